This is an optimization exercise on Yosys and OpenROAD, whose aim is small area, not a production implementation. Only simulation tests tie the RTL to the original design; equivalence was not proved. Order is by start time. A run may have started before the one above it ended, and the first run may already hold edits. Some runs may be left out. An edit can pass the tests and still lose a function that they never use. The clock input has no modelled driver; a real chip could not lean on it and would need a root buffer or a full tree. Power is estimated from default activity; no workload was simulated.

==> flow/design.v <==
module clock_div
#(parameter DIVISOR = 16)
(
input clk, reset, ce,
output reg div_clk,
output rise, fall);
reg [31:0] count;
always @(posedge clk)
begin
	if (reset)
		begin
		div_clk <= 1'b0;
		count <= 32'h0000;
		end
	else if (ce)
		begin
		count <= count + 32'd1;
		if(count>=(DIVISOR-1))
			count <= 32'h0000;
		div_clk <= (count<DIVISOR/2)?1'b1:1'b0;
		end
end
assign rise = ~reset & ce & ~div_clk & (count<DIVISOR/2);
assign fall = ~reset & ce &  div_clk & ~(count<DIVISOR/2);
endmodule
module i2s_decode
	#(parameter RESOLUTION = 24)
(
	input clk, SCLK_rise, LRCK, data_in,
	output reg[RESOLUTION-1:0] data_out_L, data_out_R
);
reg [RESOLUTION-1:0] count;
reg LR;
reg [RESOLUTION-1:0] data_L, data_R;
always @(posedge clk)
	if (SCLK_rise) begin
	count <= count + 1;
	if (LR != LRCK)
		begin
		count <= 0;
		LR <= LRCK;
		data_out_L <= data_L;
		data_out_R <= data_R;
		end
	else if (count < RESOLUTION) begin
		if (LRCK == 0)
			data_L[RESOLUTION-1-count] <= data_in;
		else
			data_R[RESOLUTION-1-count] <= data_in;
		end
	end
endmodule
module i2s_encode
	#(parameter RESOLUTION = 24)
(
	input clk, SCLK_fall, LRCK,
	input [RESOLUTION-1:0] data_in_L, data_in_R,
	output reg data_out
);
reg [31:0] count;
reg [RESOLUTION-1:0] data_buf;
reg LR;
always @(posedge clk)
	if (SCLK_fall) begin
	count <= count + 1;
	if (LR != LRCK)
		begin
		count <= 0;
		LR <= LRCK;
		if (LRCK == 0)
			data_buf <= data_in_L;
		else
			data_buf <= data_in_R;
		end
	else if (count < RESOLUTION)
		data_out <= data_buf[RESOLUTION-1-count];
	end
endmodule
module clipping
	#(parameter RESOLUTION = 24,
	SHIFT = 4)
	(
	input clk, ce, enable,
	input [RESOLUTION - 1:0]data_in,
	output reg[RESOLUTION - 1:0]data_out
);
	always @(posedge clk)
		if (ce) begin
			if (!enable)
				data_out <= data_in;
			else begin
				data_out[RESOLUTION - SHIFT - 1] <= |data_in[RESOLUTION-1:RESOLUTION - SHIFT - 1];
				data_out <= data_in << SHIFT;
			end
		end
endmodule
module echo
	#(parameter RESOLUTION = 32, DEPTH = 128)
	(
	input clk, ce, enable,
	input [RESOLUTION - 1:0] data_in,
	output reg [RESOLUTION - 1:0] data_out
	);
	reg [RESOLUTION - 1:0] buffer [DEPTH-1:0];
	integer i;
	always @(posedge clk)
		if (ce) begin
			if (!enable)
				data_out <= data_in;
			else begin
				data_out <= data_in + (buffer[DEPTH-1]<<2);
				for (i = DEPTH-1; i>0; i = i-1)
					begin
						buffer[i] <= buffer[i-1];
					end
				buffer[0] <= data_in;
			end
		end
	endmodule
module flip_flop_data
	#(parameter RESOLUTION = 24)
	(
	input clk, ce,
	input [RESOLUTION - 1:0]data_in,
	output reg[RESOLUTION - 1:0]data_out
);
reg [RESOLUTION - 1:0] data_hold;
always @(posedge clk)
	if (ce) begin
		data_out <= data_hold;
		data_hold <= data_in;
	end
endmodule
module effects
	#(parameter RESOLUTION = 24, DEPTH = 128)
	(
	input clk, data_CLK_rise,
	input [9:0] SW,
	input [RESOLUTION-1:0] data_in,
	output [RESOLUTION-1:0] data_out
	);
wire [RESOLUTION-1:0] L1;
clipping #(.RESOLUTION(RESOLUTION), .SHIFT(6)) clipL (.clk(clk), .ce(data_CLK_rise), .enable(SW[0]), .data_in(data_in), .data_out(L1));
echo #(.RESOLUTION(RESOLUTION), .DEPTH(DEPTH)) eL (.clk(clk), .ce(data_CLK_rise), .enable(SW[1]), .data_in(L1), .data_out(data_out));
endmodule
module audio_top
	#(parameter RESOLUTION = 24, ECHO_DEPTH = 128)
(
	input MCLK,
	input reset,
	input GPIO3,
	input [9:0] SW,
	output GPIO1, GPIO2, GPIO4,
	output [9:0] LEDR
	);
wire LRCK, SCLK, data_CLK;
wire SCLK_rise, SCLK_fall, data_CLK_rise, data_CLK_fall;
wire [RESOLUTION-1:0] data_L_in, data_R_in, data_L_out, data_R_out;
assign GPIO1 = LRCK;
assign GPIO2 = SCLK;
clock_div #(8) clk0 (.clk(MCLK), .reset(reset), .ce(1'b1), .div_clk(SCLK), .rise(SCLK_rise), .fall(SCLK_fall));						 
clock_div #(32) clk1 (.clk(MCLK), .reset(reset), .ce(SCLK_rise), .div_clk(data_CLK), .rise(data_CLK_rise), .fall(data_CLK_fall));	 
clock_div #(64) clk2 (.clk(MCLK), .reset(reset), .ce(SCLK_rise), .div_clk(LRCK), .rise(), .fall());									 
i2s_decode #(.RESOLUTION(RESOLUTION)) dec (.clk(MCLK), .SCLK_rise(SCLK_rise), .LRCK(LRCK), .data_in(GPIO3), .data_out_L(data_L_in), .data_out_R(data_R_in));
wire [RESOLUTION-1:0] effects_L_out, effects_R_out;
effects #(.RESOLUTION(RESOLUTION), .DEPTH(ECHO_DEPTH)) eL1 (.clk(MCLK), .data_CLK_rise(data_CLK_rise), .SW(SW), .data_in(data_R_in), .data_out(effects_L_out));
effects #(.RESOLUTION(RESOLUTION), .DEPTH(ECHO_DEPTH)) eR1 (.clk(MCLK), .data_CLK_rise(data_CLK_rise), .SW(SW), .data_in(data_L_in), .data_out(effects_R_out));
flip_flop_data #(.RESOLUTION(RESOLUTION)) bp1 (.clk(MCLK), .ce(data_CLK_fall), .data_in(effects_L_out), .data_out(data_L_out));
flip_flop_data #(.RESOLUTION(RESOLUTION)) bp2 (.clk(MCLK), .ce(data_CLK_fall), .data_in(effects_R_out), .data_out(data_R_out));
i2s_encode #(.RESOLUTION(RESOLUTION)) enc (.clk(MCLK), .SCLK_fall(SCLK_fall), .LRCK(LRCK), .data_in_L(data_L_out), .data_in_R(data_R_out), .data_out(GPIO4));
assign LEDR[9:1] = data_L_in[RESOLUTION-1:RESOLUTION-10];
assign LEDR[0] =  data_L_in[0];                                                      
endmodule
==> flow/run.sh <==
#!/bin/bash
# synth_recipe.tcl (not shown) runs the flow's synth.tcl, then flattens the netlist and writes it again
# the make line also repeats each setting of config.mk as NAME=value (left out here)
make -C /OpenROAD-flow-scripts/flow DESIGN_CONFIG=/design/flow/config.mk WORK_HOME=/design/flow/orfs CLKGATE_MAP_FILE= SYNTH_SCRIPT=/design/flow/synth_recipe.tcl finish
==> flow/config.mk <==
export PLATFORM = sky130hd
export DESIGN_NAME = audio_top
export DESIGN_NICKNAME = audio_top
export VERILOG_FILES = /design/flow/design.v
export SDC_FILE = /design/flow/constraint.sdc
export NUM_CORES = 8
export LEC_CHECK = 0
export CAP_MARGIN = 20
export CORE_MARGIN = 2
export CORE_UTILIZATION = 40
export SLEW_MARGIN = 20
==> flow/constraint.sdc <==
create_clock -name core_clock -period 40.0 [get_ports {MCLK}]
set_input_delay 8.0000 -clock core_clock [delete_from_list [all_inputs] [get_ports {MCLK}]]
set_output_delay 8.0000 -clock core_clock [all_outputs]
set_load 0.01 [all_outputs]
==> metrics.csv, run 1 <==
metric;value;unit
Post-CTS Setup Inserts;0;
CTS Root Cell;clkbuf_16;
Synth Flop Type;edfxtp_1;
GR Overflow Total;0;
clock skew;0.0553;ns
critical path class;in2reg;
DRT antenna net count;0;
slew margin rel.;0.221;
row cnt;252;
Reg clk slew, reported paths;0.06;ns
critical path peak fanout;190;
routability-driven placement congestion ratio;0.803;
unrepaired setup endpoints after global routing;no;
Post-CTS Resized;0;
Die X;693;um
hold crit path type;reg2reg;
Buffers on Ports;17;
Top cell by count, worst path;buf_4;
status;finished clean;
ys async rst share;0;
CTS tree;built;
measured slew at the worst slew-check pin;1.17;ns
Layout Area Growth over Synthesis;14.1;%
layout net count;7896;
largest net degree at the start of global routing;227;
post-route clock period utilization;0.391;
Synth top area share;0.951;
routed via count;66300;
Crit path buffers/inverters;10;
DRC marker count from the first detailed-route iteration;7011;
Max-Cap Viols;0;
final WL;242000;um
GR Layer Usage met2;0.133;
ranking of synthesized cells by area;edfxtp_1, dfxtp_1, mux2_2;
Final Hold Fails;0;
clk latency of the worst-skew pair;0.99;ns
CP Cell Sequence;clkdlybuf4s50_1 -> buf_4 -> nor2_4 -> nand2_4 -> nor3b_4 -> buf_4 -> and2_4 -> buf_12 -> buf_12 -> buf_4 -> buf_4 -> buf_6 -> buf_4 -> buf_4;
EDFF count, synth;6003;
first-pass GRT wire length;373000;um
CP delay by family, top;buffers and inverters;
initial antenna violation count;17;
fin. max-slew vios;0;
CP Launch Type;input port;
DRC viols;0;
highest clock rate;0.0640;GHz
I/O pins;26;
CP max stage cell;buf_4;
htree depth;6;
flops & latches, synth;6102;
Mapped Area;190000;sq um
most frequent cell after synthesis;edfxtp_1;
Die Area;480000;sq um
core box area;472000;sq um
Synth Warn #;9;
GR Util met3;0.0205;
DR WL/cell;16.7;um
synthesized area per cell;26.4;sq um
Cell variety after synth;68;
GRT busiest layer;met1;
TritonCTS buffer count;580;
Post-Syn Instances;7193;
total track usage;0.0963;
Sink Count;6102;
CP Capture Type;flip-flop;
most frequent cells after synthesis;edfxtp_1, nor2_1, mux2_2, dfxtp_1, nand2_1;
Initial Utilization;0.402;
TritonRoute pass-1 iters;5;
CTS hold repair buffers;0;
CP peak stage delay;0.93;ns
worst-case clock buffer depth;4;
fraction of layout cells with a size suffix above 1;0.123;
sequential share of the synthesized area;0.961;
CP required;40.60;ns
Setup Viol. Count Final;0;
Post-DP HPWL;120000;um
Die Span Y;693;um
crit path DAT;16.23;ns
DR vias/cell;4.57;
number of global-route vias before repair;65600;
setup_tns;0;ns
Tmin final;15.63;ns
area leader, netlist;edfxtp_1;
GR Util met1;0.151;
-- final cells by class --
| cell class | count | area [sq um] |
|---|---|---|
| clock buffers | 720 | 15200 |
| fillers | 37900 | 255000 |
| flip-flops and latches | 6102 | 182000 |
| well taps | 6223 | 7790 |
| repair buffers | 85 | 900 |
| inverters | 35 | 131 |
| clock inverters | 325 | 2900 |
| diodes | 5 | 12.5 |
| multi-input cells | 1025 | 7170 |
-- registers in the layout, summed over array words and instances (netlist names), 32 cells and up --
register,count
clk2.count,32
eL1.eL.buffer,2816
clk1.count,32
clk0.count,32
enc.count,32
eR1.eL.buffer,2816
-- cell families (layout without fill, tap and decap cells) --
kind of cell,Yosys count,count (layout),share of synthesized area
muxes,144,144,0.00886
AOI/OAI and AO/OA,205,205,0.00686
other,1,33,0.0000198
DFF,6102,6102,0.961
xor gates and xnor gates,81,81,0.00374
and+or+nand+nor,513,513,0.0138
buffers and inverters,93,1165,0.00209
adders and majority gates,54,54,0.00364
-- cell usage in the layout, fill, tap and decap left out, drive strengths merged, types with 8 or more instances in the layout --
cell and n:
clkinvlp 12, nand2 71, ha 52, nand3 46, clkdlybuf4s50 15, a21o 12
nor3 48, nand4 24, xnor2 45, clkinv 265, mux2 131, o31ai 11
xor2 36, nor2b 26, and3 20, dfxtp 99, edfxtp 6003, or3 24
bufinv 27, a21oi 66, a41oi 8, buf 70, o21ai 33, and4 9
a31oi 26, conb 28, a211oi 10, nor4 35, and2 9, clkbuf 720
inv 56, nor2 169, o21a 8
-- metrics by stage --
step	area, sq um	setup slack (ns)	utilization	hold slack (ns)	instances
after floorplan	190000	-39.01	-	0.400	7220
after global placement	198000	22.71	0.420	0.400	13500
after detailed placement	198000	22.38	0.420	0.405	13500
after CTS	216000	23.54	0.458	0.378	14500
after global routing	216000	23.73	0.459	0.385	14500
final	216000	24.37	0.459	0.377	14500
-- final timing paths --
path	slack [ns]	from	endpoint	cells after the start
max	24.37	reset	eR1.eL.buffer[53][19]	14
min	0.38	eL1.eL.buffer[80][11]	eL1.eL.buffer[81][11]	0
max reg2reg	30.81	clk0.count[21]	eR1.eL.buffer[53][19]	14
min reg2reg	0.38	eL1.eL.buffer[80][11]	eL1.eL.buffer[81][11]	0
-- metal layers --
layer	routed length (um)	up-vias
met3	12600	525
met4	6270	2
li1	-	30300
met5	13	-
met2	103000	1385
met1	120000	34100
Power of run 1 is not shown: the default activity estimate is doubtful for this run.
==> run 2: changes to the inputs <==
==> flow/design.v (replaced) <==
module clock_div (
	input clk, reset,
	output reg [8:0] n
);
always @(posedge clk)
	if (reset)
		n <= 9'h1ff;
	else
		n <= n + 9'd1;
endmodule
module i2s_decode
	#(parameter RESOLUTION = 24)
(
	input clk,
	input [8:0] n,
	input data_in,
	output reg [RESOLUTION-1:0] data_out_L, data_out_R
);
reg [RESOLUTION-1:0] sr;
wire [4:0] q = n[7:3];
wire shift = (n[2:0] == 3'd7) && (q >= 5'd1) && (q <= 5'd24);
always @(posedge clk) begin
	if (shift)
		sr <= {sr[RESOLUTION-2:0], data_in};
	if (n == 9'd7)
		data_out_L <= sr;
	if (n == 9'd263)
		data_out_R <= sr;
end
endmodule
module i2s_encode
	#(parameter RESOLUTION = 24)
(
	input clk,
	input [8:0] n,
	input [RESOLUTION-1:0] data_in_L, data_in_R,
	output reg data_out
);
wire [4:0] q = n[7:3];
wire [4:0] idx = 5'd24 - q;
wire [RESOLUTION-1:0] w = n[8] ? data_in_L : data_in_R;
always @(posedge clk)
	if ((n[2:0] == 3'd3) && (q >= 5'd1) && (q <= 5'd24))
		data_out <= w[idx];
endmodule
module clipping
	#(parameter RESOLUTION = 24, SHIFT = 6)
(
	input enable,
	input [RESOLUTION-1:0] data_in,
	output [RESOLUTION-1:0] data_out
);
assign data_out = enable ? (data_in << SHIFT) : data_in;
endmodule
module echo
	#(parameter W = 44, DEPTH = 128)
(
	input clk, reset, step, enable,
	input [6:0] phase,
	input [W-1:0] push,
	output [W-1:0] delayed,
	output acc
);
reg [W*DEPTH-1:0] ring;
reg [6:0] ptr;
reg pending;
wire want = step ? enable : pending;
wire match = (phase == ptr);
assign acc = want & match;
assign delayed = ring[W*DEPTH-1 -: W];
always @(posedge clk) begin
	ring <= {ring[W*(DEPTH-1)-1:0], acc ? push : delayed};
	if (reset) begin
		pending <= 1'b0;
		ptr <= 7'd0;
	end else begin
		pending <= want & ~match;
		ptr <= ptr + {6'd0, acc};
	end
end
endmodule
module flip_flop_data
	#(parameter RESOLUTION = 24)
(
	input clk, ce,
	input [RESOLUTION-1:0] data_in,
	output reg [RESOLUTION-1:0] data_out
);
always @(posedge clk)
	if (ce)
		data_out <= data_in;
endmodule
module effects
	#(parameter RESOLUTION = 24, BW = 22)
(
	input clk, step, acc, sw0,
	input [RESOLUTION-1:0] data_in,
	input [BW-1:0] delayed,
	output [BW-1:0] push,
	output reg [RESOLUTION-1:0] data_out
);
reg [RESOLUTION-1:0] c;
wire [RESOLUTION-1:0] clip;
wire [RESOLUTION-1:0] a = step ? c : data_out;
clipping #(.RESOLUTION(RESOLUTION), .SHIFT(6)) clp (.enable(sw0), .data_in(data_in), .data_out(clip));
always @(posedge clk) begin
	if (step)
		c <= clip;
	data_out <= a + (acc ? {delayed, 2'b00} : {RESOLUTION{1'b0}});
end
assign push = a[BW-1:0];
endmodule
module audio_top
	#(parameter RESOLUTION = 24, ECHO_DEPTH = 128)
(
	input MCLK,
	input reset,
	input GPIO3,
	input [9:0] SW,
	output GPIO1, GPIO2, GPIO4,
	output [9:0] LEDR
	);
localparam BW = 22;	 
wire [8:0] n;
wire [RESOLUTION-1:0] data_L_in, data_R_in, effects_L_out, effects_R_out, data_L_out, data_R_out;
wire [BW-1:0] push_L, push_R, delayed_L, delayed_R;
wire acc;
clock_div clk0 (.clk(MCLK), .reset(reset), .n(n));
assign GPIO2 = ~n[2];	 
assign GPIO1 = ~n[8];	 
wire step = ~reset & (n[7:0] == 8'hff);
i2s_decode #(.RESOLUTION(RESOLUTION)) dec (.clk(MCLK), .n(n), .data_in(GPIO3), .data_out_L(data_L_in), .data_out_R(data_R_in));
effects #(.RESOLUTION(RESOLUTION), .BW(BW)) eL1 (.clk(MCLK), .step(step), .acc(acc), .sw0(SW[0]), .data_in(data_R_in), .delayed(delayed_L), .push(push_L), .data_out(effects_L_out));
effects #(.RESOLUTION(RESOLUTION), .BW(BW)) eR1 (.clk(MCLK), .step(step), .acc(acc), .sw0(SW[0]), .data_in(data_L_in), .delayed(delayed_R), .push(push_R), .data_out(effects_R_out));
echo #(.W(2*BW), .DEPTH(ECHO_DEPTH)) dl (.clk(MCLK), .reset(reset), .step(step), .enable(SW[1]), .phase(n[6:0]),
	.push({push_L, push_R}), .delayed({delayed_L, delayed_R}), .acc(acc));
flip_flop_data #(.RESOLUTION(RESOLUTION)) bp1 (.clk(MCLK), .ce(step & n[8]), .data_in(effects_L_out), .data_out(data_L_out));
flip_flop_data #(.RESOLUTION(RESOLUTION)) bp2 (.clk(MCLK), .ce(step & ~n[8]), .data_in(effects_R_out), .data_out(data_R_out));
i2s_encode #(.RESOLUTION(RESOLUTION)) enc (.clk(MCLK), .n(n), .data_in_L(data_L_out), .data_in_R(data_R_out), .data_out(GPIO4));
assign LEDR[9:1] = data_L_in[RESOLUTION-2:RESOLUTION-10];
assign LEDR[0] = data_L_in[0];
endmodule
==> run 2 against run 1 <==
Against the previous run:
- critical path type unchanged
- die area is 34% lower
- fmax is 17% higher
- clock skew shrank 0.010 ns
- critical endpoint is now eL1.data_out[22]
- non-clock buffer count down 61
- global-route usage up 0.16 points
- first-iteration DRC count is 76% lower
- worst setup slack improved by 2.3 ns
- hold slack got worse by 0.088 ns
- still clean
- flip-flop and latch count down 236
==> metrics.csv, run 2 <==
metric;value;unit;change
area leader, netlist;dfxtp_1;;
Util after Layout;0.479;;+0.0203
total track usage;0.0979;;+0.00158
Top cell by count, worst path;o21ai_0;;
most frequent cells after synthesis;dfxtp_1, edfxtp_1, mux2_2, ha_1, and2_1;;
switching share of power;0.200;;
Cell variety after synth;58;;-15%
htree depth;6;;unchanged
Crit path buffers/inverters;4;;-6
critical path class;in2reg;;
CTS hold repair buffers;0;;unchanged
sequential share of the synthesized area;0.961;;about the same
Die Area;315000;sq um;-34%
DRC viols;0;;unchanged
core box area;309000;sq um;-35%
crit path DAT;14.20;ns;-2.03 ns
DRT antenna net count;0;;unchanged
worst-case clock buffer depth;4;;unchanged
most frequent cell after synthesis;dfxtp_1;;
Sink Count;5866;;-3.9%
first-pass GRT wire length;246000;um;-34%
Die X;561;um;-19%
CP peak stage delay;0.76;ns;-0.17 ns
TritonCTS buffer count;540;;-6.9%
M1 WL;79400;um;-34%
EDFF count, synth;169;;-97%
Synth top area share;0.920;;-0.0309
R2R Path Start;clk0.n[3];;
Setup Viol. Count Final;0;;unchanged
unrepaired setup endpoints after global routing;no;;
setup_tns;0;ns;unchanged
final hold slack;0.288;ns;-0.0882 ns
largest net degree at the start of global routing;100;;-56%
DR top layer;met4;;
Layout Area Growth over Synthesis;19.2;%;
Max-Cap Viols;0;;unchanged
number of global-route vias before repair;45000;;-31%
reg-to-reg endpoint;eL1.data_out[22];;
Synth Flop Type;dfxtp_1;;
NetSw;2.26;mW;
Die Span Y;561;um;-19%
critical path peak fanout;99;;-48%
routability-driven placement congestion ratio;0.742;;-7.6%
final WL;153000;um;-37%
fin. max-slew vios;0;;unchanged
CP Launch Type;input port;;
initial antenna violation count;14;;-3
fraction of layout cells with a size suffix above 1;0.138;;+0.0151
CP delay by family, top;buffers and inverters;;
Buffers on Ports;17;;unchanged
Initial Utilization;0.402;;about the same
GR Overflow Total;0;;unchanged
CP required;40.85;ns;+0.25 ns
Register-to-Register Path Depth;17;;+3
Gate power share;0.016;;
clk latency of the worst-skew pair;0.97;ns;-0.02 ns
total power;11.3;mW;
Flop pwr share;0.529;;
row cnt;204;;-19%
CP Capture Type;flip-flop;;
DRC marker count from the first detailed-route iteration;1666;;-76%
synthesized area per cell;19.2;sq um;-27%
CP Cell Sequence;clkdlybuf4s50_1 -> nor4_4 -> buf_12 -> mux2i_1 -> nor2_4 -> buf_4 -> and2_1 -> ha_1 -> inv_1 -> fa_1 -> nor2b_1 -> o31a_1 -> o21ai_0 -> a31o_2 -> o21ai_0 -> a311oi_1 -> xnor2_1;;
TritonRoute pass-1 iters;4;;-1
hold crit path type;reg2reg;;
largest reg by FF count;dl.ring;;
Pleak;58.7;nW;
slew margin rel.;0.410;;+0.189
clock skew;0.0449;ns;-0.0104 ns
clock power share;0.455;;
ys async rst share;0;;unchanged
Reg clk slew, reported paths;0.06;ns;about the same
routed via count;43100;;-35%
Post-CTS Setup Inserts;0;;unchanged
Hold Path Depth;0;;unchanged
ranking of synthesized cells by area;dfxtp_1, edfxtp_1, mux2_2;;
Post-Syn Instances;6454;;-10%
Mapped Area;124000;sq um;-35%
Synth Warn #;6;;-3
I/O pins;26;;unchanged
status;finished clean;;
Int Power;9.03;mW;
Tmin final;13.35;ns;-2.28 ns
CTS tree;built;;
post-route clock period utilization;0.334;;-0.0570
highest clock rate;0.0749;GHz;+17%
Worst Hold Path EP;dl.ring[2998];;
routed wl met3;7120;um;-43%
worst vdd ir;0.0449;mV;
Cell Pwr Density;76.4;nW/um^2;
DR WL/cell;13.3;um;-20%
Post-DP HPWL;81400;um;-32%
CTS Root Cell;clkbuf_16;;
metal2 WL;61200;um;-41%
internal reg-to-reg setup slack;33.28;ns;+2.47 ns
most common cell after layout, fill and taps aside;dfxtp_1;;
layout net count;7045;;-11%
max reg flops;5632;;
measured slew at the worst slew-check pin;0.884;ns;-0.284 ns
hold path startpoint;dl.ring[2954];;
Final Hold Fails;0;;unchanged
most frequent cells in the layout;dfxtp_1, clkbuf_16, edfxtp_1;;
CP max stage cell;clkdlybuf4s50_1;;
DR vias/cell;3.74;;-18%
flops & latches, synth;5866;;-3.9%
Post-CTS Resized;0;;unchanged
[run 2: cell count changes in the layout (fill, tap and decap cells not counted), sizes merged, moves of 40 or more]
| cell | previous run | this run |
|---|---|---|
| clkbuf | 720 | 776 |
| buf | 70 | 8 |
| nor3 | 48 | 6 |
| clkinv | 265 | 111 |
| dfxtp | 99 | 5697 |
| edfxtp | 6003 | 169 |
| nand2 | 71 | 18 |
| and2 | 9 | 49 |
| nor2 | 169 | 25 |
[run 2: worst max-delay path by stage]
stage | cells past startpoint | startpoint | endpoint | slack (ns)
2_1_floorplan | 13 | reset | eL1.data_out[23] | 28.35
3_3_place_gp | 17 | reset | eL1.data_out[22] | 25.31
3_5_place_dp | 17 | reset | eL1.data_out[22] | 25.41
4_1_cts | 17 | reset | eL1.data_out[22] | 26.50
5_1_grt | 17 | reset | eL1.data_out[22] | 26.08
6_report | 17 | reset | eL1.data_out[22] | 26.65
[run 2: logic make-up after synthesis]
| kind of cell | Yosys count | share of synthesized area |
|---|---|---|
| AO/OA/AOI/OAI | 110 | 0.00591 |
| XOR/XNOR | 58 | 0.00410 |
| adder cells (fa/ha/maj) | 52 | 0.00537 |
| buffers and inverters | 56 | 0.00215 |
| flip-flops | 5866 | 0.961 |
| multiplexers | 144 | 0.0142 |
| AND/OR/NAND/NOR | 168 | 0.00773 |
[run 2: area by class of cell]
type                            instances  area [sq um]
Inverter                               16          60.1
Antenna cell                           16          40.0
Clock buffer                          776         15900
Sequential cell                      5866        119000
Multi-Input combinational cell        532          4640
Timing Repair Buffer                   24           230
Tap cell                             4120          5150
Fill cell                           25400        161000
Clock inverter                        188          2690
[run 2: per-stage QoR]
step | worst slack [ns] | area, sq um | cells
floorplan | 28.35 | 124000 | 6454
global placement | 25.31 | 129000 | 10600
detailed placement | 25.41 | 129000 | 10600
CTS | 26.50 | 148000 | 11500
global route | 26.08 | 148000 | 11500
finish | 26.65 | 148000 | 11500
[run 2: routing by layer]
layer,global-route usage,up-vias
met5,0,-
met4,0.0465,0
met3,0.0232,431
met2,0.136,684
met1,0.143,20500
li1,-,21600
[run 2: power groups by stage]
stage	clock, mW	sequential, mW	combinational [mW]
2_1_floorplan	0	6.06	0.137
3_3_place_gp	0	6.11	0.189
5_1_grt	5.55	5.97	0.200
4_1_cts	5.31	5.98	0.184
6_report	5.14	5.97	0.179
3_5_place_dp	0	6.11	0.182
==> run 3: changes to the inputs <==
--- a/flow/config.mk
+++ b/flow/config.mk
@@ -9,3 +9,6 @@
 export CORE_MARGIN = 2
-export CORE_UTILIZATION = 40
+export CORE_UTILIZATION = 65
+export CTS_CLUSTER_DIAMETER = 80
+export CTS_CLUSTER_SIZE = 30
+export PLACE_DENSITY = 0.75
 export SLEW_MARGIN = 20
==> run 3 against run 2 <==
Against the previous run:
- critical path depth down 2
- sequential share of layout area up 8.6 points
- die area down 38%
- cell area down 9.7%
- total power down 22%
- via count down 6.0%
- wire length up 4.9%
- register-to-register slack better by 1.3 ns
- combinational power about the same
- sequential power about the same
- synthesized area unchanged
- critical endpoint is now eR1.data_out[22]
==> metrics.csv, run 3 <==
metric;value;unit;change
Final Hold Fails;0;;unchanged
Cell variety after synth;58;;unchanged
Buffers on Ports;17;;unchanged
flops & latches, synth;5866;;unchanged
CP required;40.81;ns;-0.04 ns
number of global-route vias before repair;43200;;-3.9%
Sink Count;5866;;unchanged
DRT antenna net count;0;;unchanged
TritonRoute pass-1 iters;5;;+1
area leader, netlist;dfxtp_1;;
Util after Layout;0.704;;+0.225
largest reg by FF count;dl.ring;;
most common cell after layout, fill and taps aside;dfxtp_1;;
core box area;190000;sq um;-39%
row cnt;160;;-22%
Post-DP HPWL;79900;um;-1.9%
Mapped Area;124000;sq um;unchanged
crit path DAT;13.36;ns;-0.84 ns
hold crit path type;reg2reg;;
slew margin rel.;0.297;;-0.113
most frequent cells after synthesis;dfxtp_1, edfxtp_1, mux2_2, ha_1, and2_1;;
DR vias/cell;4.39;;+18%
ys async rst share;0;;unchanged
CTS Root Cell;clkbuf_16;;
internal reg-to-reg setup slack;34.58;ns;+1.30 ns
setup_tns;0;ns;unchanged
CTS hold repair buffers;0;;unchanged
critical path class;in2reg;;
worst vdd ir;0.0525;mV;+17%
routability-driven placement congestion ratio;0.781;;+5.2%
clk latency of the worst-skew pair;0.88;ns;-0.09 ns
ranking of synthesized cells by area;dfxtp_1, edfxtp_1, mux2_2;;
DR WL/cell;17.4;um;+31%
routed via count;40600;;-6.0%
total track usage;0.168;;+0.0702
Post-CTS Resized;0;;unchanged
CP Launch Type;input port;;
CTS tree;built;;
DRC marker count from the first detailed-route iteration;2148;;+29%
Synth Warn #;6;;unchanged
Setup Viol. Count Final;0;;unchanged
Max-Cap Viols;0;;unchanged
Cell Pwr Density;66.2;nW/um^2;-13%
layout net count;6730;;-4.5%
post-route clock period utilization;0.314;;-0.0202
final hold slack;0.297;ns;+0.00865 ns
DRC viols;0;;unchanged
Post-Syn Instances;6454;;unchanged
fraction of layout cells with a size suffix above 1;0.0628;;-0.0749
worst-case clock buffer depth;3;;-1
largest net degree at the start of global routing;51;;-49%
max reg flops;5632;;unchanged
status;finished clean;;
R2R Path Start;clk0.n[0];;
final WL;161000;um;+4.9%
synthesized area per cell;19.2;sq um;unchanged
Reg clk slew, reported paths;0.10;ns;+0.04 ns
most frequent cells in the layout;dfxtp_1, clkbuf_16, edfxtp_1;;
Initial Utilization;0.653;;+0.252
Die Area;194000;sq um;-38%
Tmin final;12.54;ns;-0.807 ns
critical path endpoint;eR1.data_out[22];;
sequential share of the synthesized area;0.961;;unchanged
Register-to-Register Path Depth;16;;-1
GR Overflow Total;0;;unchanged
Synth top area share;0.920;;unchanged
most frequent cell after synthesis;dfxtp_1;;
reg-to-reg endpoint;eR1.data_out[22];;
I/O pins;26;;unchanged
Die Span Y;441;um;-21%
Synth Flop Type;dfxtp_1;;
EDFF count, synth;169;;unchanged
Fillers;11100;;-56%
Pleak;52.7;nW;-10%
Layout Area Growth over Synthesis;7.68;%;
highest clock rate;0.0797;GHz;+6.4%
total power;8.84;mW;-22%
CP Capture Type;flip-flop;;
initial antenna violation count;19;;+5
htree depth;4;;-2
TritonCTS buffer count;222;;-59%
clock skew;0.0512;ns;+0.00634 ns
critical path peak fanout;50;;-49%
crit path launch;reset;;
fin. max-slew vios;0;;unchanged
measured slew at the worst slew-check pin;1.05;ns;+0.171 ns
first-pass GRT wire length;249000;um;+1.3%
Post-CTS Setup Inserts;0;;unchanged
Die X;441;um;-21%
unrepaired setup endpoints after global routing;no;;
[run 3: how the worst min path moves through the flow]
stage | startpoint | end | depth (start not counted) | slack [ns]
2_1_floorplan | dl.ring[956] | dl.ring[1000] | 0 | 0.31
3_3_place_gp | dl.ring[2342] | dl.ring[2386] | 0 | 0.31
3_5_place_dp | dl.ring[1323] | dl.ring[1367] | 0 | 0.31
4_1_cts | dl.ring[38] | dl.ring[82] | 0 | 0.28
5_1_grt | dl.ring[38] | dl.ring[82] | 0 | 0.28
6_report | dl.ring[3820] | dl.ring[3864] | 0 | 0.30
[run 3: metal layers]
layer / GRT usage / wire length, um
met1: 0.240 / 78900
met2: 0.269 / 73700
met3: 0.0284 / 4650
met4: 0.0460 / 3360
met5: 0 / 0
[run 3: final cells by class]
| class | count | area [sq um] | share of cell area |
|---|---|---|---|
| sequential | 5866 | 119000 | 0.892 |
| clock buffer | 235 | 5690 | 0.0426 |
| multi-input combinational | 532 | 4630 | 0.0347 |
| tap | 2511 | 3140 | 0.0235 |
| clock inverter | 31 | 621 | 0.00465 |
| timing repair buffer | 27 | 240 | 0.00180 |
| inverter | 16 | 60.1 | 0.000450 |
| antenna | 11 | 27.5 | 0.000206 |
[run 3: metrics by stage]
| step | area (sq um) | std cells | worst slack (ns) |
|---|---|---|---|
| finish | 134000 | 9229 | 27.46 |
| global route | 134000 | 9219 | 27.17 |
| CTS | 134000 | 9218 | 27.37 |
| detailed placement | 127000 | 8952 | 26.38 |
| global placement | 127000 | 8952 | 26.33 |
| floorplan | 124000 | 6454 | 28.35 |
[run 3: cells by family (layout without fill, tap and decap cells)]
group	Yosys count	count (layout)	share of synthesized area
AOI/OAI and AO/OA	110	110	0.00591
adders and majority gates	52	52	0.00537
and+or+nand+nor	168	168	0.00773
xor gates and xnor gates	58	58	0.00410
other	0	11	0
DFF	5866	5866	0.961
buffers and inverters	56	309	0.00215
muxes	144	144	0.0142
[run 3: worst max-delay path, stage by stage]
cell and delay [ns]:
clkdlybuf4s50_1 0.74, nor4_4 0.44, buf_4 0.66, buf_4 0.70, mux2_2 0.42, ha_1 0.21
inv_1 0.07, fa_1 0.21, nor2b_1 0.08, o31a_1 0.27, o41ai_1 0.59, o21a_1 0.28
a21oi_1 0.22, a21boi_0 0.30, xnor2_1 0.14
[run 3: power breakdown]
group	leakage, nW	switching (mW)	total (mW)	internal (mW)
clock	3.06	1.66	2.71	1.05
sequential	47.4	0.0337	5.95	5.92
combinational	2.24	0.0970	0.178	0.0806
total	52.7	1.79	8.84	7.05
==> run 4: changes to the inputs <==
--- a/flow/config.mk
+++ b/flow/config.mk
@@ -9,6 +9,5 @@
 export CORE_MARGIN = 2
-export CORE_UTILIZATION = 65
+export CORE_UTILIZATION = 40
 export CTS_CLUSTER_DIAMETER = 80
 export CTS_CLUSTER_SIZE = 30
-export PLACE_DENSITY = 0.75
 export SLEW_MARGIN = 20
==> run 4 against run 3 <==
Against the previous run:
- fmax decreased by 5.8%
- worst setup slack worse by 0.78 ns
- total power increased by 1.4%
- combinational power hardly changed
- clock-buffer cell count up 16
- clock skew is 0.0077 ns lower
- cell count up 18%
- sequential power barely moved
- critical path type unchanged
==> metrics.csv, run 4 <==
metric;value;unit;change
Hold Path Depth;0;;unchanged
most common cell after layout, fill and taps aside;dfxtp_1;;
DR WL/cell;13.3;um;-23%
most frequent cells after synthesis;dfxtp_1, edfxtp_1, mux2_2, ha_1, and2_1;;
largest reg by FF count;dl.ring;;
total track usage;0.0919;;-0.0762
EDFF count, synth;169;;unchanged
Synth top area share;0.920;;unchanged
Fillers;26400;;+140%
htree depth;4;;unchanged
synthesized area per cell;19.2;sq um;unchanged
CTS Root Cell;clkbuf_16;;
Die X;561;um;+27%
final WL;145000;um;-9.7%
Sink Count;5866;;unchanged
Initial Utilization;0.402;;-0.252
XOR/XNOR share of the synthesized area;0.00410;;unchanged
Register-to-Register Path Depth;17;;+1
Max-Cap Viols;0;;unchanged
layout net count;6741;;+0.16%
Die Span Y;561;um;+27%
DP Area;129000;sq um;+1.6%
worst vdd ir;0.0377;mV;-28%
area occupied by multi-input gates;4640;sq um;about the same
CP required;40.80;ns;about the same
post-synthesis adder-cell area fraction;0.00537;;unchanged
Die Area;315000;sq um;+62%
Tmin final;13.32;ns;+0.777 ns
clk latency of the worst-skew pair;0.90;ns;+0.02 ns
post-synthesis mux area share;0.0142;;unchanged
area leader, netlist;dfxtp_1;;
DRC viols;0;;unchanged
slew margin rel.;0.392;;+0.0948
Layout Area Growth over Synthesis;9.83;%;
Post-CTS Setup Inserts;0;;unchanged
max reg flops;5632;;unchanged
post-route clock period utilization;0.333;;+0.0194
Mapped Area;124000;sq um;unchanged
hold crit path type;reg2reg;;
highest clock rate;0.0751;GHz;-5.8%
measured slew at the worst slew-check pin;0.911;ns;-0.143 ns
fin. max-slew vios;0;;unchanged
unrepaired setup endpoints after global routing;no;;
critical path class;in2reg;;
Post-DP HPWL;81400;um;+1.9%
critical path peak fanout;99;;+98%
flops & latches, synth;5866;;unchanged
initial antenna violation count;14;;-5
CP Cell Sequence;clkdlybuf4s50_1 -> nor4_4 -> buf_12 -> mux2i_1 -> nor2_4 -> buf_4 -> and2_1 -> ha_1 -> inv_1 -> fa_1 -> nor2b_1 -> o31a_1 -> o21ai_0 -> a31o_2 -> o21ai_0 -> a311oi_1 -> xnor2_1;;
Reg clk slew, reported paths;0.10;ns;about the same
setup_tns;0;ns;unchanged
most frequent cell after synthesis;dfxtp_1;;
Synth Flop Type;dfxtp_1;;
ranking of synthesized cells by area;dfxtp_1, edfxtp_1, mux2_2;;
sequential share of the synthesized area;0.961;;unchanged
I/O pins;26;;unchanged
R2R Path Start;clk0.n[3];;
routability-driven placement congestion ratio;0.742;;-5.0%
hold path startpoint;dl.ring[195];;
Seq. cell area;119000;sq um;about the same
ys async rst share;0;;unchanged
crit path launch;reset;;
fraction of layout cells with a size suffix above 1;0.0665;;+0.00375
worst-case clock buffer depth;4;;+1
final instance area;136000;sq um;+2.0%
largest net degree at the start of global routing;100;;+96%
CP max stage cell;clkdlybuf4s50_1;;
Cell Pwr Density;65.8;nW/um^2;-0.56%
Top cell by count, worst path;o21ai_0;;
Setup WS pre-CTS;25.41;ns;-0.971 ns
DR vias/cell;3.74;;-15%
setup ws final;26.68;ns;-0.777 ns
Pleak;53.0;nW;+0.57%
GR Util met3;0.0173;;-0.0110
Synth Warn #;6;;unchanged
GRT busiest layer;met1;;
CTS tree;built;;
CP Capture Type;flip-flop;;
Cell variety after synth;58;;unchanged
Post-Syn Instances;6454;;unchanged
Post-Place Cells;10600;;+18%
status;finished clean;;
core box area;309000;sq um;+63%
largest family of logic cells by synthesized area;multiplexers;;
GR Util met1;0.141;;-0.0993
number of global-route vias before repair;40800;;-5.7%
Final Hold Fails;0;;unchanged
TritonRoute pass-1 iters;4;;-1
fin cells;10900;;+18%
GR Layer Usage met2;0.128;;-0.140
simple logic cell fraction of the synthesized area;0.00773;;unchanged
first-pass GRT wire length;230000;um;-7.7%
CTS hold repair buffers;0;;unchanged
CP peak stage delay;0.76;ns;+0.02 ns
Synth Area in Compound Gates;0.00591;;unchanged
DRC marker count from the first detailed-route iteration;1830;;-15%
most frequent cells in the layout;dfxtp_1, clkbuf_16, edfxtp_1;;
clock skew;0.0435;ns;-0.00773 ns
Post-CTS Resized;0;;unchanged
DRT antenna net count;0;;unchanged
Buffers on Ports;17;;unchanged
row cnt;204;;+28%
TritonCTS buffer count;236;;+6.3%
routed via count;40600;;+0.20%
crit path DAT;14.12;ns;+0.76 ns
Util after Layout;0.441;;-0.262
GR Overflow Total;0;;unchanged
Setup Viol. Count Final;0;;unchanged
CP Launch Type;input port;;
-- run 4: changes by cell type in the layout (fill, tap and decap cells not counted), moves of 2 or more --
cell,before,now
clkbuf_16,225,239
inv_16,2,9
inv_8,0,2
buf_4,10,6
diode_2,11,9
inv_4,2,0
inv_6,2,6
clkinv_16,10,16
clkbuf_1,8,11
clkinv_8,9,2
clkinv_2,0,2
-- run 4: metrics by stage --
stage               power (mW)  hold WS (ns)
floorplan                 6.20         0.310
global placement          6.30         0.309
detailed placement        6.29         0.312
CTS                       9.11         0.285
global route              9.34         0.286
finish                    8.96         0.291
-- run 4: area by class of cell --
cell class | count | area share
antenna | 9 | 0.000165
tap | 4120 | 0.0378
timing repair buffer | 24 | 0.00169
multi-input combinational | 532 | 0.0340
clock buffer | 251 | 0.0443
sequential | 5866 | 0.875
clock inverter | 46 | 0.00688
inverter | 16 | 0.000441
-- run 4: report_power, final --
| group | internal [mW] | total (mW) | switching (mW) |
|---|---|---|---|
| Combinational | 0.0807 | 0.179 | 0.0984 |
| Sequential | 5.92 | 5.96 | 0.0485 |
| Clock | 1.14 | 2.82 | 1.68 |
| Total | 7.14 | 8.96 | 1.83 |
-- run 4: worst max-delay path, delay by kind of cell --
family | cells | cell delay, ns
fa+ha+maj | 2 | 0.61
mux | 1 | 0.23
xor+xnor | 1 | 0.16
simple gates | 4 | 1.51
buf+inv | 4 | 1.95
compound gates | 5 | 1.60
-- run 4: path summary, 6_finish.rpt --
path	slack (ns)	to
setup / recovery	26.68	eL1.data_out[22]
hold / removal	0.29	dl.ring[239]
setup reg to reg	33.31	eL1.data_out[22]
hold reg to reg	0.29	dl.ring[239]
-- run 4: routing by layer --
metal / up-vias / part of all wire
li1: 20500 / -
met1: 19500 / 0.54
met2: 363 / 0.39
met3: 282 / 0.040
met4: 0 / 0.030
met5: - / 0
-- run 4: logic make-up (layout without fill, tap and decap cells) --
kind of cell | after synthesis | in the layout
XOR/XNOR | 58 | 58
AO/OA/AOI/OAI | 110 | 110
adder cells (fa/ha/maj) | 52 | 52
flip-flops | 5866 | 5866
AND/OR/NAND/NOR | 168 | 168
buffers and inverters | 56 | 337
multiplexers | 144 | 144
other | 0 | 9
==> run 5: changes to the inputs <==
==> flow/design.v (replaced) <==
module clock_div (
	input clk, reset,
	output reg [8:0] n
);
always @(posedge clk)
	if (reset)
		n <= 9'h1ff;
	else
		n <= n + 9'd1;
endmodule
module i2s_decode
	#(parameter RESOLUTION = 24)
(
	input clk,
	input [8:0] n,
	input data_in,
	input [RESOLUTION-1:0] word_L, word_R,
	output reg [RESOLUTION-1:0] data_out_L, data_out_R,
	output top
);
reg [RESOLUTION-1:0] sr;
wire [4:0] q = n[7:3];
wire shift = (n[2:0] == 3'd7) && (q >= 5'd1) && (q <= 5'd24);
wire take = (n[7:0] == 8'd7);
always @(posedge clk) begin
	if (take)
		sr <= n[8] ? word_L : word_R;
	else if (shift)
		sr <= {sr[RESOLUTION-2:0], data_in};
	if (take & ~n[8])
		data_out_L <= sr;
	if (take & n[8])
		data_out_R <= sr;
end
assign top = sr[RESOLUTION-1];
endmodule
module i2s_encode
(
	input clk,
	input [8:0] n,
	input top,
	output reg data_out
);
wire [4:0] q = n[7:3];
always @(posedge clk)
	if ((n[2:0] == 3'd3) && (q >= 5'd1) && (q <= 5'd24))
		data_out <= top;
endmodule
module clipping
	#(parameter RESOLUTION = 24, SHIFT = 6)
(
	input enable,
	input [RESOLUTION-1:0] data_in,
	output [RESOLUTION-1:0] data_out
);
assign data_out = enable ? (data_in << SHIFT) : data_in;
endmodule
module echo
	#(parameter W = 44, DEPTH = 128)
(
	input clk, reset, step, enable,
	input [7:0] n,
	input [W-1:0] push,
	output [W-1:0] delayed,
	output acc
);
reg [W*DEPTH-1:0] ring;
reg [6:0] ptr;
reg pending;
wire window = n[7] ^ (n[6:3] != 4'd0);	 
assign acc = pending & window & (n[6:0] == ptr);
assign delayed = ring[W*DEPTH-1 -: W];
always @(posedge clk) begin
	ring <= {ring[W*(DEPTH-1)-1:0], acc ? push : delayed};
	if (reset) begin
		pending <= 1'b0;
		ptr <= 7'd0;
	end else begin
		if (step)
			pending <= enable;
		else if (acc)
			pending <= 1'b0;
		ptr <= ptr + {6'd0, acc};
	end
end
endmodule
module effects
	#(parameter RESOLUTION = 24, BW = 22)
(
	input clk, ce_step, ce_flag, ce_load, own, acc, sw0,
	input [RESOLUTION-1:0] data_in,
	input [BW-1:0] delayed,
	output [BW-1:0] push,
	output reg [RESOLUTION-1:0] data_out
);
reg [BW-1:0] c;
reg flag;
wire [RESOLUTION-1:0] clip;
wire [RESOLUTION-1:0] base = ce_load ? clip : data_out;
clipping #(.RESOLUTION(RESOLUTION), .SHIFT(6)) clp (.enable(ce_step ? sw0 : flag), .data_in(data_in), .data_out(clip));
always @(posedge clk) begin
	if (ce_step)
		c <= clip[BW-1:0];
	if (ce_flag)
		flag <= sw0;
	data_out <= base + ((acc & own) ? {delayed, 2'b00} : {RESOLUTION{1'b0}});
end
assign push = own ? data_out[BW-1:0] : c;
endmodule
module audio_top
	#(parameter RESOLUTION = 24, ECHO_DEPTH = 128)
(
	input MCLK,
	input reset,
	input GPIO3,
	input [9:0] SW,
	output GPIO1, GPIO2, GPIO4,
	output [9:0] LEDR
	);
localparam BW = 22;	 
wire [8:0] n;
wire [RESOLUTION-1:0] data_L_in, data_R_in, effects_L_out, effects_R_out;
wire [BW-1:0] push_L, push_R, delayed_L, delayed_R;
wire acc, top;
clock_div clk0 (.clk(MCLK), .reset(reset), .n(n));
assign GPIO2 = ~n[2];	 
assign GPIO1 = ~n[8];	 
wire step = n[7:0] == 8'hff;
wire s0 = step & n[8];
wire s32 = step & ~n[8];
wire p1 = n == 9'd7;
wire p33 = n == 9'd263;
i2s_decode #(.RESOLUTION(RESOLUTION)) dec (.clk(MCLK), .n(n), .data_in(GPIO3),
	.word_L(effects_L_out), .word_R(effects_R_out),
	.data_out_L(data_L_in), .data_out_R(data_R_in), .top(top));
effects #(.RESOLUTION(RESOLUTION), .BW(BW)) eL1 (.clk(MCLK), .ce_step(s32), .ce_flag(s0), .ce_load(p33), .own(n[8]),
	.acc(acc), .sw0(SW[0]), .data_in(data_R_in), .delayed(delayed_L), .push(push_L), .data_out(effects_L_out));
effects #(.RESOLUTION(RESOLUTION), .BW(BW)) eR1 (.clk(MCLK), .ce_step(s0), .ce_flag(s32), .ce_load(p1), .own(~n[8]),
	.acc(acc), .sw0(SW[0]), .data_in(data_L_in), .delayed(delayed_R), .push(push_R), .data_out(effects_R_out));
echo #(.W(2*BW), .DEPTH(ECHO_DEPTH)) dl (.clk(MCLK), .reset(reset), .step(step), .enable(SW[1]), .n(n[7:0]),
	.push({push_L, push_R}), .delayed({delayed_L, delayed_R}), .acc(acc));
i2s_encode enc (.clk(MCLK), .n(n), .top(top), .data_out(GPIO4));
assign LEDR[9:1] = data_L_in[RESOLUTION-2:RESOLUTION-10];
assign LEDR[0] = data_L_in[0];
endmodule
==> run 5 against run 4 <==
Against the previous run:
- synthesized cell count is 2.4% higher
- fmax is 16% higher
- total power is 3.8% lower
- sequential share of layout area is 0.10 points lower
- global-route usage hardly changed
- die area is 0.85% lower
- first-iteration DRC count is 12% higher
- sequential power is 2% lower
- flip-flop and latch count is 50 lower
- cell area is 1.1% lower
- critical path depth is 4 lower
- largest cell class unchanged
==> metrics.csv, run 5 <==
metric;value;unit;change
Worst Hold Path EP;dl.ring[3435];;
Post-Place Cells;10700;;+1.2%
Synth Area in Compound Gates;0.0112;;+0.00524
most frequent cells after synthesis;dfxtp_1, edfxtp_1, a21oi_1, nand2_1, o21ai_0;;
Die Area;312000;sq um;-0.85%
largest net degree at the start of global routing;53;;-47%
largest family of logic cells by synthesized area;compound AO/OA/AOI/OAI gates;;
Setup Viol. Count Final;0;;unchanged
DRC viols;0;;unchanged
Post-Syn Instances;6609;;+2.4%
clk latency of the worst-skew pair;0.91;ns;about the same
final WL;143000;um;-1.5%
most frequent cells in the layout;dfxtp_1, clkbuf_16, edfxtp_1;;
slew margin rel.;0.297;;-0.0944
first-pass GRT wire length;232000;um;+0.79%
simple logic cell fraction of the synthesized area;0.0109;;+0.00313
Post-DP HPWL;77200;um;-5.2%
Layout Area Growth over Synthesis;9.55;%;
DR WL/cell;13.0;um;-2.5%
EDFF count, synth;123;;-27%
Tmin final;11.45;ns;-1.87 ns
setup_tns;0;ns;unchanged
most frequent cell after synthesis;dfxtp_1;;
post-route clock period utilization;0.286;;-0.0468
DRT antenna net count;0;;unchanged
internal reg-to-reg setup slack;34.17;ns;+0.86 ns
final hold slack;0.275;ns;-0.0160 ns
Gate power share;0.008;;-0.012
Reg clk slew, reported paths;0.10;ns;about the same
I/O pins;26;;unchanged
critical path peak fanout;24;;-76%
area occupied by multi-input gates;4920;sq um;+6.2%
CTS tree;built;;
Initial Utilization;0.402;;about the same
ranking of synthesized cells by area;dfxtp_1, edfxtp_1, ha_1;;
worst vdd ir;0.0439;mV;+17%
Seq. cell area;118000;sq um;-1.2%
switching share of power;0.196;;-0.00818
total power;8.62;mW;-3.8%
CP Capture Type;flip-flop;;
Sink Count;5816;;-0.85%
Post-CTS Setup Inserts;0;;unchanged
sequential share of the synthesized area;0.957;;-0.00362
worst-case clock buffer depth;4;;unchanged
Setup WS pre-CTS;27.66;ns;+2.25 ns
Cell Pwr Density;64.0;nW/um^2;-2.7%
Buffers on Ports;17;;unchanged
routed via count;41300;;+1.6%
area leader, netlist;dfxtp_1;;
TritonCTS buffer count;232;;-1.7%
routability-driven placement congestion ratio;0.725;;-2.4%
unrepaired setup endpoints after global routing;no;;
Mapped Area;123000;sq um;-0.85%
fraction of layout cells with a size suffix above 1;0.0517;;-0.0148
clock power share;0.315;;about the same
GR Overflow Total;0;;unchanged
R2R Path Start;clk0.n[6];;
Die Span Y;558;um;-0.42%
Flop pwr share;0.677;;+0.012
layout net count;6880;;+2.1%
highest clock rate;0.0874;GHz;+16%
hold crit path type;reg2reg;;
most common cell after layout, fill and taps aside;dfxtp_1;;
Synth Flop Type;dfxtp_1;;
Int Power;6.94;mW;-2.8%
critical path class;in2reg;;
fin cells;11000;;+1.0%
Post-CTS Resized;0;;unchanged
measured slew at the worst slew-check pin;1.04;ns;+0.132 ns
setup ws final;28.55;ns;+1.87 ns
ys async rst share;0;;unchanged
reg-to-reg endpoint;eL1.data_out[20];;
Fillers;26300;;-0.15%
largest reg by FF count;dl.ring;;
htree depth;4;;unchanged
CP required;40.76;ns;-0.04 ns
Register-to-Register Path Depth;16;;-1
Die X;558;um;-0.42%
fin. max-slew vios;0;;unchanged
Synth top area share;0.927;;+0.00727
initial antenna violation count;6;;-8
Max-Cap Viols;0;;unchanged
NetSw;1.69;mW;-7.6%
max reg flops;5632;;unchanged
CP Launch Type;input port;;
core box area;306000;sq um;-0.90%
XOR/XNOR share of the synthesized area;0.00370;;-0.000392
flops & latches, synth;5816;;-0.85%
TritonRoute pass-1 iters;5;;+1
crit path DAT;12.20;ns;-1.92 ns
post-synthesis adder-cell area fraction;0.00531;;-0.0000556
clock skew;0.0980;ns;+0.0545 ns
CTS Root Cell;clkbuf_16;;
status;finished clean;;
Pleak;52.7;nW;-0.61%
CTS hold repair buffers;0;;unchanged
Synth Warn #;5;;-1
total track usage;0.0920;;+0.000159
row cnt;203;;-0.49%
Cell variety after synth;56;;-3.4%
number of global-route vias before repair;41700;;+2.2%
synthesized area per cell;18.6;sq um;-3.2%
Final Hold Fails;0;;unchanged
DR vias/cell;3.76;;+0.52%
hold path startpoint;dl.ring[3391];;
post-synthesis mux area share;0.00893;;-0.00524
DRC marker count from the first detailed-route iteration;2045;;+12%
Hold Path Depth;0;;unchanged
==> run 5: cell types whose count changed after synthesis, sizes merged, moves of 6 or more <==
cell / change
a21oi: +70
mux2: -53
nand2: +53
o21ai: +52
edfxtp: -46
and3: +38
nor2: +37
and2: -32
mux2i: +23
clkbuf: +20
mux4: -13
inv: +8
nand3: +6
==> run 5: cells by family after synthesis <==
logic type	after synthesis
compound gates	239
xor+xnor	52
fa+ha+maj	51
buf+inv	84
flops	5816
mux	101
simple gates	266
==> run 5: final cells by class <==
cell class	instances	share of cell area
antenna	6	0.000111
inverter	24	0.000669
timing repair buffer	33	0.00216
multi-input combinational	709	0.0366
clock buffer	248	0.0440
clock inverter	39	0.00481
tap	4100	0.0381
sequential	5816	0.874
==> run 5: worst max-delay path, stage by stage <==
cell,delay [ns]
clkdlybuf4s50_1,0.50
mux2i_2,0.18
buf_4,0.45
mux2_2,0.41
mux2_1,0.30
ha_1,0.37
a211oi_1,0.37
nand2_1,0.09
o21ai_0,0.21
a21oi_1,0.18
a221oi_1,0.66
o21ai_0,0.28
xnor2_1,0.18
==> run 5: how the worst max path moves through the flow <==
stage                                   to  slack (ns)  start  cells after the start
after floorplan           eR1.data_out[23]       28.78  SW[0]                     12
after global placement    eR1.data_out[23]       27.61  SW[0]                     13
after detailed placement  eR1.data_out[23]       27.66  SW[0]                     13
after CTS                 eR1.data_out[23]       28.62  SW[0]                     13
after global routing      eR1.data_out[23]       28.34  SW[0]                     13
final                     eR1.data_out[23]       28.55  SW[0]                     13
==> run 5: power by group through the flow <==
stage / clock (mW) / sequential [mW] / combinational, mW
CTS: 2.83 / 5.84 / 0.0760
floorplan: 0 / 5.96 / 0.0488
global route: 3.04 / 5.84 / 0.0806
finish: 2.72 / 5.84 / 0.0725
detailed placement: 0 / 5.97 / 0.0757
global placement: 0 / 5.97 / 0.0758
==> run 5: stage by stage <==
| step | utilization | area, sq um |
|---|---|---|
| global placement | 0.419 | 128000 |
| floorplan | - | 123000 |
| detailed placement | 0.419 | 128000 |
| CTS | 0.440 | 135000 |
| global route | 0.440 | 135000 |
| finish | 0.440 | 135000 |
==> run 5: layer usage <==
layer | vias up | track usage | part of all wire
li1 | 21000 | - | -
met1 | 19600 | 0.141 | 0.54
met2 | 348 | 0.129 | 0.39
met3 | 271 | 0.0170 | 0.037
met4 | 4 | 0.0307 | 0.028
met5 | - | 0 | 0.00014
==> run 6: changes to the inputs <==
==> flow/flow/run.sh (new file) <==
#!/bin/bash
# The standard layout, with the clock tree built without dummy loads
# (TritonCTS's skew-balancing load cells) and with larger sink clusters.
set -euo pipefail
export CTS_ARGS="-sink_clustering_enable -repair_clock_nets -dont_use_dummy_load -sink_clustering_size 30 -sink_clustering_max_diameter 80"
bash standard.sh > standard.log 2>&1
==> flow/standard.sh (new file) <==
#!/bin/bash
# synth_recipe.tcl (not shown) runs the flow's synth.tcl, then flattens the netlist and writes it again
# the make line also repeats each setting of config.mk as NAME=value (left out here)
make -C /OpenROAD-flow-scripts/flow DESIGN_CONFIG=/design/flow/config.mk WORK_HOME=/design/flow/orfs CLKGATE_MAP_FILE= SYNTH_SCRIPT=/design/flow/synth_recipe.tcl "${@:-finish}"
removed: flow/run.sh
==> run 6 against run 5 <==
Against the previous run:
- synthesized area is the same
- cell area shrank 0.57%
- wire length shrank 0.22%
- synthesized cell count is the same
- fmax shrank 0.57%
- clock skew grew 0.046 ns
- first-iteration DRC count grew 1.7%
- sequential share of layout area grew 0.50 points
- via count shrank 0.32%
- critical endpoint unchanged
==> metrics.csv, run 6 <==
metric;value;unit;change
DRC viols;0;;unchanged
Post-DP HPWL;77200;um;unchanged
fin cells;10900;;-0.50%
worst vdd ir;0.0439;mV;about the same
EDFF count, synth;123;;unchanged
Buffers on Ports;17;;unchanged
fin. max-slew vios;0;;unchanged
crit path launch;SW[0];;
Setup Viol. Count Final;0;;unchanged
sequential share of the synthesized area;0.957;;unchanged
most common cell after layout, fill and taps aside;dfxtp_1;;
DRC marker count from the first detailed-route iteration;2080;;+1.7%
unrepaired setup endpoints after global routing;no;;
M1 WL;77900;um;+0.21%
slew margin rel.;0.265;;-0.0319
Gate power share;0.009;;about the same
Seq. cell area;118000;sq um;unchanged
layout net count;6880;;unchanged
DR WL/cell;13.1;um;+0.28%
Die Span Y;558;um;unchanged
max reg flops;5632;;unchanged
total power;8.49;mW;-1.6%
measured slew at the worst slew-check pin;1.09;ns;+0.0473 ns
routed wl met3;4920;um;-5.8%
CP Capture Type;flip-flop;;
core box area;306000;sq um;unchanged
Synth top area share;0.927;;unchanged
Cell variety after synth;56;;unchanged
ys async rst share;0;;unchanged
Mapped Area;123000;sq um;unchanged
DR vias/cell;3.77;;+0.18%
total track usage;0.0919;;-0.000137
Max-Cap Viols;0;;unchanged
TritonRoute pass-1 iters;4;;-1
Flop pwr share;0.687;;+0.010
DR top layer;met5;;
Sink Count;5816;;unchanged
reg-to-reg endpoint;eL1.data_out[20];;
CTS Root Cell;clkbuf_16;;
R2R Path Start;clk0.n[6];;
number of global-route vias before repair;41600;;-0.28%
critical path endpoint;eR1.data_out[23];;
largest net degree at the start of global routing;53;;unchanged
CP peak stage delay;0.68;ns;+0.02 ns
Register-to-Register Path Depth;16;;unchanged
Die X;558;um;unchanged
CTS hold repair buffers;0;;unchanged
Int Power;6.89;mW;-0.76%
Final Hold Fails;0;;unchanged
Pleak;52.4;nW;-0.62%
CP Launch Type;input port;;
ranking of synthesized cells by area;dfxtp_1, edfxtp_1, ha_1;;
Die Area;312000;sq um;unchanged
Initial Utilization;0.402;;unchanged
final WL;143000;um;-0.22%
Post-CTS Setup Inserts;0;;unchanged
Post-Place Cells;10700;;unchanged
post-route clock period utilization;0.288;;+0.00165
switching share of power;0.189;;-0.00652
CP required;40.73;ns;-0.03 ns
metal2 WL;55600;um;-0.40%
CP Cell Sequence;clkdlybuf4s50_1 -> mux2i_2 -> buf_4 -> mux2_2 -> mux2_1 -> ha_1 -> a211oi_1 -> nand2_1 -> o21ai_0 -> a21oi_1 -> a221oi_1 -> o21ai_0 -> xnor2_1;;
worst-case clock buffer depth;4;;unchanged
most frequent cells in the layout;dfxtp_1, clkbuf_16, edfxtp_1;;
I/O pins;26;;unchanged
first-pass GRT wire length;231000;um;-0.19%
Synth Flop Type;dfxtp_1;;
Post-Syn Instances;6609;;unchanged
CP max stage cell;a221oi_1;;
critical path class;in2reg;;
internal reg-to-reg setup slack;34.19;ns;+0.02 ns
area leader, netlist;dfxtp_1;;
flops & latches, synth;5816;;unchanged
most frequent cell after synthesis;dfxtp_1;;
Util after Layout;0.438;;-0.00252
Fillers;26400;;+0.16%
largest reg by FF count;dl.ring;;
final hold slack;0.224;ns;-0.0502 ns
Layout Area Growth over Synthesis;8.92;%;
status;finished clean;;
Synth Warn #;5;;unchanged
Top cell by count, worst path;o21ai_0;;
initial antenna violation count;6;;unchanged
row cnt;203;;unchanged
Cell Pwr Density;63.4;nW/um^2;-0.99%
clock power share;0.304;;-0.011
GR Overflow Total;0;;unchanged
CTS tree;built;;
routed via count;41100;;-0.32%
TritonCTS buffer count;232;;unchanged
highest clock rate;0.0869;GHz;-0.57%
Tmin final;11.51;ns;+0.0661 ns
Post-CTS Resized;0;;unchanged
area occupied by multi-input gates;4920;sq um;unchanged
setup_tns;0;ns;unchanged
clk latency of the worst-skew pair;0.90;ns;about the same
DRT antenna net count;0;;unchanged
synthesized area per cell;18.6;sq um;unchanged
htree depth;4;;unchanged
Reg clk slew, reported paths;0.10;ns;about the same
hold crit path type;reg2reg;;
critical path peak fanout;24;;unchanged
crit path DAT;12.24;ns;+0.04 ns
NetSw;1.60;mW;-4.8%
fraction of layout cells with a size suffix above 1;0.0456;;-0.00604
clock skew;0.144;ns;+0.0457 ns
routability-driven placement congestion ratio;0.725;;unchanged
most frequent cells after synthesis;dfxtp_1, edfxtp_1, a21oi_1, nand2_1, o21ai_0;;
[run 6: changes by cell type in the layout (fill, tap and decap cells not counted), sizes merged]
cell      change
clkbuf       -16
clkinv       -21
inv          -16
clkinvlp      -2
[run 6: worst min-delay path by stage]
stage / startpoint / to / slack, ns / depth (start not counted)
2_1_floorplan: dl.ring[956] / dl.ring[1000] / 0.31 / 0
3_3_place_gp: dl.ring[4983] / dl.ring[5027] / 0.31 / 0
3_5_place_dp: dl.ring[1065] / dl.ring[1109] / 0.31 / 0
4_1_cts: dl.ring[2180] / dl.ring[2224] / 0.22 / 0
5_1_grt: dl.ring[62] / dl.ring[106] / 0.23 / 0
6_report: dl.ring[62] / dl.ring[106] / 0.22 / 0
[run 6: power groups by stage]
stage	Clock (mW)	Sequential [mW]	Combinational, mW
2_1_floorplan	0	5.96	0.0488
3_3_place_gp	0	5.97	0.0758
3_5_place_dp	0	5.97	0.0757
4_1_cts	2.70	5.84	0.0760
5_1_grt	2.90	5.84	0.0806
6_report	2.58	5.84	0.0726
[run 6: logic make-up (layout without fill, tap and decap cells)]
family / Yosys count / after routing / share of synthesized area
DFF: 5816 / 5816 / 0.957
and+or+nand+nor: 266 / 266 / 0.0109
AOI/OAI and AO/OA: 239 / 239 / 0.0112
muxes: 101 / 101 / 0.00893
buffers and inverters: 84 / 289 / 0.00308
xor gates and xnor gates: 52 / 52 / 0.00370
adders and majority gates: 51 / 51 / 0.00531
other: 0 / 6 / 0
[run 6: through the flow]
| step | setup WS [ns] | instance area (sq um) |
|---|---|---|
| final | 28.49 | 134000 |
| after global routing | 28.32 | 134000 |
| after CTS | 28.60 | 134000 |
| after detailed placement | 27.66 | 128000 |
| after global placement | 27.61 | 128000 |
| after floorplan | 28.78 | 123000 |
[run 6: critical path, delay by kind of cell]
kind	cells	cell delay [ns]
xor gates and xnor gates	1	0.18
muxes	3	0.89
AOI/OAI and AO/OA	5	1.74
buffers and inverters	2	0.95
and+or+nand+nor	1	0.09
adders and majority gates	1	0.37
[run 6: final cells by class]
type / instances / area share
Tap cell: 4100 / 0.0383
Clock buffer: 232 / 0.0434
Antenna cell: 6 / 0.000112
Sequential cell: 5816 / 0.879
Multi-Input combinational cell: 709 / 0.0368
Inverter: 24 / 0.000673
Timing Repair Buffer: 33 / 0.00217
[run 6: metal layers]
layer  GRT usage  up-vias
met4      0.0305        4
li1            -    21000
met1       0.141    19600
met5           0        -
met2       0.129      310
met3      0.0168      279
==> run 7: changes to the inputs <==
--- a/flow/config.mk
+++ b/flow/config.mk
@@ -9,5 +9,4 @@
 export CORE_MARGIN = 2
-export CORE_UTILIZATION = 40
-export CTS_CLUSTER_DIAMETER = 80
-export CTS_CLUSTER_SIZE = 30
+export CORE_UTILIZATION = 60
+export PLACE_DENSITY = 0.7
 export SLEW_MARGIN = 20
==> run 7 against run 6 <==
Against the previous run:
- total power shrank 0.51%
- via count shrank 1.1%
- cell area shrank 1.5%
- synthesized area is the same
- first-iteration DRC count shrank 3.7%
- synthesized cell count is the same
- clock skew shrank 0.039 ns
- non-clock buffer count shrank 3
- largest cell class unchanged
- critical endpoint unchanged
- worst setup slack lost 0.31 ns
- cell count shrank 13%
- flip-flop and latch count is the same
- largest power group unchanged
==> metrics.csv, run 7 <==
metric;value;unit;change
CP Capture Type;flip-flop;;
EDFF count, synth;123;;unchanged
ys async rst share;0;;unchanged
row cnt;166;;-18%
fin. max-slew vios;0;;unchanged
Cell Pwr Density;64.0;nW/um^2;+0.98%
core box area;204000;sq um;-33%
setup ws final;28.18;ns;-0.307 ns
htree depth;4;;unchanged
DR vias/cell;4.28;;+14%
Max-Cap Viols;0;;unchanged
Fillers;13600;;-49%
Tmin final;11.82;ns;+0.307 ns
total track usage;0.142;;+0.0501
sequential share of the synthesized area;0.957;;unchanged
ranking of synthesized cells by area;dfxtp_1, edfxtp_1, ha_1;;
DRC viols;0;;unchanged
max reg flops;5632;;unchanged
DR WL/cell;15.4;um;+18%
TritonCTS buffer count;225;;-3.0%
Post-Syn Instances;6609;;unchanged
largest reg by FF count;dl.ring;;
Reg clk slew, reported paths;0.10;ns;about the same
Post-DP HPWL;76700;um;-0.73%
Synth top area share;0.927;;unchanged
area occupied by multi-input gates;4920;sq um;unchanged
first-pass GRT wire length;234000;um;+1.3%
clock skew;0.104;ns;-0.0394 ns
Hold Path Depth;0;;unchanged
Cell variety after synth;56;;unchanged
status;finished clean;;
Mapped Area;123000;sq um;unchanged
post-route clock period utilization;0.296;;+0.00767
measured slew at the worst slew-check pin;1.08;ns;-0.0148 ns
most common cell after layout, fill and taps aside;dfxtp_1;;
Seq. cell area;118000;sq um;unchanged
layout net count;6870;;-0.15%
final hold slack;0.244;ns;+0.0193 ns
slew margin rel.;0.275;;+0.00997
most frequent cells in the layout;dfxtp_1, clkbuf_16, edfxtp_1;;
Register-to-Register Path Depth;18;;+2
Synth Warn #;5;;unchanged
Post-CTS Setup Inserts;0;;unchanged
unrepaired setup endpoints after global routing;no;;
Buffers on Ports;17;;unchanged
crit path DAT;12.56;ns;+0.32 ns
worst-case clock buffer depth;3;;-1
most frequent cells after synthesis;dfxtp_1, edfxtp_1, a21oi_1, nand2_1, o21ai_0;;
GR Overflow Total;0;;unchanged
I/O pins;26;;unchanged
Initial Utilization;0.602;;+0.200
routed via count;40700;;-1.1%
Util after Layout;0.646;;+0.208
CP required;40.74;ns;about the same
DRT antenna net count;0;;unchanged
worst vdd ir;0.0586;mV;+34%
DRC marker count from the first detailed-route iteration;2003;;-3.7%
clk latency of the worst-skew pair;0.86;ns;-0.04 ns
CP Launch Type;input port;;
Post-CTS Resized;0;;unchanged
Final Hold Fails;0;;unchanged
Die Area;209000;sq um;-33%
most frequent cell after synthesis;dfxtp_1;;
Top cell by count, worst path;o21ai_0;;
flops & latches, synth;5816;;unchanged
CTS hold repair buffers;0;;unchanged
highest clock rate;0.0846;GHz;-2.6%
area leader, netlist;dfxtp_1;;
initial antenna violation count;3;;-3
Setup WS pre-CTS;27.25;ns;-0.407 ns
Sink Count;5816;;unchanged
final WL;147000;um;+2.9%
largest net degree at the start of global routing;56;;+5.7%
CTS Root Cell;clkbuf_16;;
critical path class;in2reg;;
Pleak;52.3;nW;-0.20%
CP peak stage delay;0.68;ns;about the same
CP max stage cell;mux2i_2;;
Die X;457;um;-18%
number of global-route vias before repair;41900;;+0.87%
setup_tns;0;ns;unchanged
synthesized area per cell;18.6;sq um;unchanged
Layout Area Growth over Synthesis;7.32;%;
hold crit path type;reg2reg;;
CP Cell Sequence;clkdlybuf4s50_1 -> mux2i_2 -> buf_4 -> mux2_2 -> mux2_1 -> ha_1 -> a211oi_1 -> nor2_1 -> o21ai_0 -> a21oi_1 -> a221oi_1 -> o21ai_0 -> xnor2_1;;
Synth Flop Type;dfxtp_1;;
critical path peak fanout;16;;-33%
TritonRoute pass-1 iters;4;;unchanged
Setup Viol. Count Final;0;;unchanged
fraction of layout cells with a size suffix above 1;0.0442;;-0.00140
CTS tree;built;;
routability-driven placement congestion ratio;0.755;;+4.2%
Die Span Y;457;um;-18%
run 7: cell counts after synthesis:
Identical to the previous run, type by type.
run 7: cell families after synthesis:
| kind of cell | share of synthesized area |
|---|---|
| multiplexers | 0.00893 |
| buffers and inverters | 0.00308 |
| AO/OA/AOI/OAI | 0.0112 |
| XOR/XNOR | 0.00370 |
| AND/OR/NAND/NOR | 0.0109 |
| adder cells (fa/ha/maj) | 0.00531 |
| flip-flops | 0.957 |
run 7: where the power goes:
group	switching (mW)	internal, mW
Clock	1.54	1.01
Sequential	0.0119	5.82
Combinational	0.0446	0.0236
run 7: critical path: cells and delay by family:
kind                       cells  cell delay (ns)
AOI/OAI and AO/OA              5             1.55
muxes                          3             1.38
buffers and inverters          2             0.89
xor gates and xnor gates       1             0.19
adders and majority gates      1             0.39
and+or+nand+nor                1             0.11
run 7: metrics by stage:
| step | power, mW | cell area [sq um] | cells |
|---|---|---|---|
| 2_1_floorplan | 6.01 | 123000 | 6609 |
| 3_3_place_gp | 6.04 | 126000 | 9267 |
| 3_5_place_dp | 6.04 | 126000 | 9267 |
| 4_1_cts | 8.53 | 132000 | 9492 |
| 5_1_grt | 8.73 | 132000 | 9493 |
| 6_report | 8.45 | 132000 | 9495 |
run 7: path summary, 6_finish.rpt:
path,from,endpoint,slack [ns]
max,SW[0],eR1.data_out[23],28.18
min,dl.ring[4237],dl.ring[4281],0.24
max reg2reg,clk0.n[0],eR1.data_out[23],33.48
min reg2reg,dl.ring[4237],dl.ring[4281],0.24
run 7: area by class of cell:
cell class              instances  area share
inverters                      24    0.000702
repair buffers                 30     0.00203
flip-flops and latches       5816       0.892
multi-input cells             709      0.0373
diodes                          3   0.0000569
well taps                    2688      0.0255
clock buffers                 225      0.0427
run 7: routing by layer:
metal / share of wire / track usage / up-vias
li1: - / - / 20900
met1: 0.52 / 0.211 / 19200
met2: 0.43 / 0.215 / 301
met3: 0.028 / 0.0256 / 236
met4: 0.022 / 0.0401 / 0
met5: 0 / 0 / -
==> run 8: changes to the inputs <==
==> flow/flow/run.sh (replaced) <==
#!/bin/bash
# The standard layout, with the clock tree built without dummy loads
# (TritonCTS's skew-balancing load cells) and with larger sink clusters.
set -euo pipefail
export CTS_ARGS="-sink_clustering_enable -repair_clock_nets -dont_use_dummy_load -sink_clustering_size 35 -sink_clustering_max_diameter 80"
bash standard.sh > standard.log 2>&1
--- a/flow/config.mk
+++ b/flow/config.mk
@@ -9,4 +9,3 @@
 export CORE_MARGIN = 2
-export CORE_UTILIZATION = 60
-export PLACE_DENSITY = 0.7
+export CORE_UTILIZATION = 40
 export SLEW_MARGIN = 20
==> run 8 against run 7 <==
Against the previous run:
- total power is 0.96% lower
- register-to-register slack better by 0.64 ns
- clock skew is 0.023 ns higher
- die area is 50% higher
- first-iteration DRC count hardly changed
- sequential share of layout area is 0.91 points lower
- fmax is 2.7% higher
- wire length is 3.1% lower
- synthesized cell count stayed put
- synthesized area stayed put
- cell count is 15% higher
- critical path depth stayed put
==> metrics.csv, run 8 <==
metric;value;unit;change
status;finished clean;;
area leader, netlist;dfxtp_1;;
switching share of power;0.189;;+0.000563
DR WL/cell;13.0;um;-16%
largest net degree at the start of global routing;53;;-5.4%
Layout Area Growth over Synthesis;8.42;%;
NetSw;1.58;mW;-0.66%
Int Power;6.78;mW;-1.0%
DRT antenna net count;0;;unchanged
CP required;40.73;ns;about the same
XOR/XNOR share of the synthesized area;0.00370;;unchanged
post-route clock period utilization;0.288;;-0.00765
setup ws final;28.49;ns;+0.306 ns
Buffers on Ports;17;;unchanged
post-synthesis adder-cell area fraction;0.00531;;unchanged
EDFF count, synth;123;;unchanged
core box area;306000;sq um;+50%
first-pass GRT wire length;230000;um;-1.9%
measured slew at the worst slew-check pin;1.06;ns;-0.0108 ns
layout net count;6855;;-0.22%
Initial Utilization;0.402;;-0.200
Final Hold Fails;0;;unchanged
CTS hold repair buffers;0;;unchanged
crit path DAT;12.25;ns;-0.31 ns
final WL;142000;um;-3.1%
Die Span Y;558;um;+22%
routability-driven placement congestion ratio;0.725;;-4.1%
total power;8.37;mW;-0.96%
Cell variety after synth;56;;unchanged
Max-Cap Viols;0;;unchanged
Reg clk slew, reported paths;0.12;ns;+0.02 ns
fin. max-slew vios;0;;unchanged
initial antenna violation count;7;;+4
Flop pwr share;0.698;;+0.007
Die X;558;um;+22%
setup_tns;0;ns;unchanged
largest reg by FF count;dl.ring;;
clock skew;0.128;ns;+0.0232 ns
Util after Layout;0.436;;-0.210
Post-CTS Setup Inserts;0;;unchanged
DP Area;128000;sq um;+1.4%
Synth Area in Compound Gates;0.0112;;unchanged
largest family of logic cells by synthesized area;compound AO/OA/AOI/OAI gates;;
final instance area;133000;sq um;+1.0%
ys async rst share;0;;unchanged
synthesized area per cell;18.6;sq um;unchanged
fraction of layout cells with a size suffix above 1;0.0421;;-0.00211
CP Launch Type;input port;;
Post-Syn Instances;6609;;unchanged
worst vdd ir;0.0392;mV;-33%
most frequent cells after synthesis;dfxtp_1, edfxtp_1, a21oi_1, nand2_1, o21ai_0;;
Sink Count;5816;;unchanged
critical path peak fanout;24;;+8
Pleak;52.1;nW;-0.39%
Gate power share;0.009;;about the same
Mapped Area;123000;sq um;unchanged
Post-DP HPWL;77200;um;+0.74%
GR Overflow Total;0;;unchanged
routed via count;40900;;+0.55%
I/O pins;26;;unchanged
number of global-route vias before repair;41100;;-2.0%
Synth top area share;0.927;;unchanged
most frequent cell after synthesis;dfxtp_1;;
hold crit path type;reg2reg;;
clock power share;0.294;;-0.007
ranking of synthesized cells by area;dfxtp_1, edfxtp_1, ha_1;;
Synth Flop Type;dfxtp_1;;
critical path class;in2reg;;
CP Capture Type;flip-flop;;
most frequent cells in the layout;dfxtp_1, clkbuf_16, edfxtp_1;;
row cnt;203;;+22%
Fillers;26400;;+95%
TritonRoute pass-1 iters;4;;unchanged
Setup WS pre-CTS;27.66;ns;+0.407 ns
sequential share of the synthesized area;0.957;;unchanged
Synth Warn #;5;;unchanged
unrepaired setup endpoints after global routing;no;;
simple logic cell fraction of the synthesized area;0.0109;;unchanged
Tmin final;11.51;ns;-0.306 ns
CTS Root Cell;clkbuf_16;;
DRC viols;0;;unchanged
htree depth;4;;unchanged
Die Area;312000;sq um;+50%
Post-CTS Resized;0;;unchanged
total track usage;0.0914;;-0.0506
TritonCTS buffer count;207;;-8.0%
highest clock rate;0.0868;GHz;+2.7%
flops & latches, synth;5816;;unchanged
CTS tree;built;;
most common cell after layout, fill and taps aside;dfxtp_1;;
slew margin rel.;0.283;;+0.00726
post-synthesis mux area share;0.00893;;unchanged
clk latency of the worst-skew pair;0.89;ns;+0.03 ns
DRC marker count from the first detailed-route iteration;2001;;-0.10%
max reg flops;5632;;unchanged
DR vias/cell;3.75;;-12%
Cell Pwr Density;62.8;nW/um^2;-2.0%
worst-case clock buffer depth;4;;+1
Setup Viol. Count Final;0;;unchanged
==> run 8: cell counts after synthesis <==
Identical to the previous run, type by type.
==> run 8: worst max-delay path, cell delays in order <==
cell	delay, ns
clkdlybuf4s50_1	0.50
mux2i_2	0.18
buf_4	0.45
mux2_2	0.41
mux2_1	0.30
ha_1	0.37
a211oi_1	0.37
nand2_1	0.09
o21ai_0	0.22
a21oi_1	0.19
a221oi_1	0.68
o21ai_0	0.28
xnor2_1	0.18
==> run 8: per-layer routing <==
layer / wire [um] / track usage
met1: 77700 / 0.141
met5: 20 / 0
met3: 5190 / 0.0166
met4: 3990 / 0.0302
met2: 55300 / 0.128
==> run 8: through the flow <==
step / hold WS (ns) / cells
6_report: 0.203 / 10900
5_1_grt: 0.199 / 10900
4_1_cts: 0.196 / 10900
3_5_place_dp: 0.312 / 10700
3_3_place_gp: 0.310 / 10700
2_1_floorplan: 0.310 / 6609
==> run 8: final timing paths <==
path | startpoint | end | slack (ns) | depth (start not counted)
setup / recovery | SW[0] | eR1.data_out[23] | 28.49 | 13
hold reg to reg | dl.ring[62] | dl.ring[106] | 0.20 | 0
hold / removal | dl.ring[62] | dl.ring[106] | 0.20 | 0
setup reg to reg | clk0.n[6] | eL1.data_out[20] | 34.12 | 16
==> run 8: logic make-up after synthesis <==
logic type / count (synthesis)
buf+inv: 84
xor+xnor: 52
flops: 5816
mux: 101
compound gates: 239
simple gates: 266
fa+ha+maj: 51
==> run 8: power groups by stage <==
| stage | Combinational [mW] | Sequential, mW | Clock [mW] |
|---|---|---|---|
| 6_report | 0.0724 | 5.84 | 2.46 |
| 5_1_grt | 0.0806 | 5.84 | 2.76 |
| 4_1_cts | 0.0760 | 5.84 | 2.57 |
| 3_5_place_dp | 0.0757 | 5.97 | 0 |
| 3_3_place_gp | 0.0758 | 5.97 | 0 |
| 2_1_floorplan | 0.0488 | 5.96 | 0 |
==> run 8: cell type report <==
type | count | area, sq um | share of cell area
Sequential cell | 5816 | 118000 | 0.883
Inverter | 24 | 90.1 | 0.000676
Tap cell | 4100 | 5130 | 0.0385
Antenna cell | 12 | 30.0 | 0.000225
Multi-Input combinational cell | 709 | 4920 | 0.0369
Timing Repair Buffer | 33 | 290 | 0.00218
Clock buffer | 207 | 5180 | 0.0389
==> run 9: changes to the inputs <==
==> flow/flow/run.sh (replaced) <==
#!/bin/bash
# The standard layout, except for the clock tree: TritonCTS builds it without
# dummy loads and with the sink clusters below, then flow/leafsize.tcl gives
# each leaf clock buffer the smallest size that keeps the slew at its
# flip-flop clock pins at or below LEAF_SLEW_TARGET.
set -euo pipefail
export CTS_ARGS="-sink_clustering_enable -repair_clock_nets -dont_use_dummy_load -buf_list sky130_fd_sc_hd__clkbuf_8 -sink_clustering_size 20 -sink_clustering_max_diameter 60"
export POST_CTS_TCL="$(pwd)/flow/leafsize.tcl"
export LEAF_SLEW_TARGET=0.12
bash standard.sh > standard.log 2>&1
==> flow/flow/leafsize.tcl (new file) <==
# Resize each leaf clock buffer (one that drives flip-flop clock pins) to the
# smallest clkbuf that keeps the slew at its flip-flop clock pins at or below
# LEAF_SLEW_TARGET (ns), then legalise the placement again.
proc leaf_worst_slew {pins} {
  set w 0.0
  foreach p $pins {
    foreach a {min max} { foreach e {rise fall} {
      set s [get_property $p slew_${a}_$e]
      if {$s > $w} { set w $s }
    }}
  }
  return $w
}
set target $::env(LEAF_SLEW_TARGET)
set sizes {sky130_fd_sc_hd__clkbuf_2 sky130_fd_sc_hd__clkbuf_4 sky130_fd_sc_hd__clkbuf_8 sky130_fd_sc_hd__clkbuf_16}
estimate_parasitics -placement
set nleaf 0
set changed 0
foreach inst [[ord::get_db_block] getInsts] {
  set m [[$inst getMaster] getName]
  if {![string match sky130_fd_sc_hd__clkbuf_* $m]} continue
  set onet [[$inst findITerm X] getNet]
  if {$onet eq "NULL"} continue
  set pins {}
  set leaf 1
  foreach it [$onet getITerms] {
    if {![$it isInputSignal] && ![$it isClocked]} { if {[$it getInst] eq $inst} continue }
    if {[$it getInst] eq $inst} continue
    set mt [$it getMTerm]
    if {[$mt getName] ne "CLK"} { set leaf 0; break }
    lappend pins [get_pins [[$it getInst] getName]/CLK]
  }
  if {!$leaf || [llength $pins] == 0} continue
  incr nleaf
  set name [$inst getName]
  set chosen $m
  foreach sz $sizes {
    replace_cell [get_cells $name] $sz
    if {[leaf_worst_slew $pins] <= $target} { set chosen $sz; break }
    set chosen $sz
  }
  if {$chosen ne $m} { incr changed }
}
puts "leafsize: $nleaf leaf buffers, $changed resized"
detailed_placement
check_placement -verbose
==> run 9 against run 8 <==
Against the previous run:
- flip-flop and latch count unchanged
- wire length up 1.6%
- critical endpoint unchanged
- synthesized cell count unchanged
==> metrics.csv, run 9 <==
metric;value;unit;change
DRC viols;0;;unchanged
DR vias/cell;3.79;;+1.0%
GR Overflow Total;0;;unchanged
Setup Viol. Count Final;0;;unchanged
R2R Path Start;clk0.n[6];;
Synth Flop Type;dfxtp_1;;
GRT busiest layer;met1;;
GR Layer Usage met2;0.129;;+0.000991
Cell Pwr Density;61.8;nW/um^2;-1.5%
Tmin final;11.44;ns;-0.0771 ns
Synth Area in Compound Gates;0.0112;;unchanged
I/O pins;26;;unchanged
ranking of synthesized cells by area;dfxtp_1, edfxtp_1, ha_1;;
hold crit path type;reg2reg;;
status;finished clean;;
most frequent cells in the layout;dfxtp_1, clkbuf_8, edfxtp_1;;
final WL;144000;um;+1.6%
unrepaired setup endpoints after global routing;no;;
Pleak;52.0;nW;-0.17%
area leader, netlist;dfxtp_1;;
CP Launch Type;input port;;
EDFF count, synth;123;;unchanged
row cnt;203;;unchanged
routed via count;41900;;+2.3%
reg-to-reg endpoint;eL1.data_out[20];;
Top cell by count, worst path;o21ai_0;;
Mapped Area;123000;sq um;unchanged
Die Area;312000;sq um;unchanged
CP Cell Sequence;clkdlybuf4s50_1 -> mux2i_2 -> buf_4 -> mux2_2 -> mux2_1 -> ha_1 -> a211oi_1 -> nand2_1 -> o21ai_0 -> a21oi_1 -> a221oi_1 -> o21ai_0 -> xnor2_1;;
setup_tns;0;ns;unchanged
critical path class;in2reg;;
Die Span Y;558;um;unchanged
critical path peak fanout;24;;unchanged
Final Hold Fails;0;;unchanged
flops & latches, synth;5816;;unchanged
internal reg-to-reg setup slack;34.12;ns;about the same
Synth Warn #;5;;unchanged
fraction of layout cells with a size suffix above 1;0.0622;;+0.0200
CP peak stage delay;0.68;ns;about the same
sequential share of the synthesized area;0.957;;unchanged
most frequent cell after synthesis;dfxtp_1;;
layout net count;7000;;+2.1%
synthesized area per cell;18.6;sq um;unchanged
post-synthesis mux area share;0.00893;;unchanged
max reg flops;5632;;unchanged
GR Util met3;0.0188;;+0.00217
slew margin rel.;0.267;;-0.0156
Post-Place Cells;10700;;unchanged
largest reg by FF count;dl.ring;;
Register-to-Register Path Depth;16;;unchanged
CP Capture Type;flip-flop;;
measured slew at the worst slew-check pin;1.09;ns;+0.0232 ns
TritonRoute pass-1 iters;5;;+1
Die X;558;um;unchanged
simple logic cell fraction of the synthesized area;0.0109;;unchanged
core box area;306000;sq um;unchanged
Sink Count;5816;;unchanged
XOR/XNOR share of the synthesized area;0.00370;;unchanged
Worst Hold Path EP;dl.ring[3827];;
number of global-route vias before repair;42700;;+3.9%
clk latency of the worst-skew pair;1.03;ns;+0.14 ns
highest clock rate;0.0874;GHz;+0.67%
Cell variety after synth;56;;unchanged
Layout Area Growth over Synthesis;8.00;%;
fin cells;11000;;+1.3%
Hold Path Depth;0;;unchanged
Buffers on Ports;17;;unchanged
post-route clock period utilization;0.286;;-0.00193
CTS tree;built;;
most frequent cells after synthesis;dfxtp_1, edfxtp_1, a21oi_1, nand2_1, o21ai_0;;
total track usage;0.0934;;+0.00194
hold path startpoint;dl.ring[3783];;
DR WL/cell;13.1;um;+0.32%
DRC marker count from the first detailed-route iteration;1820;;-9.0%
fin. max-slew vios;0;;unchanged
worst vdd ir;0.0356;mV;-9.2%
Post-DP HPWL;77200;um;unchanged
Max-Cap Viols;0;;unchanged
Reg clk slew, reported paths;0.11;ns;about the same
GR Util met1;0.141;;+0.000232
Setup WS pre-CTS;27.66;ns;unchanged
initial antenna violation count;8;;+1
clock skew;0.125;ns;-0.00250 ns
crit path DAT;12.26;ns;about the same
largest family of logic cells by synthesized area;compound AO/OA/AOI/OAI gates;;
post-synthesis adder-cell area fraction;0.00531;;unchanged
CP required;40.82;ns;+0.09 ns
routability-driven placement congestion ratio;0.725;;unchanged
most common cell after layout, fill and taps aside;dfxtp_1;;
first-pass GRT wire length;235000;um;+2.2%
ys async rst share;0;;unchanged
DRT antenna net count;0;;unchanged
largest net degree at the start of global routing;53;;unchanged
Synth top area share;0.927;;unchanged
Post-Syn Instances;6609;;unchanged
CP max stage cell;a221oi_1;;
Initial Utilization;0.402;;unchanged
setup ws final;28.56;ns;+0.0771 ns
run 9: cell counts after synthesis:
No cell type changed its count.
run 9: how the worst max path moves through the flow:
stage	startpoint	cells after the start	endpoint	slack (ns)
after detailed placement	SW[0]	13	eR1.data_out[23]	27.66
final	SW[0]	13	eR1.data_out[23]	28.56
after global placement	SW[0]	13	eR1.data_out[23]	27.61
after global routing	SW[0]	13	eR1.data_out[23]	28.45
after floorplan	SW[0]	12	eR1.data_out[23]	28.78
run 9: cell families after synthesis:
kind of cell               after synthesis
and+or+nand+nor                        266
AOI/OAI and AO/OA                      239
xor gates and xnor gates                52
adders and majority gates               51
muxes                                  101
DFF                                   5816
buffers and inverters                   84
run 9: area by class of cell:
class / count / area, sq um
Clock buffer: 352 / 4670
Tap cell: 4100 / 5130
Inverter: 24 / 90.1
Sequential cell: 5816 / 118000
Multi-Input combinational cell: 709 / 4920
Antenna cell: 8 / 20.0
Timing Repair Buffer: 33 / 290
Fill cell: 26600 / 173000
run 9: per-layer routing:
metal | part of all wire | wire, um
met4 | 0.036 | 5230
met1 | 0.54 | 77400
met2 | 0.39 | 56000
met3 | 0.040 | 5770
met5 | 0.00028 | 41
run 9: power breakdown:
part	switching, mW	internal (mW)
Clock	1.54	0.765
Combinational	0.0487	0.0240
Sequential	0.0118	5.82
Total	1.60	6.61
run 9: critical path: cells and delay by family:
family | cells | cell delay, ns
XOR/XNOR | 1 | 0.18
AND/OR/NAND/NOR | 1 | 0.09
AO/OA/AOI/OAI | 5 | 1.75
multiplexers | 3 | 0.89
buffers and inverters | 2 | 0.95
adder cells (fa/ha/maj) | 1 | 0.37
run 9: stage by stage:
stage | cell area [sq um] | hold slack (ns) | total power, mW | util
after floorplan | 123000 | 0.310 | 6.01 | -
after global placement | 128000 | 0.310 | 6.05 | 0.419
after detailed placement | 128000 | 0.312 | 6.05 | 0.419
after global routing | 133000 | 0.219 | 8.55 | 0.434
final | 133000 | 0.224 | 8.21 | 0.434
==> run 10: changes to the inputs <==
--- a/flow/flow/run.sh
+++ b/flow/flow/run.sh
@@ -6,3 +6,3 @@
 set -euo pipefail
-export CTS_ARGS="-sink_clustering_enable -repair_clock_nets -dont_use_dummy_load -buf_list sky130_fd_sc_hd__clkbuf_8 -sink_clustering_size 20 -sink_clustering_max_diameter 60"
+export CTS_ARGS="-sink_clustering_enable -repair_clock_nets -dont_use_dummy_load -buf_list sky130_fd_sc_hd__clkbuf_4 -sink_clustering_size 12 -sink_clustering_max_diameter 40"
 export POST_CTS_TCL="$(pwd)/flow/leafsize.tcl"
==> run 10 against run 9 <==
Against the previous run:
- total power down 0.49%
- highest routed layer unchanged
- core utilization about the same
- hold slack worse by 0.013 ns
- via count up 3.8%
- synthesized cell count unchanged
- flip-flop and latch count unchanged
- cell count up 2.5%
- worst setup slack better by 0.32 ns
- register-to-register slack worse by 0.15 ns
- sequential power about the same
==> metrics.csv, run 10 <==
metric;value;unit;change
most common cell after layout, fill and taps aside;dfxtp_1;;
largest family of logic cells by synthesized area;compound AO/OA/AOI/OAI gates;;
switching share of power;0.200;;+0.00534
Flop pwr share;0.714;;+0.003
Hold Path Depth;0;;unchanged
sequential share of the synthesized area;0.957;;unchanged
Die X;558;um;unchanged
GR Overflow Total;0;;unchanged
fin. max-slew vios;0;;unchanged
CP Launch Type;input port;;
total power;8.17;mW;-0.49%
simple logic cell fraction of the synthesized area;0.0109;;unchanged
R2R Path Start;clk0.n[6];;
slew margin rel.;0.284;;+0.0174
crit path DAT;12.21;ns;-0.05 ns
DRC marker count from the first detailed-route iteration;1668;;-8.4%
total track usage;0.0961;;+0.00278
NetSw;1.63;mW;+2.2%
Gate power share;0.009;;about the same
final hold slack;0.211;ns;-0.0130 ns
critical path class;in2reg;;
max reg flops;5632;;unchanged
Post-Place Cells;10700;;unchanged
Sink Count;5816;;unchanged
reg-to-reg endpoint;eL1.data_out[20];;
CP required;41.10;ns;+0.28 ns
Initial Utilization;0.402;;unchanged
Synth top area share;0.927;;unchanged
internal reg-to-reg setup slack;33.97;ns;-0.15 ns
Synth Warn #;5;;unchanged
number of global-route vias before repair;45400;;+6.4%
post-route clock period utilization;0.278;;-0.00811
Worst Hold Path EP;dl.ring[5288];;
CP Capture Type;flip-flop;;
first-pass GRT wire length;242000;um;+3.2%
Final Hold Fails;0;;unchanged
final WL;147000;um;+1.9%
fraction of layout cells with a size suffix above 1;0.0959;;+0.0338
Cell Pwr Density;61.6;nW/um^2;-0.39%
most frequent cell after synthesis;dfxtp_1;;
flops & latches, synth;5816;;unchanged
core box area;306000;sq um;unchanged
Int Power;6.54;mW;-1.1%
Post-DP HPWL;77200;um;unchanged
row cnt;203;;unchanged
unrepaired setup endpoints after global routing;no;;
highest clock rate;0.0900;GHz;+2.9%
Register-to-Register Path Depth;16;;unchanged
post-synthesis adder-cell area fraction;0.00531;;unchanged
clock skew;0.222;ns;+0.0970 ns
critical path peak fanout;24;;unchanged
hold path startpoint;dl.ring[5244];;
Layout Area Growth over Synthesis;7.89;%;
worst vdd ir;0.0319;mV;-10%
Buffers on Ports;17;;unchanged
I/O pins;26;;unchanged
synthesized area per cell;18.6;sq um;unchanged
Pleak;52.3;nW;+0.67%
Reg clk slew, reported paths;0.10;ns;about the same
Setup Viol. Count Final;0;;unchanged
largest reg by FF count;dl.ring;;
XOR/XNOR share of the synthesized area;0.00370;;unchanged
Synth Area in Compound Gates;0.0112;;unchanged
fin cells;11300;;+2.5%
TritonRoute pass-1 iters;5;;unchanged
CTS tree;built;;
hold crit path type;reg2reg;;
DR WL/cell;13.0;um;-0.56%
routed via count;43500;;+3.8%
Die Area;312000;sq um;unchanged
measured slew at the worst slew-check pin;1.06;ns;-0.0258 ns
Die Span Y;558;um;unchanged
Mapped Area;123000;sq um;unchanged
EDFF count, synth;123;;unchanged
Tmin final;11.11;ns;-0.325 ns
clk latency of the worst-skew pair;1.42;ns;+0.39 ns
ranking of synthesized cells by area;dfxtp_1, edfxtp_1, ha_1;;
largest net degree at the start of global routing;53;;unchanged
most frequent cells in the layout;dfxtp_1, clkbuf_4, edfxtp_1;;
DRT antenna net count;0;;unchanged
most frequent cells after synthesis;dfxtp_1, edfxtp_1, a21oi_1, nand2_1, o21ai_0;;
Util after Layout;0.434;;-0.000438
setup_tns;0;ns;unchanged
post-synthesis mux area share;0.00893;;unchanged
Post-Syn Instances;6609;;unchanged
DR vias/cell;3.84;;+1.3%
Max-Cap Viols;0;;unchanged
Synth Flop Type;dfxtp_1;;
Cell variety after synth;56;;unchanged
status;finished clean;;
ys async rst share;0;;unchanged
DRC viols;0;;unchanged
clock power share;0.277;;-0.003
layout net count;7259;;+3.7%
routability-driven placement congestion ratio;0.725;;unchanged
initial antenna violation count;11;;+3
area leader, netlist;dfxtp_1;;
run 10: cell counts after synthesis:
Identical to the previous run, type by type.
run 10: final cells by class:
cell class / instances / area [sq um]
Inverter: 24 / 90.1
Sequential cell: 5816 / 118000
Antenna cell: 20 / 50.0
Fill cell: 26700 / 173000
Clock buffer: 611 / 4500
Timing Repair Buffer: 33 / 290
Multi-Input combinational cell: 709 / 4920
Tap cell: 4100 / 5130
run 10: critical path, cell delays in order:
cell and delay (ns):
clkdlybuf4s50_1 0.50, mux2i_2 0.18, buf_4 0.45, mux2_2 0.41, mux2_1 0.30, ha_1 0.37, a211oi_1 0.36, nand2_1 0.09
o21ai_0 0.21, a21oi_1 0.18, a221oi_1 0.67, o21ai_0 0.28, xnor2_1 0.18
run 10: power by group through the flow:
| stage | Sequential, mW | Clock, mW | Combinational, mW |
|---|---|---|---|
| finish | 5.84 | 2.26 | 0.0727 |
| global route | 5.84 | 2.64 | 0.0806 |
| detailed placement | 5.97 | 0 | 0.0757 |
| global placement | 5.97 | 0 | 0.0758 |
| floorplan | 5.96 | 0 | 0.0488 |
run 10: cells by family after synthesis:
kind of cell | after synthesis
flip-flops | 5816
buffers and inverters | 84
AND/OR/NAND/NOR | 266
adder cells (fa/ha/maj) | 51
AO/OA/AOI/OAI | 239
XOR/XNOR | 52
multiplexers | 101
run 10: through the flow:
step / area, sq um / worst slack (ns)
finish: 133000 / 28.89
global route: 133000 / 28.80
detailed placement: 128000 / 27.66
global placement: 128000 / 27.61
floorplan: 123000 / 28.78
run 10: worst max path at each step:
stage	startpoint	end	slack, ns
after global routing	SW[0]	eR1.data_out[23]	28.80
final	SW[0]	eR1.data_out[23]	28.89
after global placement	SW[0]	eR1.data_out[23]	27.61
after floorplan	SW[0]	eR1.data_out[23]	28.78
after detailed placement	SW[0]	eR1.data_out[23]	27.66
run 10: layer usage:
layer	global-route usage	routed length, um	vias to the layer above
li1	-	-	21900
met1	0.141	76800	20400
met2	0.131	57400	718
met3	0.0258	7810	448
met4	0.0446	5140	8
met5	0	53	-
==> run 11: changes to the inputs <==
--- a/flow/flow/run.sh
+++ b/flow/flow/run.sh
@@ -9,2 +9,3 @@
 export LEAF_SLEW_TARGET=0.12
+export BUFFER_PORTS_ARGS="-buffer_cell sky130_fd_sc_hd__buf_1"
 bash standard.sh > standard.log 2>&1
--- a/flow/config.mk
+++ b/flow/config.mk
@@ -10,2 +10,3 @@
 export CORE_UTILIZATION = 40
+export PLACE_DENSITY = 0.8
 export SLEW_MARGIN = 20
==> run 11 against run 10 <==
Against the previous run:
- still clean
- flip-flop and latch count unchanged
- clock-buffer cell count shrank 25
- critical path type unchanged
- sequential share of layout area up 0.16 points
==> metrics.csv, run 11 <==
metric;value;unit;change
most common cell after layout, fill and taps aside;dfxtp_1;;
largest net degree at the start of global routing;50;;-5.7%
CP Capture Type;flip-flop;;
critical path peak fanout;18;;-25%
setup ws final;29.05;ns;+0.159 ns
row cnt;203;;unchanged
sequential share of the synthesized area;0.957;;unchanged
Fillers;25700;;-3.7%
Setup Viol. Count Final;0;;unchanged
most frequent cell after synthesis;dfxtp_1;;
Seq. cell area;118000;sq um;unchanged
fin cells;11300;;-0.27%
most frequent cells after synthesis;dfxtp_1, edfxtp_1, a21oi_1, nand2_1, o21ai_0;;
unrepaired setup endpoints after global routing;no;;
Layout Area Growth over Synthesis;7.70;%;
GR Util met3;0.0259;;+0.000103
Setup WS pre-CTS;27.58;ns;-0.0804 ns
GR Overflow Total;0;;unchanged
DRT antenna net count;0;;unchanged
Cell variety after synth;56;;unchanged
status;finished clean;;
Synth Warn #;5;;unchanged
clock skew;0.152;ns;-0.0701 ns
Max-Cap Viols;0;;unchanged
Pleak;52.2;nW;-0.29%
total power;8.15;mW;-0.24%
Post-Syn Instances;6609;;unchanged
most frequent cells in the layout;dfxtp_1, clkbuf_4, edfxtp_1;;
slew margin rel.;0.213;;-0.0715
critical path class;in2reg;;
largest reg by FF count;dl.ring;;
flops & latches, synth;5816;;unchanged
Reg clk slew, reported paths;0.11;ns;about the same
synthesized area per cell;18.6;sq um;unchanged
post-route clock period utilization;0.274;;-0.00396
EDFF count, synth;123;;unchanged
CP Launch Type;input port;;
Die Span Y;558;um;unchanged
DR vias/cell;3.78;;-1.7%
area leader, netlist;dfxtp_1;;
routed via count;42600;;-2.0%
Sink Count;5816;;unchanged
clk latency of the worst-skew pair;1.30;ns;-0.12 ns
Post-Place Cells;10700;;unchanged
Synth Flop Type;dfxtp_1;;
GRT busiest layer;met2;;
DRC viols;0;;unchanged
fin. max-slew vios;0;;unchanged
Die Area;312000;sq um;unchanged
initial antenna violation count;10;;-1
crit path DAT;12.16;ns;-0.05 ns
Tmin final;10.95;ns;-0.159 ns
Final Hold Fails;0;;unchanged
measured slew at the worst slew-check pin;1.17;ns;+0.106 ns
TritonRoute pass-1 iters;4;;-1
R2R Path Start;clk0.n[0];;
final WL;159000;um;+8.2%
hold crit path type;reg2reg;;
Post-DP HPWL;89100;um;+15%
I/O pins;26;;unchanged
Buffers on Ports;17;;unchanged
CP required;41.21;ns;+0.11 ns
Synth top area share;0.927;;unchanged
Die X;558;um;unchanged
setup_tns;0;ns;unchanged
core box area;306000;sq um;unchanged
ranking of synthesized cells by area;dfxtp_1, edfxtp_1, ha_1;;
layout net count;7234;;-0.34%
GR Layer Usage met2;0.157;;+0.0259
worst vdd ir;0.0362;mV;+13%
area occupied by multi-input gates;4930;sq um;+0.10%
first-pass GRT wire length;253000;um;+4.4%
fraction of layout cells with a size suffix above 1;0.0931;;-0.00287
routability-driven placement congestion ratio;0.757;;+4.4%
hold path startpoint;dl.ring[3542];;
highest clock rate;0.0913;GHz;+1.4%
CTS tree;built;;
total track usage;0.102;;+0.00594
GR Util met1;0.140;;-0.00130
DR WL/cell;14.1;um;+8.5%
Mapped Area;123000;sq um;unchanged
Initial Utilization;0.402;;unchanged
ys async rst share;0;;unchanged
DRC marker count from the first detailed-route iteration;1752;;+5.0%
crit path launch;SW[0];;
number of global-route vias before repair;45900;;+1.0%
Util after Layout;0.433;;-0.000773
max reg flops;5632;;unchanged
Cell Pwr Density;61.6;nW/um^2;about the same
[run 11: metal layers]
layer / vias to the layer above / wire length, um
met5: - / 34
met4: 6 / 4030
met3: 325 / 6770
met2: 636 / 70100
met1: 19800 / 78300
li1: 21800 / -
[run 11: kinds of logic (layout without fill, tap and decap cells)]
kind of cell | Yosys count | in the layout | share of synthesized area
muxes | 101 | 101 | 0.00893
other | 0 | 14 | 0
AOI/OAI and AO/OA | 239 | 239 | 0.0112
and+or+nand+nor | 266 | 266 | 0.0109
xor gates and xnor gates | 52 | 52 | 0.00370
buffers and inverters | 84 | 643 | 0.00308
DFF | 5816 | 5816 | 0.957
adders and majority gates | 51 | 51 | 0.00531
[run 11: report_power, final]
part           internal [mW]  total, mW  switching [mW]
clock network          0.676       2.24            1.57
logic                 0.0229     0.0690          0.0461
registers               5.82       5.84          0.0134
[run 11: cell type report]
| type | instances | area share |
|---|---|---|
| repair buffers | 33 | 0.00139 |
| multi-input cells | 709 | 0.0372 |
| flip-flops and latches | 5816 | 0.889 |
| clock buffers | 586 | 0.0331 |
| diodes | 14 | 0.000265 |
| well taps | 4100 | 0.0387 |
| inverters | 24 | 0.000680 |
[run 11: through the flow]
| step | hold slack, ns | instance area [sq um] |
|---|---|---|
| 2_1_floorplan | 0.310 | 123000 |
| 5_1_grt | 0.222 | 132000 |
| 6_report | 0.221 | 132000 |
| 3_5_place_dp | 0.312 | 128000 |
| 3_3_place_gp | 0.310 | 128000 |
[run 11: critical path, cell delays in order]
cell	delay (ns)
buf_1	0.13
mux2i_2	0.56
buf_4	0.45
mux2_2	0.39
mux2_1	0.32
ha_1	0.38
a211oi_1	0.39
nand2_1	0.10
o21ai_0	0.20
a21oi_1	0.15
a221oi_1	0.60
o21ai_0	0.29
xnor2_1	0.19
[run 11: path summary, 6_finish.rpt]
| path | end | depth (start not counted) | slack, ns |
|---|---|---|---|
| hold / removal | dl.ring[3586] | 0 | 0.22 |
| setup / recovery | eR1.data_out[23] | 13 | 29.05 |
| hold reg to reg | dl.ring[3586] | 0 | 0.22 |
| setup reg to reg | eR1.data_out[23] | 17 | 33.57 |
==> run 12: changes to the inputs <==
--- a/flow/config.mk
+++ b/flow/config.mk
@@ -10,3 +10,2 @@
 export CORE_UTILIZATION = 40
-export PLACE_DENSITY = 0.8
 export SLEW_MARGIN = 20
==> run 12 against run 11 <==
Against the previous run:
- total power grew 0.31%
- synthesized cell count did not move
- cell area rose by 0.12%
- fmax increased by 1.8%
- critical path depth did not move
- wire length down 3.0%
- hold slack better by 0.0054 ns
- cell count up 0.26%
- clock power about the same
- die area stayed put
- register-to-register slack improved by 0.52 ns
- still clean on timing, DRC and antenna
==> metrics.csv, run 12 <==
metric;value;unit;change
fin. max-slew vios;0;;unchanged
Buffers on Ports;17;;unchanged
GR Util met1;0.142;;+0.00255
routed via count;43500;;+2.2%
Synth Flop Type;dfxtp_1;;
setup_tns;0;ns;unchanged
final hold slack;0.226;ns;+0.00542 ns
slew margin rel.;0.308;;+0.0951
ranking of synthesized cells by area;dfxtp_1, edfxtp_1, ha_1;;
routability-driven placement congestion ratio;0.731;;-3.3%
initial antenna violation count;16;;+6
flops & latches, synth;5816;;unchanged
clock skew;0.204;ns;+0.0521 ns
Die Area;312000;sq um;unchanged
Max-Cap Viols;0;;unchanged
area leader, netlist;dfxtp_1;;
most frequent cells after synthesis;dfxtp_1, edfxtp_1, a21oi_1, nand2_1, o21ai_0;;
Final Hold Fails;0;;unchanged
Reg clk slew, reported paths;0.11;ns;about the same
number of global-route vias before repair;45800;;-0.13%
CP required;41.24;ns;+0.03 ns
CP max stage cell;a221oi_1;;
EDFF count, synth;123;;unchanged
highest clock rate;0.0930;GHz;+1.8%
GR Layer Usage met2;0.145;;-0.0116
CP peak stage delay;0.80;ns;+0.20 ns
ys async rst share;0;;unchanged
Util after Layout;0.434;;+0.000507
DRT antenna net count;0;;unchanged
most frequent cell after synthesis;dfxtp_1;;
Sink Count;5816;;unchanged
CP Cell Sequence;buf_1 -> mux2i_2 -> buf_4 -> mux2_2 -> mux2_1 -> ha_1 -> nand4_1 -> nor4_1 -> nor2_1 -> a21oi_1 -> a221oi_1 -> o21ai_0 -> xnor2_1;;
worst vdd ir;0.0334;mV;-7.6%
GRT busiest layer;met2;;
synthesized area per cell;18.6;sq um;unchanged
Post-DP HPWL;85300;um;-4.2%
Post-Syn Instances;6609;;unchanged
status;finished clean;;
largest net degree at the start of global routing;53;;+6.0%
Cell variety after synth;56;;unchanged
TritonRoute pass-1 iters;4;;unchanged
Die Span Y;558;um;unchanged
DR vias/cell;3.85;;+2.0%
most common cell after layout, fill and taps aside;dfxtp_1;;
final WL;154000;um;-3.0%
hold crit path type;reg2reg;;
I/O pins;26;;unchanged
largest reg by FF count;dl.ring;;
DR WL/cell;13.6;um;-3.3%
DRC viols;0;;unchanged
Tmin final;10.76;ns;-0.199 ns
most frequent cells in the layout;dfxtp_1, clkbuf_4, edfxtp_1;;
Layout Area Growth over Synthesis;7.82;%;
Cell Pwr Density;61.7;nW/um^2;+0.19%
unrepaired setup endpoints after global routing;no;;
row cnt;203;;unchanged
DRC marker count from the first detailed-route iteration;1477;;-16%
CP Launch Type;input port;;
Synth Warn #;5;;unchanged
sequential share of the synthesized area;0.957;;unchanged
max reg flops;5632;;unchanged
fraction of layout cells with a size suffix above 1;0.0971;;+0.00400
core box area;306000;sq um;unchanged
post-route clock period utilization;0.269;;-0.00497
critical path class;in2reg;;
Die X;558;um;unchanged
Synth top area share;0.927;;unchanged
measured slew at the worst slew-check pin;1.03;ns;-0.141 ns
CP Capture Type;flip-flop;;
layout net count;7268;;+0.47%
crit path DAT;11.99;ns;-0.17 ns
clk latency of the worst-skew pair;1.42;ns;+0.12 ns
Setup Viol. Count Final;0;;unchanged
internal reg-to-reg setup slack;34.09;ns;+0.52 ns
GR Overflow Total;0;;unchanged
critical path peak fanout;24;;+6
Mapped Area;123000;sq um;unchanged
first-pass GRT wire length;250000;um;-1.1%
Initial Utilization;0.402;;unchanged
CTS tree;built;;
Pleak;52.3;nW;+0.29%
GR Util met3;0.0259;;-0.0000620
total track usage;0.101;;-0.00113
run 12: cell counts after synthesis:
No cell type changed its count.
run 12: worst paths after layout:
| path | startpoint | end | cells after the start |
|---|---|---|---|
| worst max-delay path | SW[0] | eR1.data_out[23] | 13 |
| worst min register to register | dl.ring[303] | dl.ring[347] | 0 |
| worst min-delay path | dl.ring[303] | dl.ring[347] | 0 |
| worst max register to register | clk0.n[6] | eL1.data_out[20] | 17 |
run 12: cells by family (layout without fill, tap and decap cells):
family	Yosys count	count (layout)	synth area share
AOI/OAI and AO/OA	239	239	0.0112
xor gates and xnor gates	52	52	0.00370
adders and majority gates	51	51	0.00531
buffers and inverters	84	677	0.00308
DFF	5816	5816	0.957
muxes	101	101	0.00893
other	0	9	0
and+or+nand+nor	266	266	0.0109
run 12: routing by layer:
layer	up-vias	part of all wire
met2	718	0.41
met3	448	0.049
met1	20500	0.50
met5	-	0.00061
li1	21900	-
met4	16	0.037
run 12: final cells by class:
class | count | area [sq um]
antenna | 9 | 22.5
clock buffer | 619 | 4550
fill | 26800 | 173000
inverter | 24 | 90.1
multi-input combinational | 709 | 4920
sequential | 5816 | 118000
tap | 4100 | 5130
timing repair buffer | 34 | 191
run 12: per-stage QoR:
step / setup slack [ns] / total power [mW] / cell area [sq um] / cells
floorplan: 28.78 / 6.01 / 123000 / 6609
global placement: 27.81 / 6.05 / 128000 / 10700
finish: 29.24 / 8.18 / 133000 / 11300
global route: 29.12 / 8.58 / 133000 / 11300
detailed placement: 27.85 / 6.04 / 128000 / 10700
run 12: worst max-delay path, delay by kind of cell:
family,cells,cell delay [ns]
AOI/OAI and AO/OA,3,1.33
xor gates and xnor gates,1,0.18
adders and majority gates,1,0.37
buffers and inverters,2,0.56
muxes,3,0.86
and+or+nand+nor,3,0.61
run 12: report_power, final:
part | switching (mW) | internal (mW)
combinational | 0.0510 | 0.0235
clock | 1.57 | 0.694
sequential | 0.00938 | 5.82
==> run 13: changes to the inputs <==
--- a/flow/flow/run.sh
+++ b/flow/flow/run.sh
@@ -8,3 +8,3 @@
 export POST_CTS_TCL="$(pwd)/flow/leafsize.tcl"
-export LEAF_SLEW_TARGET=0.12
+export LEAF_SLEW_TARGET=0.115
 export BUFFER_PORTS_ARGS="-buffer_cell sky130_fd_sc_hd__buf_1"
--- a/flow/config.mk
+++ b/flow/config.mk
@@ -10,2 +10,3 @@
 export CORE_UTILIZATION = 40
+export PLACE_DENSITY = 0.8
 export SLEW_MARGIN = 20
==> run 13 against run 12 <==
Against the previous run:
- first-iteration DRC count grew 22%
- flip-flop and latch count is the same
- critical endpoint unchanged
- clock power grew 2%
- sequential power is essentially flat
- global-route usage grew 0.16 points
- via count shrank 2.3%
==> metrics.csv, run 13 <==
metric;value;unit;change
status;finished clean;;
clock power share;0.281;;+0.004
fin. max-slew vios;0;;unchanged
largest reg by FF count;dl.ring;;
most common cell after layout, fill and taps aside;dfxtp_1;;
switching share of power;0.199;;-0.000639
measured slew at the worst slew-check pin;1.16;ns;+0.128 ns
Final Hold Fails;0;;unchanged
Cell Pwr Density;61.9;nW/um^2;+0.35%
Initial Utilization;0.402;;unchanged
Setup Viol. Count Final;0;;unchanged
Pleak;52.3;nW;about the same
routability-driven placement congestion ratio;0.757;;+3.4%
TritonRoute pass-1 iters;4;;unchanged
synthesized area per cell;18.6;sq um;unchanged
Top cell by count, worst path;o21ai_0;;
Mapped Area;123000;sq um;unchanged
Sink Count;5816;;unchanged
Crit path buffers/inverters;2;;unchanged
Reg clk slew, reported paths;0.11;ns;about the same
max reg flops;5632;;unchanged
routed via count;42500;;-2.3%
post-synthesis mux area share;0.00893;;unchanged
Synth Flop Type;dfxtp_1;;
Max-Cap Viols;0;;unchanged
ranking of synthesized cells by area;dfxtp_1, edfxtp_1, ha_1;;
Synth top area share;0.927;;unchanged
CP required;41.18;ns;-0.06 ns
slew margin rel.;0.222;;-0.0861
Tmin final;10.96;ns;+0.204 ns
GR Overflow Total;0;;unchanged
fraction of layout cells with a size suffix above 1;0.0931;;-0.00400
Int Power;6.58;mW;+0.56%
critical path peak fanout;18;;-25%
NetSw;1.64;mW;+0.16%
CP Capture Type;flip-flop;;
CP Launch Type;input port;;
CP Cell Sequence;buf_1 -> mux2i_2 -> buf_4 -> mux2_2 -> mux2_1 -> ha_1 -> a211oi_1 -> nand2_1 -> o21ai_0 -> a21oi_1 -> a221oi_1 -> o21ai_0 -> xnor2_1;;
first-pass GRT wire length;254000;um;+1.6%
Synth Area in Compound Gates;0.0112;;unchanged
area leader, netlist;dfxtp_1;;
initial antenna violation count;11;;-5
hold crit path type;reg2reg;;
ys async rst share;0;;unchanged
most frequent cells after synthesis;dfxtp_1, edfxtp_1, a21oi_1, nand2_1, o21ai_0;;
worst vdd ir;0.0362;mV;+8.3%
row cnt;203;;unchanged
number of global-route vias before repair;46000;;+0.36%
post-synthesis adder-cell area fraction;0.00531;;unchanged
critical path class;in2reg;;
CP delay by family, top;compound AO/OA/AOI/OAI gates;;
core box area;306000;sq um;unchanged
final WL;160000;um;+3.6%
Post-DP HPWL;89100;um;+4.4%
Fillers;25700;;-4.4%
unrepaired setup endpoints after global routing;no;;
Die Span Y;558;um;unchanged
EDFF count, synth;123;;unchanged
Buffers on Ports;17;;unchanged
sequential share of the synthesized area;0.957;;unchanged
total track usage;0.103;;+0.00161
total power;8.21;mW;+0.48%
Layout Area Growth over Synthesis;7.96;%;
Flop pwr share;0.711;;-0.003
DRC marker count from the first detailed-route iteration;1805;;+22%
most frequent cells in the layout;dfxtp_1, clkbuf_4, edfxtp_1;;
CP peak stage delay;0.60;ns;-0.20 ns
setup_tns;0;ns;unchanged
clock skew;0.166;ns;-0.0382 ns
DRC viols;0;;unchanged
largest family of logic cells by synthesized area;compound AO/OA/AOI/OAI gates;;
fin cells;11300;;-0.27%
I/O pins;26;;unchanged
Post-Syn Instances;6609;;unchanged
highest clock rate;0.0912;GHz;-1.9%
flops & latches, synth;5816;;unchanged
layout net count;7234;;-0.47%
CTS tree;built;;
DRT antenna net count;0;;unchanged
Gate power share;0.008;;about the same
Die X;558;um;unchanged
crit path DAT;12.14;ns;+0.15 ns
Util after Layout;0.434;;+0.000544
most frequent cell after synthesis;dfxtp_1;;
clk latency of the worst-skew pair;1.31;ns;-0.11 ns
simple logic cell fraction of the synthesized area;0.0109;;unchanged
DR vias/cell;3.77;;-2.0%
post-route clock period utilization;0.274;;+0.00511
DR WL/cell;14.2;um;+3.9%
CP max stage cell;a221oi_1;;
XOR/XNOR share of the synthesized area;0.00370;;unchanged
largest net degree at the start of global routing;50;;-5.7%
Cell variety after synth;56;;unchanged
Die Area;312000;sq um;unchanged
Post-Place Cells;10700;;-0.0094%
Synth Warn #;5;;unchanged
[run 13: cell counts after synthesis]
Identical to the previous run, type by type.
[run 13: stage by stage]
stage                     cell area, sq um  worst slack (ns)  hold WS (ns)
after global placement              128000             27.51         0.310
final                               133000             29.04         0.208
after detailed placement            128000             27.58         0.312
after floorplan                     123000             28.78         0.310
after global routing                133000             28.88         0.206
[run 13: worst reg2reg max path, stage by stage (launching register included)]
cell,delay (ns)
dfxtp_1,0.41
ha_1,0.27
nand2_1,0.16
nor2_1,0.20
and3_1,0.29
ha_2,0.83
mux2i_2,0.68
buf_4,0.46
mux2_2,0.41
mux2_1,0.32
ha_1,0.38
a211oi_1,0.37
nand2_1,0.10
o21ai_0,0.20
a21oi_1,0.15
a221oi_1,0.60
o21ai_0,0.29
xnor2_1,0.19
[run 13: final timing paths]
| kind | start | end | slack, ns | cells after the start |
|---|---|---|---|---|
| worst min-delay path | dl.ring[3542] | dl.ring[3586] | 0.21 | 0 |
| worst max-delay path | SW[0] | eR1.data_out[23] | 29.04 | 13 |
| worst min register to register | dl.ring[3542] | dl.ring[3586] | 0.21 | 0 |
| worst max register to register | clk0.n[0] | eR1.data_out[23] | 33.59 | 17 |
[run 13: cell type report]
type / instances / area (sq um) / area share
antenna: 12 / 30.0 / 0.000226
sequential: 5816 / 118000 / 0.886
clock buffer: 586 / 4710 / 0.0355
multi-input combinational: 709 / 4930 / 0.0371
tap: 4100 / 5130 / 0.0386
timing repair buffer: 33 / 184 / 0.00139
inverter: 24 / 90.1 / 0.000679
[run 13: power by group through the flow]
stage / registers [mW] / logic, mW / clock network [mW]
floorplan: 5.96 / 0.0488 / 0
finish: 5.84 / 0.0690 / 2.31
detailed placement: 5.97 / 0.0714 / 0
global route: 5.84 / 0.0762 / 2.62
global placement: 5.97 / 0.0714 / 0
[run 13: kinds of logic after synthesis]
logic type	after synthesis
fa+ha+maj	51
simple gates	266
buf+inv	84
flops	5816
compound gates	239
mux	101
xor+xnor	52
[run 13: per-layer routing]
layer / global-route usage / part of all wire
met1: 0.140 / 0.49
met2: 0.158 / 0.44
met3: 0.0261 / 0.042
met4: 0.0360 / 0.025
met5: 0 / 0.00034
==> run 14: changes to the inputs <==
==> flow/flow/run.sh (replaced) <==
#!/bin/bash
# Own layout flow: the standard flow with three changes.
# 1. Synthesis: the standard flow's synthesis script unchanged, except that the final ABC
#    technology mapping uses flow/abc_area.script (area-oriented amap) and the
#    adders are not pre-mapped to half/full-adder cells (ADDER_MAP_FILE empty),
#    so ABC maps them too. Registers are untouched by either.
# 2. Port buffers are buf_1.
# 3. Clock tree: TritonCTS without dummy loads, clkbuf_4 leaf clusters, then
#    flow/leafsize.tcl gives each leaf clock buffer the smallest size that
#    keeps the slew at its flip-flop clock pins at or below LEAF_SLEW_TARGET.
set -euo pipefail
here=$(pwd)
{
  echo 'proc abc {args} {'
  echo '  set i [lsearch -exact $args -script]'
  echo "  if {\$i >= 0} { lset args [expr {\$i + 1}] $here/flow/abc_area.script }"
  echo '  yosys abc {*}$args'
  echo '}'
  cat synth_recipe.tcl
} > synth_area.tcl
make -C "$FLOW_HOME" DESIGN_CONFIG="$here/config.mk" WORK_HOME="$here/orfs" CLKGATE_MAP_FILE= SYNTH_SCRIPT="$here/synth_area.tcl" synth > synth.log 2>&1
export BUFFER_PORTS_ARGS="-buffer_cell sky130_fd_sc_hd__buf_1"
export CTS_ARGS="-sink_clustering_enable -repair_clock_nets -dont_use_dummy_load -buf_list sky130_fd_sc_hd__clkbuf_4 -sink_clustering_size 12 -sink_clustering_max_diameter 40"
export POST_CTS_TCL="$here/flow/leafsize.tcl"
export LEAF_SLEW_TARGET=0.12
bash standard.sh > standard.log 2>&1
==> flow/flow/abc_area.script (new file) <==
strash
dc2
dch -f
amap
topo
--- a/flow/config.mk
+++ b/flow/config.mk
@@ -10,3 +10,2 @@
 export CORE_UTILIZATION = 40
-export PLACE_DENSITY = 0.8
 export SLEW_MARGIN = 20
==> run 14 against run 13 <==
Against the previous run:
- still clean on timing, DRC and antenna
- non-clock buffer count grew 3
- die area decreased by 0.82%
- cell area is 0.80% lower
- cell count is 1.1% lower
- flip-flop and latch count unchanged
- synthesized area decreased by 0.82%
- worst setup slack got worse by 1.0 ns
- largest cell class unchanged
- largest power group unchanged
==> metrics.csv, run 14 <==
metric;value;unit;change
DRC viols;0;;unchanged
CP required;41.14;ns;-0.04 ns
core box area;303000;sq um;-0.91%
routability-driven placement congestion ratio;0.729;;-3.6%
ys async rst share;0;;unchanged
sequential share of the synthesized area;0.965;;+0.00795
slew margin rel.;0.339;;+0.117
most common cell after layout, fill and taps aside;dfxtp_1;;
CTS tree;built;;
layout net count;7239;;+0.069%
DRC marker count from the first detailed-route iteration;1571;;-13%
final WL;146000;um;-8.6%
unrepaired setup endpoints after global routing;no;;
CP peak stage delay;0.41;ns;-0.19 ns
Synth Flop Type;dfxtp_1;;
total power;8.15;mW;-0.80%
row cnt;202;;-0.49%
Buffers on Ports;17;;unchanged
CP Capture Type;flip-flop;;
ranking of synthesized cells by area;dfxtp_1, edfxtp_1, ha_1;;
Register-to-Register Path Depth;37;;+20
DR vias/cell;3.87;;+2.5%
Die Span Y;556;um;-0.41%
worst vdd ir;0.0285;mV;-21%
CP Launch Type;input port;;
largest reg by FF count;dl.ring;;
GR Util met1;0.140;;+0.000390
total track usage;0.0959;;-0.00661
Tmin final;12.01;ns;+1.05 ns
measured slew at the worst slew-check pin;0.992;ns;-0.163 ns
most frequent cells in the layout;dfxtp_1, clkbuf_4, edfxtp_1;;
I/O pins;26;;unchanged
highest clock rate;0.0833;GHz;-8.7%
DR WL/cell;13.1;um;-7.6%
GR Util met3;0.0250;;-0.00112
Reg clk slew, reported paths;0.08;ns;-0.03 ns
Sink Count;5816;;unchanged
fraction of layout cells with a size suffix above 1;0.0908;;-0.00230
initial antenna violation count;11;;unchanged
flops & latches, synth;5816;;unchanged
clock skew;0.246;ns;+0.0802 ns
Max-Cap Viols;0;;unchanged
routed via count;43200;;+1.4%
EDFF count, synth;123;;unchanged
Synth Warn #;5;;unchanged
largest net degree at the start of global routing;49;;-2.0%
most frequent cells after synthesis;dfxtp_1, edfxtp_1, nor2_1, clkinv_1, a22oi_1;;
Top cell by count, worst path;nor2_1;;
Die X;556;um;-0.41%
Die Area;309000;sq um;-0.82%
crit path DAT;13.15;ns;+1.01 ns
GRT busiest layer;met1;;
fin. max-slew vios;0;;unchanged
Post-DP HPWL;78900;um;-11%
max reg flops;5632;;unchanged
synthesized area per cell;18.7;sq um;+0.45%
most frequent cell after synthesis;dfxtp_1;;
Final Hold Fails;0;;unchanged
Pleak;51.9;nW;-0.85%
hold crit path type;reg2reg;;
first-pass GRT wire length;238000;um;-6.1%
Synth top area share;0.935;;+0.00770
number of global-route vias before repair;45000;;-2.1%
Cell Pwr Density;61.9;nW/um^2;about the same
post-route clock period utilization;0.300;;+0.0262
clk latency of the worst-skew pair;1.39;ns;+0.08 ns
DRT antenna net count;0;;unchanged
Cell variety after synth;35;;-38%
GR Layer Usage met2;0.130;;-0.0282
Setup WS pre-CTS;26.67;ns;-0.901 ns
Initial Utilization;0.402;;about the same
CP max stage cell;a311oi_1;;
Setup Viol. Count Final;0;;unchanged
setup ws final;27.99;ns;-1.05 ns
Hold Path Depth;0;;unchanged
area leader, netlist;dfxtp_1;;
GR Overflow Total;0;;unchanged
critical path peak fanout;28;;+10
Post-Syn Instances;6525;;-1.3%
critical path class;in2reg;;
Mapped Area;122000;sq um;-0.82%
Layout Area Growth over Synthesis;7.99;%;about the same
TritonRoute pass-1 iters;5;;+1
status;finished clean;;
setup_tns;0;ns;unchanged
[run 14: cell count changes in the layout (fill, tap and decap cells not counted), sizes merged, moves of 42 or more]
cell | before | now
and3 | 44 | 2
a21oi | 106 | 51
o22a | 1 | 66
nor2 | 62 | 120
mux2 | 70 | 0
clkinv | 0 | 109
a22oi | 1 | 71
o22ai | 2 | 50
[run 14: power by group]
group / switching [mW] / total (mW) / internal, mW
clock network: 1.57 / 2.26 / 0.692
logic: 0.0418 / 0.0564 / 0.0146
registers: 0.00818 / 5.83 / 5.82
[run 14: layout make-up]
type,instances,area (sq um)
antenna,9,22.5
clock buffer,622,4550
fill,26300,171000
inverter,111,417
multi-input combinational,588,3830
sequential,5816,118000
tap,3978,4980
timing repair buffer,36,226
[run 14: metal layers]
metal | share of wire | vias up | routed length [um]
li1 | - | 21800 | -
met1 | 0.53 | 20100 | 76900
met2 | 0.38 | 735 | 56300
met3 | 0.051 | 456 | 7530
met4 | 0.037 | 6 | 5480
met5 | 0.00028 | - | 41
[run 14: cell families (layout without fill, tap and decap cells)]
logic type / Yosys count / after routing / synth area share
other: 0 / 9 / 0
AO/OA/AOI/OAI: 329 / 329 / 0.0187
AND/OR/NAND/NOR: 208 / 208 / 0.00699
adder cells (fa/ha/maj): 51 / 51 / 0.00536
flip-flops: 5816 / 5816 / 0.965
buffers and inverters: 121 / 769 / 0.00403
[run 14: stage by stage]
stage               instance area [sq um]   util  cells  hold slack, ns
finish                             132000  0.435  11200           0.146
global route                       132000  0.434  11200           0.138
detailed placement                 127000  0.419  10500           0.312
global placement                   127000  0.419  10500           0.309
floorplan                          122000      -   6525           0.310
[run 14: path summary, 6_finish.rpt]
path | from | end | slack [ns]
worst max-delay path | SW[0] | eL1.data_out[22] | 27.99
worst min-delay path | dl.ring[1262] | dl.ring[1306] | 0.15
worst max register to register | clk0.n[8] | eL1.data_out[22] | 31.87
worst min register to register | dl.ring[1262] | dl.ring[1306] | 0.15
[run 14: worst max-delay path: cells and delay by family]
| family | cells | cell delay (ns) |
|---|---|---|
| buffers and inverters | 6 | 1.01 |
| AO/OA/AOI/OAI | 12 | 2.10 |
| adder cells (fa/ha/maj) | 2 | 0.41 |
| AND/OR/NAND/NOR | 15 | 1.59 |
==> run 15: changes to the inputs <==
--- a/flow/flow/run.sh
+++ b/flow/flow/run.sh
@@ -20,3 +20,3 @@
 } > synth_area.tcl
-make -C "$FLOW_HOME" DESIGN_CONFIG="$here/config.mk" WORK_HOME="$here/orfs" CLKGATE_MAP_FILE= SYNTH_SCRIPT="$here/synth_area.tcl" synth > synth.log 2>&1
+make -C "$FLOW_HOME" DESIGN_CONFIG="$here/config.mk" WORK_HOME="$here/orfs" CLKGATE_MAP_FILE= ADDER_MAP_FILE= SYNTH_SCRIPT="$here/synth_area.tcl" synth > synth.log 2>&1
 export BUFFER_PORTS_ARGS="-buffer_cell sky130_fd_sc_hd__buf_1"
==> run 15 against run 14 <==
Against the previous run:
- core utilization is essentially flat
- sequential power hardly changed
- critical path type unchanged
- synthesized area is 0.14% lower
- sequential share of layout area rose by 0.15 points
- first-iteration DRC count is 2.7% higher
- critical path depth fell by 1
- worst setup slack worse by 0.12 ns
- non-clock buffer count is 3 lower
- fmax decreased by 1.0%
==> metrics.csv, run 15 <==
metric;value;unit;change
status;finished clean;;
number of global-route vias before repair;45700;;+1.5%
most frequent cells in the layout;dfxtp_1, clkbuf_4, nor2_1;;
layout net count;7269;;+0.41%
sequential share of the synthesized area;0.966;;+0.00137
Reg clk slew, reported paths;0.10;ns;+0.02 ns
Pleak;51.1;nW;-1.5%
CP peak stage delay;0.35;ns;-0.06 ns
crit path DAT;13.36;ns;+0.21 ns
final WL;148000;um;+1.2%
most frequent cell after synthesis;dfxtp_1;;
GR Overflow Total;0;;unchanged
row cnt;202;;unchanged
CP delay by family, top;compound AO/OA/AOI/OAI gates;;
ys async rst share;0;;unchanged
Die X;556;um;about the same
ranking of synthesized cells by area;dfxtp_1, edfxtp_1, nor2_1;;
total track usage;0.0970;;+0.00105
CP max stage cell;buf_4;;
DRC marker count from the first detailed-route iteration;1613;;+2.7%
worst vdd ir;0.0321;mV;+13%
Cell Pwr Density;61.9;nW/um^2;about the same
critical path class;in2reg;;
Top cell by count, worst path;nor2_1;;
Die Area;309000;sq um;-0.14%
DRC viols;0;;unchanged
Setup Viol. Count Final;0;;unchanged
Crit path buffers/inverters;5;;-1
DR WL/cell;13.2;um;+0.43%
CP Launch Type;input port;;
Post-DP HPWL;77700;um;-1.6%
Setup WS pre-CTS;26.40;ns;-0.278 ns
routed via count;43500;;+0.80%
Layout Area Growth over Synthesis;7.95;%;about the same
critical path peak fanout;31;;+11%
I/O pins;26;;unchanged
Max-Cap Viols;0;;unchanged
Sink Count;5816;;unchanged
synthesized area per cell;18.4;sq um;-1.6%
fin. max-slew vios;0;;unchanged
Cell variety after synth;37;;+5.7%
setup ws final;27.87;ns;-0.125 ns
Initial Utilization;0.402;;about the same
Final Hold Fails;0;;unchanged
CP Capture Type;flip-flop;;
Tmin final;12.13;ns;+0.125 ns
TritonRoute pass-1 iters;4;;-1
CP required;41.22;ns;+0.08 ns
first-pass GRT wire length;242000;um;+1.5%
core box area;303000;sq um;about the same
area leader, netlist;dfxtp_1;;
slew margin rel.;0.274;;-0.0647
setup_tns;0;ns;unchanged
Synth top area share;0.936;;+0.00133
EDFF count, synth;123;;unchanged
DR vias/cell;3.87;;about the same
Die Span Y;556;um;about the same
Mapped Area;122000;sq um;-0.14%
initial antenna violation count;14;;+3
Buffers on Ports;17;;unchanged
highest clock rate;0.0824;GHz;-1.0%
post-route clock period utilization;0.303;;+0.00312
fraction of layout cells with a size suffix above 1;0.0875;;-0.00322
final hold slack;0.229;ns;+0.0828 ns
CTS tree;built;;
most common cell after layout, fill and taps aside;dfxtp_1;;
most frequent cells after synthesis;dfxtp_1, nor2_1, nand2_1, edfxtp_1, nor2b_1;;
DRT antenna net count;0;;unchanged
hold crit path type;reg2reg;;
Synth Warn #;5;;unchanged
max reg flops;5632;;unchanged
clock skew;0.191;ns;-0.0550 ns
Synth Flop Type;dfxtp_1;;
measured slew at the worst slew-check pin;1.08;ns;+0.0871 ns
clk latency of the worst-skew pair;1.43;ns;+0.04 ns
routability-driven placement congestion ratio;0.729;;about the same
Post-Syn Instances;6622;;+1.5%
unrepaired setup endpoints after global routing;no;;
flops & latches, synth;5816;;unchanged
largest reg by FF count;dl.ring;;
largest net degree at the start of global routing;58;;+18%
## run 15: cell types whose count changed after synthesis, moves of 7 or more
| cell | delta |
|---|---|
| o22a_1 | -38 |
| nand2_1 | +74 |
| nor2b_1 | +71 |
| a31oi_1 | +62 |
| o21ai_0 | -13 |
| clkinv_1 | -39 |
| or2_0 | +7 |
| ha_1 | -49 |
| a22oi_1 | -64 |
| nor2_1 | +83 |
| o22ai_1 | -11 |
## run 15: area by class of cell
class	count	area [sq um]
fillers	26600	171000
flip-flops and latches	5816	118000
well taps	3978	4980
clock buffers	609	4530
multi-input cells	724	3800
inverters	72	270
repair buffers	33	184
diodes	11	27.5
## run 15: cell families (layout without fill, tap and decap cells)
| logic type | count (synthesis) | count (layout) | share of synthesized area |
|---|---|---|---|
| buffers and inverters | 82 | 714 | 0.00284 |
| AO/OA/AOI/OAI | 260 | 260 | 0.0138 |
| XOR/XNOR | 7 | 7 | 0.000503 |
| AND/OR/NAND/NOR | 457 | 457 | 0.0166 |
| other | 0 | 11 | 0 |
| flip-flops | 5816 | 5816 | 0.966 |
## run 15: final timing paths
| path | start | end | slack [ns] | cells past startpoint |
|---|---|---|---|---|
| max | SW[0] | eL1.data_out[23] | 27.87 | 34 |
| min | dl.ring[2366] | dl.ring[2410] | 0.23 | 0 |
| max reg2reg | clk0.n[0] | eL1.data_out[23] | 31.43 | 46 |
| min reg2reg | dl.ring[2366] | dl.ring[2410] | 0.23 | 0 |
## run 15: metal layers
metal  GRT usage  up-vias  share of wire
li1            -    22000              -
met1       0.140    20300           0.52
met2       0.136      697           0.40
met3      0.0233      502          0.045
met4      0.0475        8          0.038
met5           0        -        0.00032
## run 15: worst register-to-register path: cells and delay by family (launching register included)
family          cells  cell delay (ns)
compound gates     13             2.64
flops               1             0.42
buf+inv             9             1.97
simple gates       24             3.48
## run 15: power by group
group	internal [mW]	leakage, nW	total [mW]	switching [mW]
clock	0.693	2.82	2.27	1.58
combinational	0.00950	1.32	0.0428	0.0333
sequential	5.82	47.0	5.82	0.00527
total	6.52	51.1	8.13	1.62
## run 15: stage by stage
stage	total power, mW	std cells	util	cell area, sq um
detailed placement	6.00	10600	0.419	127000
finish	8.13	11200	0.434	131000
floorplan	5.98	6622	-	122000
global route	8.53	11200	0.434	131000
global placement	6.00	10600	0.419	127000
==> run 16: changes to the inputs <==
--- a/flow/flow/run.sh
+++ b/flow/flow/run.sh
@@ -24,3 +24,3 @@
 export POST_CTS_TCL="$here/flow/leafsize.tcl"
-export LEAF_SLEW_TARGET=0.12
+export LEAF_SLEW_TARGET=0.124
 bash standard.sh > standard.log 2>&1
==> run 16 against run 15 <==
Against the previous run:
- via count about the same
- flip-flop and latch count unchanged
- critical endpoint unchanged
- sequential power about the same
- cell area about the same
- critical path depth unchanged
- non-clock buffer count unchanged
- clock skew increased by 0.011 ns
==> metrics.csv, run 16 <==
metric;value;unit;change
most frequent cells in the layout;dfxtp_1, clkbuf_4, nor2_1;;
DR vias/cell;3.87;;about the same
Buffers on Ports;17;;unchanged
EDFF count, synth;123;;unchanged
DR WL/cell;13.2;um;about the same
Die Span Y;556;um;unchanged
Reg clk slew, reported paths;0.10;ns;about the same
Synth Flop Type;dfxtp_1;;
largest reg by FF count;dl.ring;;
setup_tns;0;ns;unchanged
sequential share of the synthesized area;0.966;;unchanged
slew margin rel.;0.257;;-0.0175
most frequent cell after synthesis;dfxtp_1;;
clk latency of the worst-skew pair;1.44;ns;about the same
Sink Count;5816;;unchanged
Cell variety after synth;37;;unchanged
DP Area;127000;sq um;unchanged
DRT antenna net count;0;;unchanged
Synth Warn #;5;;unchanged
routability-driven placement congestion ratio;0.729;;unchanged
row cnt;202;;unchanged
worst vdd ir;0.0321;mV;about the same
Setup Viol. Count Final;0;;unchanged
CP required;41.22;ns;about the same
measured slew at the worst slew-check pin;1.11;ns;+0.0261 ns
routed via count;43500;;-0.034%
flops & latches, synth;5816;;unchanged
Tmin final;12.14;ns;+0.00260 ns
total power;8.12;mW;-0.23%
layout net count;7269;;unchanged
unrepaired setup endpoints after global routing;no;;
final hold slack;0.229;ns;unchanged
most common cell after layout, fill and taps aside;dfxtp_1;;
Top cell by count, worst path;nor2_1;;
Max-Cap Viols;0;;unchanged
I/O pins;26;;unchanged
fraction of layout cells with a size suffix above 1;0.0875;;unchanged
largest net degree at the start of global routing;58;;unchanged
initial antenna violation count;14;;unchanged
Initial Utilization;0.402;;unchanged
crit path DAT;13.36;ns;about the same
Mapped Area;122000;sq um;unchanged
hold crit path type;reg2reg;;
final instance area;131000;sq um;about the same
fin. max-slew vios;0;;unchanged
Pleak;51.1;nW;about the same
ys async rst share;0;;unchanged
number of global-route vias before repair;45700;;-0.0066%
most frequent cells after synthesis;dfxtp_1, nor2_1, nand2_1, edfxtp_1, nor2b_1;;
highest clock rate;0.0824;GHz;about the same
CP peak stage delay;0.35;ns;about the same
first-pass GRT wire length;242000;um;about the same
CP Launch Type;input port;;
CP max stage cell;buf_4;;
Synth top area share;0.936;;unchanged
DRC viols;0;;unchanged
CTS tree;built;;
Final Hold Fails;0;;unchanged
area leader, netlist;dfxtp_1;;
Die Area;309000;sq um;unchanged
GR Overflow Total;0;;unchanged
Cell Pwr Density;61.8;nW/um^2;-0.16%
Post-Syn Instances;6622;;unchanged
TritonRoute pass-1 iters;4;;unchanged
final WL;148000;um;about the same
synthesized area per cell;18.4;sq um;unchanged
critical path class;in2reg;;
Layout Area Growth over Synthesis;7.88;%;about the same
status;finished clean;;
max reg flops;5632;;unchanged
critical path peak fanout;31;;unchanged
CP Capture Type;flip-flop;;
Post-DP HPWL;77700;um;unchanged
Die X;556;um;unchanged
ranking of synthesized cells by area;dfxtp_1, edfxtp_1, nor2_1;;
core box area;303000;sq um;unchanged
post-route clock period utilization;0.303;;about the same
clock skew;0.202;ns;+0.0111 ns
total track usage;0.0970;;about the same
DRC marker count from the first detailed-route iteration;1584;;-1.8%
==> run 16: cell counts after synthesis <==
No cell type changed its count.
==> run 16: routing by layer <==
metal,routed length [um],track usage
met4,5620,0.0476
met5,47,0
met1,76900,0.140
met3,6610,0.0234
met2,58800,0.136
==> run 16: power by group <==
| part | leakage (nW) | internal [mW] | total, mW | switching, mW |
|---|---|---|---|---|
| logic | 1.32 | 0.00950 | 0.0428 | 0.0333 |
| clock network | 2.78 | 0.677 | 2.25 | 1.57 |
| registers | 47.0 | 5.82 | 5.82 | 0.00528 |
==> run 16: metrics by stage <==
stage | cells | utilization | setup slack (ns)
5_1_grt | 11200 | 0.434 | 27.24
6_report | 11200 | 0.434 | 27.86
3_5_place_dp | 10600 | 0.419 | 26.40
3_3_place_gp | 10600 | 0.419 | 25.99
2_1_floorplan | 6622 | - | 26.92
==> run 16: critical path: cells and delay by family <==
family	cells	cell delay, ns
simple gates	16	1.82
buf+inv	5	0.83
compound gates	13	2.65
==> run 16: final cells by class <==
| cell class | instances | area [sq um] |
|---|---|---|
| Antenna cell | 10 | 25.0 |
| Clock buffer | 609 | 4440 |
| Sequential cell | 5816 | 118000 |
| Fill cell | 26600 | 171000 |
| Multi-Input combinational cell | 724 | 3800 |
| Tap cell | 3978 | 4980 |
| Timing Repair Buffer | 33 | 184 |
| Inverter | 72 | 270 |
==> run 16: path summary, 6_finish.rpt <==
path / startpoint / endpoint / slack [ns] / cells after the start
worst max-delay path: SW[0] / eL1.data_out[23] / 27.86 / 34
worst min-delay path: dl.ring[2366] / dl.ring[2410] / 0.23 / 0
worst max register to register: clk0.n[1] / eL1.data_out[23] / 31.43 / 46
worst min register to register: dl.ring[2366] / dl.ring[2410] / 0.23 / 0
==> run 16: logic make-up (layout without fill, tap and decap cells) <==
group                  Yosys count  in the layout  synth area share
other                            0             10                 0
XOR/XNOR                         7              7          0.000503
AO/OA/AOI/OAI                  260            260            0.0138
buffers and inverters           82            714           0.00284
AND/OR/NAND/NOR                457            457            0.0166
flip-flops                    5816           5816             0.966
==> run 17: changes to the inputs <==
--- a/flow/flow/run.sh
+++ b/flow/flow/run.sh
@@ -23,4 +23,5 @@
 export CTS_ARGS="-sink_clustering_enable -repair_clock_nets -dont_use_dummy_load -buf_list sky130_fd_sc_hd__clkbuf_4 -sink_clustering_size 12 -sink_clustering_max_diameter 40"
-export POST_CTS_TCL="$here/flow/leafsize.tcl"
-export LEAF_SLEW_TARGET=0.124
+export POST_CTS_TCL="$here/flow/post_cts.tcl"
+export DISSOLVE_MAX_SINKS=10 DISSOLVE_RADIUS_UM=70
+export LEAF_SLEW_TARGET=0.12
 bash standard.sh > standard.log 2>&1
==> flow/flow/dissolve.tcl (new file) <==
# Dissolve small leaf clock clusters: move each sink of a leaf buffer with few
# sinks to the nearest other leaf whose flip-flop clock-pin slew stays at or
# below LEAF_SLEW_TARGET, and delete the emptied buffer.
proc pin_worst_slew {pins} {
  set w 0.0
  foreach p $pins {
    foreach a {min max} { foreach e {rise fall} {
      set s [get_property $p slew_${a}_$e]
      if {$s > $w} { set w $s }
    }}
  }
  return $w
}
proc leaf_sinks {net inst} {
  set r {}
  foreach it [$net getITerms] {
    if {[$it getInst] eq $inst} continue
    lappend r $it
  }
  return $r
}
proc iterm_pin {it} { return [get_pins [[$it getInst] getName]/[[$it getMTerm] getName]] }
proc iterm_xy {it} { set b [[$it getInst] getBBox]; return [list [expr {([$b xMin]+[$b xMax])/2}] [expr {([$b yMin]+[$b yMax])/2}]] }

set target $::env(LEAF_SLEW_TARGET)
set maxsinks $::env(DISSOLVE_MAX_SINKS)
set radius [expr {$::env(DISSOLVE_RADIUS_UM) * [[ord::get_db_block] getDbUnitsPerMicron]}]
set block [ord::get_db_block]
estimate_parasitics -placement

# leaves: buffers whose output drives only flip-flop clock pins
set leaves {}
foreach inst [$block getInsts] {
  set m [[$inst getMaster] getName]
  if {![regexp {__clkbuf_[0-9]+$} $m]} continue
  set net [[$inst findITerm X] getNet]
  if {$net eq "NULL"} continue
  set ok 1; set n 0
  foreach it [leaf_sinks $net $inst] {
    if {[[$it getMTerm] getName] ne "CLK"} { set ok 0; break }
    incr n
  }
  if {$ok && $n > 0} { lappend leaves [list $n $inst] }
}
set leaves [lsort -integer -index 0 $leaves]
set alive [dict create]
foreach l $leaves { dict set alive [[lindex $l 1] getName] 1 }
set dissolved 0
foreach l $leaves {
  lassign $l n inst
  if {$n > $maxsinks} break
  set name [$inst getName]
  set net [[$inst findITerm X] getNet]
  set sinks [leaf_sinks $net $inst]
  set moved {}
  set fail 0
  foreach it $sinks {
    lassign [iterm_xy $it] sx sy
    # candidate leaves by distance from the sink to the leaf buffer
    set cands {}
    dict for {oname a} $alive {
      if {!$a || $oname eq $name} continue
      set oi [$block findInst $oname]
      set ob [$oi getBBox]
      set d [expr {abs(([$ob xMin]+[$ob xMax])/2 - $sx) + abs(([$ob yMin]+[$ob yMax])/2 - $sy)}]
      if {$d <= $radius} { lappend cands [list $d $oi] }
    }
    set placed 0
    foreach c [lsort -integer -index 0 $cands] {
      set oi [lindex $c 1]
      set onet [[$oi findITerm X] getNet]
      $it disconnect
      $it connect $onet
      estimate_parasitics -placement
      set pins {}
      foreach s [leaf_sinks $onet $oi] { lappend pins [iterm_pin $s] }
      if {[pin_worst_slew $pins] <= $target} { set placed 1; lappend moved [list $it $net]; break }
      $it disconnect
      $it connect $net
    }
    if {!$placed} { set fail 1; break }
  }
  if {$fail} {
    foreach mv $moved { lassign $mv it onet; $it disconnect; $it connect $onet }
    estimate_parasitics -placement
    continue
  }
  # all sinks moved: remove the buffer and its net
  dict set alive $name 0
  odb::dbInst_destroy $inst
  odb::dbNet_destroy $net
  incr dissolved
}
estimate_parasitics -placement
puts "dissolve: $dissolved leaf buffers removed"
==> flow/flow/post_cts.tcl (new file) <==
source [file dirname [info script]]/dissolve.tcl
source [file dirname [info script]]/leafsize.tcl
==> run 17 against run 16 <==
Against the previous run:
- first-iteration DRC count hardly changed
- clock power is essentially flat
- clock skew decreased by 0.017 ns
- cell count fell by 0.31%
- clock-buffer cell count shrank 35
- core utilization about the same
- worst setup slack got worse by 0.063 ns
- sequential share of layout area about the same
- sequential power about the same
- wire length is 0.14% lower
- global-route usage hardly changed
==> metrics.csv, run 17 <==
metric;value;unit;change
number of global-route vias before repair;45400;;-0.57%
largest reg by FF count;dl.ring;;
Mapped Area;122000;sq um;unchanged
first-pass GRT wire length;241000;um;-0.20%
CP max stage cell;buf_4;;
flops & latches, synth;5816;;unchanged
ranking of synthesized cells by area;dfxtp_1, edfxtp_1, nor2_1;;
EDFF count, synth;123;;unchanged
total track usage;0.0968;;-0.000164
Tmin final;12.20;ns;+0.0628 ns
final WL;148000;um;-0.14%
most frequent cells in the layout;dfxtp_1, clkbuf_4, nor2_1;;
most frequent cells after synthesis;dfxtp_1, nor2_1, nand2_1, edfxtp_1, nor2b_1;;
area leader, netlist;dfxtp_1;;
I/O pins;26;;unchanged
Die Span Y;556;um;unchanged
ys async rst share;0;;unchanged
Final Hold Fails;0;;unchanged
fin. max-slew vios;0;;unchanged
post-route clock period utilization;0.305;;+0.00157
unrepaired setup endpoints after global routing;no;;
Synth Warn #;5;;unchanged
critical path class;in2reg;;
CP peak stage delay;0.36;ns;about the same
Top cell by count, worst path;nor2_1;;
Setup WS pre-CTS;26.40;ns;unchanged
max reg flops;5632;;unchanged
setup ws final;27.80;ns;-0.0628 ns
DRC viols;0;;unchanged
DR vias/cell;3.86;;-0.13%
worst vdd ir;0.0321;mV;about the same
core box area;303000;sq um;unchanged
Synth top area share;0.936;;unchanged
Buffers on Ports;17;;unchanged
routability-driven placement congestion ratio;0.729;;unchanged
row cnt;202;;unchanged
GR Overflow Total;0;;unchanged
most frequent cell after synthesis;dfxtp_1;;
Cell variety after synth;37;;unchanged
clk latency of the worst-skew pair;1.44;ns;about the same
Cell Pwr Density;61.8;nW/um^2;about the same
highest clock rate;0.0820;GHz;-0.52%
DR WL/cell;13.2;um;+0.17%
status;finished clean;;
Reg clk slew, reported paths;0.11;ns;about the same
largest net degree at the start of global routing;58;;unchanged
Sink Count;5816;;unchanged
Max-Cap Viols;0;;unchanged
Pleak;51.0;nW;-0.20%
most common cell after layout, fill and taps aside;dfxtp_1;;
measured slew at the worst slew-check pin;1.10;ns;-0.000442 ns
routed via count;43300;;-0.44%
Setup Viol. Count Final;0;;unchanged
DRC marker count from the first detailed-route iteration;1585;;+0.063%
synthesized area per cell;18.4;sq um;unchanged
Initial Utilization;0.402;;unchanged
CP Capture Type;flip-flop;;
layout net count;7234;;-0.48%
setup_tns;0;ns;unchanged
slew margin rel.;0.257;;+0.000298
final instance area;131000;sq um;about the same
fraction of layout cells with a size suffix above 1;0.0831;;-0.00442
critical path peak fanout;31;;unchanged
TritonRoute pass-1 iters;4;;unchanged
crit path DAT;13.40;ns;+0.04 ns
sequential share of the synthesized area;0.966;;unchanged
Die X;556;um;unchanged
hold crit path type;reg2reg;;
Layout Area Growth over Synthesis;7.85;%;about the same
Post-Syn Instances;6622;;unchanged
DRT antenna net count;0;;unchanged
Die Area;309000;sq um;unchanged
initial antenna violation count;14;;unchanged
Post-DP HPWL;77700;um;unchanged
DP Area;127000;sq um;unchanged
final hold slack;0.231;ns;+0.00196 ns
clock skew;0.185;ns;-0.0172 ns
CP required;41.20;ns;-0.02 ns
CP Launch Type;input port;;
Synth Flop Type;dfxtp_1;;
run 17: cell counts after synthesis:
No cell type changed its count.
run 17: final cells by class:
type	instances	area [sq um]
clock buffers	574	4400
inverters	72	270
diodes	10	25.0
well taps	3978	4980
multi-input cells	724	3800
repair buffers	33	184
fillers	26600	171000
flip-flops and latches	5816	118000
run 17: worst paths after layout:
check                                 start          endpoint  slack (ns)  cells past startpoint
worst max-delay path                  SW[0]  eL1.data_out[23]       27.80                     34
worst min-delay path            dl.ring[12]       dl.ring[56]        0.23                      0
worst max register to register    clk0.n[0]  eL1.data_out[23]       31.28                     46
worst min register to register  dl.ring[12]       dl.ring[56]        0.23                      0
run 17: power by group:
part / internal (mW) / total, mW / switching [mW]
clock: 0.681 / 2.25 / 1.57
combinational: 0.00950 / 0.0427 / 0.0332
sequential: 5.82 / 5.82 / 0.00533
total: 6.51 / 8.11 / 1.60
run 17: kinds of logic after synthesis:
| logic type | Yosys count | share of synthesized area |
|---|---|---|
| buffers and inverters | 82 | 0.00284 |
| XOR/XNOR | 7 | 0.000503 |
| AND/OR/NAND/NOR | 457 | 0.0166 |
| AO/OA/AOI/OAI | 260 | 0.0138 |
| flip-flops | 5816 | 0.966 |
run 17: routing by layer:
layer,vias to the layer above,GRT usage,part of all wire
li1,21900,-,-
met1,20300,0.140,0.52
met2,640,0.137,0.40
met3,460,0.0223,0.043
met4,8,0.0452,0.035
met5,-,0,0.00034
run 17: critical path: cells and delay by family:
kind,cells,cell delay (ns)
buffers and inverters,5,0.84
AND/OR/NAND/NOR,16,1.82
AO/OA/AOI/OAI,13,2.67
run 17: through the flow:
step / utilization / total power, mW / instances
detailed placement: 0.419 / 6.00 / 10600
global placement: 0.419 / 6.00 / 10600
finish: 0.434 / 8.11 / 11200
floorplan: - / 5.98 / 6622
global route: 0.434 / 8.50 / 11200
==> run 18: changes to the inputs <==
--- a/flow/flow/run.sh
+++ b/flow/flow/run.sh
@@ -23,5 +23,4 @@
 export CTS_ARGS="-sink_clustering_enable -repair_clock_nets -dont_use_dummy_load -buf_list sky130_fd_sc_hd__clkbuf_4 -sink_clustering_size 12 -sink_clustering_max_diameter 40"
-export POST_CTS_TCL="$here/flow/post_cts.tcl"
-export DISSOLVE_MAX_SINKS=10 DISSOLVE_RADIUS_UM=70
-export LEAF_SLEW_TARGET=0.12
+export POST_CTS_TCL="$here/flow/leafsize.tcl"
+export LEAF_SLEW_TARGET=0.128
 bash standard.sh > standard.log 2>&1
removed: flow/flow/dissolve.tcl
removed: flow/flow/post_cts.tcl
==> run 18 against run 17 <==
Against the previous run:
- synthesized cell count unchanged
- fmax grew 0.45%
- wire length up 0.14%
- clock skew up 0.017 ns
- first-iteration DRC count down 1.8%
- die area unchanged
- clock-buffer cell count rose by 35
- largest cell class unchanged
- largest power group unchanged
==> metrics.csv, run 18 <==
metric;value;unit;change
Buffers on Ports;17;;unchanged
measured slew at the worst slew-check pin;1.11;ns;+0.000442 ns
most frequent cells in the layout;dfxtp_1, clkbuf_4, nor2_1;;
Max-Cap Viols;0;;unchanged
initial antenna violation count;14;;unchanged
Die Span Y;556;um;unchanged
clk latency of the worst-skew pair;1.44;ns;about the same
highest clock rate;0.0823;GHz;+0.45%
Seq. cell area;118000;sq um;unchanged
CP Launch Type;input port;;
I/O pins;26;;unchanged
CP Capture Type;flip-flop;;
largest net degree at the start of global routing;58;;unchanged
Initial Utilization;0.402;;unchanged
Fillers;26600;;+0.087%
DRC viols;0;;unchanged
Post-Syn Instances;6622;;unchanged
hold path startpoint;dl.ring[2366];;
max reg flops;5632;;unchanged
Sink Count;5816;;unchanged
Mapped Area;122000;sq um;unchanged
total power;8.11;mW;about the same
clock skew;0.202;ns;+0.0172 ns
area leader, netlist;dfxtp_1;;
CP delay by family, top;compound AO/OA/AOI/OAI gates;;
Cell variety after synth;37;;unchanged
most frequent cell after synthesis;dfxtp_1;;
final WL;148000;um;+0.14%
routed via count;43500;;+0.45%
slew margin rel.;0.257;;-0.000298
Crit path buffers/inverters;5;;unchanged
first-pass GRT wire length;242000;um;+0.17%
fin. max-slew vios;0;;unchanged
Die X;556;um;unchanged
Synth top area share;0.936;;unchanged
most frequent cells after synthesis;dfxtp_1, nor2_1, nand2_1, edfxtp_1, nor2b_1;;
Register-to-Register Path Depth;46;;unchanged
CP max stage cell;buf_4;;
reg-to-reg endpoint;eL1.data_out[23];;
final hold slack;0.229;ns;-0.00172 ns
largest reg by FF count;dl.ring;;
setup ws final;27.86;ns;+0.0544 ns
number of global-route vias before repair;45700;;+0.57%
unrepaired setup endpoints after global routing;no;;
post-route clock period utilization;0.304;;-0.00136
setup_tns;0;ns;unchanged
status;finished clean;;
DR WL/cell;13.2;um;-0.17%
TritonRoute pass-1 iters;4;;unchanged
critical path peak fanout;31;;unchanged
total track usage;0.0970;;+0.000137
Synth Flop Type;dfxtp_1;;
Die Area;309000;sq um;unchanged
fraction of layout cells with a size suffix above 1;0.0875;;+0.00442
Reg clk slew, reported paths;0.10;ns;about the same
Cell Pwr Density;61.8;nW/um^2;about the same
CTS tree;built;;
routability-driven placement congestion ratio;0.729;;unchanged
DR vias/cell;3.87;;+0.14%
Util after Layout;0.434;;about the same
layout net count;7269;;+0.48%
Synth Warn #;5;;unchanged
most common cell after layout, fill and taps aside;dfxtp_1;;
Tmin final;12.14;ns;-0.0544 ns
EDFF count, synth;123;;unchanged
Pleak;51.1;nW;+0.18%
Setup WS pre-CTS;26.40;ns;unchanged
Final Hold Fails;0;;unchanged
Layout Area Growth over Synthesis;7.86;%;about the same
DRC marker count from the first detailed-route iteration;1557;;-1.8%
flops & latches, synth;5816;;unchanged
internal reg-to-reg setup slack;31.42;ns;+0.14 ns
synthesized area per cell;18.4;sq um;unchanged
Post-DP HPWL;77700;um;unchanged
core box area;303000;sq um;unchanged
row cnt;202;;unchanged
crit path DAT;13.37;ns;-0.03 ns
CP required;41.22;ns;+0.02 ns
ys async rst share;0;;unchanged
CP peak stage delay;0.36;ns;about the same
worst vdd ir;0.0321;mV;about the same
ranking of synthesized cells by area;dfxtp_1, edfxtp_1, nor2_1;;
sequential share of the synthesized area;0.966;;unchanged
area occupied by multi-input gates;3800;sq um;unchanged
hold crit path type;reg2reg;;
Hold Path Depth;0;;unchanged
Top cell by count, worst path;nor2_1;;
R2R Path Start;clk0.n[1];;
Worst Hold Path EP;dl.ring[2410];;
Setup Viol. Count Final;0;;unchanged
GR Overflow Total;0;;unchanged
DRT antenna net count;0;;unchanged
critical path class;in2reg;;
-- run 18: logic make-up (layout without fill, tap and decap cells) --
| family | count (synthesis) | count (layout) | share of synthesized area |
|---|---|---|---|
| xor+xnor | 7 | 7 | 0.000503 |
| compound gates | 260 | 260 | 0.0138 |
| buf+inv | 82 | 714 | 0.00284 |
| flops | 5816 | 5816 | 0.966 |
| simple gates | 457 | 457 | 0.0166 |
| other cells | 0 | 10 | 0 |
-- run 18: power breakdown --
part           leakage (nW)  switching [mW]  internal (mW)
Sequential             47.0         0.00527           5.82
Clock                  2.77            1.57          0.673
Combinational          1.32          0.0333        0.00950
-- run 18: how the worst max path moves through the flow --
stage	to	start	cells past startpoint	slack, ns
finish	eL1.data_out[23]	SW[0]	34	27.86
global route	eL1.data_out[23]	SW[0]	35	27.24
detailed placement	eL1.data_out[23]	SW[0]	34	26.40
global placement	eL1.data_out[23]	SW[0]	35	25.99
floorplan	eL1.data_out[23]	SW[0]	32	26.92
-- run 18: area by class of cell --
class | count | area share
well taps | 3978 | 0.0379
flip-flops and latches | 5816 | 0.896
diodes | 10 | 0.000191
inverters | 72 | 0.00206
repair buffers | 33 | 0.00140
clock buffers | 609 | 0.0336
multi-input cells | 724 | 0.0290
-- run 18: per-stage QoR --
step / area, sq um / std cells
2_1_floorplan: 122000 / 6622
3_3_place_gp: 127000 / 10600
3_5_place_dp: 127000 / 10600
5_1_grt: 131000 / 11200
6_report: 131000 / 11200
-- run 18: routing by layer --
metal,vias up,global-route usage,share of wire
li1,22000,-,-
met2,689,0.136,0.40
met1,20300,0.139,0.52
met5,-,0,0.00032
met3,500,0.0234,0.045
met4,8,0.0475,0.038
==> run 19: changes to the inputs <==
--- a/flow/flow/run.sh
+++ b/flow/flow/run.sh
@@ -24,3 +24,3 @@
 export POST_CTS_TCL="$here/flow/leafsize.tcl"
-export LEAF_SLEW_TARGET=0.128
+export LEAF_SLEW_TARGET=0.124
 bash standard.sh > standard.log 2>&1
--- a/flow/config.mk
+++ b/flow/config.mk
@@ -9,3 +9,3 @@
 export CORE_MARGIN = 2
-export CORE_UTILIZATION = 40
+export CORE_UTILIZATION = 50
 export SLEW_MARGIN = 20
==> run 19 against run 18 <==
Against the previous run:
- still clean on timing, DRC and antenna
- clock power is essentially flat
- cell area shrank 0.71%
- wire length shrank 5.0%
- critical path depth grew 1
- flip-flop and latch count is the same
- via count grew 0.19%
- sequential share of layout area grew 0.64 points
- largest cell class unchanged
- highest routed layer unchanged
==> metrics.csv, run 19 <==
metric;value;unit;change
CP Launch Type;input port;;
Cell Pwr Density;62.1;nW/um^2;+0.50%
Reg clk slew, reported paths;0.10;ns;about the same
Post-DP HPWL;73700;um;-5.2%
CP max stage cell;buf_4;;
DRT antenna net count;0;;unchanged
unrepaired setup endpoints after global routing;no;;
post-route clock period utilization;0.306;;+0.00216
Die Area;248000;sq um;-20%
layout net count;7266;;-0.041%
CP required;41.15;ns;-0.07 ns
routability-driven placement congestion ratio;0.731;;+0.22%
GRT busiest layer;met1;;
Post-Syn Instances;6622;;unchanged
CTS tree;built;;
Die X;497;um;-10%
sequential share of the synthesized area;0.966;;unchanged
CP delay by family, top;compound AO/OA/AOI/OAI gates;;
ys async rst share;0;;unchanged
hold crit path type;reg2reg;;
Initial Utilization;0.502;;+0.0994
total track usage;0.116;;+0.0190
largest reg by FF count;dl.ring;;
Buffers on Ports;17;;unchanged
GR Util met1;0.167;;+0.0274
max reg flops;5632;;unchanged
routed via count;43600;;+0.19%
most frequent cell after synthesis;dfxtp_1;;
Die Span Y;497;um;-10%
area occupied by multi-input gates;3800;sq um;unchanged
critical path peak fanout;31;;unchanged
critical path class;in2reg;;
initial antenna violation count;11;;-3
ranking of synthesized cells by area;dfxtp_1, edfxtp_1, nor2_1;;
Seq. cell area;118000;sq um;about the same
Max-Cap Viols;0;;unchanged
Fillers;19400;;-27%
most common cell after layout, fill and taps aside;dfxtp_1;;
TritonRoute pass-1 iters;5;;+1
most frequent cells after synthesis;dfxtp_1, nor2_1, nand2_1, edfxtp_1, nor2b_1;;
crit path DAT;13.38;ns;about the same
Tmin final;12.23;ns;+0.0866 ns
slew margin rel.;0.304;;+0.0479
first-pass GRT wire length;233000;um;-3.5%
largest net degree at the start of global routing;51;;-12%
DR vias/cell;4.16;;+7.6%
CP Capture Type;flip-flop;;
clk latency of the worst-skew pair;1.32;ns;-0.12 ns
GR Layer Usage met2;0.162;;+0.0262
Top cell by count, worst path;nor2_1;;
EDFF count, synth;123;;unchanged
worst vdd ir;0.0371;mV;+16%
Sink Count;5816;;unchanged
Synth Flop Type;dfxtp_1;;
GR Overflow Total;0;;unchanged
final WL;141000;um;-5.0%
highest clock rate;0.0818;GHz;-0.71%
setup_tns;0;ns;unchanged
fin. max-slew vios;0;;unchanged
Setup Viol. Count Final;0;;unchanged
final hold slack;0.164;ns;-0.0647 ns
Cell variety after synth;37;;unchanged
DRC viols;0;;unchanged
clock skew;0.159;ns;-0.0434 ns
R2R Path Start;clk0.n[0];;
Pleak;51.0;nW;about the same
fraction of layout cells with a size suffix above 1;0.0873;;-0.000240
number of global-route vias before repair;45400;;-0.55%
GR Util met3;0.0331;;+0.00972
DRC marker count from the first detailed-route iteration;1604;;+3.0%
crit path launch;SW[0];;
I/O pins;26;;unchanged
hold path startpoint;dl.ring[327];;
Crit path buffers/inverters;5;;unchanged
row cnt;181;;-10%
core box area;243000;sq um;-20%
synthesized area per cell;18.4;sq um;unchanged
CP peak stage delay;0.35;ns;about the same
Mapped Area;122000;sq um;unchanged
flops & latches, synth;5816;;unchanged
measured slew at the worst slew-check pin;1.04;ns;-0.0616 ns
status;finished clean;;
most frequent cells in the layout;dfxtp_1, clkbuf_4, nor2_1;;
Synth top area share;0.936;;unchanged
DR WL/cell;13.4;um;+2.0%
Synth Warn #;5;;unchanged
Layout Area Growth over Synthesis;7.09;%;
area leader, netlist;dfxtp_1;;
Final Hold Fails;0;;unchanged
## run 19: cell counts after synthesis
No cell type changed its count.
## run 19: path summary, 6_finish.rpt
check	to	slack, ns	cells past startpoint
setup reg to reg	eL1.data_out[23]	31.51	47
hold / removal	dl.ring[371]	0.16	0
hold reg to reg	dl.ring[371]	0.16	0
setup / recovery	eL1.data_out[23]	27.77	35
## run 19: logic make-up (layout without fill, tap and decap cells)
| group | count (synthesis) | in the layout | share of synthesized area |
|---|---|---|---|
| flip-flops | 5816 | 5816 | 0.966 |
| AND/OR/NAND/NOR | 457 | 457 | 0.0166 |
| AO/OA/AOI/OAI | 260 | 260 | 0.0138 |
| buffers and inverters | 82 | 711 | 0.00284 |
| XOR/XNOR | 7 | 7 | 0.000503 |
| other | 0 | 17 | 0 |
## run 19: layer usage
layer  part of all wire  routed length, um
met1               0.52              72500
met5            0.00019                 27
met3              0.048               6730
met4              0.033               4590
met2               0.40              56700
## run 19: report_power, final
part           internal, mW  switching, mW  total (mW)
registers              5.82        0.00452        5.82
logic               0.00945         0.0309      0.0403
clock network         0.682           1.55        2.23
## run 19: metrics by stage
stage | instances | cell area (sq um) | util | setup WS (ns) | power [mW]
after floorplan | 6622 | 122000 | - | 26.92 | 5.98
after global placement | 9846 | 126000 | 0.519 | 26.42 | 6.00
after detailed placement | 9846 | 126000 | 0.519 | 26.51 | 6.00
after global routing | 10500 | 130000 | 0.537 | 27.19 | 8.47
final | 10500 | 130000 | 0.537 | 27.77 | 8.09
## run 19: cell type report
class	count	area share
sequential	5816	0.902
clock buffer	607	0.0341
tap	3202	0.0307
multi-input combinational	724	0.0292
inverter	72	0.00207
timing repair buffer	32	0.00135
antenna	17	0.000326
==> run 20: changes to the inputs <==
--- a/flow/config.mk
+++ b/flow/config.mk
@@ -7,5 +7,5 @@
 export LEC_CHECK = 0
-export CAP_MARGIN = 20
+export CAP_MARGIN = 0
 export CORE_MARGIN = 2
-export CORE_UTILIZATION = 50
-export SLEW_MARGIN = 20
+export CORE_UTILIZATION = 40
+export SLEW_MARGIN = 0
==> run 20 against run 19 <==
Against the previous run:
- hold slack better by 0.064 ns
- register-to-register slack lost 0.08 ns
- clock power is essentially flat
- worst setup slack gained 0.093 ns
- cell count increased by 7.4%
- die area is 25% higher
- global-route usage is 1.9 points lower
- largest cell class unchanged
- largest power group unchanged
- highest routed layer unchanged
==> metrics.csv, run 20 <==
metric;value;unit;change
sequential share of the synthesized area;0.966;;unchanged
number of global-route vias before repair;45700;;+0.56%
flops & latches, synth;5816;;unchanged
synthesized area per cell;18.4;sq um;unchanged
Buffers on Ports;17;;unchanged
hold crit path type;reg2reg;;
ranking of synthesized cells by area;dfxtp_1, edfxtp_1, nor2_1;;
max reg flops;5632;;unchanged
most frequent cells in the layout;dfxtp_1, clkbuf_4, nor2_1;;
core box area;303000;sq um;+25%
Die Span Y;556;um;+12%
largest reg by FF count;dl.ring;;
critical path class;in2reg;;
Die Area;309000;sq um;+25%
GR Overflow Total;0;;unchanged
Reg clk slew, reported paths;0.10;ns;about the same
routability-driven placement congestion ratio;0.729;;-0.22%
clock skew;0.202;ns;+0.0434 ns
Post-Syn Instances;6622;;unchanged
final WL;148000;um;+5.3%
highest clock rate;0.0824;GHz;+0.77%
DRC viols;0;;unchanged
CP max stage cell;buf_4;;
Synth top area share;0.936;;unchanged
CP peak stage delay;0.35;ns;about the same
DR vias/cell;3.87;;-7.1%
Post-DP HPWL;77700;um;+5.5%
Cell Pwr Density;61.8;nW/um^2;-0.46%
Synth Warn #;5;;unchanged
final hold slack;0.229;ns;+0.0644 ns
ys async rst share;0;;unchanged
fin. max-slew vios;0;;unchanged
initial antenna violation count;14;;+3
row cnt;202;;+12%
setup_tns;0;ns;unchanged
post-route clock period utilization;0.303;;-0.00232
Die X;556;um;+12%
Max-Cap Viols;0;;unchanged
unrepaired setup endpoints after global routing;no;;
Initial Utilization;0.402;;-0.0994
largest net degree at the start of global routing;58;;+14%
DR WL/cell;13.2;um;-2.0%
fin cells;11200;;+7.4%
Layout Area Growth over Synthesis;7.88;%;
layout net count;7269;;+0.041%
crit path DAT;13.36;ns;-0.02 ns
clk latency of the worst-skew pair;1.44;ns;+0.12 ns
CP Launch Type;input port;;
DRT antenna net count;0;;unchanged
Synth Flop Type;dfxtp_1;;
Fillers;26600;;+37%
Sink Count;5816;;unchanged
total track usage;0.0970;;-0.0190
worst vdd ir;0.0321;mV;-13%
DRC marker count from the first detailed-route iteration;1584;;-1.2%
Final Hold Fails;0;;unchanged
status;finished clean;;
Setup WS pre-CTS;26.39;ns;-0.117 ns
Top cell by count, worst path;nor2_1;;
setup ws final;27.86;ns;+0.0929 ns
slew margin rel.;0.257;;-0.0479
CTS tree;built;;
CP required;41.22;ns;+0.07 ns
area leader, netlist;dfxtp_1;;
I/O pins;26;;unchanged
Pleak;51.1;nW;about the same
measured slew at the worst slew-check pin;1.11;ns;+0.0616 ns
Post-Place Cells;10600;;+7.9%
most frequent cells after synthesis;dfxtp_1, nor2_1, nand2_1, edfxtp_1, nor2b_1;;
most common cell after layout, fill and taps aside;dfxtp_1;;
CP Capture Type;flip-flop;;
total power;8.12;mW;+0.27%
Mapped Area;122000;sq um;unchanged
first-pass GRT wire length;242000;um;+3.6%
Cell variety after synth;37;;unchanged
most frequent cell after synthesis;dfxtp_1;;
EDFF count, synth;123;;unchanged
critical path peak fanout;31;;unchanged
TritonRoute pass-1 iters;4;;-1
Setup Viol. Count Final;0;;unchanged
Tmin final;12.14;ns;-0.0929 ns
routed via count;43500;;-0.20%
fraction of layout cells with a size suffix above 1;0.0874;;+0.000102
run 20: cell count changes in the layout (fill, tap and decap cells not counted), sizes merged:
cell    change
clkbuf      +2
diode       -7
inv         -1
clkinv      +1
buf         +1
run 20: final timing paths:
path                            slack [ns]  depth (start not counted)               end           from
worst min register to register        0.23                          0     dl.ring[2410]  dl.ring[2366]
worst max-delay path                 27.86                         34  eL1.data_out[23]          SW[0]
worst min-delay path                  0.23                          0     dl.ring[2410]  dl.ring[2366]
worst max register to register       31.43                         46  eL1.data_out[23]      clk0.n[1]
run 20: cell families after synthesis:
family	Yosys count	share of synthesized area
flip-flops	5816	0.966
AO/OA/AOI/OAI	260	0.0138
buffers and inverters	82	0.00284
XOR/XNOR	7	0.000503
AND/OR/NAND/NOR	457	0.0166
run 20: cell type report:
type | count | area, sq um | share of cell area
Multi-Input combinational cell | 724 | 3800 | 0.0290
Inverter | 72 | 270 | 0.00206
Sequential cell | 5816 | 118000 | 0.896
Tap cell | 3978 | 4980 | 0.0379
Antenna cell | 10 | 25.0 | 0.000190
Timing Repair Buffer | 33 | 184 | 0.00140
Clock buffer | 609 | 4440 | 0.0338
run 20: per-layer routing:
| metal | wire length [um] | share of wire | GRT usage |
|---|---|---|---|
| met5 | 47 | 0.00032 | 0 |
| met4 | 5620 | 0.038 | 0.0476 |
| met3 | 6610 | 0.045 | 0.0234 |
| met2 | 58800 | 0.40 | 0.136 |
| met1 | 76900 | 0.52 | 0.140 |
run 20: power by group:
group          switching (mW)  internal [mW]
clock                    1.57          0.677
sequential            0.00528           5.82
combinational          0.0332        0.00950
run 20: critical path: cells and delay by family:
kind | cells | cell delay, ns
compound gates | 13 | 2.65
buf+inv | 5 | 0.83
simple gates | 16 | 1.82
run 20: per-stage QoR:
step / util / cell area, sq um
2_1_floorplan: - / 122000
3_3_place_gp: 0.419 / 127000
3_5_place_dp: 0.419 / 127000
5_1_grt: 0.434 / 131000
6_report: 0.434 / 131000
==> run 21: changes to the inputs <==
--- a/flow/flow/run.sh
+++ b/flow/flow/run.sh
@@ -23,3 +23,4 @@
 export CTS_ARGS="-sink_clustering_enable -repair_clock_nets -dont_use_dummy_load -buf_list sky130_fd_sc_hd__clkbuf_4 -sink_clustering_size 12 -sink_clustering_max_diameter 40"
-export POST_CTS_TCL="$here/flow/leafsize.tcl"
+export POST_CTS_TCL="$here/flow/post_cts.tcl"
+export DISSOLVE_MAX_SINKS=10 DISSOLVE_RADIUS_UM=70
 export LEAF_SLEW_TARGET=0.124
==> flow/flow/dissolve.tcl: back to that of run 17 <==
==> flow/flow/post_cts.tcl (new file) <==
source [file dirname [info script]]/dissolve.tcl
source [file dirname [info script]]/leafsize.tcl
--- a/flow/config.mk
+++ b/flow/config.mk
@@ -7,5 +7,5 @@
 export LEC_CHECK = 0
-export CAP_MARGIN = 0
+export CAP_MARGIN = 20
 export CORE_MARGIN = 2
 export CORE_UTILIZATION = 40
-export SLEW_MARGIN = 0
+export SLEW_MARGIN = 20
==> run 21 against run 20 <==
Against the previous run:
- die area stayed put
- worst setup slack worse by 0.096 ns
- still clean
- wire length about the same
- synthesized area unchanged
- cell count down 0.35%
- non-clock buffer count stayed put
- largest power group unchanged
- register-to-register slack got worse by 0.06 ns
==> metrics.csv, run 21 <==
metric;value;unit;change
unrepaired setup endpoints after global routing;no;;
reg-to-reg endpoint;eL1.data_out[23];;
CP peak stage delay;0.36;ns;about the same
Tmin final;12.23;ns;+0.0964 ns
initial antenna violation count;14;;unchanged
fraction of layout cells with a size suffix above 1;0.0824;;-0.00505
Final Hold Fails;0;;unchanged
Mapped Area;122000;sq um;unchanged
largest family of logic cells by synthesized area;simple AND/OR/NAND/NOR gates;;
CP Launch Type;input port;;
GRT busiest layer;met1;;
Layout Area Growth over Synthesis;7.75;%;
Synth Warn #;5;;unchanged
crit path DAT;13.43;ns;+0.07 ns
routability-driven placement congestion ratio;0.729;;unchanged
fin. max-slew vios;0;;unchanged
clk latency of the worst-skew pair;1.43;ns;about the same
row cnt;202;;unchanged
XOR/XNOR share of the synthesized area;0.000503;;unchanged
post-synthesis mux area share;0;;unchanged
Cell variety after synth;37;;unchanged
NetSw;1.60;mW;-0.65%
flops & latches, synth;5816;;unchanged
slew margin rel.;0.249;;-0.00732
GR Overflow Total;0;;unchanged
ys async rst share;0;;unchanged
Register-to-Register Path Depth;46;;unchanged
status;finished clean;;
Initial Utilization;0.402;;unchanged
Synth top area share;0.936;;unchanged
GR Util met3;0.0221;;-0.00131
internal reg-to-reg setup slack;31.37;ns;-0.06 ns
DRT antenna net count;0;;unchanged
GR Util met1;0.140;;+0.000764
first-pass GRT wire length;241000;um;-0.17%
simple logic cell fraction of the synthesized area;0.0166;;unchanged
setup_tns;0;ns;unchanged
worst vdd ir;0.0321;mV;about the same
Synth Flop Type;dfxtp_1;;
Post-Syn Instances;6622;;unchanged
DR vias/cell;3.86;;-0.17%
DR WL/cell;13.2;um;+0.34%
largest reg by FF count;dl.ring;;
Cell Pwr Density;61.6;nW/um^2;-0.22%
fin cells;11200;;-0.35%
most frequent cells in the layout;dfxtp_1, clkbuf_4, nor2_1;;
Max-Cap Viols;0;;unchanged
critical path peak fanout;31;;unchanged
ranking of synthesized cells by area;dfxtp_1, edfxtp_1, nor2_1;;
Buffers on Ports;17;;unchanged
hold crit path type;reg2reg;;
hold path startpoint;dl.ring[1410];;
Sink Count;5816;;unchanged
I/O pins;26;;unchanged
Fillers;26600;;-0.068%
final hold slack;0.228;ns;-0.000515 ns
Setup Viol. Count Final;0;;unchanged
GR Layer Usage met2;0.137;;+0.000949
most common cell after layout, fill and taps aside;dfxtp_1;;
Die Span Y;556;um;unchanged
R2R Path Start;clk0.n[0];;
EDFF count, synth;123;;unchanged
Top cell by count, worst path;nor2_1;;
critical path class;in2reg;;
area leader, netlist;dfxtp_1;;
TritonRoute pass-1 iters;4;;unchanged
Post-Place Cells;10600;;unchanged
CP Capture Type;flip-flop;;
core box area;303000;sq um;unchanged
Post-DP HPWL;77700;um;unchanged
synthesized area per cell;18.4;sq um;unchanged
DRC viols;0;;unchanged
Hold Path Depth;0;;unchanged
largest net degree at the start of global routing;58;;unchanged
CP required;41.20;ns;-0.02 ns
number of global-route vias before repair;45400;;-0.72%
area occupied by multi-input gates;3800;sq um;unchanged
Synth Area in Compound Gates;0.0138;;unchanged
total track usage;0.0969;;-0.000100
final WL;148000;um;about the same
Die X;556;um;unchanged
routed via count;43300;;-0.52%
post-route clock period utilization;0.306;;+0.00241
highest clock rate;0.0817;GHz;-0.79%
Worst Hold Path EP;dl.ring[1454];;
DRC marker count from the first detailed-route iteration;1552;;-2.0%
layout net count;7228;;-0.56%
Flop pwr share;0.720;;+0.003
Die Area;309000;sq um;unchanged
Pleak;50.9;nW;-0.32%
max reg flops;5632;;unchanged
most frequent cells after synthesis;dfxtp_1, nor2_1, nand2_1, edfxtp_1, nor2b_1;;
clock power share;0.275;;-0.002
Gate power share;0.005;;about the same
measured slew at the worst slew-check pin;1.12;ns;+0.0109 ns
clock skew;0.167;ns;-0.0355 ns
switching share of power;0.198;;-0.000618
Seq. cell area;118000;sq um;unchanged
most frequent cell after synthesis;dfxtp_1;;
Int Power;6.49;mW;-0.26%
sequential share of the synthesized area;0.966;;unchanged
Reg clk slew, reported paths;0.11;ns;about the same
post-synthesis adder-cell area fraction;0;;unchanged
CP max stage cell;buf_4;;
[run 21: kinds of logic after synthesis]
logic type             after synthesis
flip-flops                        5816
AND/OR/NAND/NOR                    457
AO/OA/AOI/OAI                      260
buffers and inverters               82
XOR/XNOR                             7
[run 21: cell type report]
class                   count  share of cell area
multi-input cells         724              0.0290
flip-flops and latches   5816               0.897
clock buffers             568              0.0326
well taps                3978              0.0379
repair buffers             33             0.00140
inverters                  72             0.00206
diodes                     12            0.000229
[run 21: worst max path at each step]
stage	cells after the start	from	end
5_1_grt	35	SW[0]	eL1.data_out[23]
3_5_place_dp	34	SW[0]	eL1.data_out[23]
2_1_floorplan	32	SW[0]	eL1.data_out[23]
3_3_place_gp	35	SW[0]	eL1.data_out[23]
6_report	34	SW[0]	eL1.data_out[23]
[run 21: critical path: cells and delay by family]
| family | cells | cell delay [ns] |
|---|---|---|
| AND/OR/NAND/NOR | 16 | 1.83 |
| buffers and inverters | 5 | 0.87 |
| AO/OA/AOI/OAI | 13 | 2.68 |
[run 21: metal layers]
layer  part of all wire  up-vias  routed length (um)
met5            0.00034        -                  50
met4              0.035        8                5140
met3              0.042      451                6190
met2               0.40      629               59200
met1               0.52    20300               77300
li1                   -    21900                   -
[run 21: power by group through the flow]
stage          Clock (mW)  Sequential [mW]  Combinational (mW)
2_1_floorplan           0             5.95              0.0221
5_1_grt              2.60             5.83              0.0484
3_3_place_gp            0             5.96              0.0448
3_5_place_dp            0             5.96              0.0445
6_report             2.22             5.82              0.0429
[run 21: metrics by stage]
stage,total power [mW],utilization,setup WS [ns],instance area (sq um)
2_1_floorplan,5.98,-,26.92,122000
3_3_place_gp,6.00,0.419,25.99,127000
3_5_place_dp,6.00,0.419,26.40,127000
5_1_grt,8.48,0.433,27.20,131000
6_report,8.09,0.433,27.77,131000
==> run 22: changes to the inputs <==
--- a/flow/flow/run.sh
+++ b/flow/flow/run.sh
@@ -1,3 +1,3 @@
 #!/bin/bash
-# Own layout flow: the standard flow with three changes.
+# Own layout flow: the standard flow (standard.sh) with these changes.
 # 1. Synthesis: the standard flow's synthesis script unchanged, except that the final ABC
@@ -5,7 +5,11 @@
 #    adders are not pre-mapped to half/full-adder cells (ADDER_MAP_FILE empty),
-#    so ABC maps them too. Registers are untouched by either.
+#    so ABC maps them too. Neither touches the registers.
 # 2. Port buffers are buf_1.
-# 3. Clock tree: TritonCTS without dummy loads, clkbuf_4 leaf clusters, then
-#    flow/leafsize.tcl gives each leaf clock buffer the smallest size that
+# 3. Clock tree: TritonCTS without dummy loads and with clkbuf_4 sink clusters
+#    of at most 12 flip-flops; then, after CTS (flow/post_cts.tcl),
+#    flow/dissolve.tcl moves the flip-flops of small leaf clusters to nearby
+#    leaves that stay within LEAF_SLEW_TARGET and removes the emptied buffers,
+#    and flow/leafsize.tcl gives each leaf clock buffer the smallest size that
 #    keeps the slew at its flip-flop clock pins at or below LEAF_SLEW_TARGET.
+# Each tool's output is in synth.log, standard.log and ORFS's orfs/logs/.
 set -euo pipefail
==> run 22 against run 21 <==
Against the previous run:
- still clean
- synthesized cell count unchanged
- clock skew unchanged
- clock-buffer cell count unchanged
- non-clock buffer count unchanged
- die area is the same
==> metrics.csv, run 22 <==
metric;value;unit;change
highest clock rate;0.0817;GHz;unchanged
Util after Layout;0.433;;unchanged
Sink Count;5816;;unchanged
Tmin final;12.23;ns;unchanged
largest net degree at the start of global routing;58;;unchanged
critical path peak fanout;31;;unchanged
CP Launch Type;input port;;
number of global-route vias before repair;45400;;unchanged
most frequent cell after synthesis;dfxtp_1;;
Synth top area share;0.936;;unchanged
worst vdd ir;0.0321;mV;unchanged
Synth Flop Type;dfxtp_1;;
row cnt;202;;unchanged
most frequent cells after synthesis;dfxtp_1, nor2_1, nand2_1, edfxtp_1, nor2b_1;;
hold crit path type;reg2reg;;
Reg clk slew, reported paths;0.11;ns;about the same
DRT antenna net count;0;;unchanged
Die X;556;um;unchanged
DRC marker count from the first detailed-route iteration;1552;;unchanged
max reg flops;5632;;unchanged
Pleak;50.9;nW;unchanged
CP required;41.20;ns;about the same
Die Area;309000;sq um;unchanged
CP delay by family, top;compound AO/OA/AOI/OAI gates;;
routability-driven placement congestion ratio;0.729;;unchanged
Top cell by count, worst path;nor2_1;;
crit path DAT;13.43;ns;about the same
Post-Place Cells;10600;;unchanged
final instance area;131000;sq um;unchanged
largest reg by FF count;dl.ring;;
measured slew at the worst slew-check pin;1.12;ns;unchanged
total power;8.09;mW;unchanged
post-route clock period utilization;0.306;;unchanged
Die Span Y;556;um;unchanged
Crit path buffers/inverters;5;;unchanged
Cell Pwr Density;61.6;nW/um^2;unchanged
I/O pins;26;;unchanged
most common cell after layout, fill and taps aside;dfxtp_1;;
fin. max-slew vios;0;;unchanged
GR Overflow Total;0;;unchanged
first-pass GRT wire length;241000;um;unchanged
CP Capture Type;flip-flop;;
core box area;303000;sq um;unchanged
CP peak stage delay;0.36;ns;about the same
slew margin rel.;0.249;;unchanged
fraction of layout cells with a size suffix above 1;0.0824;;unchanged
setup_tns;0;ns;unchanged
Mapped Area;122000;sq um;unchanged
Initial Utilization;0.402;;unchanged
EDFF count, synth;123;;unchanged
setup ws final;27.77;ns;unchanged
unrepaired setup endpoints after global routing;no;;
Synth Warn #;5;;unchanged
ranking of synthesized cells by area;dfxtp_1, edfxtp_1, nor2_1;;
TritonRoute pass-1 iters;4;;unchanged
synthesized area per cell;18.4;sq um;unchanged
status;finished clean;;
final hold slack;0.228;ns;unchanged
Post-Syn Instances;6622;;unchanged
DR vias/cell;3.86;;unchanged
Cell variety after synth;37;;unchanged
total track usage;0.0969;;unchanged
Final Hold Fails;0;;unchanged
Buffers on Ports;17;;unchanged
flops & latches, synth;5816;;unchanged
clock skew;0.167;ns;unchanged
area leader, netlist;dfxtp_1;;
CP max stage cell;buf_4;;
critical path class;in2reg;;
DP Area;127000;sq um;unchanged
Setup Viol. Count Final;0;;unchanged
Post-DP HPWL;77700;um;unchanged
Setup WS pre-CTS;26.40;ns;unchanged
clk latency of the worst-skew pair;1.43;ns;about the same
sequential share of the synthesized area;0.966;;unchanged
routed via count;43300;;unchanged
fin cells;11200;;unchanged
Layout Area Growth over Synthesis;7.75;%;unchanged
ys async rst share;0;;unchanged
final WL;148000;um;unchanged
Max-Cap Viols;0;;unchanged
layout net count;7228;;unchanged
most frequent cells in the layout;dfxtp_1, clkbuf_4, nor2_1;;
DR WL/cell;13.2;um;unchanged
DRC viols;0;;unchanged
initial antenna violation count;14;;unchanged
run 22: cell counts after synthesis:
Identical to the previous run, type by type.
run 22: logic make-up (layout without fill, tap and decap cells):
| group | after synthesis | in the layout | synth area share |
|---|---|---|---|
| AND/OR/NAND/NOR | 457 | 457 | 0.0166 |
| other | 0 | 12 | 0 |
| XOR/XNOR | 7 | 7 | 0.000503 |
| AO/OA/AOI/OAI | 260 | 260 | 0.0138 |
| flip-flops | 5816 | 5816 | 0.966 |
| buffers and inverters | 82 | 673 | 0.00284 |
run 22: area by class of cell:
type,instances,area [sq um]
fill,26600,172000
inverter,72,270
timing repair buffer,33,184
clock buffer,568,4280
multi-input combinational,724,3800
tap,3978,4980
antenna,12,30.0
sequential,5816,118000
run 22: worst register-to-register path, delay by kind of cell (launching register included):
kind | cells | cell delay (ns)
buf+inv | 9 | 1.97
simple gates | 24 | 3.46
compound gates | 13 | 2.67
flops | 1 | 0.42
run 22: path summary, 6_finish.rpt:
path / endpoint / depth (start not counted) / slack, ns / startpoint
min reg2reg: dl.ring[1454] / 0 / 0.23 / dl.ring[1410]
min: dl.ring[1454] / 0 / 0.23 / dl.ring[1410]
max: eL1.data_out[23] / 34 / 27.77 / SW[0]
max reg2reg: eL1.data_out[23] / 46 / 31.37 / clk0.n[0]
run 22: power breakdown:
| group | internal (mW) | switching [mW] | total, mW | leakage [nW] |
|---|---|---|---|---|
| Combinational | 0.00950 | 0.0334 | 0.0429 | 1.32 |
| Sequential | 5.82 | 0.00528 | 5.82 | 47.0 |
| Clock | 0.660 | 1.56 | 2.22 | 2.62 |
| Total | 6.49 | 1.60 | 8.09 | 50.9 |
run 22: metal layers:
layer	global-route usage	wire [um]	vias up
met5	0	50	-
met4	0.0449	5140	8
met3	0.0221	6190	451
met2	0.137	59200	629
met1	0.140	77300	20300
li1	-	-	21900
==> run 23: changes to the inputs <==
==> flow/flow/run.sh (replaced) <==
#!/bin/bash
# Own layout flow: the standard flow with three changes.
# 1. Synthesis: the standard flow's synthesis script unchanged, except that the final ABC
#    technology mapping uses flow/abc_area.script (area-oriented amap) and the
#    adders are not pre-mapped to half/full-adder cells (ADDER_MAP_FILE empty),
#    so ABC maps them too. Registers are untouched by either.
# 2. Port buffers are buf_1.
# 3. Clock tree: TritonCTS without dummy loads, clkbuf_4 leaf clusters, then
#    flow/leafsize.tcl gives each leaf clock buffer the smallest size that
#    keeps the slew at its flip-flop clock pins at or below LEAF_SLEW_TARGET.
set -euo pipefail
here=$(pwd)
{
  echo 'proc abc {args} {'
  echo '  set i [lsearch -exact $args -script]'
  echo "  if {\$i >= 0} { lset args [expr {\$i + 1}] $here/flow/abc_area.script }"
  echo '  yosys abc {*}$args'
  echo '}'
  cat synth_recipe.tcl
} > synth_area.tcl
make -C "$FLOW_HOME" DESIGN_CONFIG="$here/config.mk" WORK_HOME="$here/orfs" CLKGATE_MAP_FILE= ADDER_MAP_FILE= SYNTH_SCRIPT="$here/synth_area.tcl" synth > synth.log 2>&1
export BUFFER_PORTS_ARGS="-buffer_cell sky130_fd_sc_hd__buf_1"
export CTS_ARGS="-sink_clustering_enable -repair_clock_nets -dont_use_dummy_load -buf_list sky130_fd_sc_hd__clkbuf_4 -sink_clustering_size 12 -sink_clustering_max_diameter 40"
export POST_CTS_TCL="$here/flow/leafsize.tcl"
export LEAF_SLEW_TARGET=0.124
bash standard.sh > standard.log 2>&1
--- a/flow/config.mk
+++ b/flow/config.mk
@@ -10,2 +10,3 @@
 export CORE_UTILIZATION = 40
+export GPL_ROUTABILITY_DRIVEN = 0
 export SLEW_MARGIN = 20
removed: flow/flow/dissolve.tcl
removed: flow/flow/post_cts.tcl
==> run 23 against run 22 <==
Against the previous run:
- still clean on timing, DRC and antenna
- core utilization about the same
- sequential power about the same
- fmax down 0.26%
- cell area about the same
- total power down 0.18%
- register-to-register slack better by 0.06 ns
- die area unchanged
- wire length down 10%
- clock power about the same
- first-iteration DRC count up 62%
- global-route usage down 1.0 points
- critical endpoint unchanged
==> metrics.csv, run 23 <==
metric;value;unit;change
status;finished clean;;
DR WL/cell;11.8;um;-10%
CP Launch Type;input port;;
synthesized area per cell;18.4;sq um;unchanged
critical path endpoint;eL1.data_out[23];;
measured slew at the worst slew-check pin;0.933;ns;-0.183 ns
Reg clk slew, reported paths;0.11;ns;about the same
Die Area;309000;sq um;unchanged
Synth Flop Type;dfxtp_1;;
post-route clock period utilization;0.307;;+0.000810
unrepaired setup endpoints after global routing;no;;
Mapped Area;122000;sq um;unchanged
Max-Cap Viols;0;;unchanged
DR vias/cell;3.89;;+0.62%
critical path peak fanout;31;;unchanged
routed via count;43500;;+0.59%
Cell Pwr Density;61.5;nW/um^2;-0.17%
critical path class;in2reg;;
CP peak stage delay;0.33;ns;-0.03 ns
Fillers;26400;;-0.80%
highest clock rate;0.0815;GHz;-0.26%
CP Capture Type;flip-flop;;
reg-to-reg endpoint;eL1.data_out[23];;
Die Span Y;556;um;unchanged
Util after Layout;0.433;;about the same
GR Overflow Total;0;;unchanged
largest net degree at the start of global routing;87;;+50%
EDFF count, synth;123;;unchanged
ys async rst share;0;;unchanged
DRT antenna net count;0;;unchanged
Cell variety after synth;37;;unchanged
most frequent cells after synthesis;dfxtp_1, nor2_1, nand2_1, edfxtp_1, nor2b_1;;
CP required;41.05;ns;-0.15 ns
Die X;556;um;unchanged
crit path DAT;13.32;ns;-0.11 ns
max reg flops;5632;;unchanged
number of global-route vias before repair;44800;;-1.3%
CP max stage cell;buf_4;;
largest reg by FF count;dl.ring;;
crit path launch;SW[0];;
Post-DP HPWL;67200;um;-14%
Pleak;50.9;nW;about the same
setup_tns;0;ns;unchanged
Setup Viol. Count Final;0;;unchanged
Synth Warn #;5;;unchanged
Register-to-Register Path Depth;41;;-11%
slew margin rel.;0.378;;+0.129
CTS tree;built;;
most frequent cells in the layout;dfxtp_1, clkbuf_4, nor2_1;;
I/O pins;26;;unchanged
core box area;303000;sq um;unchanged
Post-Syn Instances;6622;;unchanged
TritonRoute pass-1 iters;6;;+2
final WL;133000;um;-10%
first-pass GRT wire length;224000;um;-7.2%
most frequent cell after synthesis;dfxtp_1;;
row cnt;202;;unchanged
layout net count;7231;;+0.042%
Layout Area Growth over Synthesis;7.73;%;about the same
most common cell after layout, fill and taps aside;dfxtp_1;;
ranking of synthesized cells by area;dfxtp_1, edfxtp_1, nor2_1;;
initial antenna violation count;16;;+2
Sink Count;5816;;unchanged
sequential share of the synthesized area;0.966;;unchanged
internal reg-to-reg setup slack;31.43;ns;+0.06 ns
worst vdd ir;0.0347;mV;+8.0%
Initial Utilization;0.402;;unchanged
total track usage;0.0869;;-0.0100
Synth top area share;0.936;;unchanged
fraction of layout cells with a size suffix above 1;0.0826;;+0.000243
clock skew;0.130;ns;-0.0363 ns
Tmin final;12.27;ns;+0.0324 ns
Top cell by count, worst path;nor2_1;;
Buffers on Ports;17;;unchanged
Hold Path Depth;0;;unchanged
total power;8.07;mW;-0.18%
hold crit path type;reg2reg;;
fin. max-slew vios;0;;unchanged
flops & latches, synth;5816;;unchanged
DRC viols;0;;unchanged
Final Hold Fails;0;;unchanged
R2R Path Start;clk0.n[0];;
DRC marker count from the first detailed-route iteration;2515;;+62%
area leader, netlist;dfxtp_1;;
clk latency of the worst-skew pair;1.23;ns;-0.20 ns
-- run 23: cell counts after synthesis --
No cell type changed its count.
-- run 23: area by class of cell --
class,instances,area [sq um],area share
Sequential cell,5816,118000,0.897
Tap cell,3978,4980,0.0379
Clock buffer,576,4310,0.0329
Multi-Input combinational cell,724,3800,0.0290
Inverter,72,270,0.00206
Timing Repair Buffer,28,150,0.00114
Antenna cell,6,15.0,0.000114
-- run 23: kinds of logic (layout without fill, tap and decap cells) --
group | count (synthesis) | count (layout) | share of synthesized area
buf+inv | 82 | 676 | 0.00284
compound gates | 260 | 260 | 0.0138
xor+xnor | 7 | 7 | 0.000503
other cells | 0 | 6 | 0
flops | 5816 | 5816 | 0.966
simple gates | 457 | 457 | 0.0166
-- run 23: worst min path at each step --
stage,startpoint,endpoint,slack [ns]
after floorplan,dl.ring[956],dl.ring[1000],0.31
after global placement,dl.ring[5566],dl.ring[5610],0.31
after detailed placement,dl.ring[978],dl.ring[1022],0.31
after global routing,dl.ring[1887],dl.ring[1931],0.22
final,dl.ring[1887],dl.ring[1931],0.20
-- run 23: through the flow --
| stage | worst slack (ns) | hold slack, ns | instance area [sq um] | std cells |
|---|---|---|---|---|
| after global placement | 26.38 | 0.310 | 127000 | 10600 |
| after detailed placement | 26.75 | 0.312 | 127000 | 10600 |
| after floorplan | 26.92 | 0.310 | 122000 | 6622 |
| final | 27.73 | 0.201 | 131000 | 11200 |
| after global routing | 27.27 | 0.219 | 131000 | 11200 |
-- run 23: power by group --
group / internal (mW) / leakage, nW / switching (mW)
sequential: 5.82 / 47.0 / 0.00443
clock: 0.667 / 2.65 / 1.55
combinational: 0.00950 / 1.30 / 0.0284
-- run 23: critical path: cells and delay by family --
| kind | cells | cell delay [ns] |
|---|---|---|
| compound gates | 13 | 2.54 |
| buf+inv | 5 | 0.85 |
| simple gates | 17 | 1.92 |
-- run 23: routing by layer --
layer  GRT usage  share of wire  up-vias
met3      0.0239          0.056      417
met1       0.127           0.52    20200
met2       0.117           0.39      966
met5           0        0.00076        -
met4      0.0429          0.037       14
li1            -              -    21900
==> run 24: changes to the inputs <==
--- a/flow/flow/run.sh
+++ b/flow/flow/run.sh
@@ -1,3 +1,3 @@
 #!/bin/bash
-# Own layout flow: the standard flow with three changes.
+# Own layout flow: the standard flow (standard.sh) with these changes.
 # 1. Synthesis: the standard flow's synthesis script unchanged, except that the final ABC
@@ -5,7 +5,12 @@
 #    adders are not pre-mapped to half/full-adder cells (ADDER_MAP_FILE empty),
-#    so ABC maps them too. Registers are untouched by either.
+#    so ABC maps them too. Neither touches the registers.
 # 2. Port buffers are buf_1.
-# 3. Clock tree: TritonCTS without dummy loads, clkbuf_4 leaf clusters, then
-#    flow/leafsize.tcl gives each leaf clock buffer the smallest size that
-#    keeps the slew at its flip-flop clock pins at or below LEAF_SLEW_TARGET.
+# 3. Clock tree: TritonCTS without dummy loads and with clkbuf_4 sink clusters
+#    of at most 12 flip-flops; then, after CTS (flow/post_cts.tcl),
+#    flow/dissolve.tcl moves the flip-flops of small leaf clusters to nearby
+#    leaves that stay within LEAF_SLEW_TARGET and removes the emptied buffers,
+#    and flow/leafsize.tcl gives each leaf clock buffer the smallest size that
+#    keeps the slew at its flip-flop clock pins at or below LEAF_SLEW_TARGET,
+#    and flow/uppersize.tcl does the same for the buffers above the leaves.
+# Each tool's output is in synth.log, standard.log and ORFS's orfs/logs/.
 set -euo pipefail
@@ -23,3 +28,4 @@
 export CTS_ARGS="-sink_clustering_enable -repair_clock_nets -dont_use_dummy_load -buf_list sky130_fd_sc_hd__clkbuf_4 -sink_clustering_size 12 -sink_clustering_max_diameter 40"
-export POST_CTS_TCL="$here/flow/leafsize.tcl"
+export POST_CTS_TCL="$here/flow/post_cts.tcl"
+export DISSOLVE_MAX_SINKS=10 DISSOLVE_RADIUS_UM=70
 export LEAF_SLEW_TARGET=0.124
==> flow/flow/dissolve.tcl: back to that of run 17 <==
--- a/flow/flow/leafsize.tcl
+++ b/flow/flow/leafsize.tcl
@@ -44,3 +44 @@
 puts "leafsize: $nleaf leaf buffers, $changed resized"
-detailed_placement
-check_placement -verbose
==> flow/flow/post_cts.tcl (new file) <==
# Clock-tree clean-up after TritonCTS (see run.sh), then legalise again.
set dir [file dirname [info script]]
source $dir/dissolve.tcl
source $dir/leafsize.tcl
source $dir/uppersize.tcl
detailed_placement
check_placement -verbose
==> flow/flow/uppersize.tcl (new file) <==
# Give each upper clock-tree buffer (one driving other clock buffers) the
# smallest clkbuf that keeps the slew at every flip-flop clock pin below it at
# or below LEAF_SLEW_TARGET, then legalise the placement again.
proc us_sinks {inst} {
  # flip-flop clock pins in the subtree driven by inst
  set r {}
  set net [[$inst findITerm X] getNet]
  if {$net eq "NULL"} { return $r }
  foreach it [$net getITerms] {
    set i [$it getInst]
    if {$i eq $inst} continue
    if {[[$it getMTerm] getName] eq "CLK"} {
      lappend r [get_pins [$i getName]/CLK]
    } elseif {[regexp {__clkbuf_[0-9]+$} [[$i getMaster] getName]]} {
      set r [concat $r [us_sinks $i]]
    }
  }
  return $r
}
proc us_worst {pins} {
  set w 0.0
  foreach p $pins { foreach a {min max} { foreach e {rise fall} {
    set s [get_property $p slew_${a}_$e]
    if {$s > $w} { set w $s }
  }}}
  return $w
}
set target $::env(LEAF_SLEW_TARGET)
set sizes {sky130_fd_sc_hd__clkbuf_1 sky130_fd_sc_hd__clkbuf_2 sky130_fd_sc_hd__clkbuf_4 sky130_fd_sc_hd__clkbuf_8 sky130_fd_sc_hd__clkbuf_16}
estimate_parasitics -placement
set upper {}
foreach inst [[ord::get_db_block] getInsts] {
  set m [[$inst getMaster] getName]
  if {![regexp {__clkbuf_[0-9]+$} $m]} continue
  set net [[$inst findITerm X] getNet]
  if {$net eq "NULL"} continue
  set isup 0
  foreach it [$net getITerms] {
    if {[$it getInst] ne $inst && [[$it getMTerm] getName] ne "CLK"} { set isup 1 }
  }
  if {$isup} { lappend upper $inst }
}
set changed 0
foreach inst $upper {
  set m [[$inst getMaster] getName]
  set name [$inst getName]
  set pins [us_sinks $inst]
  set before [us_worst $pins]
  set lim [expr {max($target, $before)}]
  foreach sz $sizes {
    if {$sz eq $m} break
    replace_cell [get_cells $name] $sz
    if {[us_worst $pins] <= $lim} { incr changed; set m2 $sz; break }
    replace_cell [get_cells $name] $m
  }
}
puts "uppersize: [llength $upper] upper buffers, $changed downsized"
--- a/flow/config.mk
+++ b/flow/config.mk
@@ -10,3 +10,2 @@
 export CORE_UTILIZATION = 40
-export GPL_ROUTABILITY_DRIVEN = 0
 export SLEW_MARGIN = 20
==> run 24 against run 23 <==
Against the previous run:
- the layout now fails its checks (max-capacitance violations, max-slew violations)
- flip-flop and latch count did not move
- register-to-register slack got worse by 0.68 ns
- cell area rose by 0.30%
- total power down 0.28%
- worst setup slack improved by 0.48 ns
- critical path depth fell by 2
- core utilization is 0.13 points higher
- sequential power about the same
- clock skew up 0.84 ns
- cell count grew 0.52%
- clock-buffer cell count decreased by 8
==> metrics.csv, run 24 <==
metric;value;unit;change
initial antenna violation count;14;;-2
Setup Viol. Count Final;0;;unchanged
row cnt;202;;unchanged
hold path startpoint;eL1.data_out[17];;
largest reg by FF count;dl.ring;;
most frequent cells after synthesis;dfxtp_1, nor2_1, nand2_1, edfxtp_1, nor2b_1;;
Layout Area Growth over Synthesis;8.05;%;
synthesized area per cell;18.4;sq um;unchanged
ys async rst share;0;;unchanged
DRT antenna net count;0;;unchanged
GR Overflow Total;0;;unchanged
total track usage;0.0969;;+0.0100
TritonRoute pass-1 iters;4;;-2
DRC marker count from the first detailed-route iteration;1633;;-35%
hold crit path type;reg2reg;;
Die X;556;um;unchanged
GR Util met3;0.0221;;-0.00179
layout net count;7281;;+0.69%
Top cell by count, worst path;nor2_1;;
final instance area;132000;sq um;+0.30%
largest net degree at the start of global routing;58;;-33%
GRT busiest layer;met1;;
Synth Flop Type;dfxtp_1;;
Cell Pwr Density;61.2;nW/um^2;-0.58%
DR WL/cell;13.2;um;+11%
Util after Layout;0.435;;+0.00129
Die Span Y;556;um;unchanged
routability-driven placement congestion ratio;0.729;;
CP max stage cell;buf_4;;
violated checks;max-capacitance violations, max-slew violations;;
I/O pins;26;;unchanged
highest clock rate;0.0848;GHz;+4.1%
Synth Warn #;5;;unchanged
status;finished with violations;;
unrepaired setup endpoints after global routing;no;;
number of global-route vias before repair;45400;;+1.3%
slew margin rel.;-0.117;;-0.495
critical path class;in2reg;;
most frequent cells in the layout;dfxtp_1, clkbuf_4, nor2_1;;
setup_tns;0;ns;unchanged
Reg clk slew, reported paths;0.11;ns;about the same
measured slew at the worst slew-check pin;1.67;ns;+0.742 ns
Synth top area share;0.936;;unchanged
Post-DP HPWL;77700;um;+16%
most frequent cell after synthesis;dfxtp_1;;
CP Capture Type;flip-flop;;
Initial Utilization;0.402;;unchanged
ranking of synthesized cells by area;dfxtp_1, edfxtp_1, nor2_1;;
Tmin final;11.79;ns;-0.479 ns
internal reg-to-reg setup slack;30.75;ns;-0.68 ns
Cell variety after synth;37;;unchanged
setup ws final;28.21;ns;+0.479 ns
crit path launch;SW[0];;
Max-Cap Viols;2;;+2
EDFF count, synth;123;;unchanged
CP required;41.57;ns;+0.52 ns
flops & latches, synth;5816;;unchanged
DRC viols;0;;unchanged
Final Hold Fails;0;;unchanged
fraction of layout cells with a size suffix above 1;0.0791;;-0.00346
DP Area;127000;sq um;about the same
CP peak stage delay;0.35;ns;+0.02 ns
Die Area;309000;sq um;unchanged
core box area;303000;sq um;unchanged
R2R Path Start;clk0.n[0];;
Pleak;51.2;nW;+0.53%
CP Launch Type;input port;;
GR Util met1;0.140;;+0.0131
Setup WS pre-CTS;26.40;ns;-0.355 ns
GR Layer Usage met2;0.137;;+0.0202
most common cell after layout, fill and taps aside;dfxtp_1;;
final hold slack;0.0444;ns;-0.157 ns
routed via count;43500;;-0.057%
critical path peak fanout;31;;unchanged
sequential share of the synthesized area;0.966;;unchanged
first-pass GRT wire length;241000;um;+7.7%
Buffers on Ports;17;;unchanged
clk latency of the worst-skew pair;2.53;ns;+1.30 ns
Post-Syn Instances;6622;;unchanged
Mapped Area;122000;sq um;unchanged
final WL;148000;um;+12%
DR vias/cell;3.86;;-0.57%
clock skew;0.967;ns;+0.837 ns
worst vdd ir;0.0314;mV;-9.5%
Sink Count;5816;;unchanged
area leader, netlist;dfxtp_1;;
crit path DAT;13.36;ns;+0.04 ns
max reg flops;5632;;unchanged
post-route clock period utilization;0.295;;-0.0120
fin. max-slew vios;38;;+38
==> run 24: cell counts after synthesis <==
No cell type changed its count.
==> run 24: stage by stage <==
step	cells	power, mW
floorplan	6622	5.98
detailed placement	10600	6.00
finish	11300	8.05
global route	11200	8.44
global placement	10600	6.00
==> run 24: cells by family (layout without fill, tap and decap cells) <==
family                 after synthesis  in the layout  share of synthesized area
AND/OR/NAND/NOR                    457            457                     0.0166
AO/OA/AOI/OAI                      260            260                     0.0138
XOR/XNOR                             7              7                   0.000503
other                                0             14                          0
flip-flops                        5816           5816                      0.966
buffers and inverters               82            726                    0.00284
==> run 24: critical path: cells and delay by family <==
kind	cells	cell delay, ns
compound gates	13	2.50
simple gates	14	1.81
buf+inv	5	0.86
xor+xnor	1	0.14
==> run 24: per-layer routing <==
metal,vias to the layer above,wire length [um]
met5,-,50
met4,8,5090
met3,448,6380
met2,645,59500
met1,20400,77400
li1,22000,-
==> run 24: final timing paths <==
check / end / cells after the start
max: eL1.data_out[22] / 33
min: eL1.data_out[18] / 6
max reg2reg: eL1.data_out[22] / 45
min reg2reg: eL1.data_out[18] / 6
==> run 24: power breakdown <==
part	leakage, nW	internal (mW)	total, mW	switching (mW)
combinational	1.68	0.00961	0.0429	0.0333
clock	2.54	0.622	2.19	1.56
sequential	47.0	5.82	5.82	0.00534
==> run 24: cell type report <==
type / count / area (sq um)
tap: 3978 / 4980
timing repair buffer: 86 / 714
antenna: 14 / 35.0
inverter: 72 / 270
clock buffer: 568 / 4110
sequential: 5816 / 118000
multi-input combinational: 724 / 3800
fill: 26600 / 171000

[afterwards: timing with drivers on the ports]
The results above use ideal ports. As a check the final layouts listed here were re-extracted and re-timed, cells and wires unchanged. Step 1: set_driving_cell puts a clkbuf_16 on MCLK and a buf_2 on each other input, an assumption about the parent block. Step 2, shift: input delay + t, output delay - t, t = (earliest + latest rising clock arrival at the registers) / 2. This alone moves slack from input paths to output paths. Slacks: ideal ports / drivers / drivers and shift; pairs: ideal ports / drivers.
run	shift t [ns]	setup WS [ns]	worst setup path at the end	latest minus earliest clock arrival (ns)	slew at the worst register clock pin (ns)	cell pins on the clock port's net
run 1	1.083	24.369 / 24.446 / 23.363	input to register	0.078 / 0.078	0.07 / 0.07	1
run 2	1.035	26.650 / 26.665 / 25.630	input to register	0.052 / 0.052	0.07 / 0.07	1
run 3	0.944	27.457 / 27.449 / 26.506	input to register	0.067 / 0.067	0.13 / 0.13	1
run 4	0.983	26.680 / 26.695 / 25.712	input to register	0.078 / 0.078	0.11 / 0.11	1
run 5	0.952	28.553 / 28.576 / 27.624	input to register	0.110 / 0.110	0.11 / 0.11	1
run 6	0.926	28.487 / 28.510 / 27.584	input to register	0.161 / 0.160	0.11 / 0.11	1
run 7	0.893	28.180 / 28.241 / 27.348	input to register	0.109 / 0.108	0.12 / 0.12	1
run 8	0.926	28.486 / 28.507 / 27.581	input to register	0.151 / 0.151	0.12 / 0.12	1
run 9	1.051	28.563 / 28.578 / 27.526	input to register	0.149 / 0.149	0.12 / 0.12	1
run 10	1.405	28.887 / 28.905 / 27.499	input to register	0.248 / 0.249	0.12 / 0.12	1
run 11	1.291	29.046 / 29.096 / 27.805	input to register	0.201 / 0.200	0.12 / 0.12	1
run 12	1.413	29.245 / 29.257 / 27.845	input to register	0.233 / 0.233	0.12 / 0.12	1
run 13	1.298	29.041 / 29.090 / 27.792	input to register	0.214 / 0.213	0.12 / 0.12	1
run 14	1.396	27.991 / 27.976 / 26.580	input to register	0.323 / 0.322	0.12 / 0.12	1
run 15	1.418	27.867 / 27.841 / 26.423	input to register	0.207 / 0.207	0.12 / 0.12	1
run 16	1.415	27.864 / 27.839 / 26.424	input to register	0.203 / 0.202	0.12 / 0.12	1
run 17	1.429	27.801 / 27.776 / 26.346	input to register	0.195 / 0.195	0.12 / 0.12	1
run 18	1.415	27.856 / 27.830 / 26.415	input to register	0.202 / 0.202	0.12 / 0.12	1
run 19	1.350	27.769 / 27.693 / 26.343	input to register	0.208 / 0.208	0.12 / 0.12	1
run 20	1.415	27.862 / 27.837 / 26.422	input to register	0.202 / 0.202	0.12 / 0.12	1
run 21	1.427	27.766 / 27.739 / 26.312	input to register	0.174 / 0.174	0.12 / 0.12	1
run 22	1.427	27.766 / 27.739 / 26.312	input to register	0.174 / 0.174	0.12 / 0.12	1
run 23	1.259	27.733 / 27.705 / 26.446	input to register	0.176 / 0.176	0.12 / 0.12	1
run 24	2.111	28.212 / 28.185 / 26.074	input to register	1.000 / 1.000	0.12 / 0.12	1
In run 24 the clock reaches the registers at very different times; t lies between them, and the last value is a rough guide only. The setup slack of run 24, which loses most, moves by -0.027 ns with the drivers and by -2.138 ns with both steps.
